What follows belongs to an exercise in optimizing a design on an open flow for small area; a production flow would make more cautious choices.
Function was checked by simulation only, so behaviour that the tests miss may differ from the original.
The runs stand in the order in which they began. Some may have run side by side, so a run need not build on the results above it, and the first need not be the original design.
Not every run is shown, and edits may drop behaviour that the tests do not exercise.

==> flow/design.v <==
module Font_rom(
  input wire [5:0] code,
  input wire [3:0] row,
  output reg [7:0] data
  );
always @*
  case ({code, row})
    10'h002: data = 8'b01111100;  
    10'h003: data = 8'b11000110;  
    10'h004: data = 8'b11000110;  
    10'h005: data = 8'b11001110;  
    10'h006: data = 8'b11011110;  
    10'h007: data = 8'b11110110;  
    10'h008: data = 8'b11100110;  
    10'h009: data = 8'b11000110;  
    10'h00a: data = 8'b11000110;  
    10'h00b: data = 8'b01111100;  
    10'h012: data = 8'b00011000;  
    10'h013: data = 8'b00111000;  
    10'h014: data = 8'b01111000;  
    10'h015: data = 8'b00011000;  
    10'h016: data = 8'b00011000;  
    10'h017: data = 8'b00011000;  
    10'h018: data = 8'b00011000;  
    10'h019: data = 8'b00011000;  
    10'h01a: data = 8'b00011000;  
    10'h01b: data = 8'b01111110;  
    10'h022: data = 8'b01111100;  
    10'h023: data = 8'b11000110;  
    10'h024: data = 8'b00000110;  
    10'h025: data = 8'b00001100;  
    10'h026: data = 8'b00011000;  
    10'h027: data = 8'b00110000;  
    10'h028: data = 8'b01100000;  
    10'h029: data = 8'b11000000;  
    10'h02a: data = 8'b11000110;  
    10'h02b: data = 8'b11111110;  
    10'h032: data = 8'b01111100;  
    10'h033: data = 8'b11000110;  
    10'h034: data = 8'b00000110;  
    10'h035: data = 8'b00000110;  
    10'h036: data = 8'b00111100;  
    10'h037: data = 8'b00000110;  
    10'h038: data = 8'b00000110;  
    10'h039: data = 8'b00000110;  
    10'h03a: data = 8'b11000110;  
    10'h03b: data = 8'b01111100;  
    10'h042: data = 8'b00001100;  
    10'h043: data = 8'b00011100;  
    10'h044: data = 8'b00111100;  
    10'h045: data = 8'b01101100;  
    10'h046: data = 8'b11001100;  
    10'h047: data = 8'b11111110;  
    10'h048: data = 8'b00001100;  
    10'h049: data = 8'b00001100;  
    10'h04a: data = 8'b00001100;  
    10'h04b: data = 8'b00011110;  
    10'h052: data = 8'b11111110;  
    10'h053: data = 8'b11000000;  
    10'h054: data = 8'b11000000;  
    10'h055: data = 8'b11000000;  
    10'h056: data = 8'b11111100;  
    10'h057: data = 8'b00000110;  
    10'h058: data = 8'b00000110;  
    10'h059: data = 8'b00000110;  
    10'h05a: data = 8'b11000110;  
    10'h05b: data = 8'b01111100;  
    10'h062: data = 8'b00111000;  
    10'h063: data = 8'b01100000;  
    10'h064: data = 8'b11000000;  
    10'h065: data = 8'b11000000;  
    10'h066: data = 8'b11111100;  
    10'h067: data = 8'b11000110;  
    10'h068: data = 8'b11000110;  
    10'h069: data = 8'b11000110;  
    10'h06a: data = 8'b11000110;  
    10'h06b: data = 8'b01111100;  
    10'h072: data = 8'b11111110;  
    10'h073: data = 8'b11000110;  
    10'h074: data = 8'b00000110;  
    10'h075: data = 8'b00000110;  
    10'h076: data = 8'b00001100;  
    10'h077: data = 8'b00011000;  
    10'h078: data = 8'b00110000;  
    10'h079: data = 8'b00110000;  
    10'h07a: data = 8'b00110000;  
    10'h07b: data = 8'b00110000;  
    10'h082: data = 8'b01111100;  
    10'h083: data = 8'b11000110;  
    10'h084: data = 8'b11000110;  
    10'h085: data = 8'b11000110;  
    10'h086: data = 8'b01111100;  
    10'h087: data = 8'b11000110;  
    10'h088: data = 8'b11000110;  
    10'h089: data = 8'b11000110;  
    10'h08a: data = 8'b11000110;  
    10'h08b: data = 8'b01111100;  
    10'h092: data = 8'b01111100;  
    10'h093: data = 8'b11000110;  
    10'h094: data = 8'b11000110;  
    10'h095: data = 8'b11000110;  
    10'h096: data = 8'b01111110;  
    10'h097: data = 8'b00000110;  
    10'h098: data = 8'b00000110;  
    10'h099: data = 8'b00000110;  
    10'h09a: data = 8'b00001100;  
    10'h09b: data = 8'b01111000;  
    10'h0a4: data = 8'b00011000;  
    10'h0a5: data = 8'b00011000;  
    10'h0a9: data = 8'b00011000;  
    10'h0aa: data = 8'b00011000;  
    10'h0b4: data = 8'b00011000;  
    10'h0b5: data = 8'b00011000;  
    10'h0b9: data = 8'b00011000;  
    10'h0ba: data = 8'b00011000;  
    10'h0bb: data = 8'b00110000;  
    10'h0c3: data = 8'b00000110;  
    10'h0c4: data = 8'b00001100;  
    10'h0c5: data = 8'b00011000;  
    10'h0c6: data = 8'b00110000;  
    10'h0c7: data = 8'b01100000;  
    10'h0c8: data = 8'b00110000;  
    10'h0c9: data = 8'b00011000;  
    10'h0ca: data = 8'b00001100;  
    10'h0cb: data = 8'b00000110;  
    10'h0d5: data = 8'b01111110;  
    10'h0d8: data = 8'b01111110;  
    10'h0e3: data = 8'b01100000;  
    10'h0e4: data = 8'b00110000;  
    10'h0e5: data = 8'b00011000;  
    10'h0e6: data = 8'b00001100;  
    10'h0e7: data = 8'b00000110;  
    10'h0e8: data = 8'b00001100;  
    10'h0e9: data = 8'b00011000;  
    10'h0ea: data = 8'b00110000;  
    10'h0eb: data = 8'b01100000;  
    10'h0f2: data = 8'b01111100;  
    10'h0f3: data = 8'b11000110;  
    10'h0f4: data = 8'b11000110;  
    10'h0f5: data = 8'b00001100;  
    10'h0f6: data = 8'b00011000;  
    10'h0f7: data = 8'b00011000;  
    10'h0f8: data = 8'b00011000;  
    10'h0fa: data = 8'b00011000;  
    10'h0fb: data = 8'b00011000;  
    10'h110: data = 8'b11111111;  
    10'h111: data = 8'b11111111;  
    10'h112: data = 8'b11111111;  
    10'h113: data = 8'b11111111;  
    10'h114: data = 8'b11111111;  
    10'h115: data = 8'b11111111;  
    10'h116: data = 8'b11111111;  
    10'h117: data = 8'b11111111;  
    10'h118: data = 8'b11111111;  
    10'h119: data = 8'b11111111;  
    10'h11a: data = 8'b11111111;  
    10'h11b: data = 8'b11111111;  
    10'h11c: data = 8'b11111111;  
    10'h11d: data = 8'b11111111;  
    10'h11e: data = 8'b11111111;  
    10'h11f: data = 8'b11111111;  
    10'h125: data = 8'b00111100;  
    10'h126: data = 8'b01100110;  
    10'h127: data = 8'b01000010;  
    10'h128: data = 8'b01000010;  
    10'h129: data = 8'b01100110;  
    10'h12a: data = 8'b00111100;  
    10'h134: data = 8'b00010000;  
    10'h135: data = 8'b00111000;  
    10'h136: data = 8'b00111000;  
    10'h137: data = 8'b01111100;  
    10'h138: data = 8'b01111100;  
    10'h139: data = 8'b11111110;  
    10'h13a: data = 8'b11111110;  
    10'h144: data = 8'b11111110;  
    10'h145: data = 8'b11111110;  
    10'h146: data = 8'b01111100;  
    10'h147: data = 8'b01111100;  
    10'h148: data = 8'b00111000;  
    10'h149: data = 8'b00111000;  
    10'h14a: data = 8'b00010000;  
    10'h152: data = 8'b00010000;  
    10'h153: data = 8'b00111000;  
    10'h154: data = 8'b01101100;  
    10'h155: data = 8'b11000110;  
    10'h156: data = 8'b11000110;  
    10'h157: data = 8'b11111110;  
    10'h158: data = 8'b11000110;  
    10'h159: data = 8'b11000110;  
    10'h15a: data = 8'b11000110;  
    10'h15b: data = 8'b11000110;  
    10'h162: data = 8'b11111100;  
    10'h163: data = 8'b01100110;  
    10'h164: data = 8'b01100110;  
    10'h165: data = 8'b01100110;  
    10'h166: data = 8'b01111100;  
    10'h167: data = 8'b01100110;  
    10'h168: data = 8'b01100110;  
    10'h169: data = 8'b01100110;  
    10'h16a: data = 8'b01100110;  
    10'h16b: data = 8'b11111100;  
    10'h172: data = 8'b00111100;  
    10'h173: data = 8'b01100110;  
    10'h174: data = 8'b11000010;  
    10'h175: data = 8'b11000000;  
    10'h176: data = 8'b11000000;  
    10'h177: data = 8'b11000000;  
    10'h178: data = 8'b11000000;  
    10'h179: data = 8'b11000010;  
    10'h17a: data = 8'b01100110;  
    10'h17b: data = 8'b00111100;  
    10'h182: data = 8'b11111000;  
    10'h183: data = 8'b01101100;  
    10'h184: data = 8'b01100110;  
    10'h185: data = 8'b01100110;  
    10'h186: data = 8'b01100110;  
    10'h187: data = 8'b01100110;  
    10'h188: data = 8'b01100110;  
    10'h189: data = 8'b01100110;  
    10'h18a: data = 8'b01101100;  
    10'h18b: data = 8'b11111000;  
    10'h192: data = 8'b11111110;  
    10'h193: data = 8'b01100110;  
    10'h194: data = 8'b01100010;  
    10'h195: data = 8'b01101000;  
    10'h196: data = 8'b01111000;  
    10'h197: data = 8'b01101000;  
    10'h198: data = 8'b01100000;  
    10'h199: data = 8'b01100010;  
    10'h19a: data = 8'b01100110;  
    10'h19b: data = 8'b11111110;  
    10'h1a2: data = 8'b11000110;  
    10'h1a3: data = 8'b11000110;  
    10'h1a4: data = 8'b11000110;  
    10'h1a5: data = 8'b11000110;  
    10'h1a6: data = 8'b11111110;  
    10'h1a7: data = 8'b11000110;  
    10'h1a8: data = 8'b11000110;  
    10'h1a9: data = 8'b11000110;  
    10'h1aa: data = 8'b11000110;  
    10'h1ab: data = 8'b11000110;  
    10'h1b2: data = 8'b00111100;  
    10'h1b3: data = 8'b00011000;  
    10'h1b4: data = 8'b00011000;  
    10'h1b5: data = 8'b00011000;  
    10'h1b6: data = 8'b00011000;  
    10'h1b7: data = 8'b00011000;  
    10'h1b8: data = 8'b00011000;  
    10'h1b9: data = 8'b00011000;  
    10'h1ba: data = 8'b00011000;  
    10'h1bb: data = 8'b00111100;  
    10'h1c2: data = 8'b11000011;  
    10'h1c3: data = 8'b11100111;  
    10'h1c4: data = 8'b11111111;  
    10'h1c5: data = 8'b11111111;  
    10'h1c6: data = 8'b11011011;  
    10'h1c7: data = 8'b11000011;  
    10'h1c8: data = 8'b11000011;  
    10'h1c9: data = 8'b11000011;  
    10'h1ca: data = 8'b11000011;  
    10'h1cb: data = 8'b11000011;  
    10'h1d2: data = 8'b11000110;  
    10'h1d3: data = 8'b11100110;  
    10'h1d4: data = 8'b11110110;  
    10'h1d5: data = 8'b11111110;  
    10'h1d6: data = 8'b11011110;  
    10'h1d7: data = 8'b11001110;  
    10'h1d8: data = 8'b11000110;  
    10'h1d9: data = 8'b11000110;  
    10'h1da: data = 8'b11000110;  
    10'h1db: data = 8'b11000110;  
    10'h1e2: data = 8'b01111100;  
    10'h1e3: data = 8'b11000110;  
    10'h1e4: data = 8'b11000110;  
    10'h1e5: data = 8'b11000110;  
    10'h1e6: data = 8'b11000110;  
    10'h1e7: data = 8'b11000110;  
    10'h1e8: data = 8'b11000110;  
    10'h1e9: data = 8'b11000110;  
    10'h1ea: data = 8'b11000110;  
    10'h1eb: data = 8'b01111100;  
    10'h1f2: data = 8'b11111100;  
    10'h1f3: data = 8'b01100110;  
    10'h1f4: data = 8'b01100110;  
    10'h1f5: data = 8'b01100110;  
    10'h1f6: data = 8'b01111100;  
    10'h1f7: data = 8'b01100000;  
    10'h1f8: data = 8'b01100000;  
    10'h1f9: data = 8'b01100000;  
    10'h1fa: data = 8'b01100000;  
    10'h1fb: data = 8'b11110000;  
    10'h202: data = 8'b01111100;  
    10'h203: data = 8'b11000110;  
    10'h204: data = 8'b11000110;  
    10'h205: data = 8'b11000110;  
    10'h206: data = 8'b11000110;  
    10'h207: data = 8'b11000110;  
    10'h208: data = 8'b11000110;  
    10'h209: data = 8'b11010110;  
    10'h20a: data = 8'b11011110;  
    10'h20b: data = 8'b01111100;  
    10'h20c: data = 8'b00001100;  
    10'h20d: data = 8'b00001110;  
    10'h212: data = 8'b11111100;  
    10'h213: data = 8'b01100110;  
    10'h214: data = 8'b01100110;  
    10'h215: data = 8'b01100110;  
    10'h216: data = 8'b01111100;  
    10'h217: data = 8'b01101100;  
    10'h218: data = 8'b01100110;  
    10'h219: data = 8'b01100110;  
    10'h21a: data = 8'b01100110;  
    10'h21b: data = 8'b11100110;  
    10'h222: data = 8'b01111100;  
    10'h223: data = 8'b11000110;  
    10'h224: data = 8'b11000110;  
    10'h225: data = 8'b01100000;  
    10'h226: data = 8'b00111000;  
    10'h227: data = 8'b00001100;  
    10'h228: data = 8'b00000110;  
    10'h229: data = 8'b11000110;  
    10'h22a: data = 8'b11000110;  
    10'h22b: data = 8'b01111100;  
    10'h232: data = 8'b11111111;  
    10'h233: data = 8'b11011011;  
    10'h234: data = 8'b10011001;  
    10'h235: data = 8'b00011000;  
    10'h236: data = 8'b00011000;  
    10'h237: data = 8'b00011000;  
    10'h238: data = 8'b00011000;  
    10'h239: data = 8'b00011000;  
    10'h23a: data = 8'b00011000;  
    10'h23b: data = 8'b00111100;  
    10'h242: data = 8'b11000110;  
    10'h243: data = 8'b11000110;  
    10'h244: data = 8'b11000110;  
    10'h245: data = 8'b11000110;  
    10'h246: data = 8'b11000110;  
    10'h247: data = 8'b11000110;  
    10'h248: data = 8'b11000110;  
    10'h249: data = 8'b11000110;  
    10'h24a: data = 8'b11000110;  
    10'h24b: data = 8'b01111100;  
    10'h252: data = 8'b11000011;  
    10'h253: data = 8'b11000011;  
    10'h254: data = 8'b11000011;  
    10'h255: data = 8'b11000011;  
    10'h256: data = 8'b11000011;  
    10'h257: data = 8'b11011011;  
    10'h258: data = 8'b11011011;  
    10'h259: data = 8'b11111111;  
    10'h25a: data = 8'b01100110;  
    10'h25b: data = 8'b01100110;  
    10'h262: data = 8'b11111111;  
    10'h263: data = 8'b11000011;  
    10'h264: data = 8'b10000110;  
    10'h265: data = 8'b00001100;  
    10'h266: data = 8'b00011000;  
    10'h267: data = 8'b00110000;  
    10'h268: data = 8'b01100000;  
    10'h269: data = 8'b11000001;  
    10'h26a: data = 8'b11000011;  
    10'h26b: data = 8'b11111111;  
    default: data = 8'b00000000;
  endcase
endmodule
`timescale 10ns / 1ps 
module SincronizadorVGA(
  input wire clk,reset,
  output wire hsync,vsync,video_on,
  output wire [9:0] pixelx,pixely
  );
localparam HD=10'd640;  
localparam HF=10'd48; 
localparam HB=10'd16; 
localparam HR=10'd96; 
localparam VD=10'd480; 
localparam VF=10'd10; 
localparam VB=10'd33; 
localparam VR=10'd2; 
reg [1:0] mod4_reg;  
reg [9:0] hcount_reg,hcount_next; 
reg [9:0] vcount_reg,vcount_next; 
reg vsync_reg,hsync_reg;
wire vsync_next,hsync_next;
wire h_end,v_end; 
reg pixel_tick;
always @(posedge clk,posedge reset)
if (reset) 
begin
vcount_reg<=0;
hcount_reg<=0;
vsync_reg<=1'b0;
hsync_reg<=1'b0;
end
else 
begin
vcount_reg<=vcount_next;
hcount_reg<=hcount_next;
vsync_reg<=vsync_next;
hsync_reg<=hsync_next;
end
always @(posedge clk,posedge reset)
if (reset)
begin
pixel_tick<=0;
mod4_reg<=2'b00;
end
else if (mod4_reg== 2'b11) 
begin
pixel_tick<=0;
mod4_reg<=2'b00;
end
else 
begin
if (mod4_reg== 2'b10)
begin
pixel_tick<=~pixel_tick;  
mod4_reg<=mod4_reg+1;
end
else
begin
pixel_tick<=0;
mod4_reg<=mod4_reg+1;
end
end
assign h_end=(hcount_reg==(HD+HF+HB+HR-1)); 
assign v_end=(vcount_reg==(VD+VF+VB+VR-1)); 
always @*
if (pixel_tick) 
if (h_end)  
hcount_next=0;
else
hcount_next=hcount_reg+1; 
else
hcount_next=hcount_reg; 
always @*
if (pixel_tick & h_end) 
if (v_end)  
vcount_next=0;
else
vcount_next=vcount_reg+1; 
else
vcount_next=vcount_reg;  
assign hsync_next=~(hcount_reg>=(HD+HB) && hcount_reg<=(HD+HB+HR-1));
assign vsync_next=~(vcount_reg>=(VD+VB-23) && vcount_reg<=(VD+VB+VR-1-23));
assign video_on=(hcount_reg<HD) && (vcount_reg<VD); 
assign hsync=hsync_reg;
assign vsync=vsync_reg;
assign pixelx=hcount_reg;
assign pixely=vcount_reg;
endmodule
module ImpresionDatos(
  input wire [9:0] x, y,
  input wire I,
  output wire fg_big, fg_txt,
  output wire [21:0] dsel,
  output wire [5:0] ccode,
  output wire [2:0] bgcolor
  );
wire [6:0] xc = x[9:3];
wire [9:0] x1 = x + 10'd1;
wire [6:0] xc1 = x1[9:3];
assign fg_big = ((y >= 10'd197 && y <= 10'd295) && (x >= 10'd58 && x <= 10'd122)) || ((y == 10'd296) && (x >= 10'd58 && x <= 10'd122)) || ((y >= 10'd197 && y <= 10'd295) && (x >= 10'd123 && x <= 10'd182)) || ((y == 10'd296) && (x >= 10'd123 && x <= 10'd182)) || ((y >= 10'd197 && y <= 10'd295) && (x >= 10'd260 && x <= 10'd323)) || ((y >= 10'd197 && y <= 10'd295) && (x >= 10'd324 && x <= 10'd388)) || ((y >= 10'd197 && y <= 10'd295) && (x >= 10'd459 && x <= 10'd523)) || ((y == 10'd296) && (x >= 10'd459 && x <= 10'd523)) || ((y >= 10'd197 && y <= 10'd295) && (x >= 10'd524 && x <= 10'd587)) || ((y == 10'd296) && (x >= 10'd524 && x <= 10'd587));
assign fg_txt = ((y >= 10'd16 && y <= 10'd29) && (xc == 7'd36)) || ((y >= 10'd80 && y <= 10'd95) && (xc == 7'd30) && I) || ((y >= 10'd80 && y <= 10'd95) && (xc == 7'd36) && I) || ((y >= 10'd80 && y <= 10'd95) && (xc == 7'd51) && I) || ((y == 10'd96) && (xc == 7'd3)) || ((y == 10'd96) && (xc == 7'd18)) || ((y == 10'd96) && (xc == 7'd30) && I) || ((y == 10'd96) && (xc == 7'd36) && I) || ((y == 10'd96) && (xc == 7'd51) && I) || ((y >= 10'd97 && y <= 10'd111) && (xc == 7'd3)) || ((y >= 10'd97 && y <= 10'd111) && (xc == 7'd18)) || ((y >= 10'd97 && y <= 10'd111) && (xc == 7'd30) && I) || ((y >= 10'd97 && y <= 10'd111) && (xc == 7'd35) && I) || ((y >= 10'd97 && y <= 10'd111) && (xc == 7'd53) && I) || ((y == 10'd112) && (xc == 7'd3)) || ((y == 10'd112) && (xc == 7'd18)) || ((y == 10'd112) && (xc == 7'd30) && I) || ((y == 10'd112) && (xc == 7'd35) && I) || ((y == 10'd112) && (xc == 7'd53) && I) || ((y >= 10'd113 && y <= 10'd128) && (xc == 7'd30) && I) || ((y >= 10'd16 && y <= 10'd29) && (xc == 7'd37)) || ((y >= 10'd80 && y <= 10'd95) && (xc == 7'd35) && I) || ((y >= 10'd80 && y <= 10'd95) && (xc == 7'd37) && I) || ((y >= 10'd80 && y <= 10'd95) && (xc == 7'd69) && I) || ((y >= 10'd80 && y <= 10'd95) && (xc == 7'd71) && I) || ((y == 10'd96) && (xc == 7'd17)) || ((y == 10'd96) && (xc == 7'd35) && I) || ((y == 10'd96) && (xc == 7'd37) && I) || ((y == 10'd96) && (xc == 7'd69) && I) || ((y == 10'd96) && (xc == 7'd71) && I) || ((y >= 10'd97 && y <= 10'd111) && (xc == 7'd17)) || ((y >= 10'd97 && y <= 10'd111) && (xc == 7'd34) && I) || ((y >= 10'd97 && y <= 10'd111) && (xc == 7'd52) && I) || ((y == 10'd112) && (xc == 7'd17)) || ((y == 10'd112) && (xc == 7'd34) && I) || ((y == 10'd112) && (xc == 7'd52) && I) || ((y >= 10'd113 && y <= 10'd128) && (xc == 7'd56) && I) || ((y >= 10'd418 && y <= 10'd428) && (xc == 7'd9)) || ((y >= 10'd16 && y <= 10'd29) && (xc == 7'd38)) || ((y >= 10'd80 && y <= 10'd95) && (xc == 7'd53) && I) || ((y == 10'd96) && (xc == 7'd53) && I) || ((y >= 10'd418 && y <= 10'd428) && (xc == 7'd8)) || ((y >= 10'd16 && y <= 10'd29) && (xc == 7'd39)) || ((y >= 10'd16 && y <= 10'd29) && (xc == 7'd41)) || ((y >= 10'd80 && y <= 10'd95) && (xc == 7'd54) && I) || ((y >= 10'd80 && y <= 10'd95) && (xc == 7'd74) && I) || ((y == 10'd96) && (xc == 7'd54) && I) || ((y == 10'd96) && (xc == 7'd74) && I) || ((y >= 10'd97 && y <= 10'd111) && (xc == 7'd55) && I) || ((y >= 10'd97 && y <= 10'd111) && (xc == 7'd68) && I) || ((y == 10'd112) && (xc == 7'd55) && I) || ((y == 10'd112) && (xc == 7'd59) && I) || ((y == 10'd112) && (xc == 7'd68) && I) || ((y >= 10'd113 && y <= 10'd128) && (xc == 7'd59) && I) || ((y >= 10'd434 && y <= 10'd446) && (xc1 == 7'd72)) || ((y >= 10'd16 && y <= 10'd29) && (xc == 7'd40)) || ((y == 10'd96) && (xc == 7'd8)) || ((y == 10'd96) && (xc == 7'd16)) || ((y == 10'd96) && (xc == 7'd75) && I) || ((y >= 10'd97 && y <= 10'd111) && (xc == 7'd8)) || ((y >= 10'd97 && y <= 10'd111) && (xc == 7'd16)) || ((y >= 10'd97 && y <= 10'd111) && (xc == 7'd75) && I) || ((y == 10'd112) && (xc == 7'd8)) || ((y == 10'd112) && (xc == 7'd16)) || ((y == 10'd112) && (xc == 7'd75) && I) || ((y >= 10'd113 && y <= 10'd128) && (xc == 7'd40) && I) || ((y >= 10'd418 && y <= 10'd428) && (xc == 7'd6)) || ((y >= 10'd16 && y <= 10'd29) && (xc1 == 7'd43)) || ((y >= 10'd16 && y <= 10'd29) && (xc1 == 7'd44)) || ((y >= 10'd80 && y <= 10'd95) && (xc == 7'd31) && I) || ((y == 10'd96) && (xc == 7'd4)) || ((y == 10'd96) && (xc == 7'd31) && I) || ((y >= 10'd97 && y <= 10'd111) && (xc == 7'd4)) || ((y >= 10'd97 && y <= 10'd111) && (xc == 7'd31) && I) || ((y == 10'd112) && (xc == 7'd4)) || ((y == 10'd112) && (xc == 7'd31) && I) || ((y >= 10'd113 && y <= 10'd128) && (xc == 7'd31) && I) || ((y >= 10'd80 && y <= 10'd95) && (xc == 7'd32) && I) || ((y == 10'd96) && (xc == 7'd32) && I) || ((y >= 10'd418 && y <= 10'd428) && (xc1 == 7'd74)) || ((y >= 10'd80 && y <= 10'd95) && (xc == 7'd33) && I) || ((y >= 10'd80 && y <= 10'd95) && (xc == 7'd50) && I) || ((y >= 10'd80 && y <= 10'd95) && (xc == 7'd55) && I) || ((y >= 10'd80 && y <= 10'd95) && (xc == 7'd67) && I) || ((y == 10'd96) && (xc == 7'd6)) || ((y == 10'd96) && (xc == 7'd33) && I) || ((y == 10'd96) && (xc == 7'd50) && I) || ((y == 10'd96) && (xc == 7'd55) && I) || ((y == 10'd96) && (xc == 7'd67) && I) || ((y >= 10'd97 && y <= 10'd111) && (xc == 7'd6)) || ((y >= 10'd97 && y <= 10'd111) && (xc == 7'd33) && I) || ((y >= 10'd97 && y <= 10'd111) && (xc == 7'd50) && I) || ((y >= 10'd97 && y <= 10'd111) && (xc == 7'd56) && I) || ((y >= 10'd97 && y <= 10'd111) && (xc == 7'd67) && I) || ((y >= 10'd97 && y <= 10'd111) && (xc == 7'd71) && I) || ((y == 10'd112) && (xc == 7'd6)) || ((y == 10'd112) && (xc == 7'd33) && I) || ((y == 10'd112) && (xc == 7'd50) && I) || ((y == 10'd112) && (xc == 7'd56) && I) || ((y == 10'd112) && (xc == 7'd67) && I) || ((y == 10'd112) && (xc == 7'd71) && I) || ((y >= 10'd113 && y <= 10'd128) && (xc == 7'd33) && I) || ((y >= 10'd113 && y <= 10'd128) && (xc == 7'd36) && I) || ((y >= 10'd113 && y <= 10'd128) && (xc == 7'd50) && I) || ((y >= 10'd80 && y <= 10'd95) && (xc == 7'd34) && I) || ((y >= 10'd80 && y <= 10'd95) && (xc == 7'd70) && I) || ((y == 10'd96) && (xc == 7'd10)) || ((y == 10'd96) && (xc == 7'd34) && I) || ((y == 10'd96) && (xc == 7'd41) && I) || ((y == 10'd96) && (xc == 7'd70) && I) || ((y >= 10'd97 && y <= 10'd111) && (xc == 7'd10)) || ((y >= 10'd97 && y <= 10'd111) && (xc == 7'd37) && I) || ((y >= 10'd97 && y <= 10'd111) && (xc == 7'd41) && I) || ((y >= 10'd97 && y <= 10'd111) && (xc == 7'd51) && I) || ((y >= 10'd97 && y <= 10'd111) && (xc == 7'd73) && I) || ((y == 10'd112) && (xc == 7'd10)) || ((y == 10'd112) && (xc == 7'd37) && I) || ((y == 10'd112) && (xc == 7'd41) && I) || ((y == 10'd112) && (xc == 7'd51) && I) || ((y == 10'd112) && (xc == 7'd73) && I) || ((y >= 10'd113 && y <= 10'd128) && (xc == 7'd35) && I) || ((y >= 10'd113 && y <= 10'd128) && (xc == 7'd38) && I) || ((y >= 10'd113 && y <= 10'd128) && (xc == 7'd57) && I) || ((y >= 10'd418 && y <= 10'd428) && (xc == 7'd4)) || ((y >= 10'd418 && y <= 10'd428) && (xc == 7'd11)) || ((y >= 10'd80 && y <= 10'd95) && (xc == 7'd38) && I) || ((y >= 10'd80 && y <= 10'd95) && (xc == 7'd48) && I) || ((y >= 10'd80 && y <= 10'd95) && (xc == 7'd65) && I) || ((y == 10'd96) && (xc == 7'd9)) || ((y == 10'd96) && (xc == 7'd38) && I) || ((y == 10'd96) && (xc == 7'd48) && I) || ((y == 10'd96) && (xc == 7'd65) && I) || ((y >= 10'd97 && y <= 10'd111) && (xc == 7'd9)) || ((y >= 10'd97 && y <= 10'd111) && (xc == 7'd48) && I) || ((y >= 10'd97 && y <= 10'd111) && (xc == 7'd54) && I) || ((y >= 10'd97 && y <= 10'd111) && (xc == 7'd65) && I) || ((y >= 10'd97 && y <= 10'd111) && (xc == 7'd70) && I) || ((y == 10'd112) && (xc == 7'd9)) || ((y == 10'd112) && (xc == 7'd48) && I) || ((y == 10'd112) && (xc == 7'd54) && I) || ((y == 10'd112) && (xc == 7'd65) && I) || ((y == 10'd112) && (xc == 7'd70) && I) || ((y >= 10'd113 && y <= 10'd128) && (xc == 7'd48) && I) || ((y >= 10'd418 && y <= 10'd428) && (xc == 7'd10)) || ((y >= 10'd80 && y <= 10'd95) && (xc == 7'd47) && I) || ((y >= 10'd80 && y <= 10'd95) && (xc == 7'd64) && I) || ((y == 10'd96) && (xc == 7'd39) && I) || ((y == 10'd96) && (xc == 7'd47) && I) || ((y == 10'd96) && (xc == 7'd64) && I) || ((y >= 10'd97 && y <= 10'd111) && (xc == 7'd39) && I) || ((y >= 10'd97 && y <= 10'd111) && (xc == 7'd47) && I) || ((y >= 10'd97 && y <= 10'd111) && (xc == 7'd64) && I) || ((y == 10'd112) && (xc == 7'd39) && I) || ((y == 10'd112) && (xc == 7'd47) && I) || ((y == 10'd112) && (xc == 7'd64) && I) || ((y >= 10'd113 && y <= 10'd128) && (xc == 7'd47) && I) || ((y >= 10'd80 && y <= 10'd95) && (xc == 7'd49) && I) || ((y == 10'd96) && (xc == 7'd49) && I) || ((y >= 10'd80 && y <= 10'd95) && (xc == 7'd52) && I) || ((y == 10'd96) && (xc == 7'd11)) || ((y == 10'd96) && (xc == 7'd52) && I) || ((y >= 10'd97 && y <= 10'd111) && (xc == 7'd11)) || ((y == 10'd112) && (xc == 7'd11)) || ((y >= 10'd113 && y <= 10'd128) && (xc == 7'd54) && I) || ((y >= 10'd80 && y <= 10'd95) && (xc == 7'd56) && I) || ((y == 10'd96) && (xc >= 7'd56 && xc <= 7'd57) && I) || ((y >= 10'd97 && y <= 10'd111) && (xc == 7'd32) && I) || ((y >= 10'd97 && y <= 10'd111) && (xc == 7'd57) && I) || ((y == 10'd112) && (xc == 7'd32) && I) || ((y == 10'd112) && (xc == 7'd57) && I) || ((y >= 10'd80 && y <= 10'd95) && (xc == 7'd66) && I) || ((y == 10'd96) && (xc == 7'd66) && I) || ((y >= 10'd80 && y <= 10'd95) && (xc == 7'd68) && I) || ((y == 10'd96) && (xc == 7'd68) && I) || ((y == 10'd112) && (xc == 7'd58) && I) || ((y >= 10'd113 && y <= 10'd128) && (xc == 7'd58) && I) || ((y >= 10'd434 && y <= 10'd446) && (xc1 == 7'd70)) || ((y >= 10'd80 && y <= 10'd95) && (xc == 7'd72) && I) || ((y == 10'd96) && (xc >= 7'd12 && xc <= 7'd13)) || ((y == 10'd96) && (xc == 7'd72) && I) || ((y >= 10'd97 && y <= 10'd111) && (xc >= 7'd12 && xc <= 7'd13)) || ((y >= 10'd97 && y <= 10'd111) && (xc == 7'd36) && I) || ((y >= 10'd97 && y <= 10'd111) && (xc == 7'd69) && I) || ((y >= 10'd97 && y <= 10'd111) && (xc == 7'd72) && I) || ((y == 10'd112) && (xc >= 7'd12 && xc <= 7'd13)) || ((y == 10'd112) && (xc == 7'd36) && I) || ((y == 10'd112) && (xc == 7'd69) && I) || ((y == 10'd112) && (xc == 7'd72) && I) || ((y >= 10'd113 && y <= 10'd128) && (xc == 7'd37) && I) || ((y >= 10'd418 && y <= 10'd428) && (xc == 7'd3)) || ((y >= 10'd80 && y <= 10'd95) && (xc == 7'd73) && I) || ((y == 10'd96) && (xc == 7'd73) && I) || ((y == 10'd96) && (xc == 7'd5)) || ((y >= 10'd97 && y <= 10'd111) && (xc == 7'd5)) || ((y == 10'd112) && (xc == 7'd5)) || ((y == 10'd96) && (xc == 7'd7)) || ((y == 10'd96) && (xc == 7'd14)) || ((y == 10'd96) && (xc == 7'd40) && I) || ((y >= 10'd97 && y <= 10'd111) && (xc == 7'd7)) || ((y >= 10'd97 && y <= 10'd111) && (xc == 7'd14)) || ((y >= 10'd97 && y <= 10'd111) && (xc == 7'd38) && I) || ((y >= 10'd97 && y <= 10'd111) && (xc == 7'd40) && I) || ((y == 10'd112) && (xc == 7'd7)) || ((y == 10'd112) && (xc == 7'd14)) || ((y == 10'd112) && (xc == 7'd38) && I) || ((y == 10'd112) && (xc == 7'd40) && I) || ((y >= 10'd113 && y <= 10'd128) && (xc == 7'd51) && I) || ((y >= 10'd113 && y <= 10'd128) && (xc == 7'd55) && I) || ((y >= 10'd434 && y <= 10'd446) && (xc1 == 7'd71)) || ((y == 10'd96) && (xc == 7'd15)) || ((y == 10'd96) && (xc == 7'd76) && I) || ((y >= 10'd97 && y <= 10'd111) && (xc == 7'd15)) || ((y >= 10'd97 && y <= 10'd111) && (xc == 7'd74) && I) || ((y >= 10'd97 && y <= 10'd111) && (xc == 7'd76) && I) || ((y == 10'd112) && (xc == 7'd15)) || ((y == 10'd112) && (xc == 7'd74) && I) || ((y == 10'd112) && (xc == 7'd76) && I) || ((y >= 10'd113 && y <= 10'd128) && (xc == 7'd39) && I) || ((y >= 10'd113 && y <= 10'd128) && (xc == 7'd41) && I) || ((y >= 10'd418 && y <= 10'd428) && (xc == 7'd5)) || ((y >= 10'd418 && y <= 10'd428) && (xc == 7'd7)) || ((y >= 10'd418 && y <= 10'd428) && (xc == 7'd12)) || ((y >= 10'd97 && y <= 10'd111) && (xc == 7'd49) && I) || ((y == 10'd112) && (xc == 7'd49) && I) || ((y >= 10'd97 && y <= 10'd111) && (xc == 7'd66) && I) || ((y == 10'd112) && (xc == 7'd66) && I) || ((y >= 10'd113 && y <= 10'd128) && (xc == 7'd32) && I) || ((y >= 10'd418 && y <= 10'd428) && (xc1 == 7'd73)) || ((y >= 10'd113 && y <= 10'd128) && (xc == 7'd34) && I) || ((y >= 10'd113 && y <= 10'd128) && (xc == 7'd49) && I) || ((y >= 10'd113 && y <= 10'd128) && (xc == 7'd52) && I) || ((y >= 10'd113 && y <= 10'd128) && (xc == 7'd53) && I) || ((y >= 10'd418 && y <= 10'd428) && (xc1 == 7'd75)) || ((y >= 10'd418 && y <= 10'd428) && (xc1 == 7'd76)) || ((y >= 10'd434 && y <= 10'd446) && (xc1 == 7'd74)) || ((y >= 10'd434 && y <= 10'd446) && (xc1 == 7'd75)) || ((y >= 10'd450 && y <= 10'd461) && (xc == 7'd13)) || ((y >= 10'd450 && y <= 10'd461) && (xc == 7'd14)) || ((y >= 10'd450 && y <= 10'd461) && (xc == 7'd16)) || ((y >= 10'd450 && y <= 10'd461) && (xc == 7'd17)) || ((y >= 10'd450 && y <= 10'd461) && (xc == 7'd19)) || ((y >= 10'd450 && y <= 10'd461) && (xc == 7'd20)) || ((y >= 10'd450 && y <= 10'd461) && (xc == 7'd72)) || ((y >= 10'd450 && y <= 10'd461) && (x >= 10'd585 && x <= 10'd591)) || ((y >= 10'd450 && y <= 10'd461) && (xc1 == 7'd76)) || ((y >= 10'd450 && y <= 10'd461) && (xc1 == 7'd77));
assign dsel[0] = ((y >= 10'd197 && y <= 10'd295) && (x >= 10'd524 && x <= 10'd587)) || ((y == 10'd296) && (x >= 10'd524 && x <= 10'd587));  
assign dsel[1] = ((y >= 10'd197 && y <= 10'd295) && (x >= 10'd459 && x <= 10'd523)) || ((y == 10'd296) && (x >= 10'd459 && x <= 10'd523));  
assign dsel[2] = ((y >= 10'd197 && y <= 10'd295) && (x >= 10'd324 && x <= 10'd388));  
assign dsel[3] = ((y >= 10'd197 && y <= 10'd295) && (x >= 10'd260 && x <= 10'd323));  
assign dsel[4] = ((y >= 10'd197 && y <= 10'd295) && (x >= 10'd123 && x <= 10'd182)) || ((y == 10'd296) && (x >= 10'd123 && x <= 10'd182));  
assign dsel[5] = ((y >= 10'd197 && y <= 10'd295) && (x >= 10'd58 && x <= 10'd122)) || ((y == 10'd296) && (x >= 10'd58 && x <= 10'd122));  
assign dsel[6] = ((y >= 10'd450 && y <= 10'd461) && (x >= 10'd585 && x <= 10'd591));  
assign dsel[7] = ((y >= 10'd450 && y <= 10'd461) && (xc == 7'd72));  
assign dsel[8] = ((y >= 10'd450 && y <= 10'd461) && (xc1 == 7'd77));  
assign dsel[9] = ((y >= 10'd450 && y <= 10'd461) && (xc1 == 7'd76));  
assign dsel[10] = ((y >= 10'd418 && y <= 10'd428) && (xc1 == 7'd76));  
assign dsel[11] = ((y >= 10'd418 && y <= 10'd428) && (xc1 == 7'd75));  
assign dsel[12] = ((y >= 10'd434 && y <= 10'd446) && (xc1 == 7'd75));  
assign dsel[13] = ((y >= 10'd434 && y <= 10'd446) && (xc1 == 7'd74));  
assign dsel[14] = ((y >= 10'd16 && y <= 10'd29) && (xc1 == 7'd44));  
assign dsel[15] = ((y >= 10'd16 && y <= 10'd29) && (xc1 == 7'd43));  
assign dsel[16] = ((y >= 10'd450 && y <= 10'd461) && (xc == 7'd20));  
assign dsel[17] = ((y >= 10'd450 && y <= 10'd461) && (xc == 7'd19));  
assign dsel[18] = ((y >= 10'd450 && y <= 10'd461) && (xc == 7'd17));  
assign dsel[19] = ((y >= 10'd450 && y <= 10'd461) && (xc == 7'd16));  
assign dsel[20] = ((y >= 10'd450 && y <= 10'd461) && (xc == 7'd14));  
assign dsel[21] = ((y >= 10'd450 && y <= 10'd461) && (xc == 7'd13));  
assign ccode[0] = ((y >= 10'd16 && y <= 10'd29) && (xc == 7'd37)) || ((y >= 10'd80 && y <= 10'd95) && (xc == 7'd35) && I) || ((y >= 10'd80 && y <= 10'd95) && (xc == 7'd37) && I) || ((y >= 10'd80 && y <= 10'd95) && (xc == 7'd69) && I) || ((y >= 10'd80 && y <= 10'd95) && (xc == 7'd71) && I) || ((y == 10'd96) && (xc == 7'd17)) || ((y == 10'd96) && (xc == 7'd35) && I) || ((y == 10'd96) && (xc == 7'd37) && I) || ((y == 10'd96) && (xc == 7'd69) && I) || ((y == 10'd96) && (xc == 7'd71) && I) || ((y >= 10'd97 && y <= 10'd111) && (xc == 7'd17)) || ((y >= 10'd97 && y <= 10'd111) && (xc == 7'd34) && I) || ((y >= 10'd97 && y <= 10'd111) && (xc == 7'd52) && I) || ((y == 10'd112) && (xc == 7'd17)) || ((y == 10'd112) && (xc == 7'd34) && I) || ((y == 10'd112) && (xc == 7'd52) && I) || ((y >= 10'd113 && y <= 10'd128) && (xc == 7'd56) && I) || ((y >= 10'd418 && y <= 10'd428) && (xc == 7'd9)) || ((y >= 10'd16 && y <= 10'd29) && (xc == 7'd39)) || ((y >= 10'd16 && y <= 10'd29) && (xc == 7'd41)) || ((y >= 10'd80 && y <= 10'd95) && (xc == 7'd54) && I) || ((y >= 10'd80 && y <= 10'd95) && (xc == 7'd74) && I) || ((y == 10'd96) && (xc == 7'd54) && I) || ((y == 10'd96) && (xc == 7'd74) && I) || ((y >= 10'd97 && y <= 10'd111) && (xc == 7'd55) && I) || ((y >= 10'd97 && y <= 10'd111) && (xc == 7'd68) && I) || ((y == 10'd112) && (xc == 7'd55) && I) || ((y == 10'd112) && (xc == 7'd59) && I) || ((y == 10'd112) && (xc == 7'd68) && I) || ((y >= 10'd113 && y <= 10'd128) && (xc == 7'd59) && I) || ((y >= 10'd434 && y <= 10'd446) && (xc1 == 7'd72)) || ((y >= 10'd16 && y <= 10'd29) && (xc == 7'd40)) || ((y == 10'd96) && (xc == 7'd8)) || ((y == 10'd96) && (xc == 7'd16)) || ((y == 10'd96) && (xc == 7'd75) && I) || ((y >= 10'd97 && y <= 10'd111) && (xc == 7'd8)) || ((y >= 10'd97 && y <= 10'd111) && (xc == 7'd16)) || ((y >= 10'd97 && y <= 10'd111) && (xc == 7'd75) && I) || ((y == 10'd112) && (xc == 7'd8)) || ((y == 10'd112) && (xc == 7'd16)) || ((y == 10'd112) && (xc == 7'd75) && I) || ((y >= 10'd113 && y <= 10'd128) && (xc == 7'd40) && I) || ((y >= 10'd418 && y <= 10'd428) && (xc == 7'd6)) || ((y >= 10'd80 && y <= 10'd95) && (xc == 7'd31) && I) || ((y == 10'd96) && (xc == 7'd4)) || ((y == 10'd96) && (xc == 7'd31) && I) || ((y >= 10'd97 && y <= 10'd111) && (xc == 7'd4)) || ((y >= 10'd97 && y <= 10'd111) && (xc == 7'd31) && I) || ((y == 10'd112) && (xc == 7'd4)) || ((y == 10'd112) && (xc == 7'd31) && I) || ((y >= 10'd113 && y <= 10'd128) && (xc == 7'd31) && I) || ((y >= 10'd80 && y <= 10'd95) && (xc == 7'd34) && I) || ((y >= 10'd80 && y <= 10'd95) && (xc == 7'd70) && I) || ((y == 10'd96) && (xc == 7'd10)) || ((y == 10'd96) && (xc == 7'd34) && I) || ((y == 10'd96) && (xc == 7'd41) && I) || ((y == 10'd96) && (xc == 7'd70) && I) || ((y >= 10'd97 && y <= 10'd111) && (xc == 7'd10)) || ((y >= 10'd97 && y <= 10'd111) && (xc == 7'd37) && I) || ((y >= 10'd97 && y <= 10'd111) && (xc == 7'd41) && I) || ((y >= 10'd97 && y <= 10'd111) && (xc == 7'd51) && I) || ((y >= 10'd97 && y <= 10'd111) && (xc == 7'd73) && I) || ((y == 10'd112) && (xc == 7'd10)) || ((y == 10'd112) && (xc == 7'd37) && I) || ((y == 10'd112) && (xc == 7'd41) && I) || ((y == 10'd112) && (xc == 7'd51) && I) || ((y == 10'd112) && (xc == 7'd73) && I) || ((y >= 10'd113 && y <= 10'd128) && (xc == 7'd35) && I) || ((y >= 10'd113 && y <= 10'd128) && (xc == 7'd38) && I) || ((y >= 10'd113 && y <= 10'd128) && (xc == 7'd57) && I) || ((y >= 10'd418 && y <= 10'd428) && (xc == 7'd4)) || ((y >= 10'd418 && y <= 10'd428) && (xc == 7'd11)) || ((y >= 10'd80 && y <= 10'd95) && (xc == 7'd38) && I) || ((y >= 10'd80 && y <= 10'd95) && (xc == 7'd48) && I) || ((y >= 10'd80 && y <= 10'd95) && (xc == 7'd65) && I) || ((y == 10'd96) && (xc == 7'd9)) || ((y == 10'd96) && (xc == 7'd38) && I) || ((y == 10'd96) && (xc == 7'd48) && I) || ((y == 10'd96) && (xc == 7'd65) && I) || ((y >= 10'd97 && y <= 10'd111) && (xc == 7'd9)) || ((y >= 10'd97 && y <= 10'd111) && (xc == 7'd48) && I) || ((y >= 10'd97 && y <= 10'd111) && (xc == 7'd54) && I) || ((y >= 10'd97 && y <= 10'd111) && (xc == 7'd65) && I) || ((y >= 10'd97 && y <= 10'd111) && (xc == 7'd70) && I) || ((y == 10'd112) && (xc == 7'd9)) || ((y == 10'd112) && (xc == 7'd48) && I) || ((y == 10'd112) && (xc == 7'd54) && I) || ((y == 10'd112) && (xc == 7'd65) && I) || ((y == 10'd112) && (xc == 7'd70) && I) || ((y >= 10'd113 && y <= 10'd128) && (xc == 7'd48) && I) || ((y >= 10'd418 && y <= 10'd428) && (xc == 7'd10)) || ((y >= 10'd80 && y <= 10'd95) && (xc == 7'd49) && I) || ((y == 10'd96) && (xc == 7'd49) && I) || ((y >= 10'd80 && y <= 10'd95) && (xc == 7'd56) && I) || ((y == 10'd96) && (xc >= 7'd56 && xc <= 7'd57) && I) || ((y >= 10'd97 && y <= 10'd111) && (xc == 7'd32) && I) || ((y >= 10'd97 && y <= 10'd111) && (xc == 7'd57) && I) || ((y == 10'd112) && (xc == 7'd32) && I) || ((y == 10'd112) && (xc == 7'd57) && I) || ((y >= 10'd80 && y <= 10'd95) && (xc == 7'd72) && I) || ((y == 10'd96) && (xc >= 7'd12 && xc <= 7'd13)) || ((y == 10'd96) && (xc == 7'd72) && I) || ((y >= 10'd97 && y <= 10'd111) && (xc >= 7'd12 && xc <= 7'd13)) || ((y >= 10'd97 && y <= 10'd111) && (xc == 7'd36) && I) || ((y >= 10'd97 && y <= 10'd111) && (xc == 7'd69) && I) || ((y >= 10'd97 && y <= 10'd111) && (xc == 7'd72) && I) || ((y == 10'd112) && (xc >= 7'd12 && xc <= 7'd13)) || ((y == 10'd112) && (xc == 7'd36) && I) || ((y == 10'd112) && (xc == 7'd69) && I) || ((y == 10'd112) && (xc == 7'd72) && I) || ((y >= 10'd113 && y <= 10'd128) && (xc == 7'd37) && I) || ((y >= 10'd418 && y <= 10'd428) && (xc == 7'd3)) || ((y == 10'd96) && (xc == 7'd5)) || ((y >= 10'd97 && y <= 10'd111) && (xc == 7'd5)) || ((y == 10'd112) && (xc == 7'd5)) || ((y == 10'd96) && (xc == 7'd7)) || ((y == 10'd96) && (xc == 7'd14)) || ((y == 10'd96) && (xc == 7'd40) && I) || ((y >= 10'd97 && y <= 10'd111) && (xc == 7'd7)) || ((y >= 10'd97 && y <= 10'd111) && (xc == 7'd14)) || ((y >= 10'd97 && y <= 10'd111) && (xc == 7'd38) && I) || ((y >= 10'd97 && y <= 10'd111) && (xc == 7'd40) && I) || ((y == 10'd112) && (xc == 7'd7)) || ((y == 10'd112) && (xc == 7'd14)) || ((y == 10'd112) && (xc == 7'd38) && I) || ((y == 10'd112) && (xc == 7'd40) && I) || ((y >= 10'd113 && y <= 10'd128) && (xc == 7'd51) && I) || ((y >= 10'd113 && y <= 10'd128) && (xc == 7'd55) && I) || ((y >= 10'd434 && y <= 10'd446) && (xc1 == 7'd71)) || ((y >= 10'd113 && y <= 10'd128) && (xc == 7'd34) && I);
assign ccode[1] = ((y >= 10'd16 && y <= 10'd29) && (xc == 7'd36)) || ((y >= 10'd80 && y <= 10'd95) && (xc == 7'd30) && I) || ((y >= 10'd80 && y <= 10'd95) && (xc == 7'd36) && I) || ((y >= 10'd80 && y <= 10'd95) && (xc == 7'd51) && I) || ((y == 10'd96) && (xc == 7'd3)) || ((y == 10'd96) && (xc == 7'd18)) || ((y == 10'd96) && (xc == 7'd30) && I) || ((y == 10'd96) && (xc == 7'd36) && I) || ((y == 10'd96) && (xc == 7'd51) && I) || ((y >= 10'd97 && y <= 10'd111) && (xc == 7'd3)) || ((y >= 10'd97 && y <= 10'd111) && (xc == 7'd18)) || ((y >= 10'd97 && y <= 10'd111) && (xc == 7'd30) && I) || ((y >= 10'd97 && y <= 10'd111) && (xc == 7'd35) && I) || ((y >= 10'd97 && y <= 10'd111) && (xc == 7'd53) && I) || ((y == 10'd112) && (xc == 7'd3)) || ((y == 10'd112) && (xc == 7'd18)) || ((y == 10'd112) && (xc == 7'd30) && I) || ((y == 10'd112) && (xc == 7'd35) && I) || ((y == 10'd112) && (xc == 7'd53) && I) || ((y >= 10'd113 && y <= 10'd128) && (xc == 7'd30) && I) || ((y >= 10'd80 && y <= 10'd95) && (xc == 7'd38) && I) || ((y >= 10'd80 && y <= 10'd95) && (xc == 7'd48) && I) || ((y >= 10'd80 && y <= 10'd95) && (xc == 7'd65) && I) || ((y == 10'd96) && (xc == 7'd9)) || ((y == 10'd96) && (xc == 7'd38) && I) || ((y == 10'd96) && (xc == 7'd48) && I) || ((y == 10'd96) && (xc == 7'd65) && I) || ((y >= 10'd97 && y <= 10'd111) && (xc == 7'd9)) || ((y >= 10'd97 && y <= 10'd111) && (xc == 7'd48) && I) || ((y >= 10'd97 && y <= 10'd111) && (xc == 7'd54) && I) || ((y >= 10'd97 && y <= 10'd111) && (xc == 7'd65) && I) || ((y >= 10'd97 && y <= 10'd111) && (xc == 7'd70) && I) || ((y == 10'd112) && (xc == 7'd9)) || ((y == 10'd112) && (xc == 7'd48) && I) || ((y == 10'd112) && (xc == 7'd54) && I) || ((y == 10'd112) && (xc == 7'd65) && I) || ((y == 10'd112) && (xc == 7'd70) && I) || ((y >= 10'd113 && y <= 10'd128) && (xc == 7'd48) && I) || ((y >= 10'd418 && y <= 10'd428) && (xc == 7'd10)) || ((y >= 10'd80 && y <= 10'd95) && (xc == 7'd47) && I) || ((y >= 10'd80 && y <= 10'd95) && (xc == 7'd64) && I) || ((y == 10'd96) && (xc == 7'd39) && I) || ((y == 10'd96) && (xc == 7'd47) && I) || ((y == 10'd96) && (xc == 7'd64) && I) || ((y >= 10'd97 && y <= 10'd111) && (xc == 7'd39) && I) || ((y >= 10'd97 && y <= 10'd111) && (xc == 7'd47) && I) || ((y >= 10'd97 && y <= 10'd111) && (xc == 7'd64) && I) || ((y == 10'd112) && (xc == 7'd39) && I) || ((y == 10'd112) && (xc == 7'd47) && I) || ((y == 10'd112) && (xc == 7'd64) && I) || ((y >= 10'd113 && y <= 10'd128) && (xc == 7'd47) && I) || ((y >= 10'd80 && y <= 10'd95) && (xc == 7'd49) && I) || ((y == 10'd96) && (xc == 7'd49) && I) || ((y >= 10'd80 && y <= 10'd95) && (xc == 7'd66) && I) || ((y == 10'd96) && (xc == 7'd66) && I) || ((y >= 10'd80 && y <= 10'd95) && (xc == 7'd72) && I) || ((y == 10'd96) && (xc >= 7'd12 && xc <= 7'd13)) || ((y == 10'd96) && (xc == 7'd72) && I) || ((y >= 10'd97 && y <= 10'd111) && (xc >= 7'd12 && xc <= 7'd13)) || ((y >= 10'd97 && y <= 10'd111) && (xc == 7'd36) && I) || ((y >= 10'd97 && y <= 10'd111) && (xc == 7'd69) && I) || ((y >= 10'd97 && y <= 10'd111) && (xc == 7'd72) && I) || ((y == 10'd112) && (xc >= 7'd12 && xc <= 7'd13)) || ((y == 10'd112) && (xc == 7'd36) && I) || ((y == 10'd112) && (xc == 7'd69) && I) || ((y == 10'd112) && (xc == 7'd72) && I) || ((y >= 10'd113 && y <= 10'd128) && (xc == 7'd37) && I) || ((y >= 10'd418 && y <= 10'd428) && (xc == 7'd3)) || ((y >= 10'd80 && y <= 10'd95) && (xc == 7'd73) && I) || ((y == 10'd96) && (xc == 7'd73) && I) || ((y == 10'd96) && (xc == 7'd5)) || ((y >= 10'd97 && y <= 10'd111) && (xc == 7'd5)) || ((y == 10'd112) && (xc == 7'd5)) || ((y == 10'd96) && (xc == 7'd7)) || ((y == 10'd96) && (xc == 7'd14)) || ((y == 10'd96) && (xc == 7'd40) && I) || ((y >= 10'd97 && y <= 10'd111) && (xc == 7'd7)) || ((y >= 10'd97 && y <= 10'd111) && (xc == 7'd14)) || ((y >= 10'd97 && y <= 10'd111) && (xc == 7'd38) && I) || ((y >= 10'd97 && y <= 10'd111) && (xc == 7'd40) && I) || ((y == 10'd112) && (xc == 7'd7)) || ((y == 10'd112) && (xc == 7'd14)) || ((y == 10'd112) && (xc == 7'd38) && I) || ((y == 10'd112) && (xc == 7'd40) && I) || ((y >= 10'd113 && y <= 10'd128) && (xc == 7'd51) && I) || ((y >= 10'd113 && y <= 10'd128) && (xc == 7'd55) && I) || ((y >= 10'd434 && y <= 10'd446) && (xc1 == 7'd71)) || ((y == 10'd96) && (xc == 7'd15)) || ((y == 10'd96) && (xc == 7'd76) && I) || ((y >= 10'd97 && y <= 10'd111) && (xc == 7'd15)) || ((y >= 10'd97 && y <= 10'd111) && (xc == 7'd74) && I) || ((y >= 10'd97 && y <= 10'd111) && (xc == 7'd76) && I) || ((y == 10'd112) && (xc == 7'd15)) || ((y == 10'd112) && (xc == 7'd74) && I) || ((y == 10'd112) && (xc == 7'd76) && I) || ((y >= 10'd113 && y <= 10'd128) && (xc == 7'd39) && I) || ((y >= 10'd113 && y <= 10'd128) && (xc == 7'd41) && I) || ((y >= 10'd418 && y <= 10'd428) && (xc == 7'd5)) || ((y >= 10'd418 && y <= 10'd428) && (xc == 7'd7)) || ((y >= 10'd418 && y <= 10'd428) && (xc == 7'd12)) || ((y >= 10'd97 && y <= 10'd111) && (xc == 7'd66) && I) || ((y == 10'd112) && (xc == 7'd66) && I) || ((y >= 10'd113 && y <= 10'd128) && (xc == 7'd32) && I) || ((y >= 10'd418 && y <= 10'd428) && (xc1 == 7'd73)) || ((y >= 10'd113 && y <= 10'd128) && (xc == 7'd34) && I) || ((y >= 10'd113 && y <= 10'd128) && (xc == 7'd52) && I);
assign ccode[2] = ((y >= 10'd16 && y <= 10'd29) && (xc == 7'd38)) || ((y >= 10'd80 && y <= 10'd95) && (xc == 7'd53) && I) || ((y == 10'd96) && (xc == 7'd53) && I) || ((y >= 10'd418 && y <= 10'd428) && (xc == 7'd8)) || ((y >= 10'd16 && y <= 10'd29) && (xc == 7'd39)) || ((y >= 10'd16 && y <= 10'd29) && (xc == 7'd41)) || ((y >= 10'd80 && y <= 10'd95) && (xc == 7'd54) && I) || ((y >= 10'd80 && y <= 10'd95) && (xc == 7'd74) && I) || ((y == 10'd96) && (xc == 7'd54) && I) || ((y == 10'd96) && (xc == 7'd74) && I) || ((y >= 10'd97 && y <= 10'd111) && (xc == 7'd55) && I) || ((y >= 10'd97 && y <= 10'd111) && (xc == 7'd68) && I) || ((y == 10'd112) && (xc == 7'd55) && I) || ((y == 10'd112) && (xc == 7'd59) && I) || ((y == 10'd112) && (xc == 7'd68) && I) || ((y >= 10'd113 && y <= 10'd128) && (xc == 7'd59) && I) || ((y >= 10'd434 && y <= 10'd446) && (xc1 == 7'd72)) || ((y >= 10'd16 && y <= 10'd29) && (xc == 7'd40)) || ((y == 10'd96) && (xc == 7'd8)) || ((y == 10'd96) && (xc == 7'd16)) || ((y == 10'd96) && (xc == 7'd75) && I) || ((y >= 10'd97 && y <= 10'd111) && (xc == 7'd8)) || ((y >= 10'd97 && y <= 10'd111) && (xc == 7'd16)) || ((y >= 10'd97 && y <= 10'd111) && (xc == 7'd75) && I) || ((y == 10'd112) && (xc == 7'd8)) || ((y == 10'd112) && (xc == 7'd16)) || ((y == 10'd112) && (xc == 7'd75) && I) || ((y >= 10'd113 && y <= 10'd128) && (xc == 7'd40) && I) || ((y >= 10'd418 && y <= 10'd428) && (xc == 7'd6)) || ((y >= 10'd80 && y <= 10'd95) && (xc == 7'd31) && I) || ((y == 10'd96) && (xc == 7'd4)) || ((y == 10'd96) && (xc == 7'd31) && I) || ((y >= 10'd97 && y <= 10'd111) && (xc == 7'd4)) || ((y >= 10'd97 && y <= 10'd111) && (xc == 7'd31) && I) || ((y == 10'd112) && (xc == 7'd4)) || ((y == 10'd112) && (xc == 7'd31) && I) || ((y >= 10'd113 && y <= 10'd128) && (xc == 7'd31) && I) || ((y >= 10'd80 && y <= 10'd95) && (xc == 7'd47) && I) || ((y >= 10'd80 && y <= 10'd95) && (xc == 7'd64) && I) || ((y == 10'd96) && (xc == 7'd39) && I) || ((y == 10'd96) && (xc == 7'd47) && I) || ((y == 10'd96) && (xc == 7'd64) && I) || ((y >= 10'd97 && y <= 10'd111) && (xc == 7'd39) && I) || ((y >= 10'd97 && y <= 10'd111) && (xc == 7'd47) && I) || ((y >= 10'd97 && y <= 10'd111) && (xc == 7'd64) && I) || ((y == 10'd112) && (xc == 7'd39) && I) || ((y == 10'd112) && (xc == 7'd47) && I) || ((y == 10'd112) && (xc == 7'd64) && I) || ((y >= 10'd113 && y <= 10'd128) && (xc == 7'd47) && I) || ((y >= 10'd80 && y <= 10'd95) && (xc == 7'd52) && I) || ((y == 10'd96) && (xc == 7'd11)) || ((y == 10'd96) && (xc == 7'd52) && I) || ((y >= 10'd97 && y <= 10'd111) && (xc == 7'd11)) || ((y == 10'd112) && (xc == 7'd11)) || ((y >= 10'd113 && y <= 10'd128) && (xc == 7'd54) && I) || ((y >= 10'd80 && y <= 10'd95) && (xc == 7'd66) && I) || ((y == 10'd96) && (xc == 7'd66) && I) || ((y >= 10'd80 && y <= 10'd95) && (xc == 7'd72) && I) || ((y == 10'd96) && (xc >= 7'd12 && xc <= 7'd13)) || ((y == 10'd96) && (xc == 7'd72) && I) || ((y >= 10'd97 && y <= 10'd111) && (xc >= 7'd12 && xc <= 7'd13)) || ((y >= 10'd97 && y <= 10'd111) && (xc == 7'd36) && I) || ((y >= 10'd97 && y <= 10'd111) && (xc == 7'd69) && I) || ((y >= 10'd97 && y <= 10'd111) && (xc == 7'd72) && I) || ((y == 10'd112) && (xc >= 7'd12 && xc <= 7'd13)) || ((y == 10'd112) && (xc == 7'd36) && I) || ((y == 10'd112) && (xc == 7'd69) && I) || ((y == 10'd112) && (xc == 7'd72) && I) || ((y >= 10'd113 && y <= 10'd128) && (xc == 7'd37) && I) || ((y >= 10'd418 && y <= 10'd428) && (xc == 7'd3)) || ((y == 10'd96) && (xc == 7'd15)) || ((y == 10'd96) && (xc == 7'd76) && I) || ((y >= 10'd97 && y <= 10'd111) && (xc == 7'd15)) || ((y >= 10'd97 && y <= 10'd111) && (xc == 7'd74) && I) || ((y >= 10'd97 && y <= 10'd111) && (xc == 7'd76) && I) || ((y == 10'd112) && (xc == 7'd15)) || ((y == 10'd112) && (xc == 7'd74) && I) || ((y == 10'd112) && (xc == 7'd76) && I) || ((y >= 10'd113 && y <= 10'd128) && (xc == 7'd39) && I) || ((y >= 10'd113 && y <= 10'd128) && (xc == 7'd41) && I) || ((y >= 10'd418 && y <= 10'd428) && (xc == 7'd5)) || ((y >= 10'd418 && y <= 10'd428) && (xc == 7'd7)) || ((y >= 10'd418 && y <= 10'd428) && (xc == 7'd12)) || ((y >= 10'd97 && y <= 10'd111) && (xc == 7'd49) && I) || ((y == 10'd112) && (xc == 7'd49) && I) || ((y >= 10'd113 && y <= 10'd128) && (xc == 7'd34) && I) || ((y >= 10'd113 && y <= 10'd128) && (xc == 7'd49) && I) || ((y >= 10'd113 && y <= 10'd128) && (xc == 7'd52) && I);
assign ccode[3] = ((y >= 10'd16 && y <= 10'd29) && (xc == 7'd37)) || ((y >= 10'd80 && y <= 10'd95) && (xc == 7'd35) && I) || ((y >= 10'd80 && y <= 10'd95) && (xc == 7'd37) && I) || ((y >= 10'd80 && y <= 10'd95) && (xc == 7'd69) && I) || ((y >= 10'd80 && y <= 10'd95) && (xc == 7'd71) && I) || ((y == 10'd96) && (xc == 7'd17)) || ((y == 10'd96) && (xc == 7'd35) && I) || ((y == 10'd96) && (xc == 7'd37) && I) || ((y == 10'd96) && (xc == 7'd69) && I) || ((y == 10'd96) && (xc == 7'd71) && I) || ((y >= 10'd97 && y <= 10'd111) && (xc == 7'd17)) || ((y >= 10'd97 && y <= 10'd111) && (xc == 7'd34) && I) || ((y >= 10'd97 && y <= 10'd111) && (xc == 7'd52) && I) || ((y == 10'd112) && (xc == 7'd17)) || ((y == 10'd112) && (xc == 7'd34) && I) || ((y == 10'd112) && (xc == 7'd52) && I) || ((y >= 10'd113 && y <= 10'd128) && (xc == 7'd56) && I) || ((y >= 10'd418 && y <= 10'd428) && (xc == 7'd9)) || ((y >= 10'd16 && y <= 10'd29) && (xc == 7'd38)) || ((y >= 10'd80 && y <= 10'd95) && (xc == 7'd53) && I) || ((y == 10'd96) && (xc == 7'd53) && I) || ((y >= 10'd418 && y <= 10'd428) && (xc == 7'd8)) || ((y >= 10'd16 && y <= 10'd29) && (xc == 7'd40)) || ((y == 10'd96) && (xc == 7'd8)) || ((y == 10'd96) && (xc == 7'd16)) || ((y == 10'd96) && (xc == 7'd75) && I) || ((y >= 10'd97 && y <= 10'd111) && (xc == 7'd8)) || ((y >= 10'd97 && y <= 10'd111) && (xc == 7'd16)) || ((y >= 10'd97 && y <= 10'd111) && (xc == 7'd75) && I) || ((y == 10'd112) && (xc == 7'd8)) || ((y == 10'd112) && (xc == 7'd16)) || ((y == 10'd112) && (xc == 7'd75) && I) || ((y >= 10'd113 && y <= 10'd128) && (xc == 7'd40) && I) || ((y >= 10'd418 && y <= 10'd428) && (xc == 7'd6)) || ((y >= 10'd80 && y <= 10'd95) && (xc == 7'd66) && I) || ((y == 10'd96) && (xc == 7'd66) && I) || ((y >= 10'd80 && y <= 10'd95) && (xc == 7'd68) && I) || ((y == 10'd96) && (xc == 7'd68) && I) || ((y == 10'd112) && (xc == 7'd58) && I) || ((y >= 10'd113 && y <= 10'd128) && (xc == 7'd58) && I) || ((y >= 10'd434 && y <= 10'd446) && (xc1 == 7'd70)) || ((y >= 10'd80 && y <= 10'd95) && (xc == 7'd73) && I) || ((y == 10'd96) && (xc == 7'd73) && I) || ((y == 10'd96) && (xc == 7'd7)) || ((y == 10'd96) && (xc == 7'd14)) || ((y == 10'd96) && (xc == 7'd40) && I) || ((y >= 10'd97 && y <= 10'd111) && (xc == 7'd7)) || ((y >= 10'd97 && y <= 10'd111) && (xc == 7'd14)) || ((y >= 10'd97 && y <= 10'd111) && (xc == 7'd38) && I) || ((y >= 10'd97 && y <= 10'd111) && (xc == 7'd40) && I) || ((y == 10'd112) && (xc == 7'd7)) || ((y == 10'd112) && (xc == 7'd14)) || ((y == 10'd112) && (xc == 7'd38) && I) || ((y == 10'd112) && (xc == 7'd40) && I) || ((y >= 10'd113 && y <= 10'd128) && (xc == 7'd51) && I) || ((y >= 10'd113 && y <= 10'd128) && (xc == 7'd55) && I) || ((y >= 10'd434 && y <= 10'd446) && (xc1 == 7'd71)) || ((y == 10'd96) && (xc == 7'd15)) || ((y == 10'd96) && (xc == 7'd76) && I) || ((y >= 10'd97 && y <= 10'd111) && (xc == 7'd15)) || ((y >= 10'd97 && y <= 10'd111) && (xc == 7'd74) && I) || ((y >= 10'd97 && y <= 10'd111) && (xc == 7'd76) && I) || ((y == 10'd112) && (xc == 7'd15)) || ((y == 10'd112) && (xc == 7'd74) && I) || ((y == 10'd112) && (xc == 7'd76) && I) || ((y >= 10'd113 && y <= 10'd128) && (xc == 7'd39) && I) || ((y >= 10'd113 && y <= 10'd128) && (xc == 7'd41) && I) || ((y >= 10'd418 && y <= 10'd428) && (xc == 7'd5)) || ((y >= 10'd418 && y <= 10'd428) && (xc == 7'd7)) || ((y >= 10'd418 && y <= 10'd428) && (xc == 7'd12)) || ((y >= 10'd113 && y <= 10'd128) && (xc == 7'd34) && I) || ((y >= 10'd113 && y <= 10'd128) && (xc == 7'd49) && I);
assign ccode[4] = ((y >= 10'd16 && y <= 10'd29) && (xc == 7'd37)) || ((y >= 10'd80 && y <= 10'd95) && (xc == 7'd35) && I) || ((y >= 10'd80 && y <= 10'd95) && (xc == 7'd37) && I) || ((y >= 10'd80 && y <= 10'd95) && (xc == 7'd69) && I) || ((y >= 10'd80 && y <= 10'd95) && (xc == 7'd71) && I) || ((y == 10'd96) && (xc == 7'd17)) || ((y == 10'd96) && (xc == 7'd35) && I) || ((y == 10'd96) && (xc == 7'd37) && I) || ((y == 10'd96) && (xc == 7'd69) && I) || ((y == 10'd96) && (xc == 7'd71) && I) || ((y >= 10'd97 && y <= 10'd111) && (xc == 7'd17)) || ((y >= 10'd97 && y <= 10'd111) && (xc == 7'd34) && I) || ((y >= 10'd97 && y <= 10'd111) && (xc == 7'd52) && I) || ((y == 10'd112) && (xc == 7'd17)) || ((y == 10'd112) && (xc == 7'd34) && I) || ((y == 10'd112) && (xc == 7'd52) && I) || ((y >= 10'd113 && y <= 10'd128) && (xc == 7'd56) && I) || ((y >= 10'd418 && y <= 10'd428) && (xc == 7'd9)) || ((y >= 10'd16 && y <= 10'd29) && (xc == 7'd38)) || ((y >= 10'd80 && y <= 10'd95) && (xc == 7'd53) && I) || ((y == 10'd96) && (xc == 7'd53) && I) || ((y >= 10'd418 && y <= 10'd428) && (xc == 7'd8)) || ((y >= 10'd16 && y <= 10'd29) && (xc == 7'd39)) || ((y >= 10'd16 && y <= 10'd29) && (xc == 7'd41)) || ((y >= 10'd80 && y <= 10'd95) && (xc == 7'd54) && I) || ((y >= 10'd80 && y <= 10'd95) && (xc == 7'd74) && I) || ((y == 10'd96) && (xc == 7'd54) && I) || ((y == 10'd96) && (xc == 7'd74) && I) || ((y >= 10'd97 && y <= 10'd111) && (xc == 7'd55) && I) || ((y >= 10'd97 && y <= 10'd111) && (xc == 7'd68) && I) || ((y == 10'd112) && (xc == 7'd55) && I) || ((y == 10'd112) && (xc == 7'd59) && I) || ((y == 10'd112) && (xc == 7'd68) && I) || ((y >= 10'd113 && y <= 10'd128) && (xc == 7'd59) && I) || ((y >= 10'd434 && y <= 10'd446) && (xc1 == 7'd72)) || ((y >= 10'd16 && y <= 10'd29) && (xc == 7'd40)) || ((y == 10'd96) && (xc == 7'd8)) || ((y == 10'd96) && (xc == 7'd16)) || ((y == 10'd96) && (xc == 7'd75) && I) || ((y >= 10'd97 && y <= 10'd111) && (xc == 7'd8)) || ((y >= 10'd97 && y <= 10'd111) && (xc == 7'd16)) || ((y >= 10'd97 && y <= 10'd111) && (xc == 7'd75) && I) || ((y == 10'd112) && (xc == 7'd8)) || ((y == 10'd112) && (xc == 7'd16)) || ((y == 10'd112) && (xc == 7'd75) && I) || ((y >= 10'd113 && y <= 10'd128) && (xc == 7'd40) && I) || ((y >= 10'd418 && y <= 10'd428) && (xc == 7'd6)) || ((y >= 10'd80 && y <= 10'd95) && (xc == 7'd33) && I) || ((y >= 10'd80 && y <= 10'd95) && (xc == 7'd50) && I) || ((y >= 10'd80 && y <= 10'd95) && (xc == 7'd55) && I) || ((y >= 10'd80 && y <= 10'd95) && (xc == 7'd67) && I) || ((y == 10'd96) && (xc == 7'd6)) || ((y == 10'd96) && (xc == 7'd33) && I) || ((y == 10'd96) && (xc == 7'd50) && I) || ((y == 10'd96) && (xc == 7'd55) && I) || ((y == 10'd96) && (xc == 7'd67) && I) || ((y >= 10'd97 && y <= 10'd111) && (xc == 7'd6)) || ((y >= 10'd97 && y <= 10'd111) && (xc == 7'd33) && I) || ((y >= 10'd97 && y <= 10'd111) && (xc == 7'd50) && I) || ((y >= 10'd97 && y <= 10'd111) && (xc == 7'd56) && I) || ((y >= 10'd97 && y <= 10'd111) && (xc == 7'd67) && I) || ((y >= 10'd97 && y <= 10'd111) && (xc == 7'd71) && I) || ((y == 10'd112) && (xc == 7'd6)) || ((y == 10'd112) && (xc == 7'd33) && I) || ((y == 10'd112) && (xc == 7'd50) && I) || ((y == 10'd112) && (xc == 7'd56) && I) || ((y == 10'd112) && (xc == 7'd67) && I) || ((y == 10'd112) && (xc == 7'd71) && I) || ((y >= 10'd113 && y <= 10'd128) && (xc == 7'd33) && I) || ((y >= 10'd113 && y <= 10'd128) && (xc == 7'd36) && I) || ((y >= 10'd113 && y <= 10'd128) && (xc == 7'd50) && I) || ((y >= 10'd80 && y <= 10'd95) && (xc == 7'd47) && I) || ((y >= 10'd80 && y <= 10'd95) && (xc == 7'd64) && I) || ((y == 10'd96) && (xc == 7'd39) && I) || ((y == 10'd96) && (xc == 7'd47) && I) || ((y == 10'd96) && (xc == 7'd64) && I) || ((y >= 10'd97 && y <= 10'd111) && (xc == 7'd39) && I) || ((y >= 10'd97 && y <= 10'd111) && (xc == 7'd47) && I) || ((y >= 10'd97 && y <= 10'd111) && (xc == 7'd64) && I) || ((y == 10'd112) && (xc == 7'd39) && I) || ((y == 10'd112) && (xc == 7'd47) && I) || ((y == 10'd112) && (xc == 7'd64) && I) || ((y >= 10'd113 && y <= 10'd128) && (xc == 7'd47) && I) || ((y >= 10'd80 && y <= 10'd95) && (xc == 7'd49) && I) || ((y == 10'd96) && (xc == 7'd49) && I) || ((y >= 10'd80 && y <= 10'd95) && (xc == 7'd68) && I) || ((y == 10'd96) && (xc == 7'd68) && I) || ((y == 10'd112) && (xc == 7'd58) && I) || ((y >= 10'd113 && y <= 10'd128) && (xc == 7'd58) && I) || ((y >= 10'd434 && y <= 10'd446) && (xc1 == 7'd70)) || ((y >= 10'd80 && y <= 10'd95) && (xc == 7'd72) && I) || ((y == 10'd96) && (xc >= 7'd12 && xc <= 7'd13)) || ((y == 10'd96) && (xc == 7'd72) && I) || ((y >= 10'd97 && y <= 10'd111) && (xc >= 7'd12 && xc <= 7'd13)) || ((y >= 10'd97 && y <= 10'd111) && (xc == 7'd36) && I) || ((y >= 10'd97 && y <= 10'd111) && (xc == 7'd69) && I) || ((y >= 10'd97 && y <= 10'd111) && (xc == 7'd72) && I) || ((y == 10'd112) && (xc >= 7'd12 && xc <= 7'd13)) || ((y == 10'd112) && (xc == 7'd36) && I) || ((y == 10'd112) && (xc == 7'd69) && I) || ((y == 10'd112) && (xc == 7'd72) && I) || ((y >= 10'd113 && y <= 10'd128) && (xc == 7'd37) && I) || ((y >= 10'd418 && y <= 10'd428) && (xc == 7'd3)) || ((y >= 10'd80 && y <= 10'd95) && (xc == 7'd73) && I) || ((y == 10'd96) && (xc == 7'd73) && I) || ((y == 10'd96) && (xc == 7'd7)) || ((y == 10'd96) && (xc == 7'd14)) || ((y == 10'd96) && (xc == 7'd40) && I) || ((y >= 10'd97 && y <= 10'd111) && (xc == 7'd7)) || ((y >= 10'd97 && y <= 10'd111) && (xc == 7'd14)) || ((y >= 10'd97 && y <= 10'd111) && (xc == 7'd38) && I) || ((y >= 10'd97 && y <= 10'd111) && (xc == 7'd40) && I) || ((y == 10'd112) && (xc == 7'd7)) || ((y == 10'd112) && (xc == 7'd14)) || ((y == 10'd112) && (xc == 7'd38) && I) || ((y == 10'd112) && (xc == 7'd40) && I) || ((y >= 10'd113 && y <= 10'd128) && (xc == 7'd51) && I) || ((y >= 10'd113 && y <= 10'd128) && (xc == 7'd55) && I) || ((y >= 10'd434 && y <= 10'd446) && (xc1 == 7'd71)) || ((y == 10'd96) && (xc == 7'd15)) || ((y == 10'd96) && (xc == 7'd76) && I) || ((y >= 10'd97 && y <= 10'd111) && (xc == 7'd15)) || ((y >= 10'd97 && y <= 10'd111) && (xc == 7'd74) && I) || ((y >= 10'd97 && y <= 10'd111) && (xc == 7'd76) && I) || ((y == 10'd112) && (xc == 7'd15)) || ((y == 10'd112) && (xc == 7'd74) && I) || ((y == 10'd112) && (xc == 7'd76) && I) || ((y >= 10'd113 && y <= 10'd128) && (xc == 7'd39) && I) || ((y >= 10'd113 && y <= 10'd128) && (xc == 7'd41) && I) || ((y >= 10'd418 && y <= 10'd428) && (xc == 7'd5)) || ((y >= 10'd418 && y <= 10'd428) && (xc == 7'd7)) || ((y >= 10'd418 && y <= 10'd428) && (xc == 7'd12)) || ((y >= 10'd97 && y <= 10'd111) && (xc == 7'd49) && I) || ((y == 10'd112) && (xc == 7'd49) && I) || ((y >= 10'd97 && y <= 10'd111) && (xc == 7'd66) && I) || ((y == 10'd112) && (xc == 7'd66) && I) || ((y >= 10'd113 && y <= 10'd128) && (xc == 7'd34) && I);
assign ccode[5] = ((y >= 10'd16 && y <= 10'd29) && (xc == 7'd36)) || ((y >= 10'd80 && y <= 10'd95) && (xc == 7'd30) && I) || ((y >= 10'd80 && y <= 10'd95) && (xc == 7'd36) && I) || ((y >= 10'd80 && y <= 10'd95) && (xc == 7'd51) && I) || ((y == 10'd96) && (xc == 7'd3)) || ((y == 10'd96) && (xc == 7'd18)) || ((y == 10'd96) && (xc == 7'd30) && I) || ((y == 10'd96) && (xc == 7'd36) && I) || ((y == 10'd96) && (xc == 7'd51) && I) || ((y >= 10'd97 && y <= 10'd111) && (xc == 7'd3)) || ((y >= 10'd97 && y <= 10'd111) && (xc == 7'd18)) || ((y >= 10'd97 && y <= 10'd111) && (xc == 7'd30) && I) || ((y >= 10'd97 && y <= 10'd111) && (xc == 7'd35) && I) || ((y >= 10'd97 && y <= 10'd111) && (xc == 7'd53) && I) || ((y == 10'd112) && (xc == 7'd3)) || ((y == 10'd112) && (xc == 7'd18)) || ((y == 10'd112) && (xc == 7'd30) && I) || ((y == 10'd112) && (xc == 7'd35) && I) || ((y == 10'd112) && (xc == 7'd53) && I) || ((y >= 10'd113 && y <= 10'd128) && (xc == 7'd30) && I) || ((y >= 10'd80 && y <= 10'd95) && (xc == 7'd31) && I) || ((y == 10'd96) && (xc == 7'd4)) || ((y == 10'd96) && (xc == 7'd31) && I) || ((y >= 10'd97 && y <= 10'd111) && (xc == 7'd4)) || ((y >= 10'd97 && y <= 10'd111) && (xc == 7'd31) && I) || ((y == 10'd112) && (xc == 7'd4)) || ((y == 10'd112) && (xc == 7'd31) && I) || ((y >= 10'd113 && y <= 10'd128) && (xc == 7'd31) && I) || ((y >= 10'd80 && y <= 10'd95) && (xc == 7'd34) && I) || ((y >= 10'd80 && y <= 10'd95) && (xc == 7'd70) && I) || ((y == 10'd96) && (xc == 7'd10)) || ((y == 10'd96) && (xc == 7'd34) && I) || ((y == 10'd96) && (xc == 7'd41) && I) || ((y == 10'd96) && (xc == 7'd70) && I) || ((y >= 10'd97 && y <= 10'd111) && (xc == 7'd10)) || ((y >= 10'd97 && y <= 10'd111) && (xc == 7'd37) && I) || ((y >= 10'd97 && y <= 10'd111) && (xc == 7'd41) && I) || ((y >= 10'd97 && y <= 10'd111) && (xc == 7'd51) && I) || ((y >= 10'd97 && y <= 10'd111) && (xc == 7'd73) && I) || ((y == 10'd112) && (xc == 7'd10)) || ((y == 10'd112) && (xc == 7'd37) && I) || ((y == 10'd112) && (xc == 7'd41) && I) || ((y == 10'd112) && (xc == 7'd51) && I) || ((y == 10'd112) && (xc == 7'd73) && I) || ((y >= 10'd113 && y <= 10'd128) && (xc == 7'd35) && I) || ((y >= 10'd113 && y <= 10'd128) && (xc == 7'd38) && I) || ((y >= 10'd113 && y <= 10'd128) && (xc == 7'd57) && I) || ((y >= 10'd418 && y <= 10'd428) && (xc == 7'd4)) || ((y >= 10'd418 && y <= 10'd428) && (xc == 7'd11)) || ((y >= 10'd80 && y <= 10'd95) && (xc == 7'd38) && I) || ((y >= 10'd80 && y <= 10'd95) && (xc == 7'd48) && I) || ((y >= 10'd80 && y <= 10'd95) && (xc == 7'd65) && I) || ((y == 10'd96) && (xc == 7'd9)) || ((y == 10'd96) && (xc == 7'd38) && I) || ((y == 10'd96) && (xc == 7'd48) && I) || ((y == 10'd96) && (xc == 7'd65) && I) || ((y >= 10'd97 && y <= 10'd111) && (xc == 7'd9)) || ((y >= 10'd97 && y <= 10'd111) && (xc == 7'd48) && I) || ((y >= 10'd97 && y <= 10'd111) && (xc == 7'd54) && I) || ((y >= 10'd97 && y <= 10'd111) && (xc == 7'd65) && I) || ((y >= 10'd97 && y <= 10'd111) && (xc == 7'd70) && I) || ((y == 10'd112) && (xc == 7'd9)) || ((y == 10'd112) && (xc == 7'd48) && I) || ((y == 10'd112) && (xc == 7'd54) && I) || ((y == 10'd112) && (xc == 7'd65) && I) || ((y == 10'd112) && (xc == 7'd70) && I) || ((y >= 10'd113 && y <= 10'd128) && (xc == 7'd48) && I) || ((y >= 10'd418 && y <= 10'd428) && (xc == 7'd10)) || ((y >= 10'd80 && y <= 10'd95) && (xc == 7'd52) && I) || ((y == 10'd96) && (xc == 7'd11)) || ((y == 10'd96) && (xc == 7'd52) && I) || ((y >= 10'd97 && y <= 10'd111) && (xc == 7'd11)) || ((y == 10'd112) && (xc == 7'd11)) || ((y >= 10'd113 && y <= 10'd128) && (xc == 7'd54) && I) || ((y >= 10'd113 && y <= 10'd128) && (xc == 7'd52) && I) || ((y >= 10'd113 && y <= 10'd128) && (xc == 7'd53) && I);
assign bgcolor[0] = ((y >= 10'd141 && y <= 10'd151) && 1'b1) || ((y == 10'd152) && (x <= 10'd32)) || ((y == 10'd152) && (x == 10'd33)) || ((y == 10'd152) && (x == 10'd34)) || ((y == 10'd152) && (x >= 10'd37 && x <= 10'd205)) || ((y == 10'd152) && (x == 10'd208)) || ((y == 10'd152) && (x == 10'd209)) || ((y == 10'd152) && (x >= 10'd210 && x <= 10'd232)) || ((y == 10'd152) && (x == 10'd233)) || ((y == 10'd152) && (x == 10'd234)) || ((y == 10'd152) && (x >= 10'd237 && x <= 10'd405)) || ((y == 10'd152) && (x == 10'd408)) || ((y == 10'd152) && (x == 10'd409)) || ((y == 10'd152) && (x >= 10'd410 && x <= 10'd432)) || ((y == 10'd152) && (x == 10'd433)) || ((y == 10'd152) && (x == 10'd434)) || ((y == 10'd152) && (x >= 10'd437 && x <= 10'd605)) || ((y == 10'd152) && (x == 10'd608)) || ((y == 10'd152) && (x == 10'd609)) || ((y == 10'd152) && (x >= 10'd610)) || ((y == 10'd153) && (x <= 10'd30)) || ((y == 10'd153) && (x == 10'd31)) || ((y == 10'd153) && (x >= 10'd34 && x <= 10'd208)) || ((y == 10'd153) && (x == 10'd211)) || ((y == 10'd153) && (x >= 10'd212 && x <= 10'd230)) || ((y == 10'd153) && (x == 10'd231)) || ((y == 10'd153) && (x >= 10'd234 && x <= 10'd408)) || ((y == 10'd153) && (x == 10'd411)) || ((y == 10'd153) && (x >= 10'd412 && x <= 10'd430)) || ((y == 10'd153) && (x == 10'd431)) || ((y == 10'd153) && (x >= 10'd434 && x <= 10'd608)) || ((y == 10'd153) && (x == 10'd611)) || ((y == 10'd153) && (x >= 10'd612)) || ((y == 10'd154) && (x <= 10'd30)) || ((y == 10'd154) && (x >= 10'd33 && x <= 10'd209)) || ((y == 10'd154) && (x >= 10'd212 && x <= 10'd230)) || ((y == 10'd154) && (x >= 10'd233 && x <= 10'd409)) || ((y == 10'd154) && (x >= 10'd412 && x <= 10'd430)) || ((y == 10'd154) && (x >= 10'd433 && x <= 10'd609)) || ((y == 10'd154) && (x >= 10'd612)) || ((y == 10'd155) && (x <= 10'd29)) || ((y == 10'd155) && (x == 10'd30)) || ((y == 10'd155) && (x >= 10'd32 && x <= 10'd210)) || ((y == 10'd155) && (x == 10'd212)) || ((y == 10'd155) && (x >= 10'd213 && x <= 10'd229)) || ((y == 10'd155) && (x == 10'd230)) || ((y == 10'd155) && (x >= 10'd232 && x <= 10'd410)) || ((y == 10'd155) && (x == 10'd412)) || ((y == 10'd155) && (x >= 10'd413 && x <= 10'd429)) || ((y == 10'd155) && (x == 10'd430)) || ((y == 10'd155) && (x >= 10'd432 && x <= 10'd610)) || ((y == 10'd155) && (x == 10'd612)) || ((y == 10'd155) && (x >= 10'd613)) || ((y == 10'd156) && (x <= 10'd28)) || ((y == 10'd156) && (x == 10'd29)) || ((y == 10'd156) && (x == 10'd30)) || ((y == 10'd156) && (x >= 10'd31 && x <= 10'd211)) || ((y == 10'd156) && (x == 10'd212)) || ((y == 10'd156) && (x == 10'd213)) || ((y == 10'd156) && (x >= 10'd214 && x <= 10'd228)) || ((y == 10'd156) && (x == 10'd229)) || ((y == 10'd156) && (x == 10'd230)) || ((y == 10'd156) && (x >= 10'd231 && x <= 10'd411)) || ((y == 10'd156) && (x == 10'd412)) || ((y == 10'd156) && (x == 10'd413)) || ((y == 10'd156) && (x >= 10'd414 && x <= 10'd428)) || ((y == 10'd156) && (x == 10'd429)) || ((y == 10'd156) && (x == 10'd430)) || ((y == 10'd156) && (x >= 10'd431 && x <= 10'd611)) || ((y == 10'd156) && (x == 10'd612)) || ((y == 10'd156) && (x == 10'd613)) || ((y == 10'd156) && (x >= 10'd614)) || ((y == 10'd157) && (x <= 10'd28)) || ((y == 10'd157) && (x == 10'd29)) || ((y == 10'd157) && (x >= 10'd31 && x <= 10'd211)) || ((y == 10'd157) && (x == 10'd213)) || ((y == 10'd157) && (x >= 10'd214 && x <= 10'd228)) || ((y == 10'd157) && (x == 10'd229)) || ((y == 10'd157) && (x >= 10'd231 && x <= 10'd411)) || ((y == 10'd157) && (x == 10'd413)) || ((y == 10'd157) && (x >= 10'd414 && x <= 10'd428)) || ((y == 10'd157) && (x == 10'd429)) || ((y == 10'd157) && (x >= 10'd431 && x <= 10'd611)) || ((y == 10'd157) && (x == 10'd613)) || ((y == 10'd157) && (x >= 10'd614)) || ((y == 10'd158) && (x <= 10'd28)) || ((y == 10'd158) && (x >= 10'd31 && x <= 10'd211)) || ((y == 10'd158) && (x >= 10'd214 && x <= 10'd228)) || ((y == 10'd158) && (x >= 10'd231 && x <= 10'd411)) || ((y == 10'd158) && (x >= 10'd414 && x <= 10'd428)) || ((y == 10'd158) && (x >= 10'd431 && x <= 10'd611)) || ((y == 10'd158) && (x >= 10'd614)) || ((y >= 10'd159 && y <= 10'd244) && (x <= 10'd28)) || ((y >= 10'd159 && y <= 10'd244) && (x == 10'd29)) || ((y >= 10'd159 && y <= 10'd244) && (x >= 10'd30 && x <= 10'd212)) || ((y >= 10'd159 && y <= 10'd244) && (x == 10'd213)) || ((y >= 10'd159 && y <= 10'd244) && (x >= 10'd214 && x <= 10'd228)) || ((y >= 10'd159 && y <= 10'd244) && (x == 10'd229)) || ((y >= 10'd159 && y <= 10'd244) && (x >= 10'd230 && x <= 10'd412)) || ((y >= 10'd159 && y <= 10'd244) && (x == 10'd413)) || ((y >= 10'd159 && y <= 10'd244) && (x >= 10'd414 && x <= 10'd428)) || ((y >= 10'd159 && y <= 10'd244) && (x == 10'd429)) || ((y >= 10'd159 && y <= 10'd244) && (x >= 10'd430 && x <= 10'd612)) || ((y >= 10'd159 && y <= 10'd244) && (x == 10'd613)) || ((y >= 10'd159 && y <= 10'd244) && (x >= 10'd614)) || ((y >= 10'd245 && y <= 10'd247) && 1'b1) || ((y >= 10'd248 && y <= 10'd333) && (x <= 10'd28)) || ((y >= 10'd248 && y <= 10'd333) && (x == 10'd29)) || ((y >= 10'd248 && y <= 10'd333) && (x >= 10'd30 && x <= 10'd212)) || ((y >= 10'd248 && y <= 10'd333) && (x == 10'd213)) || ((y >= 10'd248 && y <= 10'd333) && (x >= 10'd214 && x <= 10'd228)) || ((y >= 10'd248 && y <= 10'd333) && (x == 10'd229)) || ((y >= 10'd248 && y <= 10'd333) && (x >= 10'd230 && x <= 10'd412)) || ((y >= 10'd248 && y <= 10'd333) && (x == 10'd413)) || ((y >= 10'd248 && y <= 10'd333) && (x >= 10'd414 && x <= 10'd428)) || ((y >= 10'd248 && y <= 10'd333) && (x == 10'd429)) || ((y >= 10'd248 && y <= 10'd333) && (x >= 10'd430 && x <= 10'd611)) || ((y >= 10'd248 && y <= 10'd333) && (x >= 10'd612 && x <= 10'd613)) || ((y >= 10'd248 && y <= 10'd333) && (x >= 10'd614)) || ((y == 10'd334) && (x <= 10'd30)) || ((y == 10'd334) && (x >= 10'd33 && x <= 10'd209)) || ((y == 10'd334) && (x >= 10'd212 && x <= 10'd230)) || ((y == 10'd334) && (x >= 10'd233 && x <= 10'd409)) || ((y == 10'd334) && (x >= 10'd412 && x <= 10'd430)) || ((y == 10'd334) && (x >= 10'd433 && x <= 10'd609)) || ((y == 10'd334) && (x >= 10'd612)) || ((y == 10'd335) && (x <= 10'd30)) || ((y == 10'd335) && (x == 10'd31)) || ((y == 10'd335) && (x >= 10'd34 && x <= 10'd208)) || ((y == 10'd335) && (x == 10'd211)) || ((y == 10'd335) && (x >= 10'd212 && x <= 10'd230)) || ((y == 10'd335) && (x == 10'd231)) || ((y == 10'd335) && (x >= 10'd234 && x <= 10'd408)) || ((y == 10'd335) && (x == 10'd411)) || ((y == 10'd335) && (x >= 10'd412 && x <= 10'd430)) || ((y == 10'd335) && (x == 10'd431)) || ((y == 10'd335) && (x >= 10'd434 && x <= 10'd608)) || ((y == 10'd335) && (x == 10'd611)) || ((y == 10'd335) && (x >= 10'd612)) || ((y == 10'd336) && (x <= 10'd32)) || ((y == 10'd336) && (x == 10'd33)) || ((y == 10'd336) && (x == 10'd34)) || ((y == 10'd336) && (x >= 10'd37 && x <= 10'd205)) || ((y == 10'd336) && (x == 10'd208)) || ((y == 10'd336) && (x == 10'd209)) || ((y == 10'd336) && (x >= 10'd210 && x <= 10'd232)) || ((y == 10'd336) && (x == 10'd233)) || ((y == 10'd336) && (x == 10'd234)) || ((y == 10'd336) && (x >= 10'd237 && x <= 10'd405)) || ((y == 10'd336) && (x == 10'd408)) || ((y == 10'd336) && (x == 10'd409)) || ((y == 10'd336) && (x >= 10'd410 && x <= 10'd432)) || ((y == 10'd336) && (x == 10'd433)) || ((y == 10'd336) && (x == 10'd434)) || ((y == 10'd336) && (x >= 10'd437 && x <= 10'd605)) || ((y == 10'd336) && (x == 10'd608)) || ((y == 10'd336) && (x == 10'd609)) || ((y == 10'd336) && (x >= 10'd610)) || ((y == 10'd337) && (x <= 10'd33)) || ((y == 10'd337) && (x >= 10'd34 && x <= 10'd35)) || ((y == 10'd337) && (x >= 10'd37 && x <= 10'd205)) || ((y == 10'd337) && (x >= 10'd207 && x <= 10'd208)) || ((y == 10'd337) && (x >= 10'd209 && x <= 10'd233)) || ((y == 10'd337) && (x >= 10'd234 && x <= 10'd235)) || ((y == 10'd337) && (x >= 10'd237 && x <= 10'd405)) || ((y == 10'd337) && (x >= 10'd407 && x <= 10'd408)) || ((y == 10'd337) && (x >= 10'd409 && x <= 10'd433)) || ((y == 10'd337) && (x >= 10'd434 && x <= 10'd435)) || ((y == 10'd337) && (x >= 10'd437 && x <= 10'd605)) || ((y == 10'd337) && (x >= 10'd607 && x <= 10'd608)) || ((y == 10'd337) && (x >= 10'd609)) || ((y >= 10'd338 && y <= 10'd348) && 1'b1) || ((y >= 10'd352 && y <= 10'd353) && 1'b1);
assign bgcolor[1] = ((y == 10'd152) && (x == 10'd33)) || ((y == 10'd152) && (x >= 10'd37 && x <= 10'd205)) || ((y == 10'd152) && (x == 10'd209)) || ((y == 10'd152) && (x == 10'd233)) || ((y == 10'd152) && (x >= 10'd237 && x <= 10'd405)) || ((y == 10'd152) && (x == 10'd409)) || ((y == 10'd152) && (x == 10'd433)) || ((y == 10'd152) && (x >= 10'd437 && x <= 10'd605)) || ((y == 10'd152) && (x == 10'd609)) || ((y == 10'd153) && (x == 10'd31)) || ((y == 10'd153) && (x >= 10'd34 && x <= 10'd208)) || ((y == 10'd153) && (x == 10'd211)) || ((y == 10'd153) && (x == 10'd231)) || ((y == 10'd153) && (x >= 10'd234 && x <= 10'd408)) || ((y == 10'd153) && (x == 10'd411)) || ((y == 10'd153) && (x == 10'd431)) || ((y == 10'd153) && (x >= 10'd434 && x <= 10'd608)) || ((y == 10'd153) && (x == 10'd611)) || ((y == 10'd154) && (x >= 10'd33 && x <= 10'd209)) || ((y == 10'd154) && (x >= 10'd233 && x <= 10'd409)) || ((y == 10'd154) && (x >= 10'd433 && x <= 10'd609)) || ((y == 10'd155) && (x == 10'd30)) || ((y == 10'd155) && (x >= 10'd32 && x <= 10'd210)) || ((y == 10'd155) && (x == 10'd212)) || ((y == 10'd155) && (x == 10'd230)) || ((y == 10'd155) && (x >= 10'd232 && x <= 10'd410)) || ((y == 10'd155) && (x == 10'd412)) || ((y == 10'd155) && (x == 10'd430)) || ((y == 10'd155) && (x >= 10'd432 && x <= 10'd610)) || ((y == 10'd155) && (x == 10'd612)) || ((y == 10'd156) && (x == 10'd29)) || ((y == 10'd156) && (x >= 10'd31 && x <= 10'd211)) || ((y == 10'd156) && (x == 10'd213)) || ((y == 10'd156) && (x == 10'd229)) || ((y == 10'd156) && (x >= 10'd231 && x <= 10'd411)) || ((y == 10'd156) && (x == 10'd413)) || ((y == 10'd156) && (x == 10'd429)) || ((y == 10'd156) && (x >= 10'd431 && x <= 10'd611)) || ((y == 10'd156) && (x == 10'd613)) || ((y == 10'd157) && (x == 10'd29)) || ((y == 10'd157) && (x >= 10'd31 && x <= 10'd211)) || ((y == 10'd157) && (x == 10'd213)) || ((y == 10'd157) && (x == 10'd229)) || ((y == 10'd157) && (x >= 10'd231 && x <= 10'd411)) || ((y == 10'd157) && (x == 10'd413)) || ((y == 10'd157) && (x == 10'd429)) || ((y == 10'd157) && (x >= 10'd431 && x <= 10'd611)) || ((y == 10'd157) && (x == 10'd613)) || ((y == 10'd158) && (x >= 10'd31 && x <= 10'd211)) || ((y == 10'd158) && (x >= 10'd231 && x <= 10'd411)) || ((y == 10'd158) && (x >= 10'd431 && x <= 10'd611)) || ((y >= 10'd159 && y <= 10'd244) && (x >= 10'd30 && x <= 10'd212)) || ((y >= 10'd159 && y <= 10'd244) && (x >= 10'd230 && x <= 10'd412)) || ((y >= 10'd159 && y <= 10'd244) && (x >= 10'd430 && x <= 10'd612)) || ((y >= 10'd248 && y <= 10'd333) && (x >= 10'd30 && x <= 10'd212)) || ((y >= 10'd248 && y <= 10'd333) && (x >= 10'd230 && x <= 10'd412)) || ((y >= 10'd248 && y <= 10'd333) && (x >= 10'd430 && x <= 10'd611)) || ((y == 10'd334) && (x >= 10'd33 && x <= 10'd209)) || ((y == 10'd334) && (x >= 10'd233 && x <= 10'd409)) || ((y == 10'd334) && (x >= 10'd433 && x <= 10'd609)) || ((y == 10'd335) && (x == 10'd31)) || ((y == 10'd335) && (x >= 10'd34 && x <= 10'd208)) || ((y == 10'd335) && (x == 10'd211)) || ((y == 10'd335) && (x == 10'd231)) || ((y == 10'd335) && (x >= 10'd234 && x <= 10'd408)) || ((y == 10'd335) && (x == 10'd411)) || ((y == 10'd335) && (x == 10'd431)) || ((y == 10'd335) && (x >= 10'd434 && x <= 10'd608)) || ((y == 10'd335) && (x == 10'd611)) || ((y == 10'd336) && (x == 10'd33)) || ((y == 10'd336) && (x >= 10'd37 && x <= 10'd205)) || ((y == 10'd336) && (x == 10'd209)) || ((y == 10'd336) && (x == 10'd233)) || ((y == 10'd336) && (x >= 10'd237 && x <= 10'd405)) || ((y == 10'd336) && (x == 10'd409)) || ((y == 10'd336) && (x == 10'd433)) || ((y == 10'd336) && (x >= 10'd437 && x <= 10'd605)) || ((y == 10'd336) && (x == 10'd609)) || ((y == 10'd337) && (x >= 10'd34 && x <= 10'd35)) || ((y == 10'd337) && (x >= 10'd207 && x <= 10'd208)) || ((y == 10'd337) && (x >= 10'd234 && x <= 10'd235)) || ((y == 10'd337) && (x >= 10'd407 && x <= 10'd408)) || ((y == 10'd337) && (x >= 10'd434 && x <= 10'd435)) || ((y == 10'd337) && (x >= 10'd607 && x <= 10'd608)) || ((y >= 10'd473 && y <= 10'd480) && 1'b1);
assign bgcolor[2] = ((y == 10'd152) && (x == 10'd34)) || ((y == 10'd152) && (x >= 10'd35 && x <= 10'd36)) || ((y == 10'd152) && (x >= 10'd206 && x <= 10'd207)) || ((y == 10'd152) && (x == 10'd208)) || ((y == 10'd152) && (x == 10'd234)) || ((y == 10'd152) && (x >= 10'd235 && x <= 10'd236)) || ((y == 10'd152) && (x >= 10'd406 && x <= 10'd407)) || ((y == 10'd152) && (x == 10'd408)) || ((y == 10'd152) && (x == 10'd434)) || ((y == 10'd152) && (x >= 10'd435 && x <= 10'd436)) || ((y == 10'd152) && (x >= 10'd606 && x <= 10'd607)) || ((y == 10'd152) && (x == 10'd608)) || ((y == 10'd153) && (x >= 10'd32 && x <= 10'd33)) || ((y == 10'd153) && (x >= 10'd209 && x <= 10'd210)) || ((y == 10'd153) && (x >= 10'd232 && x <= 10'd233)) || ((y == 10'd153) && (x >= 10'd409 && x <= 10'd410)) || ((y == 10'd153) && (x >= 10'd432 && x <= 10'd433)) || ((y == 10'd153) && (x >= 10'd609 && x <= 10'd610)) || ((y == 10'd154) && (x >= 10'd31 && x <= 10'd32)) || ((y == 10'd154) && (x >= 10'd210 && x <= 10'd211)) || ((y == 10'd154) && (x >= 10'd231 && x <= 10'd232)) || ((y == 10'd154) && (x >= 10'd410 && x <= 10'd411)) || ((y == 10'd154) && (x >= 10'd431 && x <= 10'd432)) || ((y == 10'd154) && (x >= 10'd610 && x <= 10'd611)) || ((y == 10'd155) && (x == 10'd31)) || ((y == 10'd155) && (x == 10'd211)) || ((y == 10'd155) && (x == 10'd231)) || ((y == 10'd155) && (x == 10'd411)) || ((y == 10'd155) && (x == 10'd431)) || ((y == 10'd155) && (x == 10'd611)) || ((y == 10'd156) && (x == 10'd30)) || ((y == 10'd156) && (x == 10'd212)) || ((y == 10'd156) && (x == 10'd230)) || ((y == 10'd156) && (x == 10'd412)) || ((y == 10'd156) && (x == 10'd430)) || ((y == 10'd156) && (x == 10'd612)) || ((y == 10'd157) && (x == 10'd30)) || ((y == 10'd157) && (x == 10'd212)) || ((y == 10'd157) && (x == 10'd230)) || ((y == 10'd157) && (x == 10'd412)) || ((y == 10'd157) && (x == 10'd430)) || ((y == 10'd157) && (x == 10'd612)) || ((y == 10'd158) && (x >= 10'd29 && x <= 10'd30)) || ((y == 10'd158) && (x >= 10'd212 && x <= 10'd213)) || ((y == 10'd158) && (x >= 10'd229 && x <= 10'd230)) || ((y == 10'd158) && (x >= 10'd412 && x <= 10'd413)) || ((y == 10'd158) && (x >= 10'd429 && x <= 10'd430)) || ((y == 10'd158) && (x >= 10'd612 && x <= 10'd613)) || ((y >= 10'd159 && y <= 10'd244) && (x == 10'd29)) || ((y >= 10'd159 && y <= 10'd244) && (x == 10'd213)) || ((y >= 10'd159 && y <= 10'd244) && (x == 10'd229)) || ((y >= 10'd159 && y <= 10'd244) && (x == 10'd413)) || ((y >= 10'd159 && y <= 10'd244) && (x == 10'd429)) || ((y >= 10'd159 && y <= 10'd244) && (x == 10'd613)) || ((y >= 10'd248 && y <= 10'd333) && (x == 10'd29)) || ((y >= 10'd248 && y <= 10'd333) && (x == 10'd213)) || ((y >= 10'd248 && y <= 10'd333) && (x == 10'd229)) || ((y >= 10'd248 && y <= 10'd333) && (x == 10'd413)) || ((y >= 10'd248 && y <= 10'd333) && (x == 10'd429)) || ((y >= 10'd248 && y <= 10'd333) && (x >= 10'd612 && x <= 10'd613)) || ((y == 10'd334) && (x >= 10'd31 && x <= 10'd32)) || ((y == 10'd334) && (x >= 10'd210 && x <= 10'd211)) || ((y == 10'd334) && (x >= 10'd231 && x <= 10'd232)) || ((y == 10'd334) && (x >= 10'd410 && x <= 10'd411)) || ((y == 10'd334) && (x >= 10'd431 && x <= 10'd432)) || ((y == 10'd334) && (x >= 10'd610 && x <= 10'd611)) || ((y == 10'd335) && (x >= 10'd32 && x <= 10'd33)) || ((y == 10'd335) && (x >= 10'd209 && x <= 10'd210)) || ((y == 10'd335) && (x >= 10'd232 && x <= 10'd233)) || ((y == 10'd335) && (x >= 10'd409 && x <= 10'd410)) || ((y == 10'd335) && (x >= 10'd432 && x <= 10'd433)) || ((y == 10'd335) && (x >= 10'd609 && x <= 10'd610)) || ((y == 10'd336) && (x == 10'd34)) || ((y == 10'd336) && (x >= 10'd35 && x <= 10'd36)) || ((y == 10'd336) && (x >= 10'd206 && x <= 10'd207)) || ((y == 10'd336) && (x == 10'd208)) || ((y == 10'd336) && (x == 10'd234)) || ((y == 10'd336) && (x >= 10'd235 && x <= 10'd236)) || ((y == 10'd336) && (x >= 10'd406 && x <= 10'd407)) || ((y == 10'd336) && (x == 10'd408)) || ((y == 10'd336) && (x == 10'd434)) || ((y == 10'd336) && (x >= 10'd435 && x <= 10'd436)) || ((y == 10'd336) && (x >= 10'd606 && x <= 10'd607)) || ((y == 10'd336) && (x == 10'd608)) || ((y == 10'd337) && (x == 10'd36)) || ((y == 10'd337) && (x >= 10'd37 && x <= 10'd205)) || ((y == 10'd337) && (x == 10'd206)) || ((y == 10'd337) && (x == 10'd236)) || ((y == 10'd337) && (x >= 10'd237 && x <= 10'd405)) || ((y == 10'd337) && (x == 10'd406)) || ((y == 10'd337) && (x == 10'd436)) || ((y == 10'd337) && (x >= 10'd437 && x <= 10'd605)) || ((y == 10'd337) && (x == 10'd606));
endmodule
`timescale 1ns / 1ps
module Interfaz(
    input wire clk,reset,
    input wire instrucciones,ProgramarCrono,ring,
    input wire inicioSecuencia,
    input wire [7:0] datoRTC,
    input wire [7:0] cursor,
    input wire Escribir,
    output wire  [11:0] rgbO,
    output wire hsync,vsync,
    output wire video_on,
    input wire [7:0] datos0,datos1,datos2,datos3,datos4,datos5,datos6,datos7,datos8,
    datos9,datos10,
    output wire [9:0] pixelx, pixely,
    output wire [17:0] rom_addrGraficos,
    input wire [11:0] datoGraficos
    );
localparam [5:0] BLANK = 6'd16;  
localparam [5:0] BLOCK = 6'd17;  
SincronizadorVGA SincronizadorVGA_unit(
    .clk(clk),.reset(reset),
    .hsync(hsync),.vsync(vsync),.video_on(video_on),
    .pixelx(pixelx),.pixely(pixely));
wire [9:0] x = pixelx;
wire [9:0] y = pixely;
reg tick;
always @(posedge clk)
  tick <= (y >= 10'd480);
reg cargado;
always @(posedge clk, posedge reset)
  if (reset) cargado <= 1'b0;
  else if (tick) cargado <= 1'b1;
reg [7:0] d0,d1,d2,d3,d4,d5,d6,d7,d8,d9,d10;
always @(posedge clk)
  if (tick) begin
    d0 <= datos0; d1 <= datos1; d2 <= datos2; d3 <= datos3; d4 <= datos4; d5 <= datos5;
    d6 <= datos6; d7 <= datos7; d8 <= datos8; d9 <= datos9; d10 <= datos10;
  end
wire fg_big, fg_txt;
wire [21:0] dsel;
wire [5:0] ccode;
wire [2:0] bgcolor;
ImpresionDatos ImpresionDatos_unit(
    .x(x), .y(y), .I(instrucciones),
    .fg_big(fg_big), .fg_txt(fg_txt), .dsel(dsel), .ccode(ccode), .bgcolor(bgcolor));
wire ce = Escribir;
wire cc = Escribir | ProgramarCrono;
wire fg_cur =
    (cursor == 8'h21 && ce && x >= 10'd459 && x <= 10'd587 && y >= 10'd300 && y <= 10'd302) ||
    (cursor == 8'h22 && ce && x >= 10'd260 && x <= 10'd388 && y >= 10'd299 && y <= 10'd301) ||
    (cursor == 8'h23 && ce && x >= 10'd58  && x <= 10'd182 && y >= 10'd300 && y <= 10'd302) ||
    (cursor == 8'h43 && cc && x >= 10'd104 && x <= 10'd120 && y >= 10'd463 && y <= 10'd464) ||
    (cursor == 8'h42 && cc && x >= 10'd128 && x <= 10'd144 && y >= 10'd463 && y <= 10'd464) ||
    (cursor == 8'h41 && cc && x >= 10'd152 && x <= 10'd168 && y >= 10'd463 && y <= 10'd464) ||
    (cursor == 8'h28 && ce && x >= 10'd343 && x <= 10'd358 && y >= 10'd31  && y <= 10'd32 ) ||
    (cursor == 8'h27 && ce && x >= 10'd591 && x <= 10'd606 && y >= 10'd448 && y <= 10'd449) ||
    (cursor == 8'h24 && ce && x >= 10'd576 && x <= 10'd591 && y >= 10'd463 && y <= 10'd464) ||
    (cursor == 8'h26 && ce && x >= 10'd599 && x <= 10'd614 && y >= 10'd430 && y <= 10'd431) ||
    (cursor == 8'h25 && ce && x >= 10'd607 && x <= 10'd622 && y >= 10'd463 && y <= 10'd464);
wire [3:0] nib =
    ({4{dsel[0]}}  & d0[3:0]) | ({4{dsel[1]}}  & d0[7:4]) |
    ({4{dsel[2]}}  & d1[3:0]) | ({4{dsel[3]}}  & d1[7:4]) |
    ({4{dsel[4]}}  & d2[3:0]) | ({4{dsel[5]}}  & d2[7:4]) |
    ({4{dsel[6]}}  & d3[3:0]) | ({4{dsel[7]}}  & d3[7:4]) |
    ({4{dsel[8]}}  & d4[3:0]) | ({4{dsel[9]}}  & d4[7:4]) |
    ({4{dsel[10]}} & d5[3:0]) | ({4{dsel[11]}} & d5[7:4]) |
    ({4{dsel[12]}} & d6[3:0]) | ({4{dsel[13]}} & d6[7:4]) |
    ({4{dsel[14]}} & d7[3:0]) | ({4{dsel[15]}} & d7[7:4]) |
    ({4{dsel[16]}} & d8[3:0]) | ({4{dsel[17]}} & d8[7:4]) |
    ({4{dsel[18]}} & d9[3:0]) | ({4{dsel[19]}} & d9[7:4]) |
    ({4{dsel[20]}} & d10[3:0]) | ({4{dsel[21]}} & d10[7:4]);
wire esdigito = |dsel;
wire fg = fg_big | fg_txt | fg_cur;
wire [5:0] fgcode = esdigito ? (cargado ? {2'b00, nib} : BLANK) : (fg_cur ? BLOCK : ccode);
reg [5:0] code;
reg [2:0] color_addr;
reg memInt, graficos;
reg [3:0] row_addr;
reg [2:0] f8;
reg [5:0] contadorx;
wire zona_cuadros = (y >= 10'd152) && (y <= 10'd338);
always @(posedge clk) begin
  color_addr <= fg ? 3'd2 : bgcolor;
  memInt <= fg ? ~fg_txt : (y >= 10'd152);
  graficos <= fg_big;
  if (fg) code <= fgcode;
  else if (!zona_cuadros) code <= BLOCK;
  row_addr <= y[3:0];
  if (!memInt) f8 <= x[2:0];
  if (x < 10'd212) contadorx <= x[5:0] + 6'd5;
  else if (x < 10'd412) contadorx <= x[5:0] - 6'd4;
  else if (x < 10'd640) contadorx <= x[5:0] - 6'd12;
  else contadorx <= x[5:0] + 6'd5;
end
wire [7:0] font_word;
Font_rom Font_memory_unit(.code(code), .row(row_addr), .data(font_word));
reg font_bit;
always @(posedge clk, posedge reset)
  if (reset) font_bit <= 1'b0;
  else font_bit <= memInt | font_word[~f8];
reg [9:0] kdig;
always @*
  case (code)
    6'd1: kdig = 10'd928;
    6'd2: kdig = 10'd6;
    6'd3: kdig = 10'd107;
    6'd4: kdig = 10'd208;
    6'd5: kdig = 10'd308;
    6'd6: kdig = 10'd409;
    6'd7: kdig = 10'd510;
    6'd8: kdig = 10'd611;
    6'd9: kdig = 10'd713;
    default: kdig = 10'd827;
  endcase
assign rom_addrGraficos = {contadorx, 2'b00, y + kdig};
reg [11:0] color;
always @*
  case (color_addr)
    3'd0: color = 12'h032;
    3'd1: color = 12'h000;
    3'd2: color = 12'hFFE;
    3'd3: color = 12'h111;
    3'd4: color = 12'h222;
    3'd5: color = 12'h333;
    3'd6: color = 12'h032;
    default: color = 12'h120;
  endcase
wire [11:0] colorMux = graficos ? datoGraficos :
                       (ring && y >= 10'd473 && y <= 10'd480) ? 12'hf11 : color;
assign rgbO = (font_bit && video_on) ? colorMux : 12'h032;
endmodule
==> flow/run.sh <==
#!/bin/bash
# synth_recipe.tcl (not shown) runs the flow's synth.tcl, then flattens the netlist and writes it again
# the make line also repeats each setting of config.mk as NAME=value (left out here)
make -C /OpenROAD-flow-scripts/flow DESIGN_CONFIG=/design/flow/config.mk WORK_HOME=/design/flow/orfs CLKGATE_MAP_FILE= SYNTH_SCRIPT=/design/flow/synth_recipe.tcl finish
==> flow/config.mk <==
export PLATFORM = sky130hd
export DESIGN_NAME = Interfaz
export DESIGN_NICKNAME = Interfaz
export VERILOG_FILES = /design/flow/design.v
export SDC_FILE = /design/flow/constraint.sdc
export NUM_CORES = 4
export LEC_CHECK = 0
export CAP_MARGIN = 20
export CORE_MARGIN = 2
export CORE_UTILIZATION = 40
export SLEW_MARGIN = 20
export SYNTH_MEMORY_MAX_BITS = 32768
==> flow/constraint.sdc <==
create_clock -name core_clock -period 10.0 [get_ports {clk}]
set_input_delay 2.0000 -clock core_clock [delete_from_list [all_inputs] [get_ports {clk}]]
set_output_delay 2.0000 -clock core_clock [all_outputs]
set_load 0.01 [all_outputs]
==> results.cfg, run 1 <==
[clock_network]
clkTransAtPathRegs_ns = 0.08
hold_buffers = 0
post_cts_resized = 0
cts-root-buf = clkbuf_16
htree_levels = 4
cts_setup_buffers = 0
cts_buffers = 17
tritoncts = built
worstSkewPairLatency_ns = 0.47
numClockSinks = 150
cts_buffer_depth = 2

[logic_synthesis]
synth_edf_count = 97
synth_area_sq_um = 16600
ys_seq_area_frac = 0.248
ys_types = 105
syn_inst = 2212
synthArstFlopShare = 0.180
ys_ff_latch = 150
postSynthAreaPerCell_sq_um = 7.49
ys.flop_type = edfxtp_1
yosys_warnings = 3

[global_route]
antenna_found_initial = 1
grt_pass1_wl_um = 122000
grt_usage = 0.371
grt_max_degree = 89
grt_pass1_vias = 18284
grt_overflow_total = 0

[sta]
fin_ws_ns = 3.26
slew_violations = 0
setup_tns_ns = 0
relSlewSlack = 0.182
fin_crit_ns = 6.74
max_freq_mhz = 148
fin_crit_sh = 0.674
worstMarginPinSlew_ns = 1.23
rsz0062_at_grt = false
setup_viol = 0
hold_violations = 0
fin_worst_skew_ns = 0.0164

[placed_design]
place.gp.congestion = 1.09
pre_cts_ws_ns = 2.99
portBuffers = 164
dp_hpwl_um = 60500
place_area_sq_um = 18600

[setup_path]
start_kind = register
critPathCaptureType = register
crit_start = SincronizadorVGA_unit.hcount_reg[1]$_DFFE_PP0P_
timing.rr.start = SincronizadorVGA_unit.hcount_reg[1]$_DFFE_PP0P_
r2r_cells = 17
cp.arrival_ns = 7.05
crit_required_ns = 10.30
critical_path_peak_fanout = 37
path_class = register to register
regToRegSetupSlack_ns = 3.26

[final_layout]
final_cell_mix = 227 x nand2_1, 179 x nor2_1, 165 x a21oi_1
utilization = 0.469
synthToLayoutAreaGrowth_pct = 15.6
final_nets = 2429
n_antenna_cell = 0
final_cell_area_sq_um = 19200
final_common_cell = nand2_1
layout-drive-gt1-share = 0.0709

[worst_hold_path]
hold_path.startpoint = SincronizadorVGA_unit.mod4_reg[0]$_DFF_PP0_
hold_class = register to register

[drt]
drc = 0
wl_per_cell_um = 29.6
vias = 19816
ant_nets = 0
first_pass_iters = 6
dr.first_iter.drc_count = 3318
routed_via_density = 7.07
routed_wl_um = 82900

[run_status]
status = timing/DRC/antenna clean

[floorplanning]
dieWidth_um = 208
dieArea_sq_um = 43100
io_pins = 176
die_y_um = 208
start_util = 0.406
fp-row-count = 74
core-area_sq_um = 40800

[job]
cap_violations = 0
==> cells in the mapped netlist, types with 22 or more instances <==
cell | count | area (sq um)
edfxtp_1 | 97 | 2910
o211ai_1 | 34 | 255
a21oi_1 | 165 | 826
ha_1 | 46 | 576
mux2i_1 | 23 | 230
inv_1 | 49 | 184
nor3_1 | 64 | 320
nor4_1 | 24 | 150
o22ai_1 | 35 | 219
o21ai_0 | 162 | 811
dfxtp_1 | 26 | 521
nand4_1 | 36 | 225
and3_1 | 25 | 156
dfrtp_1 | 27 | 676
o31ai_1 | 26 | 195
xnor2_1 | 22 | 193
nand2_1 | 227 | 852
buf_2 | 39 | 195
a31oi_1 | 39 | 244
a211oi_1 | 33 | 248
or3_1 | 28 | 175
nor2_1 | 179 | 672
and2_1 | 26 | 163
nor2b_1 | 40 | 250
a22oi_1 | 35 | 263
nand2b_1 | 38 | 238
nand3_1 | 84 | 420
clkbuf_1 | 134 | 503
==> cell families (layout without fill, tap and decap cells) <==
kind of cell | count (synthesis) | count (layout) | synth area share
simple gates | 921 | 921 | 0.297
compound gates | 784 | 784 | 0.322
buf+inv | 251 | 309 | 0.0621
flops | 150 | 150 | 0.248
fa+ha+maj | 48 | 48 | 0.0371
mux | 29 | 29 | 0.0191
xor+xnor | 28 | 28 | 0.0148
other cells | 1 | 2 | 0.000226
==> layer usage <==
layer | up-vias | share of wire | track usage
li1 | 8592 | - | -
met1 | 9431 | 0.40 | 0.500
met4 | 2 | 0.056 | 0.194
met3 | 263 | 0.13 | 0.107
met5 | - | 0.00039 | 0
met2 | 1528 | 0.42 | 0.534
==> stage by stage <==
step | hold WS, ns | instances
floorplan | 0.430 | 2213
global placement | 0.442 | 2771
detailed placement | 0.461 | 2771
CTS | 0.479 | 2803
global route | 0.489 | 2803
finish | 0.473 | 2803
==> worst max-delay path, cell delays in order (launching register included) <==
cell	delay (ns)
dfrtp_1	0.34
buf_4	0.43
clkinv_1	0.56
ha_1	0.37
buf_4	0.23
nand2b_1	0.50
a211oi_1	0.38
nor4_1	0.10
buf_4	0.22
o41ai_1	0.35
o311ai_1	0.17
a311oi_2	0.76
nand4_1	0.31
nor4_1	0.63
o22ai_1	0.46
ha_1	0.46
mux2i_1	0.10
a2bb2oi_1	0.16
==> how the worst min path moves through the flow <==
stage                                                             end  depth (start not counted)
after floorplan           SincronizadorVGA_unit.mod4_reg[0]$_DFF_PP0_                          1
after global placement    SincronizadorVGA_unit.mod4_reg[0]$_DFF_PP0_                          1
final                     SincronizadorVGA_unit.mod4_reg[0]$_DFF_PP0_                          1
after CTS                 SincronizadorVGA_unit.mod4_reg[0]$_DFF_PP0_                          1
after detailed placement  SincronizadorVGA_unit.mod4_reg[0]$_DFF_PP0_                          1
after global routing      SincronizadorVGA_unit.mod4_reg[0]$_DFF_PP0_                          1
==> final cells by class <==
type / instances / area, sq um
well taps: 532 / 666
clock inverters: 14 / 180
flip-flops and latches: 150 / 4120
fillers: 4096 / 21700
clock buffers: 18 / 429
repair buffers: 223 / 2080
multi-input cells: 1812 / 11500
inverters: 54 / 203
Power of run 1 is not shown: the default activity estimate is doubtful for this run.
==> inputs of run 2 (changes only) <==
==> flow/design.v (replaced) <==
module Font_rom(
  input wire [5:0] code,
  input wire [3:0] row,
  output reg [7:0] data
  );
always @*
  case ({code, row})
    10'h002: data = 8'b01111100;  
    10'h003: data = 8'b11000110;  
    10'h004: data = 8'b11000110;  
    10'h005: data = 8'b11001110;  
    10'h006: data = 8'b11011110;  
    10'h007: data = 8'b11110110;  
    10'h008: data = 8'b11100110;  
    10'h009: data = 8'b11000110;  
    10'h00a: data = 8'b11000110;  
    10'h00b: data = 8'b01111100;  
    10'h012: data = 8'b00011000;  
    10'h013: data = 8'b00111000;  
    10'h014: data = 8'b01111000;  
    10'h015: data = 8'b00011000;  
    10'h016: data = 8'b00011000;  
    10'h017: data = 8'b00011000;  
    10'h018: data = 8'b00011000;  
    10'h019: data = 8'b00011000;  
    10'h01a: data = 8'b00011000;  
    10'h01b: data = 8'b01111110;  
    10'h022: data = 8'b01111100;  
    10'h023: data = 8'b11000110;  
    10'h024: data = 8'b00000110;  
    10'h025: data = 8'b00001100;  
    10'h026: data = 8'b00011000;  
    10'h027: data = 8'b00110000;  
    10'h028: data = 8'b01100000;  
    10'h029: data = 8'b11000000;  
    10'h02a: data = 8'b11000110;  
    10'h02b: data = 8'b11111110;  
    10'h032: data = 8'b01111100;  
    10'h033: data = 8'b11000110;  
    10'h034: data = 8'b00000110;  
    10'h035: data = 8'b00000110;  
    10'h036: data = 8'b00111100;  
    10'h037: data = 8'b00000110;  
    10'h038: data = 8'b00000110;  
    10'h039: data = 8'b00000110;  
    10'h03a: data = 8'b11000110;  
    10'h03b: data = 8'b01111100;  
    10'h042: data = 8'b00001100;  
    10'h043: data = 8'b00011100;  
    10'h044: data = 8'b00111100;  
    10'h045: data = 8'b01101100;  
    10'h046: data = 8'b11001100;  
    10'h047: data = 8'b11111110;  
    10'h048: data = 8'b00001100;  
    10'h049: data = 8'b00001100;  
    10'h04a: data = 8'b00001100;  
    10'h04b: data = 8'b00011110;  
    10'h052: data = 8'b11111110;  
    10'h053: data = 8'b11000000;  
    10'h054: data = 8'b11000000;  
    10'h055: data = 8'b11000000;  
    10'h056: data = 8'b11111100;  
    10'h057: data = 8'b00000110;  
    10'h058: data = 8'b00000110;  
    10'h059: data = 8'b00000110;  
    10'h05a: data = 8'b11000110;  
    10'h05b: data = 8'b01111100;  
    10'h062: data = 8'b00111000;  
    10'h063: data = 8'b01100000;  
    10'h064: data = 8'b11000000;  
    10'h065: data = 8'b11000000;  
    10'h066: data = 8'b11111100;  
    10'h067: data = 8'b11000110;  
    10'h068: data = 8'b11000110;  
    10'h069: data = 8'b11000110;  
    10'h06a: data = 8'b11000110;  
    10'h06b: data = 8'b01111100;  
    10'h072: data = 8'b11111110;  
    10'h073: data = 8'b11000110;  
    10'h074: data = 8'b00000110;  
    10'h075: data = 8'b00000110;  
    10'h076: data = 8'b00001100;  
    10'h077: data = 8'b00011000;  
    10'h078: data = 8'b00110000;  
    10'h079: data = 8'b00110000;  
    10'h07a: data = 8'b00110000;  
    10'h07b: data = 8'b00110000;  
    10'h082: data = 8'b01111100;  
    10'h083: data = 8'b11000110;  
    10'h084: data = 8'b11000110;  
    10'h085: data = 8'b11000110;  
    10'h086: data = 8'b01111100;  
    10'h087: data = 8'b11000110;  
    10'h088: data = 8'b11000110;  
    10'h089: data = 8'b11000110;  
    10'h08a: data = 8'b11000110;  
    10'h08b: data = 8'b01111100;  
    10'h092: data = 8'b01111100;  
    10'h093: data = 8'b11000110;  
    10'h094: data = 8'b11000110;  
    10'h095: data = 8'b11000110;  
    10'h096: data = 8'b01111110;  
    10'h097: data = 8'b00000110;  
    10'h098: data = 8'b00000110;  
    10'h099: data = 8'b00000110;  
    10'h09a: data = 8'b00001100;  
    10'h09b: data = 8'b01111000;  
    10'h0a4: data = 8'b00011000;  
    10'h0a5: data = 8'b00011000;  
    10'h0a9: data = 8'b00011000;  
    10'h0aa: data = 8'b00011000;  
    10'h0b4: data = 8'b00011000;  
    10'h0b5: data = 8'b00011000;  
    10'h0b9: data = 8'b00011000;  
    10'h0ba: data = 8'b00011000;  
    10'h0bb: data = 8'b00110000;  
    10'h0c3: data = 8'b00000110;  
    10'h0c4: data = 8'b00001100;  
    10'h0c5: data = 8'b00011000;  
    10'h0c6: data = 8'b00110000;  
    10'h0c7: data = 8'b01100000;  
    10'h0c8: data = 8'b00110000;  
    10'h0c9: data = 8'b00011000;  
    10'h0ca: data = 8'b00001100;  
    10'h0cb: data = 8'b00000110;  
    10'h0d5: data = 8'b01111110;  
    10'h0d8: data = 8'b01111110;  
    10'h0e3: data = 8'b01100000;  
    10'h0e4: data = 8'b00110000;  
    10'h0e5: data = 8'b00011000;  
    10'h0e6: data = 8'b00001100;  
    10'h0e7: data = 8'b00000110;  
    10'h0e8: data = 8'b00001100;  
    10'h0e9: data = 8'b00011000;  
    10'h0ea: data = 8'b00110000;  
    10'h0eb: data = 8'b01100000;  
    10'h0f2: data = 8'b01111100;  
    10'h0f3: data = 8'b11000110;  
    10'h0f4: data = 8'b11000110;  
    10'h0f5: data = 8'b00001100;  
    10'h0f6: data = 8'b00011000;  
    10'h0f7: data = 8'b00011000;  
    10'h0f8: data = 8'b00011000;  
    10'h0fa: data = 8'b00011000;  
    10'h0fb: data = 8'b00011000;  
    10'h110: data = 8'b11111111;  
    10'h111: data = 8'b11111111;  
    10'h112: data = 8'b11111111;  
    10'h113: data = 8'b11111111;  
    10'h114: data = 8'b11111111;  
    10'h115: data = 8'b11111111;  
    10'h116: data = 8'b11111111;  
    10'h117: data = 8'b11111111;  
    10'h118: data = 8'b11111111;  
    10'h119: data = 8'b11111111;  
    10'h11a: data = 8'b11111111;  
    10'h11b: data = 8'b11111111;  
    10'h11c: data = 8'b11111111;  
    10'h11d: data = 8'b11111111;  
    10'h11e: data = 8'b11111111;  
    10'h11f: data = 8'b11111111;  
    10'h125: data = 8'b00111100;  
    10'h126: data = 8'b01100110;  
    10'h127: data = 8'b01000010;  
    10'h128: data = 8'b01000010;  
    10'h129: data = 8'b01100110;  
    10'h12a: data = 8'b00111100;  
    10'h134: data = 8'b00010000;  
    10'h135: data = 8'b00111000;  
    10'h136: data = 8'b00111000;  
    10'h137: data = 8'b01111100;  
    10'h138: data = 8'b01111100;  
    10'h139: data = 8'b11111110;  
    10'h13a: data = 8'b11111110;  
    10'h144: data = 8'b11111110;  
    10'h145: data = 8'b11111110;  
    10'h146: data = 8'b01111100;  
    10'h147: data = 8'b01111100;  
    10'h148: data = 8'b00111000;  
    10'h149: data = 8'b00111000;  
    10'h14a: data = 8'b00010000;  
    10'h152: data = 8'b00010000;  
    10'h153: data = 8'b00111000;  
    10'h154: data = 8'b01101100;  
    10'h155: data = 8'b11000110;  
    10'h156: data = 8'b11000110;  
    10'h157: data = 8'b11111110;  
    10'h158: data = 8'b11000110;  
    10'h159: data = 8'b11000110;  
    10'h15a: data = 8'b11000110;  
    10'h15b: data = 8'b11000110;  
    10'h162: data = 8'b11111100;  
    10'h163: data = 8'b01100110;  
    10'h164: data = 8'b01100110;  
    10'h165: data = 8'b01100110;  
    10'h166: data = 8'b01111100;  
    10'h167: data = 8'b01100110;  
    10'h168: data = 8'b01100110;  
    10'h169: data = 8'b01100110;  
    10'h16a: data = 8'b01100110;  
    10'h16b: data = 8'b11111100;  
    10'h172: data = 8'b00111100;  
    10'h173: data = 8'b01100110;  
    10'h174: data = 8'b11000010;  
    10'h175: data = 8'b11000000;  
    10'h176: data = 8'b11000000;  
    10'h177: data = 8'b11000000;  
    10'h178: data = 8'b11000000;  
    10'h179: data = 8'b11000010;  
    10'h17a: data = 8'b01100110;  
    10'h17b: data = 8'b00111100;  
    10'h182: data = 8'b11111000;  
    10'h183: data = 8'b01101100;  
    10'h184: data = 8'b01100110;  
    10'h185: data = 8'b01100110;  
    10'h186: data = 8'b01100110;  
    10'h187: data = 8'b01100110;  
    10'h188: data = 8'b01100110;  
    10'h189: data = 8'b01100110;  
    10'h18a: data = 8'b01101100;  
    10'h18b: data = 8'b11111000;  
    10'h192: data = 8'b11111110;  
    10'h193: data = 8'b01100110;  
    10'h194: data = 8'b01100010;  
    10'h195: data = 8'b01101000;  
    10'h196: data = 8'b01111000;  
    10'h197: data = 8'b01101000;  
    10'h198: data = 8'b01100000;  
    10'h199: data = 8'b01100010;  
    10'h19a: data = 8'b01100110;  
    10'h19b: data = 8'b11111110;  
    10'h1a2: data = 8'b11000110;  
    10'h1a3: data = 8'b11000110;  
    10'h1a4: data = 8'b11000110;  
    10'h1a5: data = 8'b11000110;  
    10'h1a6: data = 8'b11111110;  
    10'h1a7: data = 8'b11000110;  
    10'h1a8: data = 8'b11000110;  
    10'h1a9: data = 8'b11000110;  
    10'h1aa: data = 8'b11000110;  
    10'h1ab: data = 8'b11000110;  
    10'h1b2: data = 8'b00111100;  
    10'h1b3: data = 8'b00011000;  
    10'h1b4: data = 8'b00011000;  
    10'h1b5: data = 8'b00011000;  
    10'h1b6: data = 8'b00011000;  
    10'h1b7: data = 8'b00011000;  
    10'h1b8: data = 8'b00011000;  
    10'h1b9: data = 8'b00011000;  
    10'h1ba: data = 8'b00011000;  
    10'h1bb: data = 8'b00111100;  
    10'h1c2: data = 8'b11000011;  
    10'h1c3: data = 8'b11100111;  
    10'h1c4: data = 8'b11111111;  
    10'h1c5: data = 8'b11111111;  
    10'h1c6: data = 8'b11011011;  
    10'h1c7: data = 8'b11000011;  
    10'h1c8: data = 8'b11000011;  
    10'h1c9: data = 8'b11000011;  
    10'h1ca: data = 8'b11000011;  
    10'h1cb: data = 8'b11000011;  
    10'h1d2: data = 8'b11000110;  
    10'h1d3: data = 8'b11100110;  
    10'h1d4: data = 8'b11110110;  
    10'h1d5: data = 8'b11111110;  
    10'h1d6: data = 8'b11011110;  
    10'h1d7: data = 8'b11001110;  
    10'h1d8: data = 8'b11000110;  
    10'h1d9: data = 8'b11000110;  
    10'h1da: data = 8'b11000110;  
    10'h1db: data = 8'b11000110;  
    10'h1e2: data = 8'b01111100;  
    10'h1e3: data = 8'b11000110;  
    10'h1e4: data = 8'b11000110;  
    10'h1e5: data = 8'b11000110;  
    10'h1e6: data = 8'b11000110;  
    10'h1e7: data = 8'b11000110;  
    10'h1e8: data = 8'b11000110;  
    10'h1e9: data = 8'b11000110;  
    10'h1ea: data = 8'b11000110;  
    10'h1eb: data = 8'b01111100;  
    10'h1f2: data = 8'b11111100;  
    10'h1f3: data = 8'b01100110;  
    10'h1f4: data = 8'b01100110;  
    10'h1f5: data = 8'b01100110;  
    10'h1f6: data = 8'b01111100;  
    10'h1f7: data = 8'b01100000;  
    10'h1f8: data = 8'b01100000;  
    10'h1f9: data = 8'b01100000;  
    10'h1fa: data = 8'b01100000;  
    10'h1fb: data = 8'b11110000;  
    10'h202: data = 8'b01111100;  
    10'h203: data = 8'b11000110;  
    10'h204: data = 8'b11000110;  
    10'h205: data = 8'b11000110;  
    10'h206: data = 8'b11000110;  
    10'h207: data = 8'b11000110;  
    10'h208: data = 8'b11000110;  
    10'h209: data = 8'b11010110;  
    10'h20a: data = 8'b11011110;  
    10'h20b: data = 8'b01111100;  
    10'h20c: data = 8'b00001100;  
    10'h20d: data = 8'b00001110;  
    10'h212: data = 8'b11111100;  
    10'h213: data = 8'b01100110;  
    10'h214: data = 8'b01100110;  
    10'h215: data = 8'b01100110;  
    10'h216: data = 8'b01111100;  
    10'h217: data = 8'b01101100;  
    10'h218: data = 8'b01100110;  
    10'h219: data = 8'b01100110;  
    10'h21a: data = 8'b01100110;  
    10'h21b: data = 8'b11100110;  
    10'h222: data = 8'b01111100;  
    10'h223: data = 8'b11000110;  
    10'h224: data = 8'b11000110;  
    10'h225: data = 8'b01100000;  
    10'h226: data = 8'b00111000;  
    10'h227: data = 8'b00001100;  
    10'h228: data = 8'b00000110;  
    10'h229: data = 8'b11000110;  
    10'h22a: data = 8'b11000110;  
    10'h22b: data = 8'b01111100;  
    10'h232: data = 8'b11111111;  
    10'h233: data = 8'b11011011;  
    10'h234: data = 8'b10011001;  
    10'h235: data = 8'b00011000;  
    10'h236: data = 8'b00011000;  
    10'h237: data = 8'b00011000;  
    10'h238: data = 8'b00011000;  
    10'h239: data = 8'b00011000;  
    10'h23a: data = 8'b00011000;  
    10'h23b: data = 8'b00111100;  
    10'h242: data = 8'b11000110;  
    10'h243: data = 8'b11000110;  
    10'h244: data = 8'b11000110;  
    10'h245: data = 8'b11000110;  
    10'h246: data = 8'b11000110;  
    10'h247: data = 8'b11000110;  
    10'h248: data = 8'b11000110;  
    10'h249: data = 8'b11000110;  
    10'h24a: data = 8'b11000110;  
    10'h24b: data = 8'b01111100;  
    10'h252: data = 8'b11000011;  
    10'h253: data = 8'b11000011;  
    10'h254: data = 8'b11000011;  
    10'h255: data = 8'b11000011;  
    10'h256: data = 8'b11000011;  
    10'h257: data = 8'b11011011;  
    10'h258: data = 8'b11011011;  
    10'h259: data = 8'b11111111;  
    10'h25a: data = 8'b01100110;  
    10'h25b: data = 8'b01100110;  
    10'h262: data = 8'b11111111;  
    10'h263: data = 8'b11000011;  
    10'h264: data = 8'b10000110;  
    10'h265: data = 8'b00001100;  
    10'h266: data = 8'b00011000;  
    10'h267: data = 8'b00110000;  
    10'h268: data = 8'b01100000;  
    10'h269: data = 8'b11000001;  
    10'h26a: data = 8'b11000011;  
    10'h26b: data = 8'b11111111;  
    default: data = 8'b00000000;
  endcase
endmodule
`timescale 1ns / 1ps
module SincronizadorVGA(
  input wire clk,reset,
  output wire hsync,vsync,video_on,
  output wire [9:0] pixelx,pixely
  );
function automatic ge(input [9:0] a, input [9:0] c);
  integer i;
  reg r;
  begin
    r = 1'b1;
    for (i = 0; i < 10; i = i + 1)
      r = c[i] ? (a[i] & r) : (a[i] | r);
    ge = r;
  end
endfunction
reg [1:0] mod4_reg;
reg [9:0] hcount_reg, vcount_reg;
reg vsync_reg, hsync_reg;
wire pixel_tick = &mod4_reg;
wire h_end = (hcount_reg == 10'd799);
wire v_end = (vcount_reg == 10'd524);
always @(posedge clk, posedge reset)
  if (reset) begin
    mod4_reg <= 2'b00;
    hcount_reg <= 10'd0;
    vcount_reg <= 10'd0;
    hsync_reg <= 1'b0;
    vsync_reg <= 1'b0;
  end else begin
    mod4_reg <= mod4_reg + 2'd1;
    if (pixel_tick) begin
      hcount_reg <= h_end ? 10'd0 : hcount_reg + 10'd1;
      if (h_end)
        vcount_reg <= v_end ? 10'd0 : vcount_reg + 10'd1;
    end
    hsync_reg <= ~(ge(hcount_reg, 10'd656) & ~ge(hcount_reg, 10'd752));
    vsync_reg <= ~(vcount_reg[9:1] == 9'd245);
  end
assign video_on = ~ge(hcount_reg, 10'd640) & ~ge(vcount_reg, 10'd480);
assign hsync = hsync_reg;
assign vsync = vsync_reg;
assign pixelx = hcount_reg;
assign pixely = vcount_reg;
endmodule
module ImpresionDatos(
  input wire [9:0] x, y,
  input wire I,
  output wire fg_big,    
  output wire fg_txt,    
  output wire isdig,     
  output wire [5:0] tval,  
  output reg [2:0] bgcolor
  );
function automatic ge(input [9:0] a, input [9:0] c);
  integer i;
  reg r;
  begin
    r = 1'b1;
    for (i = 0; i < 10; i = i + 1)
      r = c[i] ? (a[i] & r) : (a[i] | r);
    ge = r;
  end
endfunction
reg [3:0] band;
always @*
  if ((ge(y, 10'd16) & ~ge(y, 10'd30))) band = 4'd1; else if ((ge(y, 10'd80) & ~ge(y, 10'd96))) band = 4'd2; else if ((y == 10'd96)) band = 4'd3; else if ((ge(y, 10'd97) & ~ge(y, 10'd112))) band = 4'd4; else if ((y == 10'd112)) band = 4'd5; else if ((ge(y, 10'd113) & ~ge(y, 10'd129))) band = 4'd6; else if ((ge(y, 10'd418) & ~ge(y, 10'd429))) band = 4'd7; else if ((ge(y, 10'd434) & ~ge(y, 10'd447))) band = 4'd8; else if ((ge(y, 10'd450) & ~ge(y, 10'd462))) band = 4'd9; else band = 4'd0;
wire x7 = &x[2:0];
reg [8:0] t;  
always @*
  case ({band, x[9:3], x7})
    12'h148: t = 9'h122;
    12'h149: t = 9'h122;
    12'h14a: t = 9'h119;
    12'h14b: t = 9'h119;
    12'h14c: t = 9'h11c;
    12'h14d: t = 9'h11c;
    12'h14e: t = 9'h115;
    12'h14f: t = 9'h115;
    12'h150: t = 9'h11d;
    12'h151: t = 9'h11d;
    12'h152: t = 9'h115;
    12'h153: t = 9'h115;
    12'h155: t = 9'h14f;
    12'h156: t = 9'h14f;
    12'h157: t = 9'h14e;
    12'h158: t = 9'h14e;
    12'h23c: t = 9'h1a2;
    12'h23d: t = 9'h1a2;
    12'h23e: t = 9'h1a5;
    12'h23f: t = 9'h1a5;
    12'h240: t = 9'h180;
    12'h241: t = 9'h180;
    12'h242: t = 9'h190;
    12'h243: t = 9'h190;
    12'h244: t = 9'h1a1;
    12'h245: t = 9'h1a1;
    12'h246: t = 9'h199;
    12'h247: t = 9'h199;
    12'h248: t = 9'h1a2;
    12'h249: t = 9'h1a2;
    12'h24a: t = 9'h199;
    12'h24b: t = 9'h199;
    12'h24c: t = 9'h1a3;
    12'h24d: t = 9'h1a3;
    12'h25e: t = 9'h196;
    12'h25f: t = 9'h196;
    12'h260: t = 9'h1a3;
    12'h261: t = 9'h1a3;
    12'h262: t = 9'h193;
    12'h263: t = 9'h193;
    12'h264: t = 9'h190;
    12'h265: t = 9'h190;
    12'h266: t = 9'h1a2;
    12'h267: t = 9'h1a2;
    12'h268: t = 9'h1a4;
    12'h269: t = 9'h1a4;
    12'h26a: t = 9'h19c;
    12'h26b: t = 9'h19c;
    12'h26c: t = 9'h195;
    12'h26d: t = 9'h195;
    12'h26e: t = 9'h190;
    12'h26f: t = 9'h190;
    12'h270: t = 9'h181;
    12'h271: t = 9'h181;
    12'h280: t = 9'h196;
    12'h281: t = 9'h196;
    12'h282: t = 9'h1a3;
    12'h283: t = 9'h1a3;
    12'h284: t = 9'h18e;
    12'h285: t = 9'h18e;
    12'h286: t = 9'h190;
    12'h287: t = 9'h190;
    12'h288: t = 9'h198;
    12'h289: t = 9'h198;
    12'h28a: t = 9'h199;
    12'h28b: t = 9'h199;
    12'h28c: t = 9'h1a1;
    12'h28d: t = 9'h1a1;
    12'h28e: t = 9'h199;
    12'h28f: t = 9'h199;
    12'h290: t = 9'h197;
    12'h291: t = 9'h197;
    12'h292: t = 9'h19a;
    12'h293: t = 9'h19a;
    12'h294: t = 9'h195;
    12'h295: t = 9'h195;
    12'h306: t = 9'h122;
    12'h307: t = 9'h122;
    12'h308: t = 9'h125;
    12'h309: t = 9'h125;
    12'h30a: t = 9'h103;
    12'h30b: t = 9'h103;
    12'h30c: t = 9'h110;
    12'h30d: t = 9'h110;
    12'h30e: t = 9'h11b;
    12'h30f: t = 9'h11b;
    12'h310: t = 9'h11d;
    12'h311: t = 9'h11d;
    12'h312: t = 9'h123;
    12'h313: t = 9'h123;
    12'h314: t = 9'h121;
    12'h315: t = 9'h121;
    12'h316: t = 9'h124;
    12'h317: t = 9'h124;
    12'h318: t = 9'h117;
    12'h319: t = 9'h117;
    12'h31a: t = 9'h117;
    12'h31b: t = 9'h117;
    12'h31c: t = 9'h11b;
    12'h31d: t = 9'h11b;
    12'h31e: t = 9'h11e;
    12'h31f: t = 9'h11e;
    12'h320: t = 9'h11d;
    12'h321: t = 9'h11d;
    12'h322: t = 9'h119;
    12'h323: t = 9'h119;
    12'h324: t = 9'h122;
    12'h325: t = 9'h122;
    12'h33c: t = 9'h1a2;
    12'h33d: t = 9'h1a2;
    12'h33e: t = 9'h1a5;
    12'h33f: t = 9'h1a5;
    12'h340: t = 9'h180;
    12'h341: t = 9'h180;
    12'h342: t = 9'h190;
    12'h343: t = 9'h190;
    12'h344: t = 9'h1a1;
    12'h345: t = 9'h1a1;
    12'h346: t = 9'h199;
    12'h347: t = 9'h199;
    12'h348: t = 9'h1a2;
    12'h349: t = 9'h1a2;
    12'h34a: t = 9'h199;
    12'h34b: t = 9'h199;
    12'h34c: t = 9'h1a3;
    12'h34d: t = 9'h1a3;
    12'h34e: t = 9'h196;
    12'h34f: t = 9'h196;
    12'h350: t = 9'h19b;
    12'h351: t = 9'h19b;
    12'h352: t = 9'h1a1;
    12'h353: t = 9'h1a1;
    12'h35e: t = 9'h196;
    12'h35f: t = 9'h196;
    12'h360: t = 9'h1a3;
    12'h361: t = 9'h1a3;
    12'h362: t = 9'h193;
    12'h363: t = 9'h193;
    12'h364: t = 9'h190;
    12'h365: t = 9'h190;
    12'h366: t = 9'h1a2;
    12'h367: t = 9'h1a2;
    12'h368: t = 9'h1a4;
    12'h369: t = 9'h1a4;
    12'h36a: t = 9'h19c;
    12'h36b: t = 9'h19c;
    12'h36c: t = 9'h195;
    12'h36d: t = 9'h195;
    12'h36e: t = 9'h190;
    12'h36f: t = 9'h190;
    12'h370: t = 9'h181;
    12'h371: t = 9'h181;
    12'h372: t = 9'h181;
    12'h373: t = 9'h181;
    12'h380: t = 9'h196;
    12'h381: t = 9'h196;
    12'h382: t = 9'h1a3;
    12'h383: t = 9'h1a3;
    12'h384: t = 9'h18e;
    12'h385: t = 9'h18e;
    12'h386: t = 9'h190;
    12'h387: t = 9'h190;
    12'h388: t = 9'h198;
    12'h389: t = 9'h198;
    12'h38a: t = 9'h199;
    12'h38b: t = 9'h199;
    12'h38c: t = 9'h1a1;
    12'h38d: t = 9'h1a1;
    12'h38e: t = 9'h199;
    12'h38f: t = 9'h199;
    12'h390: t = 9'h197;
    12'h391: t = 9'h197;
    12'h392: t = 9'h19a;
    12'h393: t = 9'h19a;
    12'h394: t = 9'h195;
    12'h395: t = 9'h195;
    12'h396: t = 9'h19d;
    12'h397: t = 9'h19d;
    12'h398: t = 9'h19e;
    12'h399: t = 9'h19e;
    12'h406: t = 9'h122;
    12'h407: t = 9'h122;
    12'h408: t = 9'h125;
    12'h409: t = 9'h125;
    12'h40a: t = 9'h103;
    12'h40b: t = 9'h103;
    12'h40c: t = 9'h110;
    12'h40d: t = 9'h110;
    12'h40e: t = 9'h11b;
    12'h40f: t = 9'h11b;
    12'h410: t = 9'h11d;
    12'h411: t = 9'h11d;
    12'h412: t = 9'h123;
    12'h413: t = 9'h123;
    12'h414: t = 9'h121;
    12'h415: t = 9'h121;
    12'h416: t = 9'h124;
    12'h417: t = 9'h124;
    12'h418: t = 9'h117;
    12'h419: t = 9'h117;
    12'h41a: t = 9'h117;
    12'h41b: t = 9'h117;
    12'h41c: t = 9'h11b;
    12'h41d: t = 9'h11b;
    12'h41e: t = 9'h11e;
    12'h41f: t = 9'h11e;
    12'h420: t = 9'h11d;
    12'h421: t = 9'h11d;
    12'h422: t = 9'h119;
    12'h423: t = 9'h119;
    12'h424: t = 9'h122;
    12'h425: t = 9'h122;
    12'h43c: t = 9'h1a2;
    12'h43d: t = 9'h1a2;
    12'h43e: t = 9'h1a5;
    12'h43f: t = 9'h1a5;
    12'h440: t = 9'h181;
    12'h441: t = 9'h181;
    12'h442: t = 9'h190;
    12'h443: t = 9'h190;
    12'h444: t = 9'h199;
    12'h445: t = 9'h199;
    12'h446: t = 9'h1a2;
    12'h447: t = 9'h1a2;
    12'h448: t = 9'h197;
    12'h449: t = 9'h197;
    12'h44a: t = 9'h1a1;
    12'h44b: t = 9'h1a1;
    12'h44c: t = 9'h19b;
    12'h44d: t = 9'h19b;
    12'h44e: t = 9'h196;
    12'h44f: t = 9'h196;
    12'h450: t = 9'h19b;
    12'h451: t = 9'h19b;
    12'h452: t = 9'h1a1;
    12'h453: t = 9'h1a1;
    12'h45e: t = 9'h196;
    12'h45f: t = 9'h196;
    12'h460: t = 9'h1a3;
    12'h461: t = 9'h1a3;
    12'h462: t = 9'h194;
    12'h463: t = 9'h194;
    12'h464: t = 9'h190;
    12'h465: t = 9'h190;
    12'h466: t = 9'h1a1;
    12'h467: t = 9'h1a1;
    12'h468: t = 9'h199;
    12'h469: t = 9'h199;
    12'h46a: t = 9'h1a2;
    12'h46b: t = 9'h1a2;
    12'h46c: t = 9'h1a3;
    12'h46d: t = 9'h1a3;
    12'h46e: t = 9'h195;
    12'h46f: t = 9'h195;
    12'h470: t = 9'h190;
    12'h471: t = 9'h190;
    12'h472: t = 9'h181;
    12'h473: t = 9'h181;
    12'h480: t = 9'h196;
    12'h481: t = 9'h196;
    12'h482: t = 9'h1a3;
    12'h483: t = 9'h1a3;
    12'h484: t = 9'h192;
    12'h485: t = 9'h192;
    12'h486: t = 9'h190;
    12'h487: t = 9'h190;
    12'h488: t = 9'h195;
    12'h489: t = 9'h195;
    12'h48a: t = 9'h197;
    12'h48b: t = 9'h197;
    12'h48c: t = 9'h1a3;
    12'h48d: t = 9'h1a3;
    12'h48e: t = 9'h190;
    12'h48f: t = 9'h190;
    12'h490: t = 9'h197;
    12'h491: t = 9'h197;
    12'h492: t = 9'h1a1;
    12'h493: t = 9'h1a1;
    12'h494: t = 9'h19e;
    12'h495: t = 9'h19e;
    12'h496: t = 9'h19d;
    12'h497: t = 9'h19d;
    12'h498: t = 9'h19e;
    12'h499: t = 9'h19e;
    12'h506: t = 9'h122;
    12'h507: t = 9'h122;
    12'h508: t = 9'h125;
    12'h509: t = 9'h125;
    12'h50a: t = 9'h103;
    12'h50b: t = 9'h103;
    12'h50c: t = 9'h110;
    12'h50d: t = 9'h110;
    12'h50e: t = 9'h11b;
    12'h50f: t = 9'h11b;
    12'h510: t = 9'h11d;
    12'h511: t = 9'h11d;
    12'h512: t = 9'h123;
    12'h513: t = 9'h123;
    12'h514: t = 9'h121;
    12'h515: t = 9'h121;
    12'h516: t = 9'h124;
    12'h517: t = 9'h124;
    12'h518: t = 9'h117;
    12'h519: t = 9'h117;
    12'h51a: t = 9'h117;
    12'h51b: t = 9'h117;
    12'h51c: t = 9'h11b;
    12'h51d: t = 9'h11b;
    12'h51e: t = 9'h11e;
    12'h51f: t = 9'h11e;
    12'h520: t = 9'h11d;
    12'h521: t = 9'h11d;
    12'h522: t = 9'h119;
    12'h523: t = 9'h119;
    12'h524: t = 9'h122;
    12'h525: t = 9'h122;
    12'h53c: t = 9'h1a2;
    12'h53d: t = 9'h1a2;
    12'h53e: t = 9'h1a5;
    12'h53f: t = 9'h1a5;
    12'h540: t = 9'h181;
    12'h541: t = 9'h181;
    12'h542: t = 9'h190;
    12'h543: t = 9'h190;
    12'h544: t = 9'h199;
    12'h545: t = 9'h199;
    12'h546: t = 9'h1a2;
    12'h547: t = 9'h1a2;
    12'h548: t = 9'h197;
    12'h549: t = 9'h197;
    12'h54a: t = 9'h1a1;
    12'h54b: t = 9'h1a1;
    12'h54c: t = 9'h19b;
    12'h54d: t = 9'h19b;
    12'h54e: t = 9'h196;
    12'h54f: t = 9'h196;
    12'h550: t = 9'h19b;
    12'h551: t = 9'h19b;
    12'h552: t = 9'h1a1;
    12'h553: t = 9'h1a1;
    12'h55e: t = 9'h196;
    12'h55f: t = 9'h196;
    12'h560: t = 9'h1a3;
    12'h561: t = 9'h1a3;
    12'h562: t = 9'h194;
    12'h563: t = 9'h194;
    12'h564: t = 9'h190;
    12'h565: t = 9'h190;
    12'h566: t = 9'h1a1;
    12'h567: t = 9'h1a1;
    12'h568: t = 9'h199;
    12'h569: t = 9'h199;
    12'h56a: t = 9'h1a2;
    12'h56b: t = 9'h1a2;
    12'h56c: t = 9'h1a3;
    12'h56d: t = 9'h1a3;
    12'h56e: t = 9'h195;
    12'h56f: t = 9'h195;
    12'h570: t = 9'h190;
    12'h571: t = 9'h190;
    12'h572: t = 9'h181;
    12'h573: t = 9'h181;
    12'h574: t = 9'h198;
    12'h575: t = 9'h198;
    12'h576: t = 9'h195;
    12'h577: t = 9'h195;
    12'h580: t = 9'h196;
    12'h581: t = 9'h196;
    12'h582: t = 9'h1a3;
    12'h583: t = 9'h1a3;
    12'h584: t = 9'h192;
    12'h585: t = 9'h192;
    12'h586: t = 9'h190;
    12'h587: t = 9'h190;
    12'h588: t = 9'h195;
    12'h589: t = 9'h195;
    12'h58a: t = 9'h197;
    12'h58b: t = 9'h197;
    12'h58c: t = 9'h1a3;
    12'h58d: t = 9'h1a3;
    12'h58e: t = 9'h190;
    12'h58f: t = 9'h190;
    12'h590: t = 9'h197;
    12'h591: t = 9'h197;
    12'h592: t = 9'h1a1;
    12'h593: t = 9'h1a1;
    12'h594: t = 9'h19e;
    12'h595: t = 9'h19e;
    12'h596: t = 9'h19d;
    12'h597: t = 9'h19d;
    12'h598: t = 9'h19e;
    12'h599: t = 9'h19e;
    12'h63c: t = 9'h1a2;
    12'h63d: t = 9'h1a2;
    12'h63e: t = 9'h1a5;
    12'h63f: t = 9'h1a5;
    12'h640: t = 9'h182;
    12'h641: t = 9'h182;
    12'h642: t = 9'h190;
    12'h643: t = 9'h190;
    12'h644: t = 9'h19f;
    12'h645: t = 9'h19f;
    12'h646: t = 9'h1a1;
    12'h647: t = 9'h1a1;
    12'h648: t = 9'h190;
    12'h649: t = 9'h190;
    12'h64a: t = 9'h197;
    12'h64b: t = 9'h197;
    12'h64c: t = 9'h1a1;
    12'h64d: t = 9'h1a1;
    12'h64e: t = 9'h19e;
    12'h64f: t = 9'h19e;
    12'h650: t = 9'h19d;
    12'h651: t = 9'h19d;
    12'h652: t = 9'h19e;
    12'h653: t = 9'h19e;
    12'h65e: t = 9'h196;
    12'h65f: t = 9'h196;
    12'h660: t = 9'h1a3;
    12'h661: t = 9'h1a3;
    12'h662: t = 9'h18c;
    12'h663: t = 9'h18c;
    12'h664: t = 9'h190;
    12'h665: t = 9'h190;
    12'h666: t = 9'h19b;
    12'h667: t = 9'h19b;
    12'h668: t = 9'h1a6;
    12'h669: t = 9'h1a6;
    12'h66a: t = 9'h1a0;
    12'h66b: t = 9'h1a0;
    12'h66c: t = 9'h1a4;
    12'h66d: t = 9'h1a4;
    12'h66e: t = 9'h19b;
    12'h66f: t = 9'h19b;
    12'h670: t = 9'h199;
    12'h671: t = 9'h199;
    12'h672: t = 9'h1a1;
    12'h673: t = 9'h1a1;
    12'h674: t = 9'h198;
    12'h675: t = 9'h198;
    12'h676: t = 9'h195;
    12'h677: t = 9'h195;
    12'h706: t = 9'h117;
    12'h707: t = 9'h117;
    12'h708: t = 9'h121;
    12'h709: t = 9'h121;
    12'h70a: t = 9'h11e;
    12'h70b: t = 9'h11e;
    12'h70c: t = 9'h11d;
    12'h70d: t = 9'h11d;
    12'h70e: t = 9'h11e;
    12'h70f: t = 9'h11e;
    12'h710: t = 9'h11c;
    12'h711: t = 9'h11c;
    12'h712: t = 9'h119;
    12'h713: t = 9'h119;
    12'h714: t = 9'h123;
    12'h715: t = 9'h123;
    12'h716: t = 9'h121;
    12'h717: t = 9'h121;
    12'h718: t = 9'h11e;
    12'h719: t = 9'h11e;
    12'h791: t = 9'h102;
    12'h792: t = 9'h102;
    12'h793: t = 9'h100;
    12'h794: t = 9'h100;
    12'h795: t = 9'h14b;
    12'h796: t = 9'h14b;
    12'h797: t = 9'h14a;
    12'h798: t = 9'h14a;
    12'h88b: t = 9'h118;
    12'h88c: t = 9'h118;
    12'h88d: t = 9'h11b;
    12'h88e: t = 9'h11b;
    12'h88f: t = 9'h115;
    12'h890: t = 9'h115;
    12'h893: t = 9'h14d;
    12'h894: t = 9'h14d;
    12'h895: t = 9'h14c;
    12'h896: t = 9'h14c;
    12'h91a: t = 9'h155;
    12'h91b: t = 9'h155;
    12'h91c: t = 9'h154;
    12'h91d: t = 9'h154;
    12'h920: t = 9'h153;
    12'h921: t = 9'h153;
    12'h922: t = 9'h152;
    12'h923: t = 9'h152;
    12'h926: t = 9'h151;
    12'h927: t = 9'h151;
    12'h928: t = 9'h150;
    12'h929: t = 9'h150;
    12'h990: t = 9'h147;
    12'h991: t = 9'h147;
    12'h992: t = 9'h146;
    12'h993: t = 9'h146;
    12'h997: t = 9'h149;
    12'h998: t = 9'h149;
    12'h999: t = 9'h148;
    12'h99a: t = 9'h148;
    default: t = 9'h000;
  endcase
assign fg_txt = t[8] & (~t[7] | I) & ~((band == 4'd9 && x == 10'd584));
assign isdig = t[6];
assign tval = t[5:0];
assign fg_big = ((ge(x, 10'd58) & ~ge(x, 10'd123)) & (ge(y, 10'd197) & ~ge(y, 10'd297))) ||
                ((ge(x, 10'd123) & ~ge(x, 10'd183)) & (ge(y, 10'd197) & ~ge(y, 10'd297))) ||
                ((ge(x, 10'd260) & ~ge(x, 10'd324)) & (ge(y, 10'd197) & ~ge(y, 10'd296))) ||
                ((ge(x, 10'd324) & ~ge(x, 10'd389)) & (ge(y, 10'd197) & ~ge(y, 10'd296))) ||
                ((ge(x, 10'd459) & ~ge(x, 10'd524)) & (ge(y, 10'd197) & ~ge(y, 10'd297))) ||
                ((ge(x, 10'd524) & ~ge(x, 10'd588)) & (ge(y, 10'd197) & ~ge(y, 10'd297)));
reg [3:0] e;
always @*
  case (x)
    10'd29: e = 4'd0;
    10'd30: e = 4'd1;
    10'd31: e = 4'd2;
    10'd32: e = 4'd3;
    10'd33: e = 4'd4;
    10'd34: e = 4'd5;
    10'd35: e = 4'd6;
    10'd36: e = 4'd7;
    10'd206: e = 4'd7;
    10'd207: e = 4'd6;
    10'd208: e = 4'd5;
    10'd209: e = 4'd4;
    10'd210: e = 4'd3;
    10'd211: e = 4'd2;
    10'd212: e = 4'd1;
    10'd213: e = 4'd0;
    10'd229: e = 4'd0;
    10'd230: e = 4'd1;
    10'd231: e = 4'd2;
    10'd232: e = 4'd3;
    10'd233: e = 4'd4;
    10'd234: e = 4'd5;
    10'd235: e = 4'd6;
    10'd236: e = 4'd7;
    10'd406: e = 4'd7;
    10'd407: e = 4'd6;
    10'd408: e = 4'd5;
    10'd409: e = 4'd4;
    10'd410: e = 4'd3;
    10'd411: e = 4'd2;
    10'd412: e = 4'd1;
    10'd413: e = 4'd0;
    10'd429: e = 4'd0;
    10'd430: e = 4'd1;
    10'd431: e = 4'd2;
    10'd432: e = 4'd3;
    10'd433: e = 4'd4;
    10'd434: e = 4'd5;
    10'd435: e = 4'd6;
    10'd436: e = 4'd7;
    10'd606: e = 4'd7;
    10'd607: e = 4'd6;
    10'd608: e = 4'd5;
    10'd609: e = 4'd4;
    10'd610: e = 4'd3;
    10'd611: e = 4'd2;
    10'd612: e = 4'd10;
    10'd613: e = 4'd0;
    default: e = ((ge(x, 10'd29) & ~ge(x, 10'd214)) | (ge(x, 10'd229) & ~ge(x, 10'd414)) | (ge(x, 10'd429) & ~ge(x, 10'd614))) ? 4'd8 : 4'd9;
  endcase
reg [4:0] rt;
always @*
  if (~ge(y, 10'd141)) rt = 5'd0; else if ((ge(y, 10'd141) & ~ge(y, 10'd152))) rt = 5'd1; else if ((y == 10'd152)) rt = 5'd2; else if ((y == 10'd153)) rt = 5'd3; else if ((y == 10'd154)) rt = 5'd4; else if ((y == 10'd155)) rt = 5'd5; else if ((y == 10'd156)) rt = 5'd6; else if ((y == 10'd157)) rt = 5'd7; else if ((y == 10'd158)) rt = 5'd8; else if ((ge(y, 10'd159) & ~ge(y, 10'd245))) rt = 5'd9; else if ((ge(y, 10'd245) & ~ge(y, 10'd248))) rt = 5'd10; else if ((ge(y, 10'd248) & ~ge(y, 10'd334))) rt = 5'd11; else if ((y == 10'd334)) rt = 5'd12; else if ((y == 10'd335)) rt = 5'd13; else if ((y == 10'd336)) rt = 5'd14; else if ((y == 10'd337)) rt = 5'd15; else if ((ge(y, 10'd338) & ~ge(y, 10'd349))) rt = 5'd16; else if ((ge(y, 10'd349) & ~ge(y, 10'd352))) rt = 5'd17; else if ((ge(y, 10'd352) & ~ge(y, 10'd354))) rt = 5'd18; else if ((ge(y, 10'd354) & ~ge(y, 10'd473))) rt = 5'd19; else if ((ge(y, 10'd473) & ~ge(y, 10'd481))) rt = 5'd20; else if ((ge(y, 10'd481) & ~ge(y, 10'd525))) rt = 5'd21; else rt = 5'd31;
always @*
  case ({rt, e})
    9'h010: bgcolor = 3'd1;
    9'h011: bgcolor = 3'd1;
    9'h012: bgcolor = 3'd1;
    9'h013: bgcolor = 3'd1;
    9'h014: bgcolor = 3'd1;
    9'h015: bgcolor = 3'd1;
    9'h016: bgcolor = 3'd1;
    9'h017: bgcolor = 3'd1;
    9'h018: bgcolor = 3'd1;
    9'h019: bgcolor = 3'd1;
    9'h01a: bgcolor = 3'd1;
    9'h020: bgcolor = 3'd1;
    9'h021: bgcolor = 3'd1;
    9'h022: bgcolor = 3'd1;
    9'h023: bgcolor = 3'd1;
    9'h024: bgcolor = 3'd3;
    9'h025: bgcolor = 3'd5;
    9'h026: bgcolor = 3'd4;
    9'h027: bgcolor = 3'd4;
    9'h028: bgcolor = 3'd3;
    9'h029: bgcolor = 3'd1;
    9'h02a: bgcolor = 3'd1;
    9'h030: bgcolor = 3'd1;
    9'h031: bgcolor = 3'd1;
    9'h032: bgcolor = 3'd3;
    9'h033: bgcolor = 3'd4;
    9'h034: bgcolor = 3'd4;
    9'h035: bgcolor = 3'd3;
    9'h036: bgcolor = 3'd3;
    9'h037: bgcolor = 3'd3;
    9'h038: bgcolor = 3'd3;
    9'h039: bgcolor = 3'd1;
    9'h03a: bgcolor = 3'd1;
    9'h040: bgcolor = 3'd1;
    9'h041: bgcolor = 3'd1;
    9'h042: bgcolor = 3'd4;
    9'h043: bgcolor = 3'd4;
    9'h044: bgcolor = 3'd3;
    9'h045: bgcolor = 3'd3;
    9'h046: bgcolor = 3'd3;
    9'h047: bgcolor = 3'd3;
    9'h048: bgcolor = 3'd3;
    9'h049: bgcolor = 3'd1;
    9'h04a: bgcolor = 3'd1;
    9'h050: bgcolor = 3'd1;
    9'h051: bgcolor = 3'd3;
    9'h052: bgcolor = 3'd4;
    9'h053: bgcolor = 3'd3;
    9'h054: bgcolor = 3'd3;
    9'h055: bgcolor = 3'd3;
    9'h056: bgcolor = 3'd3;
    9'h057: bgcolor = 3'd3;
    9'h058: bgcolor = 3'd3;
    9'h059: bgcolor = 3'd1;
    9'h05a: bgcolor = 3'd3;
    9'h060: bgcolor = 3'd3;
    9'h061: bgcolor = 3'd5;
    9'h062: bgcolor = 3'd3;
    9'h063: bgcolor = 3'd3;
    9'h064: bgcolor = 3'd3;
    9'h065: bgcolor = 3'd3;
    9'h066: bgcolor = 3'd3;
    9'h067: bgcolor = 3'd3;
    9'h068: bgcolor = 3'd3;
    9'h069: bgcolor = 3'd1;
    9'h06a: bgcolor = 3'd5;
    9'h070: bgcolor = 3'd3;
    9'h071: bgcolor = 3'd4;
    9'h072: bgcolor = 3'd3;
    9'h073: bgcolor = 3'd3;
    9'h074: bgcolor = 3'd3;
    9'h075: bgcolor = 3'd3;
    9'h076: bgcolor = 3'd3;
    9'h077: bgcolor = 3'd3;
    9'h078: bgcolor = 3'd3;
    9'h079: bgcolor = 3'd1;
    9'h07a: bgcolor = 3'd4;
    9'h080: bgcolor = 3'd4;
    9'h081: bgcolor = 3'd4;
    9'h082: bgcolor = 3'd3;
    9'h083: bgcolor = 3'd3;
    9'h084: bgcolor = 3'd3;
    9'h085: bgcolor = 3'd3;
    9'h086: bgcolor = 3'd3;
    9'h087: bgcolor = 3'd3;
    9'h088: bgcolor = 3'd3;
    9'h089: bgcolor = 3'd1;
    9'h08a: bgcolor = 3'd4;
    9'h090: bgcolor = 3'd5;
    9'h091: bgcolor = 3'd3;
    9'h092: bgcolor = 3'd3;
    9'h093: bgcolor = 3'd3;
    9'h094: bgcolor = 3'd3;
    9'h095: bgcolor = 3'd3;
    9'h096: bgcolor = 3'd3;
    9'h097: bgcolor = 3'd3;
    9'h098: bgcolor = 3'd3;
    9'h099: bgcolor = 3'd1;
    9'h09a: bgcolor = 3'd3;
    9'h0a0: bgcolor = 3'd1;
    9'h0a1: bgcolor = 3'd1;
    9'h0a2: bgcolor = 3'd1;
    9'h0a3: bgcolor = 3'd1;
    9'h0a4: bgcolor = 3'd1;
    9'h0a5: bgcolor = 3'd1;
    9'h0a6: bgcolor = 3'd1;
    9'h0a7: bgcolor = 3'd1;
    9'h0a8: bgcolor = 3'd1;
    9'h0a9: bgcolor = 3'd1;
    9'h0aa: bgcolor = 3'd1;
    9'h0b0: bgcolor = 3'd5;
    9'h0b1: bgcolor = 3'd3;
    9'h0b2: bgcolor = 3'd3;
    9'h0b3: bgcolor = 3'd3;
    9'h0b4: bgcolor = 3'd3;
    9'h0b5: bgcolor = 3'd3;
    9'h0b6: bgcolor = 3'd3;
    9'h0b7: bgcolor = 3'd3;
    9'h0b8: bgcolor = 3'd3;
    9'h0b9: bgcolor = 3'd1;
    9'h0ba: bgcolor = 3'd5;
    9'h0c0: bgcolor = 3'd1;
    9'h0c1: bgcolor = 3'd1;
    9'h0c2: bgcolor = 3'd4;
    9'h0c3: bgcolor = 3'd4;
    9'h0c4: bgcolor = 3'd3;
    9'h0c5: bgcolor = 3'd3;
    9'h0c6: bgcolor = 3'd3;
    9'h0c7: bgcolor = 3'd3;
    9'h0c8: bgcolor = 3'd3;
    9'h0c9: bgcolor = 3'd1;
    9'h0ca: bgcolor = 3'd1;
    9'h0d0: bgcolor = 3'd1;
    9'h0d1: bgcolor = 3'd1;
    9'h0d2: bgcolor = 3'd3;
    9'h0d3: bgcolor = 3'd4;
    9'h0d4: bgcolor = 3'd4;
    9'h0d5: bgcolor = 3'd3;
    9'h0d6: bgcolor = 3'd3;
    9'h0d7: bgcolor = 3'd3;
    9'h0d8: bgcolor = 3'd3;
    9'h0d9: bgcolor = 3'd1;
    9'h0da: bgcolor = 3'd1;
    9'h0e0: bgcolor = 3'd1;
    9'h0e1: bgcolor = 3'd1;
    9'h0e2: bgcolor = 3'd1;
    9'h0e3: bgcolor = 3'd1;
    9'h0e4: bgcolor = 3'd3;
    9'h0e5: bgcolor = 3'd5;
    9'h0e6: bgcolor = 3'd4;
    9'h0e7: bgcolor = 3'd4;
    9'h0e8: bgcolor = 3'd3;
    9'h0e9: bgcolor = 3'd1;
    9'h0ea: bgcolor = 3'd1;
    9'h0f0: bgcolor = 3'd1;
    9'h0f1: bgcolor = 3'd1;
    9'h0f2: bgcolor = 3'd1;
    9'h0f3: bgcolor = 3'd1;
    9'h0f4: bgcolor = 3'd1;
    9'h0f5: bgcolor = 3'd3;
    9'h0f6: bgcolor = 3'd3;
    9'h0f7: bgcolor = 3'd4;
    9'h0f8: bgcolor = 3'd5;
    9'h0f9: bgcolor = 3'd1;
    9'h0fa: bgcolor = 3'd1;
    9'h100: bgcolor = 3'd1;
    9'h101: bgcolor = 3'd1;
    9'h102: bgcolor = 3'd1;
    9'h103: bgcolor = 3'd1;
    9'h104: bgcolor = 3'd1;
    9'h105: bgcolor = 3'd1;
    9'h106: bgcolor = 3'd1;
    9'h107: bgcolor = 3'd1;
    9'h108: bgcolor = 3'd1;
    9'h109: bgcolor = 3'd1;
    9'h10a: bgcolor = 3'd1;
    9'h120: bgcolor = 3'd1;
    9'h121: bgcolor = 3'd1;
    9'h122: bgcolor = 3'd1;
    9'h123: bgcolor = 3'd1;
    9'h124: bgcolor = 3'd1;
    9'h125: bgcolor = 3'd1;
    9'h126: bgcolor = 3'd1;
    9'h127: bgcolor = 3'd1;
    9'h128: bgcolor = 3'd1;
    9'h129: bgcolor = 3'd1;
    9'h12a: bgcolor = 3'd1;
    9'h140: bgcolor = 3'd2;
    9'h141: bgcolor = 3'd2;
    9'h142: bgcolor = 3'd2;
    9'h143: bgcolor = 3'd2;
    9'h144: bgcolor = 3'd2;
    9'h145: bgcolor = 3'd2;
    9'h146: bgcolor = 3'd2;
    9'h147: bgcolor = 3'd2;
    9'h148: bgcolor = 3'd2;
    9'h149: bgcolor = 3'd2;
    9'h14a: bgcolor = 3'd2;
    default: bgcolor = 3'd0;
  endcase
endmodule
`timescale 1ns / 1ps
module Interfaz(
    input wire clk,reset,
    input wire instrucciones,ProgramarCrono,ring,
    input wire inicioSecuencia,
    input wire [7:0] datoRTC,
    input wire [7:0] cursor,
    input wire Escribir,
    output wire  [11:0] rgbO,
    output wire hsync,vsync,
    output wire video_on,
    input wire [7:0] datos0,datos1,datos2,datos3,datos4,datos5,datos6,datos7,datos8,
    datos9,datos10,
    output wire [9:0] pixelx, pixely,
    output wire [17:0] rom_addrGraficos,
    input wire [11:0] datoGraficos
    );
function automatic ge(input [9:0] a, input [9:0] c);
  integer i;
  reg r;
  begin
    r = 1'b1;
    for (i = 0; i < 10; i = i + 1)
      r = c[i] ? (a[i] & r) : (a[i] | r);
    ge = r;
  end
endfunction
function automatic rng(input [9:0] v, input [9:0] a, input [9:0] b);
  rng = ge(v, a) & ~ge(v, b + 10'd1);
endfunction
function automatic [9:0] add10(input [9:0] a, input [9:0] b);
  integer i;
  reg c;
  begin
    c = 1'b0;
    for (i = 0; i < 10; i = i + 1) begin
      add10[i] = a[i] ^ b[i] ^ c;
      c = (a[i] & b[i]) | (c & (a[i] ^ b[i]));
    end
  end
endfunction
localparam [5:0] BLANK = 6'd16;  
localparam [5:0] BLOCK = 6'd17;  
SincronizadorVGA SincronizadorVGA_unit(
    .clk(clk),.reset(reset),
    .hsync(hsync),.vsync(vsync),.video_on(video_on),
    .pixelx(pixelx),.pixely(pixely));
wire [9:0] x = pixelx;
wire [9:0] y = pixely;
reg tick;
always @(posedge clk)
  tick <= ge(y, 10'd480);
reg cargado;
always @(posedge clk, posedge reset)
  if (reset) cargado <= 1'b0;
  else if (tick) cargado <= 1'b1;
reg [7:0] d0,d1,d2,d3,d4,d5,d6,d7,d8,d9,d10;
always @(posedge clk)
  if (tick) begin
    d0 <= datos0; d1 <= datos1; d2 <= datos2; d3 <= datos3; d4 <= datos4; d5 <= datos5;
    d6 <= datos6; d7 <= datos7; d8 <= datos8; d9 <= datos9; d10 <= datos10;
  end
wire fg_big, fg_txt, isdig;
wire [5:0] tval;
wire [2:0] bgcolor;
ImpresionDatos ImpresionDatos_unit(
    .x(x), .y(y), .I(instrucciones),
    .fg_big(fg_big), .fg_txt(fg_txt), .isdig(isdig), .tval(tval), .bgcolor(bgcolor));
wire ce = Escribir;
wire cc = Escribir | ProgramarCrono;
wire fg_cur =
    (cursor == 8'h21 && ce && rng(x, 10'd459, 10'd587) && rng(y, 10'd300, 10'd302)) ||
    (cursor == 8'h22 && ce && rng(x, 10'd260, 10'd388) && rng(y, 10'd299, 10'd301)) ||
    (cursor == 8'h23 && ce && rng(x, 10'd58, 10'd182) && rng(y, 10'd300, 10'd302)) ||
    (cursor == 8'h43 && cc && rng(x, 10'd104, 10'd120) && rng(y, 10'd463, 10'd464)) ||
    (cursor == 8'h42 && cc && rng(x, 10'd128, 10'd144) && rng(y, 10'd463, 10'd464)) ||
    (cursor == 8'h41 && cc && rng(x, 10'd152, 10'd168) && rng(y, 10'd463, 10'd464)) ||
    (cursor == 8'h28 && ce && rng(x, 10'd343, 10'd358) && rng(y, 10'd31, 10'd32)) ||
    (cursor == 8'h27 && ce && rng(x, 10'd591, 10'd606) && rng(y, 10'd448, 10'd449)) ||
    (cursor == 8'h24 && ce && rng(x, 10'd576, 10'd591) && rng(y, 10'd463, 10'd464)) ||
    (cursor == 8'h26 && ce && rng(x, 10'd599, 10'd614) && rng(y, 10'd430, 10'd431)) ||
    (cursor == 8'h25 && ce && rng(x, 10'd607, 10'd622) && rng(y, 10'd463, 10'd464));
wire [4:0] dbig = ge(x, 10'd524) ? 5'd0 : ge(x, 10'd459) ? 5'd1 : ge(x, 10'd324) ? 5'd2 :
                  ge(x, 10'd260) ? 5'd3 : ge(x, 10'd123) ? 5'd4 : 5'd5;
wire [4:0] dn = fg_big ? dbig : tval[4:0];
reg [3:0] nib;
always @*
  case (dn)
    5'd0:  nib = d0[3:0];  5'd1:  nib = d0[7:4];
    5'd2:  nib = d1[3:0];  5'd3:  nib = d1[7:4];
    5'd4:  nib = d2[3:0];  5'd5:  nib = d2[7:4];
    5'd6:  nib = d3[3:0];  5'd7:  nib = d3[7:4];
    5'd8:  nib = d4[3:0];  5'd9:  nib = d4[7:4];
    5'd10: nib = d5[3:0];  5'd11: nib = d5[7:4];
    5'd12: nib = d6[3:0];  5'd13: nib = d6[7:4];
    5'd14: nib = d7[3:0];  5'd15: nib = d7[7:4];
    5'd16: nib = d8[3:0];  5'd17: nib = d8[7:4];
    5'd18: nib = d9[3:0];  5'd19: nib = d9[7:4];
    5'd20: nib = d10[3:0]; default: nib = d10[7:4];
  endcase
wire esdigito = fg_big | isdig;
wire fg = fg_big | fg_txt | fg_cur;
wire [5:0] fgcode = esdigito ? (cargado ? {2'b00, nib} : BLANK) : (fg_txt ? tval : BLOCK);
reg [5:0] code;
reg [2:0] color_addr;
reg memInt, graficos;
reg [3:0] row_addr;
reg [2:0] f8;
reg [5:0] contadorx;
wire [5:0] kx = ~ge(x, 10'd212) ? 6'd5 : ~ge(x, 10'd412) ? 6'd60 : ~ge(x, 10'd640) ? 6'd52 : 6'd5;
wire [9:0] cx = add10({4'd0, x[5:0]}, {4'd0, kx});
wire zona_cuadros = rng(y, 10'd152, 10'd338);
always @(posedge clk) begin
  color_addr <= fg ? 3'd2 : bgcolor;
  memInt <= fg ? ~fg_txt : ge(y, 10'd152);
  graficos <= fg_big;
  if (fg) code <= fgcode;
  else if (!zona_cuadros) code <= BLOCK;
  row_addr <= y[3:0];
  if (!memInt) f8 <= x[2:0];
  contadorx <= cx[5:0];
end
wire [7:0] font_word;
Font_rom Font_memory_unit(.code(code), .row(row_addr), .data(font_word));
reg font_bit;
always @(posedge clk, posedge reset)
  if (reset) font_bit <= 1'b0;
  else font_bit <= memInt | font_word[~f8];
reg [9:0] kdig;
always @*
  case (code)
    6'd1: kdig = 10'd928;
    6'd2: kdig = 10'd6;
    6'd3: kdig = 10'd107;
    6'd4: kdig = 10'd208;
    6'd5: kdig = 10'd308;
    6'd6: kdig = 10'd409;
    6'd7: kdig = 10'd510;
    6'd8: kdig = 10'd611;
    6'd9: kdig = 10'd713;
    default: kdig = 10'd827;
  endcase
assign rom_addrGraficos = {contadorx, 2'b00, add10(y, kdig)};
reg [11:0] color;
always @*
  case (color_addr)
    3'd0: color = 12'h032;
    3'd1: color = 12'h000;
    3'd2: color = 12'hFFE;
    3'd3: color = 12'h111;
    3'd4: color = 12'h222;
    3'd5: color = 12'h333;
    3'd6: color = 12'h032;
    default: color = 12'h120;
  endcase
wire [11:0] colorMux = graficos ? datoGraficos :
                       (ring && rng(y, 10'd473, 10'd480)) ? 12'hf11 : color;
assign rgbO = (font_bit && video_on) ? colorMux : 12'h032;
endmodule
--- a/flow/config.mk
+++ b/flow/config.mk
@@ -7,5 +7,6 @@
 export LEC_CHECK = 0
+export ABC_AREA = 1
 export CAP_MARGIN = 20
 export CORE_MARGIN = 2
-export CORE_UTILIZATION = 40
+export CORE_UTILIZATION = 60
 export SLEW_MARGIN = 20
==> results.cfg, run 2 <==
[final_layout]
utilization = 0.713
final_cell_count_no_fill = 2664
layout-drive-gt1-share = 0.0614
nFillCells = 1921
n_antenna_cell = 0
final_nets = 2510
final_common_cell = nand2_1
final_cell_mix = 573 x nand2_1, 343 x nor2_1, 274 x inv_1
synthToLayoutAreaGrowth_pct = 17.5

[floorplanning]
die_y_um = 157
core-area_sq_um = 23300
io_pins = 176
dieArea_sq_um = 24800
start_util = 0.607
dieWidth_um = 157
fp-row-count = 56

[drt]
drc = 0
wl_met2_um = 22900
routed_wl_um = 54500
ant_nets = 0
first_pass_iters = 17
m1WireLength_um = 19800
vias = 17278
routed_via_density = 6.49
top_layer_used = met4
wl_met3_um = 8270
dr.first_iter.drc_count = 3155
wl_per_cell_um = 20.4

[clock_network]
tritoncts = built
numClockSinks = 149
hold_buffers = 0
cts_buffers = 17
cts_setup_buffers = 0
cts-root-buf = clkbuf_16
htree_levels = 4
clkTransAtPathRegs_ns = 0.07
cts_buffer_depth = 2
worstSkewPairLatency_ns = 0.45
post_cts_resized = 0

[global_route]
antenna_found_initial = 0
grt_max_degree = 90
grt_pass1_wl_um = 83900
grt_usage = 0.433
grt_overflow_total = 0
grt_pass1_vias = 15956

[setup_path]
start_kind = register
critical_path_buf_inv_count = 5
critical_path_peak_fanout = 11
critPathCaptureType = output pin
cp_slowest_stage_delay_ns = 0.55
cp.arrival_ns = 5.11
crit_family = adder cells
path_class = register to output pin
crit_start = code[5]$_SDFFCE_PP0N_
timing.rr.start = SincronizadorVGA_unit.vcount_reg[1]$_DFFE_PP0P_
timing.critical_path.cells = nor2_1 > inv_1 > or2_2 > ha_1 > fa_1 > fa_1 > inv_1 > fa_1 > fa_1 > fa_1 > inv_1 > fa_1 > fa_1 > inv_1 > fa_1 > xnor2_1 > xnor2_1 > clkdlybuf4s50_1
crit_required_ns = 8.00
worst_path_most_repeated_cell = fa_1
critPathSlowestCell = edfxtp_1

[logic_synthesis]
ys_ff_latch = 149
synth_top_area_cell = edfxtp_1
yosysMostFrequentCell = nand2_1
synthArstFlopShare = 0.174
synth_top_area_share = 0.206
syn_inst = 2195
postSynthAreaPerCell_sq_um = 6.43
ys_types = 71
synth_area_sq_um = 14100
synthTopCellsByCount = 573 x nand2_1, 343 x nor2_1, 274 x inv_1, 143 x nand3_1, 124 x o21ai_0
yosys_warnings = 4
ys_seq_area_frac = 0.289
synth_area_leaders = edfxtp_1 21%, nand2_1 15%, nor2_1 9.1%, inv_1 7.3%, nand3_1 5.1%
synth_edf_count = 97
ys.flop_type = edfxtp_1

[sta]
fin_crit_ns = 7.11
max_freq_mhz = 141
worstMarginPinSlew_ns = 0.962
slew_violations = 0
relSlewSlack = 0.352
setup_tns_ns = 0
setup_viol = 0
fin_worst_skew_ns = 0.0204
fin_ws_ns = 2.89
hold_violations = 0
fin_crit_sh = 0.711
rsz0062_at_grt = false

[placed_design]
dp_cells = 2631
portBuffers = 164
place.gp.congestion = 1.13
pre_cts_ws_ns = 3.36
dp_hpwl_um = 40800

[run_status]
status = timing/DRC/antenna clean

[worst_hold_path]
hold_path.startpoint = SincronizadorVGA_unit.mod4_reg[0]$_DFF_PP0_
hold_class = register to register

[job]
cap_violations = 0
## run 2: cell types whose count changed in the layout (fill, tap and decap cells not counted), sizes merged, moves of 30 or more
cell / change
nor2: +196
nand3: +65
buf: -52
nand2: +370
nand2b: -38
nor2b: -40
o21ai: -37
inv: +249
a21oi: -69
a31oi: -30
## run 2: routing by layer
| layer | up-vias | GRT usage |
|---|---|---|
| met2 | 1624 | 0.658 |
| met1 | 7679 | 0.562 |
| met5 | - | 0 |
| li1 | 7589 | - |
| met4 | 0 | 0.226 |
| met3 | 386 | 0.120 |
## run 2: cell families (layout without fill, tap and decap cells)
family | count (synthesis) | in the layout | share of synthesized area
flip-flops | 149 | 149 | 0.289
AND/OR/NAND/NOR | 1247 | 1247 | 0.386
XOR/XNOR | 11 | 11 | 0.00682
AO/OA/AOI/OAI | 378 | 378 | 0.164
buffers and inverters | 354 | 503 | 0.0992
other | 1 | 2 | 0.000266
adder cells (fa/ha/maj) | 55 | 55 | 0.0546
## run 2: final timing paths
check                                                                        to  slack, ns  depth (start not counted)
worst min register to register      SincronizadorVGA_unit.mod4_reg[0]$_DFF_PP0_       0.49                          1
max in group asynchronous       SincronizadorVGA_unit.vcount_reg[7]$_DFFE_PP0P_       7.73                          3
min in group asynchronous       SincronizadorVGA_unit.hcount_reg[2]$_DFFE_PP0P_       1.95                          3
worst max-delay path                                        rom_addrGraficos[9]       2.89                         18
worst max register to register                                         register       4.30                         29
worst min-delay path                SincronizadorVGA_unit.mod4_reg[0]$_DFF_PP0_       0.49                          1
## run 2: worst reg2reg max path, delay by kind of cell (launching register included)
kind | cells | cell delay [ns]
simple gates | 20 | 3.04
buf+inv | 5 | 0.76
fa+ha+maj | 2 | 0.75
compound gates | 2 | 0.52
flops | 1 | 0.50
## run 2: final cells by class
class / count / area, sq um / share of cell area
Clock buffer: 17 / 425 / 0.0257
Sequential cell: 149 / 4090 / 0.246
Tap cell: 319 / 399 / 0.0241
Inverter: 300 / 1130 / 0.0680
Timing Repair Buffer: 171 / 1710 / 0.103
Clock inverter: 15 / 191 / 0.0115
Multi-Input combinational cell: 1693 / 8640 / 0.521
## run 2: metrics by stage
stage / cell area (sq um) / hold slack, ns
detailed placement: 15900 / 0.479
CTS: 16600 / 0.490
floorplan: 14100 / 0.429
global route: 16600 / 0.514
finish: 16600 / 0.491
global placement: 15900 / 0.454
Power of run 2 is not shown: the default activity estimate is doubtful for this run.
==> inputs of run 3 (changes only) <==
==> flow/flow/run.sh (new file) <==
#!/bin/bash
# Own layout flow: the standard ORFS flow with three changes that only affect cell area:
#  - synthesis maps the logic with an area-oriented ABC script (flow/abc_area.script) and
#    without the adder extraction pass (ADDER_MAP_FILE empty); registers are untouched;
#  - ports are buffered with sky130_fd_sc_hd__buf_1 instead of the resizer's default choice.
# Each make run writes its full output to its own log file here.
set -euo pipefail
W=$PWD
mkdir -p "$W/scripts_area"
cp -r "$FLOW_HOME/scripts/." "$W/scripts_area/"
cp "$W/flow/abc_area.script" "$W/scripts_area/abc_area.script"
bash standard.sh SCRIPTS_DIR="$W/scripts_area" ABC_AREA=1 ADDER_MAP_FILE= \
  BUFFER_PORTS_ARGS="-buffer_cell sky130_fd_sc_hd__buf_1" synth > "$W/flow_synth.log" 2>&1
bash standard.sh SCRIPTS_DIR="$W/scripts_area" ABC_AREA=1 ADDER_MAP_FILE= \
  BUFFER_PORTS_ARGS="-buffer_cell sky130_fd_sc_hd__buf_1" finish > "$W/flow_finish.log" 2>&1
==> flow/flow/abc_area.script (new file) <==
strash
ifraig
scorr
dc2
strash
&get -n
&dch -f
&nf -R 1000
&put
==> flow/standard.sh (new file) <==
#!/bin/bash
# synth_recipe.tcl (not shown) runs the flow's synth.tcl, then flattens the netlist and writes it again
# the make line also repeats each setting of config.mk as NAME=value (left out here)
make -C /OpenROAD-flow-scripts/flow DESIGN_CONFIG=/design/flow/config.mk WORK_HOME=/design/flow/orfs CLKGATE_MAP_FILE= SYNTH_SCRIPT=/design/flow/synth_recipe.tcl "${@:-finish}"
removed: flow/run.sh
==> results.cfg, run 3 <==
[run_status]
status = timing/DRC/antenna clean

[sta]
fin_crit_sh = 0.803
worstMarginPinSlew_ns = 1.09
rsz0062_at_grt = false
hold_violations = 0
fin_worst_skew_ns = 0.0146
max_freq_mhz = 124
setup_viol = 0
relSlewSlack = 0.268
setup_tns_ns = 0
fin_crit_ns = 8.03
slew_violations = 0

[clock_network]
cts_buffer_depth = 2
clkTransAtPathRegs_ns = 0.07
cts_buffers = 17
cts-root-buf = clkbuf_16
htree_levels = 4
tritoncts = built
numClockSinks = 149
post_cts_resized = 0
cts_setup_buffers = 0
worstSkewPairLatency_ns = 0.44
hold_buffers = 0

[setup_path]
critPathCaptureType = register
worst_path_most_repeated_cell = nand2_1
critical_path_peak_fanout = 24
r2r_cells = 28
path_class = register to register
critPathSlowestCell = dfrtp_1
start_kind = register
cp.arrival_ns = 8.37
cp_slowest_stage_delay_ns = 0.92
regToRegSetupSlack_ns = 1.97
crit_required_ns = 10.34
timing.rr.start = SincronizadorVGA_unit.vcount_reg[7]$_DFFE_PP0P_

[drt]
routed_via_density = 7.49
vias = 14746
wl_per_cell_um = 23.9
routed_wl_um = 47100
dr.first_iter.drc_count = 3710
ant_nets = 0
first_pass_iters = 13
drc = 0

[logic_synthesis]
ys_ff_latch = 149
synth_top_area_cell = edfxtp_1
ys_seq_area_frac = 0.356
synthArstFlopShare = 0.174
synth_top_family_by_area = simple AND/OR/NAND/NOR gates
syn_inst = 1519
synth_edf_count = 97
yosys.area_share.xor_xnor = 0.0221
synthTopCellsByCount = 233 x nand2_1, 210 x nor2_1, 131 x o21ai_0, 124 x a21oi_1, 97 x edfxtp_1
synth_compound_area_frac = 0.269
yosys.area_share.simple = 0.337
synth_top_area_share = 0.254
yosysMostFrequentCell = nand2_1
synth_mux_area_frac = 0
yosys_warnings = 4
synthAdderAreaFrac = 0.00262
ys.flop_type = edfxtp_1
ys_types = 65
postSynthAreaPerCell_sq_um = 7.55
synth_area_leaders = edfxtp_1 25%, nand2_1 7.6%, nor2_1 6.9%, o21ai_0 5.7%, dfrtp_1 5.7%
synth_area_sq_um = 11500

[placed_design]
place.gp.congestion = 1.09
portBuffers = 164
dp_cells = 1937
dp_hpwl_um = 32900

[floorplanning]
dieArea_sq_um = 20200
dieWidth_um = 142
start_util = 0.613
core-area_sq_um = 18700
io_pins = 176
fp-row-count = 50
die_y_um = 142

[global_route]
grt_max_degree = 90
grt_pass1_wl_um = 71100
grt_usage = 0.452
grt_overflow_total = 0
grt_pass1_vias = 12937
antenna_found_initial = 0

[final_layout]
n_antenna_cell = 0
final_common_cell = nand2_1
final_cell_mix = 233 x nand2_1, 210 x nor2_1, 164 x buf_1
final_cell_count_no_fill = 1970
layout-drive-gt1-share = 0.0323
synthToLayoutAreaGrowth_pct = 14.9
final_nets = 1846

[worst_hold_path]
hold_class = register to register
hold_path.startpoint = SincronizadorVGA_unit.mod4_reg[0]$_DFF_PP0_
hold_end = SincronizadorVGA_unit.mod4_reg[0]$_DFF_PP0_
worstHoldPathCells = 1

[job]
cap_violations = 0
==> run 3: metrics by stage <==
stage	setup slack (ns)	area (sq um)	hold WS (ns)	utilization
2_1_floorplan	4.47	11500	0.454	-
3_3_place_gp	2.78	12500	0.467	0.670
3_5_place_dp	2.37	12500	0.484	0.670
4_1_cts	2.33	13200	0.500	0.703
5_1_grt	1.72	13200	0.547	0.705
6_report	1.97	13200	0.496	0.705
==> run 3: kinds of logic after synthesis <==
family | count (synthesis)
compound gates | 485
xor+xnor | 29
fa+ha+maj | 3
buf+inv | 36
flops | 149
other cells | 1
simple gates | 816
==> run 3: per-layer routing <==
layer,wire length (um),share of wire,track usage
met1,16200,0.35,0.584
met4,3180,0.068,0.218
met2,20200,0.43,0.696
met5,75,0.0016,0.0201
met3,7340,0.16,0.130
==> run 3: worst max-delay path: cells and delay by family (launching register included) <==
| kind | cells | cell delay (ns) |
|---|---|---|
| flip-flops | 1 | 0.92 |
| AND/OR/NAND/NOR | 18 | 4.90 |
| buffers and inverters | 4 | 0.65 |
| AO/OA/AOI/OAI | 6 | 1.45 |
==> run 3: how the worst max path moves through the flow <==
stage | from | cells past startpoint | slack, ns | to
floorplan | SincronizadorVGA_unit.vcount_reg[9]$_DFFE_PP0P_ | 27 | 4.47 | register
global placement | SincronizadorVGA_unit.vcount_reg[7]$_DFFE_PP0P_ | 28 | 2.78 | register
detailed placement | SincronizadorVGA_unit.vcount_reg[7]$_DFFE_PP0P_ | 28 | 2.37 | register
CTS | SincronizadorVGA_unit.vcount_reg[7]$_DFFE_PP0P_ | 28 | 2.33 | register
global route | SincronizadorVGA_unit.vcount_reg[9]$_DFFE_PP0P_ | 29 | 1.72 | register
finish | SincronizadorVGA_unit.vcount_reg[7]$_DFFE_PP0P_ | 28 | 1.97 | register
==> run 3: layout make-up <==
| class | instances | area [sq um] |
|---|---|---|
| Multi-Input combinational cell | 1335 | 7250 |
| Fill cell | 1503 | 5520 |
| Sequential cell | 149 | 4090 |
| Timing Repair Buffer | 186 | 801 |
| Clock buffer | 17 | 425 |
| Tap cell | 234 | 293 |
| Clock inverter | 15 | 199 |
| Inverter | 34 | 128 |
Power of run 3 is not shown: the default activity estimate is doubtful for this run.
==> inputs of run 4 (changes only) <==
==> flow/design.v (replaced) <==
module Font_rom(
  input wire [5:0] code,
  input wire [3:0] row,
  output reg [7:0] data
  );
always @*
  case ({code, row})
    10'h012: data = 8'b11000110;  
    10'h013: data = 8'b11000110;  
    10'h014: data = 8'b11000110;  
    10'h015: data = 8'b11000110;  
    10'h016: data = 8'b11000110;  
    10'h017: data = 8'b11000110;  
    10'h018: data = 8'b11000110;  
    10'h019: data = 8'b11000110;  
    10'h01a: data = 8'b11000110;  
    10'h01b: data = 8'b01111100;  
    10'h022: data = 8'b00010000;  
    10'h023: data = 8'b00111000;  
    10'h024: data = 8'b01101100;  
    10'h025: data = 8'b11000110;  
    10'h026: data = 8'b11000110;  
    10'h027: data = 8'b11111110;  
    10'h028: data = 8'b11000110;  
    10'h029: data = 8'b11000110;  
    10'h02a: data = 8'b11000110;  
    10'h02b: data = 8'b11000110;  
    10'h032: data = 8'b01111100;  
    10'h033: data = 8'b11000110;  
    10'h034: data = 8'b11000110;  
    10'h035: data = 8'b11000110;  
    10'h036: data = 8'b11000110;  
    10'h037: data = 8'b11000110;  
    10'h038: data = 8'b11000110;  
    10'h039: data = 8'b11010110;  
    10'h03a: data = 8'b11011110;  
    10'h03b: data = 8'b01111100;  
    10'h03c: data = 8'b00001100;  
    10'h03d: data = 8'b00001110;  
    10'h042: data = 8'b11111110;  
    10'h043: data = 8'b01100110;  
    10'h044: data = 8'b01100010;  
    10'h045: data = 8'b01101000;  
    10'h046: data = 8'b01111000;  
    10'h047: data = 8'b01101000;  
    10'h048: data = 8'b01100000;  
    10'h049: data = 8'b01100010;  
    10'h04a: data = 8'b01100110;  
    10'h04b: data = 8'b11111110;  
    10'h052: data = 8'b11111111;  
    10'h053: data = 8'b11011011;  
    10'h054: data = 8'b10011001;  
    10'h055: data = 8'b00011000;  
    10'h056: data = 8'b00011000;  
    10'h057: data = 8'b00011000;  
    10'h058: data = 8'b00011000;  
    10'h059: data = 8'b00011000;  
    10'h05a: data = 8'b00011000;  
    10'h05b: data = 8'b00111100;  
    10'h062: data = 8'b11111111;  
    10'h063: data = 8'b11000011;  
    10'h064: data = 8'b10000110;  
    10'h065: data = 8'b00001100;  
    10'h066: data = 8'b00011000;  
    10'h067: data = 8'b00110000;  
    10'h068: data = 8'b01100000;  
    10'h069: data = 8'b11000001;  
    10'h06a: data = 8'b11000011;  
    10'h06b: data = 8'b11111111;  
    10'h072: data = 8'b00111100;  
    10'h073: data = 8'b00011000;  
    10'h074: data = 8'b00011000;  
    10'h075: data = 8'b00011000;  
    10'h076: data = 8'b00011000;  
    10'h077: data = 8'b00011000;  
    10'h078: data = 8'b00011000;  
    10'h079: data = 8'b00011000;  
    10'h07a: data = 8'b00011000;  
    10'h07b: data = 8'b00111100;  
    10'h082: data = 8'b11000110;  
    10'h083: data = 8'b11100110;  
    10'h084: data = 8'b11110110;  
    10'h085: data = 8'b11111110;  
    10'h086: data = 8'b11011110;  
    10'h087: data = 8'b11001110;  
    10'h088: data = 8'b11000110;  
    10'h089: data = 8'b11000110;  
    10'h08a: data = 8'b11000110;  
    10'h08b: data = 8'b11000110;  
    10'h0a2: data = 8'b00111100;  
    10'h0a3: data = 8'b01100110;  
    10'h0a4: data = 8'b11000010;  
    10'h0a5: data = 8'b11000000;  
    10'h0a6: data = 8'b11000000;  
    10'h0a7: data = 8'b11000000;  
    10'h0a8: data = 8'b11000000;  
    10'h0a9: data = 8'b11000010;  
    10'h0aa: data = 8'b01100110;  
    10'h0ab: data = 8'b00111100;  
    10'h0b0: data = 8'b11111111;  
    10'h0b1: data = 8'b11111111;  
    10'h0b2: data = 8'b11111111;  
    10'h0b3: data = 8'b11111111;  
    10'h0b4: data = 8'b11111111;  
    10'h0b5: data = 8'b11111111;  
    10'h0b6: data = 8'b11111111;  
    10'h0b7: data = 8'b11111111;  
    10'h0b8: data = 8'b11111111;  
    10'h0b9: data = 8'b11111111;  
    10'h0ba: data = 8'b11111111;  
    10'h0bb: data = 8'b11111111;  
    10'h0bc: data = 8'b11111111;  
    10'h0bd: data = 8'b11111111;  
    10'h0be: data = 8'b11111111;  
    10'h0bf: data = 8'b11111111;  
    10'h0c2: data = 8'b11000011;  
    10'h0c3: data = 8'b11000011;  
    10'h0c4: data = 8'b11000011;  
    10'h0c5: data = 8'b11000011;  
    10'h0c6: data = 8'b11000011;  
    10'h0c7: data = 8'b11011011;  
    10'h0c8: data = 8'b11011011;  
    10'h0c9: data = 8'b11111111;  
    10'h0ca: data = 8'b01100110;  
    10'h0cb: data = 8'b01100110;  
    10'h0d2: data = 8'b11000011;  
    10'h0d3: data = 8'b11100111;  
    10'h0d4: data = 8'b11111111;  
    10'h0d5: data = 8'b11111111;  
    10'h0d6: data = 8'b11011011;  
    10'h0d7: data = 8'b11000011;  
    10'h0d8: data = 8'b11000011;  
    10'h0d9: data = 8'b11000011;  
    10'h0da: data = 8'b11000011;  
    10'h0db: data = 8'b11000011;  
    10'h0e2: data = 8'b11111100;  
    10'h0e3: data = 8'b01100110;  
    10'h0e4: data = 8'b01100110;  
    10'h0e5: data = 8'b01100110;  
    10'h0e6: data = 8'b01111100;  
    10'h0e7: data = 8'b01100110;  
    10'h0e8: data = 8'b01100110;  
    10'h0e9: data = 8'b01100110;  
    10'h0ea: data = 8'b01100110;  
    10'h0eb: data = 8'b11111100;  
    10'h0f2: data = 8'b11000110;  
    10'h0f3: data = 8'b11000110;  
    10'h0f4: data = 8'b11000110;  
    10'h0f5: data = 8'b11000110;  
    10'h0f6: data = 8'b11111110;  
    10'h0f7: data = 8'b11000110;  
    10'h0f8: data = 8'b11000110;  
    10'h0f9: data = 8'b11000110;  
    10'h0fa: data = 8'b11000110;  
    10'h0fb: data = 8'b11000110;  
    10'h102: data = 8'b11111100;  
    10'h103: data = 8'b01100110;  
    10'h104: data = 8'b01100110;  
    10'h105: data = 8'b01100110;  
    10'h106: data = 8'b01111100;  
    10'h107: data = 8'b01101100;  
    10'h108: data = 8'b01100110;  
    10'h109: data = 8'b01100110;  
    10'h10a: data = 8'b01100110;  
    10'h10b: data = 8'b11100110;  
    10'h112: data = 8'b01111100;  
    10'h113: data = 8'b11000110;  
    10'h114: data = 8'b11000110;  
    10'h115: data = 8'b11000110;  
    10'h116: data = 8'b11000110;  
    10'h117: data = 8'b11000110;  
    10'h118: data = 8'b11000110;  
    10'h119: data = 8'b11000110;  
    10'h11a: data = 8'b11000110;  
    10'h11b: data = 8'b01111100;  
    10'h122: data = 8'b11111100;  
    10'h123: data = 8'b01100110;  
    10'h124: data = 8'b01100110;  
    10'h125: data = 8'b01100110;  
    10'h126: data = 8'b01111100;  
    10'h127: data = 8'b01100000;  
    10'h128: data = 8'b01100000;  
    10'h129: data = 8'b01100000;  
    10'h12a: data = 8'b01100000;  
    10'h12b: data = 8'b11110000;  
    10'h134: data = 8'b00010000;  
    10'h135: data = 8'b00111000;  
    10'h136: data = 8'b00111000;  
    10'h137: data = 8'b01111100;  
    10'h138: data = 8'b01111100;  
    10'h139: data = 8'b11111110;  
    10'h13a: data = 8'b11111110;  
    10'h142: data = 8'b11111000;  
    10'h143: data = 8'b01101100;  
    10'h144: data = 8'b01100110;  
    10'h145: data = 8'b01100110;  
    10'h146: data = 8'b01100110;  
    10'h147: data = 8'b01100110;  
    10'h148: data = 8'b01100110;  
    10'h149: data = 8'b01100110;  
    10'h14a: data = 8'b01101100;  
    10'h14b: data = 8'b11111000;  
    10'h155: data = 8'b00111100;  
    10'h156: data = 8'b01100110;  
    10'h157: data = 8'b01000010;  
    10'h158: data = 8'b01000010;  
    10'h159: data = 8'b01100110;  
    10'h15a: data = 8'b00111100;  
    10'h162: data = 8'b01111100;  
    10'h163: data = 8'b11000110;  
    10'h164: data = 8'b11000110;  
    10'h165: data = 8'b01100000;  
    10'h166: data = 8'b00111000;  
    10'h167: data = 8'b00001100;  
    10'h168: data = 8'b00000110;  
    10'h169: data = 8'b11000110;  
    10'h16a: data = 8'b11000110;  
    10'h16b: data = 8'b01111100;  
    10'h174: data = 8'b11111110;  
    10'h175: data = 8'b11111110;  
    10'h176: data = 8'b01111100;  
    10'h177: data = 8'b01111100;  
    10'h178: data = 8'b00111000;  
    10'h179: data = 8'b00111000;  
    10'h17a: data = 8'b00010000;  
    10'h302: data = 8'b01111100;  
    10'h303: data = 8'b11000110;  
    10'h304: data = 8'b11000110;  
    10'h305: data = 8'b11001110;  
    10'h306: data = 8'b11011110;  
    10'h307: data = 8'b11110110;  
    10'h308: data = 8'b11100110;  
    10'h309: data = 8'b11000110;  
    10'h30a: data = 8'b11000110;  
    10'h30b: data = 8'b01111100;  
    10'h312: data = 8'b00011000;  
    10'h313: data = 8'b00111000;  
    10'h314: data = 8'b01111000;  
    10'h315: data = 8'b00011000;  
    10'h316: data = 8'b00011000;  
    10'h317: data = 8'b00011000;  
    10'h318: data = 8'b00011000;  
    10'h319: data = 8'b00011000;  
    10'h31a: data = 8'b00011000;  
    10'h31b: data = 8'b01111110;  
    10'h322: data = 8'b01111100;  
    10'h323: data = 8'b11000110;  
    10'h324: data = 8'b00000110;  
    10'h325: data = 8'b00001100;  
    10'h326: data = 8'b00011000;  
    10'h327: data = 8'b00110000;  
    10'h328: data = 8'b01100000;  
    10'h329: data = 8'b11000000;  
    10'h32a: data = 8'b11000110;  
    10'h32b: data = 8'b11111110;  
    10'h332: data = 8'b01111100;  
    10'h333: data = 8'b11000110;  
    10'h334: data = 8'b00000110;  
    10'h335: data = 8'b00000110;  
    10'h336: data = 8'b00111100;  
    10'h337: data = 8'b00000110;  
    10'h338: data = 8'b00000110;  
    10'h339: data = 8'b00000110;  
    10'h33a: data = 8'b11000110;  
    10'h33b: data = 8'b01111100;  
    10'h342: data = 8'b00001100;  
    10'h343: data = 8'b00011100;  
    10'h344: data = 8'b00111100;  
    10'h345: data = 8'b01101100;  
    10'h346: data = 8'b11001100;  
    10'h347: data = 8'b11111110;  
    10'h348: data = 8'b00001100;  
    10'h349: data = 8'b00001100;  
    10'h34a: data = 8'b00001100;  
    10'h34b: data = 8'b00011110;  
    10'h352: data = 8'b11111110;  
    10'h353: data = 8'b11000000;  
    10'h354: data = 8'b11000000;  
    10'h355: data = 8'b11000000;  
    10'h356: data = 8'b11111100;  
    10'h357: data = 8'b00000110;  
    10'h358: data = 8'b00000110;  
    10'h359: data = 8'b00000110;  
    10'h35a: data = 8'b11000110;  
    10'h35b: data = 8'b01111100;  
    10'h362: data = 8'b00111000;  
    10'h363: data = 8'b01100000;  
    10'h364: data = 8'b11000000;  
    10'h365: data = 8'b11000000;  
    10'h366: data = 8'b11111100;  
    10'h367: data = 8'b11000110;  
    10'h368: data = 8'b11000110;  
    10'h369: data = 8'b11000110;  
    10'h36a: data = 8'b11000110;  
    10'h36b: data = 8'b01111100;  
    10'h372: data = 8'b11111110;  
    10'h373: data = 8'b11000110;  
    10'h374: data = 8'b00000110;  
    10'h375: data = 8'b00000110;  
    10'h376: data = 8'b00001100;  
    10'h377: data = 8'b00011000;  
    10'h378: data = 8'b00110000;  
    10'h379: data = 8'b00110000;  
    10'h37a: data = 8'b00110000;  
    10'h37b: data = 8'b00110000;  
    10'h382: data = 8'b01111100;  
    10'h383: data = 8'b11000110;  
    10'h384: data = 8'b11000110;  
    10'h385: data = 8'b11000110;  
    10'h386: data = 8'b01111100;  
    10'h387: data = 8'b11000110;  
    10'h388: data = 8'b11000110;  
    10'h389: data = 8'b11000110;  
    10'h38a: data = 8'b11000110;  
    10'h38b: data = 8'b01111100;  
    10'h392: data = 8'b01111100;  
    10'h393: data = 8'b11000110;  
    10'h394: data = 8'b11000110;  
    10'h395: data = 8'b11000110;  
    10'h396: data = 8'b01111110;  
    10'h397: data = 8'b00000110;  
    10'h398: data = 8'b00000110;  
    10'h399: data = 8'b00000110;  
    10'h39a: data = 8'b00001100;  
    10'h39b: data = 8'b01111000;  
    10'h3a4: data = 8'b00011000;  
    10'h3a5: data = 8'b00011000;  
    10'h3a9: data = 8'b00011000;  
    10'h3aa: data = 8'b00011000;  
    10'h3b4: data = 8'b00011000;  
    10'h3b5: data = 8'b00011000;  
    10'h3b9: data = 8'b00011000;  
    10'h3ba: data = 8'b00011000;  
    10'h3bb: data = 8'b00110000;  
    10'h3c3: data = 8'b00000110;  
    10'h3c4: data = 8'b00001100;  
    10'h3c5: data = 8'b00011000;  
    10'h3c6: data = 8'b00110000;  
    10'h3c7: data = 8'b01100000;  
    10'h3c8: data = 8'b00110000;  
    10'h3c9: data = 8'b00011000;  
    10'h3ca: data = 8'b00001100;  
    10'h3cb: data = 8'b00000110;  
    10'h3d5: data = 8'b01111110;  
    10'h3d8: data = 8'b01111110;  
    10'h3e3: data = 8'b01100000;  
    10'h3e4: data = 8'b00110000;  
    10'h3e5: data = 8'b00011000;  
    10'h3e6: data = 8'b00001100;  
    10'h3e7: data = 8'b00000110;  
    10'h3e8: data = 8'b00001100;  
    10'h3e9: data = 8'b00011000;  
    10'h3ea: data = 8'b00110000;  
    10'h3eb: data = 8'b01100000;  
    10'h3f2: data = 8'b01111100;  
    10'h3f3: data = 8'b11000110;  
    10'h3f4: data = 8'b11000110;  
    10'h3f5: data = 8'b00001100;  
    10'h3f6: data = 8'b00011000;  
    10'h3f7: data = 8'b00011000;  
    10'h3f8: data = 8'b00011000;  
    10'h3fa: data = 8'b00011000;  
    10'h3fb: data = 8'b00011000;  
    default: data = 8'b00000000;
  endcase
endmodule
`timescale 1ns / 1ps
module SincronizadorVGA(
  input wire clk,reset,
  output wire hsync,vsync,video_on,
  output wire [9:0] pixelx,pixely
  );
function automatic ge(input [9:0] a, input [9:0] c);
  integer i;
  reg r;
  begin
    r = 1'b1;
    for (i = 0; i < 10; i = i + 1)
      r = c[i] ? (a[i] & r) : (a[i] | r);
    ge = r;
  end
endfunction
reg [1:0] mod4_reg;
reg [9:0] hcount_reg, vcount_reg;
reg vsync_reg, hsync_reg;
wire pixel_tick = &mod4_reg;
wire h_end = (hcount_reg == 10'd799);
wire v_end = (vcount_reg == 10'd524);
always @(posedge clk, posedge reset)
  if (reset) begin
    mod4_reg <= 2'b00;
    hcount_reg <= 10'd0;
    vcount_reg <= 10'd0;
    hsync_reg <= 1'b0;
    vsync_reg <= 1'b0;
  end else begin
    mod4_reg <= mod4_reg + 2'd1;
    if (pixel_tick) begin
      hcount_reg <= h_end ? 10'd0 : hcount_reg + 10'd1;
      if (h_end)
        vcount_reg <= v_end ? 10'd0 : vcount_reg + 10'd1;
    end
    hsync_reg <= ~(ge(hcount_reg, 10'd656) & ~ge(hcount_reg, 10'd752));
    vsync_reg <= ~(vcount_reg[9:1] == 9'd245);
  end
assign video_on = ~ge(hcount_reg, 10'd640) & ~ge(vcount_reg, 10'd480);
assign hsync = hsync_reg;
assign vsync = vsync_reg;
assign pixelx = hcount_reg;
assign pixely = vcount_reg;
endmodule
module ImpresionDatos(
  input wire [9:0] x, y,
  input wire I,
  output wire fg_big,    
  output wire fg_txt,    
  output wire tcur,      
  output wire isdig,     
  output wire [5:0] tval,  
  output reg [2:0] bgcolor,
  output wire [5:0] cblank, cblock  
  );
function automatic ge(input [9:0] a, input [9:0] c);
  integer i;
  reg r;
  begin
    r = 1'b1;
    for (i = 0; i < 10; i = i + 1)
      r = c[i] ? (a[i] & r) : (a[i] | r);
    ge = r;
  end
endfunction
reg [3:0] band;
always @*
  if ((ge(y, 10'd16) & ~ge(y, 10'd30))) band = 4'd1; else if ((ge(y, 10'd31) & ~ge(y, 10'd33))) band = 4'd2; else if ((ge(y, 10'd80) & ~ge(y, 10'd96))) band = 4'd3; else if ((y == 10'd96)) band = 4'd4; else if ((ge(y, 10'd97) & ~ge(y, 10'd112))) band = 4'd5; else if ((y == 10'd112)) band = 4'd6; else if ((ge(y, 10'd113) & ~ge(y, 10'd129))) band = 4'd7; else if ((ge(y, 10'd418) & ~ge(y, 10'd429))) band = 4'd8; else if ((ge(y, 10'd430) & ~ge(y, 10'd432))) band = 4'd9; else if ((ge(y, 10'd434) & ~ge(y, 10'd447))) band = 4'd10; else if ((ge(y, 10'd448) & ~ge(y, 10'd450))) band = 4'd11; else if ((ge(y, 10'd450) & ~ge(y, 10'd462))) band = 4'd12; else if ((ge(y, 10'd463) & ~ge(y, 10'd465))) band = 4'd13; else band = 4'd0;
assign cblank = 6'd9;
assign cblock = 6'd11;
wire [1:0] xk = (x[2:0] == 3'd0) ? 2'd0 : (x[2:0] == 3'd7) ? 2'd2 : 2'd1;
reg [5:0] t;  
always @*
  case ({band, x[9:3], xk})
    13'h0290: t = 6'd22;
    13'h0291: t = 6'd22;
    13'h0292: t = 6'd22;
    13'h0294: t = 6'd4;
    13'h0295: t = 6'd4;
    13'h0296: t = 6'd4;
    13'h0298: t = 6'd13;
    13'h0299: t = 6'd13;
    13'h029a: t = 6'd13;
    13'h029c: t = 6'd2;
    13'h029d: t = 6'd2;
    13'h029e: t = 6'd2;
    13'h02a0: t = 6'd8;
    13'h02a1: t = 6'd8;
    13'h02a2: t = 6'd8;
    13'h02a4: t = 6'd2;
    13'h02a5: t = 6'd2;
    13'h02a6: t = 6'd2;
    13'h02aa: t = 6'd39;
    13'h02ac: t = 6'd39;
    13'h02ad: t = 6'd39;
    13'h02ae: t = 6'd38;
    13'h02b0: t = 6'd38;
    13'h02b1: t = 6'd38;
    13'h04aa: t = 6'd8;
    13'h04ac: t = 6'd8;
    13'h04ad: t = 6'd8;
    13'h04ae: t = 6'd8;
    13'h04b0: t = 6'd8;
    13'h04b1: t = 6'd8;
    13'h0678: t = 6'd22;
    13'h0679: t = 6'd22;
    13'h067a: t = 6'd22;
    13'h067c: t = 6'd12;
    13'h067d: t = 6'd12;
    13'h067e: t = 6'd12;
    13'h0680: t = 6'd48;
    13'h0681: t = 6'd48;
    13'h0682: t = 6'd48;
    13'h0684: t = 6'd9;
    13'h0685: t = 6'd9;
    13'h0686: t = 6'd9;
    13'h0688: t = 6'd16;
    13'h0689: t = 6'd16;
    13'h068a: t = 6'd16;
    13'h068c: t = 6'd4;
    13'h068d: t = 6'd4;
    13'h068e: t = 6'd4;
    13'h0690: t = 6'd22;
    13'h0691: t = 6'd22;
    13'h0692: t = 6'd22;
    13'h0694: t = 6'd4;
    13'h0695: t = 6'd4;
    13'h0696: t = 6'd4;
    13'h0698: t = 6'd5;
    13'h0699: t = 6'd5;
    13'h069a: t = 6'd5;
    13'h06bc: t = 6'd14;
    13'h06bd: t = 6'd14;
    13'h06be: t = 6'd14;
    13'h06c0: t = 6'd5;
    13'h06c1: t = 6'd5;
    13'h06c2: t = 6'd5;
    13'h06c4: t = 6'd19;
    13'h06c5: t = 6'd19;
    13'h06c6: t = 6'd19;
    13'h06c8: t = 6'd9;
    13'h06c9: t = 6'd9;
    13'h06ca: t = 6'd9;
    13'h06cc: t = 6'd22;
    13'h06cd: t = 6'd22;
    13'h06ce: t = 6'd22;
    13'h06d0: t = 6'd1;
    13'h06d1: t = 6'd1;
    13'h06d2: t = 6'd1;
    13'h06d4: t = 6'd13;
    13'h06d5: t = 6'd13;
    13'h06d6: t = 6'd13;
    13'h06d8: t = 6'd2;
    13'h06d9: t = 6'd2;
    13'h06da: t = 6'd2;
    13'h06dc: t = 6'd9;
    13'h06dd: t = 6'd9;
    13'h06de: t = 6'd9;
    13'h06e0: t = 6'd49;
    13'h06e1: t = 6'd49;
    13'h06e2: t = 6'd49;
    13'h0700: t = 6'd14;
    13'h0701: t = 6'd14;
    13'h0702: t = 6'd14;
    13'h0704: t = 6'd5;
    13'h0705: t = 6'd5;
    13'h0706: t = 6'd5;
    13'h0708: t = 6'd62;
    13'h0709: t = 6'd62;
    13'h070a: t = 6'd62;
    13'h070c: t = 6'd9;
    13'h070d: t = 6'd9;
    13'h070e: t = 6'd9;
    13'h0710: t = 6'd20;
    13'h0711: t = 6'd20;
    13'h0712: t = 6'd20;
    13'h0714: t = 6'd4;
    13'h0715: t = 6'd4;
    13'h0716: t = 6'd4;
    13'h0718: t = 6'd16;
    13'h0719: t = 6'd16;
    13'h071a: t = 6'd16;
    13'h071c: t = 6'd4;
    13'h071d: t = 6'd4;
    13'h071e: t = 6'd4;
    13'h0720: t = 6'd10;
    13'h0721: t = 6'd10;
    13'h0722: t = 6'd10;
    13'h0724: t = 6'd15;
    13'h0725: t = 6'd15;
    13'h0726: t = 6'd15;
    13'h0728: t = 6'd2;
    13'h0729: t = 6'd2;
    13'h072a: t = 6'd2;
    13'h080c: t = 6'd22;
    13'h080d: t = 6'd22;
    13'h080e: t = 6'd22;
    13'h0810: t = 6'd12;
    13'h0811: t = 6'd12;
    13'h0812: t = 6'd12;
    13'h0814: t = 6'd51;
    13'h0815: t = 6'd51;
    13'h0816: t = 6'd51;
    13'h0818: t = 6'd9;
    13'h0819: t = 6'd9;
    13'h081a: t = 6'd9;
    13'h081c: t = 6'd7;
    13'h081d: t = 6'd7;
    13'h081e: t = 6'd7;
    13'h0820: t = 6'd8;
    13'h0821: t = 6'd8;
    13'h0822: t = 6'd8;
    13'h0824: t = 6'd5;
    13'h0825: t = 6'd5;
    13'h0826: t = 6'd5;
    13'h0828: t = 6'd16;
    13'h0829: t = 6'd16;
    13'h082a: t = 6'd16;
    13'h082c: t = 6'd1;
    13'h082d: t = 6'd1;
    13'h082e: t = 6'd1;
    13'h0830: t = 6'd10;
    13'h0831: t = 6'd10;
    13'h0832: t = 6'd10;
    13'h0834: t = 6'd10;
    13'h0835: t = 6'd10;
    13'h0836: t = 6'd10;
    13'h0838: t = 6'd7;
    13'h0839: t = 6'd7;
    13'h083a: t = 6'd7;
    13'h083c: t = 6'd17;
    13'h083d: t = 6'd17;
    13'h083e: t = 6'd17;
    13'h0840: t = 6'd8;
    13'h0841: t = 6'd8;
    13'h0842: t = 6'd8;
    13'h0844: t = 6'd4;
    13'h0845: t = 6'd4;
    13'h0846: t = 6'd4;
    13'h0848: t = 6'd22;
    13'h0849: t = 6'd22;
    13'h084a: t = 6'd22;
    13'h0878: t = 6'd22;
    13'h0879: t = 6'd22;
    13'h087a: t = 6'd22;
    13'h087c: t = 6'd12;
    13'h087d: t = 6'd12;
    13'h087e: t = 6'd12;
    13'h0880: t = 6'd48;
    13'h0881: t = 6'd48;
    13'h0882: t = 6'd48;
    13'h0884: t = 6'd9;
    13'h0885: t = 6'd9;
    13'h0886: t = 6'd9;
    13'h0888: t = 6'd16;
    13'h0889: t = 6'd16;
    13'h088a: t = 6'd16;
    13'h088c: t = 6'd4;
    13'h088d: t = 6'd4;
    13'h088e: t = 6'd4;
    13'h0890: t = 6'd22;
    13'h0891: t = 6'd22;
    13'h0892: t = 6'd22;
    13'h0894: t = 6'd4;
    13'h0895: t = 6'd4;
    13'h0896: t = 6'd4;
    13'h0898: t = 6'd5;
    13'h0899: t = 6'd5;
    13'h089a: t = 6'd5;
    13'h089c: t = 6'd14;
    13'h089d: t = 6'd14;
    13'h089e: t = 6'd14;
    13'h08a0: t = 6'd7;
    13'h08a1: t = 6'd7;
    13'h08a2: t = 6'd7;
    13'h08a4: t = 6'd16;
    13'h08a5: t = 6'd16;
    13'h08a6: t = 6'd16;
    13'h08bc: t = 6'd14;
    13'h08bd: t = 6'd14;
    13'h08be: t = 6'd14;
    13'h08c0: t = 6'd5;
    13'h08c1: t = 6'd5;
    13'h08c2: t = 6'd5;
    13'h08c4: t = 6'd19;
    13'h08c5: t = 6'd19;
    13'h08c6: t = 6'd19;
    13'h08c8: t = 6'd9;
    13'h08c9: t = 6'd9;
    13'h08ca: t = 6'd9;
    13'h08cc: t = 6'd22;
    13'h08cd: t = 6'd22;
    13'h08ce: t = 6'd22;
    13'h08d0: t = 6'd1;
    13'h08d1: t = 6'd1;
    13'h08d2: t = 6'd1;
    13'h08d4: t = 6'd13;
    13'h08d5: t = 6'd13;
    13'h08d6: t = 6'd13;
    13'h08d8: t = 6'd2;
    13'h08d9: t = 6'd2;
    13'h08da: t = 6'd2;
    13'h08dc: t = 6'd9;
    13'h08dd: t = 6'd9;
    13'h08de: t = 6'd9;
    13'h08e0: t = 6'd49;
    13'h08e1: t = 6'd49;
    13'h08e2: t = 6'd49;
    13'h08e4: t = 6'd49;
    13'h08e5: t = 6'd49;
    13'h08e6: t = 6'd49;
    13'h0900: t = 6'd14;
    13'h0901: t = 6'd14;
    13'h0902: t = 6'd14;
    13'h0904: t = 6'd5;
    13'h0905: t = 6'd5;
    13'h0906: t = 6'd5;
    13'h0908: t = 6'd62;
    13'h0909: t = 6'd62;
    13'h090a: t = 6'd62;
    13'h090c: t = 6'd9;
    13'h090d: t = 6'd9;
    13'h090e: t = 6'd9;
    13'h0910: t = 6'd20;
    13'h0911: t = 6'd20;
    13'h0912: t = 6'd20;
    13'h0914: t = 6'd4;
    13'h0915: t = 6'd4;
    13'h0916: t = 6'd4;
    13'h0918: t = 6'd16;
    13'h0919: t = 6'd16;
    13'h091a: t = 6'd16;
    13'h091c: t = 6'd4;
    13'h091d: t = 6'd4;
    13'h091e: t = 6'd4;
    13'h0920: t = 6'd10;
    13'h0921: t = 6'd10;
    13'h0922: t = 6'd10;
    13'h0924: t = 6'd15;
    13'h0925: t = 6'd15;
    13'h0926: t = 6'd15;
    13'h0928: t = 6'd2;
    13'h0929: t = 6'd2;
    13'h092a: t = 6'd2;
    13'h092c: t = 6'd8;
    13'h092d: t = 6'd8;
    13'h092e: t = 6'd8;
    13'h0930: t = 6'd17;
    13'h0931: t = 6'd17;
    13'h0932: t = 6'd17;
    13'h0a0c: t = 6'd22;
    13'h0a0d: t = 6'd22;
    13'h0a0e: t = 6'd22;
    13'h0a10: t = 6'd12;
    13'h0a11: t = 6'd12;
    13'h0a12: t = 6'd12;
    13'h0a14: t = 6'd51;
    13'h0a15: t = 6'd51;
    13'h0a16: t = 6'd51;
    13'h0a18: t = 6'd9;
    13'h0a19: t = 6'd9;
    13'h0a1a: t = 6'd9;
    13'h0a1c: t = 6'd7;
    13'h0a1d: t = 6'd7;
    13'h0a1e: t = 6'd7;
    13'h0a20: t = 6'd8;
    13'h0a21: t = 6'd8;
    13'h0a22: t = 6'd8;
    13'h0a24: t = 6'd5;
    13'h0a25: t = 6'd5;
    13'h0a26: t = 6'd5;
    13'h0a28: t = 6'd16;
    13'h0a29: t = 6'd16;
    13'h0a2a: t = 6'd16;
    13'h0a2c: t = 6'd1;
    13'h0a2d: t = 6'd1;
    13'h0a2e: t = 6'd1;
    13'h0a30: t = 6'd10;
    13'h0a31: t = 6'd10;
    13'h0a32: t = 6'd10;
    13'h0a34: t = 6'd10;
    13'h0a35: t = 6'd10;
    13'h0a36: t = 6'd10;
    13'h0a38: t = 6'd7;
    13'h0a39: t = 6'd7;
    13'h0a3a: t = 6'd7;
    13'h0a3c: t = 6'd17;
    13'h0a3d: t = 6'd17;
    13'h0a3e: t = 6'd17;
    13'h0a40: t = 6'd8;
    13'h0a41: t = 6'd8;
    13'h0a42: t = 6'd8;
    13'h0a44: t = 6'd4;
    13'h0a45: t = 6'd4;
    13'h0a46: t = 6'd4;
    13'h0a48: t = 6'd22;
    13'h0a49: t = 6'd22;
    13'h0a4a: t = 6'd22;
    13'h0a78: t = 6'd22;
    13'h0a79: t = 6'd22;
    13'h0a7a: t = 6'd22;
    13'h0a7c: t = 6'd12;
    13'h0a7d: t = 6'd12;
    13'h0a7e: t = 6'd12;
    13'h0a80: t = 6'd49;
    13'h0a81: t = 6'd49;
    13'h0a82: t = 6'd49;
    13'h0a84: t = 6'd9;
    13'h0a85: t = 6'd9;
    13'h0a86: t = 6'd9;
    13'h0a88: t = 6'd4;
    13'h0a89: t = 6'd4;
    13'h0a8a: t = 6'd4;
    13'h0a8c: t = 6'd22;
    13'h0a8d: t = 6'd22;
    13'h0a8e: t = 6'd22;
    13'h0a90: t = 6'd10;
    13'h0a91: t = 6'd10;
    13'h0a92: t = 6'd10;
    13'h0a94: t = 6'd16;
    13'h0a95: t = 6'd16;
    13'h0a96: t = 6'd16;
    13'h0a98: t = 6'd7;
    13'h0a99: t = 6'd7;
    13'h0a9a: t = 6'd7;
    13'h0a9c: t = 6'd14;
    13'h0a9d: t = 6'd14;
    13'h0a9e: t = 6'd14;
    13'h0aa0: t = 6'd7;
    13'h0aa1: t = 6'd7;
    13'h0aa2: t = 6'd7;
    13'h0aa4: t = 6'd16;
    13'h0aa5: t = 6'd16;
    13'h0aa6: t = 6'd16;
    13'h0abc: t = 6'd14;
    13'h0abd: t = 6'd14;
    13'h0abe: t = 6'd14;
    13'h0ac0: t = 6'd5;
    13'h0ac1: t = 6'd5;
    13'h0ac2: t = 6'd5;
    13'h0ac4: t = 6'd23;
    13'h0ac5: t = 6'd23;
    13'h0ac6: t = 6'd23;
    13'h0ac8: t = 6'd9;
    13'h0ac9: t = 6'd9;
    13'h0aca: t = 6'd9;
    13'h0acc: t = 6'd16;
    13'h0acd: t = 6'd16;
    13'h0ace: t = 6'd16;
    13'h0ad0: t = 6'd4;
    13'h0ad1: t = 6'd4;
    13'h0ad2: t = 6'd4;
    13'h0ad4: t = 6'd22;
    13'h0ad5: t = 6'd22;
    13'h0ad6: t = 6'd22;
    13'h0ad8: t = 6'd5;
    13'h0ad9: t = 6'd5;
    13'h0ada: t = 6'd5;
    13'h0adc: t = 6'd2;
    13'h0add: t = 6'd2;
    13'h0ade: t = 6'd2;
    13'h0ae0: t = 6'd9;
    13'h0ae1: t = 6'd9;
    13'h0ae2: t = 6'd9;
    13'h0ae4: t = 6'd49;
    13'h0ae5: t = 6'd49;
    13'h0ae6: t = 6'd49;
    13'h0b00: t = 6'd14;
    13'h0b01: t = 6'd14;
    13'h0b02: t = 6'd14;
    13'h0b04: t = 6'd5;
    13'h0b05: t = 6'd5;
    13'h0b06: t = 6'd5;
    13'h0b08: t = 6'd21;
    13'h0b09: t = 6'd21;
    13'h0b0a: t = 6'd21;
    13'h0b0c: t = 6'd9;
    13'h0b0d: t = 6'd9;
    13'h0b0e: t = 6'd9;
    13'h0b10: t = 6'd2;
    13'h0b11: t = 6'd2;
    13'h0b12: t = 6'd2;
    13'h0b14: t = 6'd10;
    13'h0b15: t = 6'd10;
    13'h0b16: t = 6'd10;
    13'h0b18: t = 6'd5;
    13'h0b19: t = 6'd5;
    13'h0b1a: t = 6'd5;
    13'h0b1c: t = 6'd9;
    13'h0b1d: t = 6'd9;
    13'h0b1e: t = 6'd9;
    13'h0b20: t = 6'd10;
    13'h0b21: t = 6'd10;
    13'h0b22: t = 6'd10;
    13'h0b24: t = 6'd16;
    13'h0b25: t = 6'd16;
    13'h0b26: t = 6'd16;
    13'h0b28: t = 6'd17;
    13'h0b29: t = 6'd17;
    13'h0b2a: t = 6'd17;
    13'h0b2c: t = 6'd8;
    13'h0b2d: t = 6'd8;
    13'h0b2e: t = 6'd8;
    13'h0b30: t = 6'd17;
    13'h0b31: t = 6'd17;
    13'h0b32: t = 6'd17;
    13'h0c0c: t = 6'd22;
    13'h0c0d: t = 6'd22;
    13'h0c0e: t = 6'd22;
    13'h0c10: t = 6'd12;
    13'h0c11: t = 6'd12;
    13'h0c12: t = 6'd12;
    13'h0c14: t = 6'd51;
    13'h0c15: t = 6'd51;
    13'h0c16: t = 6'd51;
    13'h0c18: t = 6'd9;
    13'h0c19: t = 6'd9;
    13'h0c1a: t = 6'd9;
    13'h0c1c: t = 6'd7;
    13'h0c1d: t = 6'd7;
    13'h0c1e: t = 6'd7;
    13'h0c20: t = 6'd8;
    13'h0c21: t = 6'd8;
    13'h0c22: t = 6'd8;
    13'h0c24: t = 6'd5;
    13'h0c25: t = 6'd5;
    13'h0c26: t = 6'd5;
    13'h0c28: t = 6'd16;
    13'h0c29: t = 6'd16;
    13'h0c2a: t = 6'd16;
    13'h0c2c: t = 6'd1;
    13'h0c2d: t = 6'd1;
    13'h0c2e: t = 6'd1;
    13'h0c30: t = 6'd10;
    13'h0c31: t = 6'd10;
    13'h0c32: t = 6'd10;
    13'h0c34: t = 6'd10;
    13'h0c35: t = 6'd10;
    13'h0c36: t = 6'd10;
    13'h0c38: t = 6'd7;
    13'h0c39: t = 6'd7;
    13'h0c3a: t = 6'd7;
    13'h0c3c: t = 6'd17;
    13'h0c3d: t = 6'd17;
    13'h0c3e: t = 6'd17;
    13'h0c40: t = 6'd8;
    13'h0c41: t = 6'd8;
    13'h0c42: t = 6'd8;
    13'h0c44: t = 6'd4;
    13'h0c45: t = 6'd4;
    13'h0c46: t = 6'd4;
    13'h0c48: t = 6'd22;
    13'h0c49: t = 6'd22;
    13'h0c4a: t = 6'd22;
    13'h0c78: t = 6'd22;
    13'h0c79: t = 6'd22;
    13'h0c7a: t = 6'd22;
    13'h0c7c: t = 6'd12;
    13'h0c7d: t = 6'd12;
    13'h0c7e: t = 6'd12;
    13'h0c80: t = 6'd49;
    13'h0c81: t = 6'd49;
    13'h0c82: t = 6'd49;
    13'h0c84: t = 6'd9;
    13'h0c85: t = 6'd9;
    13'h0c86: t = 6'd9;
    13'h0c88: t = 6'd4;
    13'h0c89: t = 6'd4;
    13'h0c8a: t = 6'd4;
    13'h0c8c: t = 6'd22;
    13'h0c8d: t = 6'd22;
    13'h0c8e: t = 6'd22;
    13'h0c90: t = 6'd10;
    13'h0c91: t = 6'd10;
    13'h0c92: t = 6'd10;
    13'h0c94: t = 6'd16;
    13'h0c95: t = 6'd16;
    13'h0c96: t = 6'd16;
    13'h0c98: t = 6'd7;
    13'h0c99: t = 6'd7;
    13'h0c9a: t = 6'd7;
    13'h0c9c: t = 6'd14;
    13'h0c9d: t = 6'd14;
    13'h0c9e: t = 6'd14;
    13'h0ca0: t = 6'd7;
    13'h0ca1: t = 6'd7;
    13'h0ca2: t = 6'd7;
    13'h0ca4: t = 6'd16;
    13'h0ca5: t = 6'd16;
    13'h0ca6: t = 6'd16;
    13'h0cbc: t = 6'd14;
    13'h0cbd: t = 6'd14;
    13'h0cbe: t = 6'd14;
    13'h0cc0: t = 6'd5;
    13'h0cc1: t = 6'd5;
    13'h0cc2: t = 6'd5;
    13'h0cc4: t = 6'd23;
    13'h0cc5: t = 6'd23;
    13'h0cc6: t = 6'd23;
    13'h0cc8: t = 6'd9;
    13'h0cc9: t = 6'd9;
    13'h0cca: t = 6'd9;
    13'h0ccc: t = 6'd16;
    13'h0ccd: t = 6'd16;
    13'h0cce: t = 6'd16;
    13'h0cd0: t = 6'd4;
    13'h0cd1: t = 6'd4;
    13'h0cd2: t = 6'd4;
    13'h0cd4: t = 6'd22;
    13'h0cd5: t = 6'd22;
    13'h0cd6: t = 6'd22;
    13'h0cd8: t = 6'd5;
    13'h0cd9: t = 6'd5;
    13'h0cda: t = 6'd5;
    13'h0cdc: t = 6'd2;
    13'h0cdd: t = 6'd2;
    13'h0cde: t = 6'd2;
    13'h0ce0: t = 6'd9;
    13'h0ce1: t = 6'd9;
    13'h0ce2: t = 6'd9;
    13'h0ce4: t = 6'd49;
    13'h0ce5: t = 6'd49;
    13'h0ce6: t = 6'd49;
    13'h0ce8: t = 6'd20;
    13'h0ce9: t = 6'd20;
    13'h0cea: t = 6'd20;
    13'h0cec: t = 6'd2;
    13'h0ced: t = 6'd2;
    13'h0cee: t = 6'd2;
    13'h0d00: t = 6'd14;
    13'h0d01: t = 6'd14;
    13'h0d02: t = 6'd14;
    13'h0d04: t = 6'd5;
    13'h0d05: t = 6'd5;
    13'h0d06: t = 6'd5;
    13'h0d08: t = 6'd21;
    13'h0d09: t = 6'd21;
    13'h0d0a: t = 6'd21;
    13'h0d0c: t = 6'd9;
    13'h0d0d: t = 6'd9;
    13'h0d0e: t = 6'd9;
    13'h0d10: t = 6'd2;
    13'h0d11: t = 6'd2;
    13'h0d12: t = 6'd2;
    13'h0d14: t = 6'd10;
    13'h0d15: t = 6'd10;
    13'h0d16: t = 6'd10;
    13'h0d18: t = 6'd5;
    13'h0d19: t = 6'd5;
    13'h0d1a: t = 6'd5;
    13'h0d1c: t = 6'd9;
    13'h0d1d: t = 6'd9;
    13'h0d1e: t = 6'd9;
    13'h0d20: t = 6'd10;
    13'h0d21: t = 6'd10;
    13'h0d22: t = 6'd10;
    13'h0d24: t = 6'd16;
    13'h0d25: t = 6'd16;
    13'h0d26: t = 6'd16;
    13'h0d28: t = 6'd17;
    13'h0d29: t = 6'd17;
    13'h0d2a: t = 6'd17;
    13'h0d2c: t = 6'd8;
    13'h0d2d: t = 6'd8;
    13'h0d2e: t = 6'd8;
    13'h0d30: t = 6'd17;
    13'h0d31: t = 6'd17;
    13'h0d32: t = 6'd17;
    13'h0e78: t = 6'd22;
    13'h0e79: t = 6'd22;
    13'h0e7a: t = 6'd22;
    13'h0e7c: t = 6'd12;
    13'h0e7d: t = 6'd12;
    13'h0e7e: t = 6'd12;
    13'h0e80: t = 6'd50;
    13'h0e81: t = 6'd50;
    13'h0e82: t = 6'd50;
    13'h0e84: t = 6'd9;
    13'h0e85: t = 6'd9;
    13'h0e86: t = 6'd9;
    13'h0e88: t = 6'd18;
    13'h0e89: t = 6'd18;
    13'h0e8a: t = 6'd18;
    13'h0e8c: t = 6'd16;
    13'h0e8d: t = 6'd16;
    13'h0e8e: t = 6'd16;
    13'h0e90: t = 6'd9;
    13'h0e91: t = 6'd9;
    13'h0e92: t = 6'd9;
    13'h0e94: t = 6'd10;
    13'h0e95: t = 6'd10;
    13'h0e96: t = 6'd10;
    13'h0e98: t = 6'd16;
    13'h0e99: t = 6'd16;
    13'h0e9a: t = 6'd16;
    13'h0e9c: t = 6'd17;
    13'h0e9d: t = 6'd17;
    13'h0e9e: t = 6'd17;
    13'h0ea0: t = 6'd8;
    13'h0ea1: t = 6'd8;
    13'h0ea2: t = 6'd8;
    13'h0ea4: t = 6'd17;
    13'h0ea5: t = 6'd17;
    13'h0ea6: t = 6'd17;
    13'h0ebc: t = 6'd14;
    13'h0ebd: t = 6'd14;
    13'h0ebe: t = 6'd14;
    13'h0ec0: t = 6'd5;
    13'h0ec1: t = 6'd5;
    13'h0ec2: t = 6'd5;
    13'h0ec4: t = 6'd60;
    13'h0ec5: t = 6'd60;
    13'h0ec6: t = 6'd60;
    13'h0ec8: t = 6'd9;
    13'h0ec9: t = 6'd9;
    13'h0eca: t = 6'd9;
    13'h0ecc: t = 6'd7;
    13'h0ecd: t = 6'd7;
    13'h0ece: t = 6'd7;
    13'h0ed0: t = 6'd6;
    13'h0ed1: t = 6'd6;
    13'h0ed2: t = 6'd6;
    13'h0ed4: t = 6'd3;
    13'h0ed5: t = 6'd3;
    13'h0ed6: t = 6'd3;
    13'h0ed8: t = 6'd1;
    13'h0ed9: t = 6'd1;
    13'h0eda: t = 6'd1;
    13'h0edc: t = 6'd7;
    13'h0edd: t = 6'd7;
    13'h0ede: t = 6'd7;
    13'h0ee0: t = 6'd4;
    13'h0ee1: t = 6'd4;
    13'h0ee2: t = 6'd4;
    13'h0ee4: t = 6'd16;
    13'h0ee5: t = 6'd16;
    13'h0ee6: t = 6'd16;
    13'h0ee8: t = 6'd20;
    13'h0ee9: t = 6'd20;
    13'h0eea: t = 6'd20;
    13'h0eec: t = 6'd2;
    13'h0eed: t = 6'd2;
    13'h0eee: t = 6'd2;
    13'h100c: t = 6'd10;
    13'h100d: t = 6'd10;
    13'h100e: t = 6'd10;
    13'h1010: t = 6'd16;
    13'h1011: t = 6'd16;
    13'h1012: t = 6'd16;
    13'h1014: t = 6'd17;
    13'h1015: t = 6'd17;
    13'h1016: t = 6'd17;
    13'h1018: t = 6'd8;
    13'h1019: t = 6'd8;
    13'h101a: t = 6'd8;
    13'h101c: t = 6'd17;
    13'h101d: t = 6'd17;
    13'h101e: t = 6'd17;
    13'h1020: t = 6'd13;
    13'h1021: t = 6'd13;
    13'h1022: t = 6'd13;
    13'h1024: t = 6'd4;
    13'h1025: t = 6'd4;
    13'h1026: t = 6'd4;
    13'h1028: t = 6'd5;
    13'h1029: t = 6'd5;
    13'h102a: t = 6'd5;
    13'h102c: t = 6'd16;
    13'h102d: t = 6'd16;
    13'h102e: t = 6'd16;
    13'h1030: t = 6'd17;
    13'h1031: t = 6'd17;
    13'h1032: t = 6'd17;
    13'h1122: t = 6'd50;
    13'h1124: t = 6'd50;
    13'h1125: t = 6'd50;
    13'h1126: t = 6'd48;
    13'h1128: t = 6'd48;
    13'h1129: t = 6'd48;
    13'h112a: t = 6'd35;
    13'h112c: t = 6'd35;
    13'h112d: t = 6'd35;
    13'h112e: t = 6'd34;
    13'h1130: t = 6'd34;
    13'h1131: t = 6'd34;
    13'h132a: t = 6'd6;
    13'h132c: t = 6'd6;
    13'h132d: t = 6'd6;
    13'h132e: t = 6'd6;
    13'h1330: t = 6'd6;
    13'h1331: t = 6'd6;
    13'h1516: t = 6'd20;
    13'h1518: t = 6'd20;
    13'h1519: t = 6'd20;
    13'h151a: t = 6'd7;
    13'h151c: t = 6'd7;
    13'h151d: t = 6'd7;
    13'h151e: t = 6'd2;
    13'h1520: t = 6'd2;
    13'h1521: t = 6'd2;
    13'h1526: t = 6'd37;
    13'h1528: t = 6'd37;
    13'h1529: t = 6'd37;
    13'h152a: t = 6'd36;
    13'h152c: t = 6'd36;
    13'h152d: t = 6'd36;
    13'h1726: t = 6'd7;
    13'h1728: t = 6'd7;
    13'h1729: t = 6'd7;
    13'h172a: t = 6'd7;
    13'h172c: t = 6'd7;
    13'h172d: t = 6'd7;
    13'h1834: t = 6'd45;
    13'h1835: t = 6'd45;
    13'h1836: t = 6'd45;
    13'h1838: t = 6'd44;
    13'h1839: t = 6'd44;
    13'h183a: t = 6'd44;
    13'h1840: t = 6'd43;
    13'h1841: t = 6'd43;
    13'h1842: t = 6'd43;
    13'h1844: t = 6'd42;
    13'h1845: t = 6'd42;
    13'h1846: t = 6'd42;
    13'h184c: t = 6'd41;
    13'h184d: t = 6'd41;
    13'h184e: t = 6'd41;
    13'h1850: t = 6'd40;
    13'h1851: t = 6'd40;
    13'h1852: t = 6'd40;
    13'h1920: t = 6'd31;
    13'h1921: t = 6'd31;
    13'h1922: t = 6'd31;
    13'h1925: t = 6'd30;
    13'h1926: t = 6'd30;
    13'h192e: t = 6'd33;
    13'h1930: t = 6'd33;
    13'h1931: t = 6'd33;
    13'h1932: t = 6'd32;
    13'h1934: t = 6'd32;
    13'h1935: t = 6'd32;
    13'h1a34: t = 6'd19;
    13'h1a35: t = 6'd19;
    13'h1a36: t = 6'd19;
    13'h1a38: t = 6'd19;
    13'h1a39: t = 6'd19;
    13'h1a3a: t = 6'd19;
    13'h1a3c: t = 6'd19;
    13'h1a40: t = 6'd18;
    13'h1a41: t = 6'd18;
    13'h1a42: t = 6'd18;
    13'h1a44: t = 6'd18;
    13'h1a45: t = 6'd18;
    13'h1a46: t = 6'd18;
    13'h1a48: t = 6'd18;
    13'h1a4c: t = 6'd17;
    13'h1a4d: t = 6'd17;
    13'h1a4e: t = 6'd17;
    13'h1a50: t = 6'd17;
    13'h1a51: t = 6'd17;
    13'h1a52: t = 6'd17;
    13'h1a54: t = 6'd17;
    13'h1b20: t = 6'd4;
    13'h1b21: t = 6'd4;
    13'h1b22: t = 6'd4;
    13'h1b24: t = 6'd4;
    13'h1b25: t = 6'd4;
    13'h1b26: t = 6'd4;
    13'h1b2e: t = 6'd5;
    13'h1b30: t = 6'd5;
    13'h1b31: t = 6'd5;
    13'h1b32: t = 6'd5;
    13'h1b34: t = 6'd5;
    13'h1b35: t = 6'd5;
    default: t = 6'd0;
  endcase
wire curband = (band == 4'd2) | (band == 4'd9) | (band == 4'd11) | (band == 4'd13);
wire instr = ((band == 4'd3) | (band == 4'd4) | (band == 4'd5) | (band == 4'd6) | (band == 4'd7)) & ge(x, 10'd240);  
wire valid = |t;
assign fg_txt = valid & ~curband & (~instr | I);
assign tcur = valid & curband;
assign isdig = (t[5:3] == 3'd3) | (t[5:3] == 3'd4) | ((t[5:3] == 3'd5) & ~(t[2] & t[1]));  
assign tval = t[5:0];
assign fg_big = ((ge(x, 10'd58) & ~ge(x, 10'd123)) & (ge(y, 10'd197) & ~ge(y, 10'd297))) ||
                ((ge(x, 10'd123) & ~ge(x, 10'd183)) & (ge(y, 10'd197) & ~ge(y, 10'd297))) ||
                ((ge(x, 10'd260) & ~ge(x, 10'd324)) & (ge(y, 10'd197) & ~ge(y, 10'd296))) ||
                ((ge(x, 10'd324) & ~ge(x, 10'd389)) & (ge(y, 10'd197) & ~ge(y, 10'd296))) ||
                ((ge(x, 10'd459) & ~ge(x, 10'd524)) & (ge(y, 10'd197) & ~ge(y, 10'd297))) ||
                ((ge(x, 10'd524) & ~ge(x, 10'd588)) & (ge(y, 10'd197) & ~ge(y, 10'd297)));
reg [3:0] e;
wire [2:0] dl = x[2:0] + 3'd3;       
wire [2:0] dr = ~(x[2:0] + 3'd2);    
wire zl = (ge(x, 10'd29) & ~ge(x, 10'd37)) | (ge(x, 10'd229) & ~ge(x, 10'd237)) | (ge(x, 10'd429) & ~ge(x, 10'd437));
wire zr = (ge(x, 10'd206) & ~ge(x, 10'd214)) | (ge(x, 10'd406) & ~ge(x, 10'd414)) | (ge(x, 10'd606) & ~ge(x, 10'd614));
wire zi = (ge(x, 10'd29) & ~ge(x, 10'd214)) | (ge(x, 10'd229) & ~ge(x, 10'd414)) | (ge(x, 10'd429) & ~ge(x, 10'd614));
always @*
  if (x == 10'd612) e = 4'd10;
  else if (zl) e = {1'b0, dl};
  else if (zr) e = {1'b0, dr};
  else if (zi) e = 4'd8;
  else e = 4'd9;
wire upper = ge(y, 10'd152) & ~ge(y, 10'd159);
wire lower = ge(y, 10'd334) & ~ge(y, 10'd338);
wire [2:0] r = upper ? y[2:0] : (3'd0 - y[2:0]);
wire [3:0] ec = (e == 4'd10) ? 4'd1 : e;
reg [2:0] corner;
always @*
  case (r)
    3'd0: corner = (ec == 4'd9 || ec <= 4'd3) ? 3'd1 : (ec == 4'd4) ? 3'd3 : (ec == 4'd5) ? 3'd5 : (ec <= 4'd7) ? 3'd4 : 3'd3;
    3'd1: corner = (ec == 4'd9 || ec <= 4'd1) ? 3'd1 : (ec == 4'd2) ? 3'd3 : (ec <= 4'd4) ? 3'd4 : 3'd3;
    3'd2: corner = (ec == 4'd9 || ec <= 4'd1) ? 3'd1 : (ec <= 4'd3) ? 3'd4 : 3'd3;
    3'd3: corner = (ec == 4'd9 || ec == 4'd0) ? 3'd1 : (ec == 4'd1) ? 3'd3 : (ec == 4'd2) ? 3'd4 : 3'd3;
    3'd4: corner = (ec == 4'd9) ? 3'd1 : (ec == 4'd1) ? 3'd5 : 3'd3;
    3'd5: corner = (ec == 4'd9) ? 3'd1 : (ec == 4'd1) ? 3'd4 : 3'd3;
    3'd6: corner = (ec == 4'd9) ? 3'd1 : (ec <= 4'd1) ? 3'd4 : 3'd3;
    default: corner = (ec == 4'd9 || ec <= 4'd4) ? 3'd1 : (ec <= 4'd6) ? 3'd3 : (ec == 4'd7) ? 3'd4 : 3'd5;
  endcase
wire side = (ge(y, 10'd159) & ~ge(y, 10'd245)) | (ge(y, 10'd248) & ~ge(y, 10'd334));
wire side_edge = (e == 4'd0) | ((e == 4'd10) & ge(y, 10'd248));
wire [2:0] sidec = (e == 4'd9) ? 3'd1 : side_edge ? 3'd5 : 3'd3;
wire [2:0] flat = (~ge(y, 10'd141)) ? 3'd0 : (~ge(y, 10'd152)) ? 3'd1 : (~ge(y, 10'd338)) ? 3'd1 :
                  (~ge(y, 10'd349)) ? 3'd1 : (~ge(y, 10'd352)) ? 3'd0 : (~ge(y, 10'd354)) ? 3'd1 :
                  (~ge(y, 10'd473)) ? 3'd0 : (~ge(y, 10'd481)) ? 3'd2 : 3'd0;
always @*
  bgcolor = (upper | lower) ? corner : side ? sidec : flat;
endmodule
`timescale 1ns / 1ps
module Interfaz(
    input wire clk,reset,
    input wire instrucciones,ProgramarCrono,ring,
    input wire inicioSecuencia,
    input wire [7:0] datoRTC,
    input wire [7:0] cursor,
    input wire Escribir,
    output wire  [11:0] rgbO,
    output wire hsync,vsync,
    output wire video_on,
    input wire [7:0] datos0,datos1,datos2,datos3,datos4,datos5,datos6,datos7,datos8,
    datos9,datos10,
    output wire [9:0] pixelx, pixely,
    output wire [17:0] rom_addrGraficos,
    input wire [11:0] datoGraficos
    );
function automatic ge(input [9:0] a, input [9:0] c);
  integer i;
  reg r;
  begin
    r = 1'b1;
    for (i = 0; i < 10; i = i + 1)
      r = c[i] ? (a[i] & r) : (a[i] | r);
    ge = r;
  end
endfunction
function automatic rng(input [9:0] v, input [9:0] a, input [9:0] b);
  rng = ge(v, a) & ~ge(v, b + 10'd1);
endfunction
function automatic [9:0] add10(input [9:0] a, input [9:0] b);
  integer i;
  reg c;
  begin
    c = 1'b0;
    for (i = 0; i < 10; i = i + 1) begin
      add10[i] = a[i] ^ b[i] ^ c;
      c = (a[i] & b[i]) | (c & (a[i] ^ b[i]));
    end
  end
endfunction
SincronizadorVGA SincronizadorVGA_unit(
    .clk(clk),.reset(reset),
    .hsync(hsync),.vsync(vsync),.video_on(video_on),
    .pixelx(pixelx),.pixely(pixely));
wire [9:0] x = pixelx;
wire [9:0] y = pixely;
reg tick;
always @(posedge clk)
  tick <= ge(y, 10'd480);
reg cargado;
always @(posedge clk, posedge reset)
  if (reset) cargado <= 1'b0;
  else if (tick) cargado <= 1'b1;
reg [7:0] d0,d1,d2,d3,d4,d5,d6,d7,d8,d9,d10;
always @(posedge clk)
  if (tick) begin
    d0 <= datos0; d1 <= datos1; d2 <= datos2; d3 <= datos3; d4 <= datos4; d5 <= datos5;
    d6 <= datos6; d7 <= datos7; d8 <= datos8; d9 <= datos9; d10 <= datos10;
  end
wire fg_big, fg_txt, isdig, tcur;
wire [5:0] tval;
wire [2:0] bgcolor;
wire [5:0] BLANK, BLOCK;  
ImpresionDatos ImpresionDatos_unit(
    .x(x), .y(y), .I(instrucciones),
    .fg_big(fg_big), .fg_txt(fg_txt), .tcur(tcur), .isdig(isdig), .tval(tval), .bgcolor(bgcolor),
    .cblank(BLANK), .cblock(BLOCK));
wire c2 = (cursor[7:4] == 4'h2) & Escribir;
wire c4 = (cursor[7:4] == 4'h4) & (Escribir | ProgramarCrono);
wire fg_cur =
    (tcur && cursor[3:0] == tval[3:0] && (tval[4] ? c4 : c2)) ||
    (c2 && cursor[3:0] == 4'h1 && rng(x, 10'd459, 10'd587) && rng(y, 10'd300, 10'd302)) ||
    (c2 && cursor[3:0] == 4'h2 && rng(x, 10'd260, 10'd388) && rng(y, 10'd299, 10'd301)) ||
    (c2 && cursor[3:0] == 4'h3 && rng(x, 10'd58, 10'd182) && rng(y, 10'd300, 10'd302));
wire [5:0] dbig = ge(x, 10'd524) ? 6'd24 : ge(x, 10'd459) ? 6'd25 : ge(x, 10'd324) ? 6'd26 :
                  ge(x, 10'd260) ? 6'd27 : ge(x, 10'd123) ? 6'd28 : 6'd29;
wire [5:0] dn = fg_big ? dbig : tval;  
reg [3:0] nib;
always @*
  case (dn)
    6'd24: nib = d0[3:0];
    6'd25: nib = d0[7:4];
    6'd26: nib = d1[3:0];
    6'd27: nib = d1[7:4];
    6'd28: nib = d2[3:0];
    6'd29: nib = d2[7:4];
    6'd30: nib = d3[3:0];
    6'd31: nib = d3[7:4];
    6'd32: nib = d4[3:0];
    6'd33: nib = d4[7:4];
    6'd34: nib = d5[3:0];
    6'd35: nib = d5[7:4];
    6'd36: nib = d6[3:0];
    6'd37: nib = d6[7:4];
    6'd38: nib = d7[3:0];
    6'd39: nib = d7[7:4];
    6'd40: nib = d8[3:0];
    6'd41: nib = d8[7:4];
    6'd42: nib = d9[3:0];
    6'd43: nib = d9[7:4];
    6'd44: nib = d10[3:0];
    default: nib = d10[7:4];
  endcase
wire esdigito = fg_big | isdig;
wire fg = fg_big | fg_txt | fg_cur;
wire [5:0] fgcode = esdigito ? (cargado ? {2'b11, nib} : BLANK) : (fg_txt ? tval : BLOCK);
reg [5:0] code;
reg [2:0] color_addr;
reg memInt, graficos;
reg [2:0] f8;
reg [5:0] contadorx;
wire [5:0] kx = ~ge(x, 10'd212) ? 6'd5 : ~ge(x, 10'd412) ? 6'd60 : ~ge(x, 10'd640) ? 6'd52 : 6'd5;
wire [9:0] cx = add10({4'd0, x[5:0]}, {4'd0, kx});
wire zona_cuadros = rng(y, 10'd152, 10'd338);
always @(posedge clk) begin
  color_addr <= fg ? 3'd2 : bgcolor;
  memInt <= fg ? ~fg_txt : ge(y, 10'd152);
  graficos <= fg_big;
  if (fg) code <= fgcode;
  else if (!zona_cuadros) code <= BLOCK;
  if (!memInt) f8 <= x[2:0];
  contadorx <= cx[5:0];
end
wire [3:0] row_addr = y[3:0];
wire [7:0] font_word;
Font_rom Font_memory_unit(.code(code), .row(row_addr), .data(font_word));
reg font_bit;
always @(posedge clk, posedge reset)
  if (reset) font_bit <= 1'b0;
  else font_bit <= memInt | font_word[~f8];
reg [9:0] kdig;
always @*
  case (code)
    6'd49: kdig = 10'd928;
    6'd50: kdig = 10'd6;
    6'd51: kdig = 10'd107;
    6'd52: kdig = 10'd208;
    6'd53: kdig = 10'd308;
    6'd54: kdig = 10'd409;
    6'd55: kdig = 10'd510;
    6'd56: kdig = 10'd611;
    6'd57: kdig = 10'd713;
    default: kdig = 10'd827;
  endcase
assign rom_addrGraficos = {contadorx, 2'b00, add10(y, kdig)};
reg [11:0] color;
always @*
  case (color_addr)
    3'd0: color = 12'h032;
    3'd1: color = 12'h000;
    3'd2: color = 12'hFFE;
    3'd3: color = 12'h111;
    3'd4: color = 12'h222;
    3'd5: color = 12'h333;
    3'd6: color = 12'h032;
    default: color = 12'h120;
  endcase
wire [11:0] colorMux = graficos ? datoGraficos :
                       (ring && rng(y, 10'd473, 10'd480)) ? 12'hf11 : color;
assign rgbO = (font_bit && video_on) ? colorMux : 12'h032;
endmodule
==> flow/flow/abc_area.script (replaced) <==
strash
ifraig
scorr
dc2
strash
&get -n
&dch -f
&nf -R 1000
&put
strash
&get -n
&dch -f
&nf -R 1000
&put
strash
&get -n
&dch -f
&nf -R 1000
&put
==> results.cfg, run 4 <==
[placed_design]
place.gp.congestion = 1.11
place_area_sq_um = 11500
dp_hpwl_um = 32500
dp_cells = 1785
portBuffers = 164

[setup_path]
cp.arrival_ns = 8.69
critical_path_peak_fanout = 23
start_kind = register
timing.rr.start = SincronizadorVGA_unit.vcount_reg[2]$_DFFE_PP0P_
crit_required_ns = 10.13
endpoint = code[0]$_SDFFCE_PN1P_
r2r_cells = 21
regToRegSetupSlack_ns = 1.44
path_class = register to register
r2r-end = code[0]$_SDFFCE_PN1P_
crit_start = SincronizadorVGA_unit.vcount_reg[2]$_DFFE_PP0P_
critPathCaptureType = register

[floorplanning]
dieArea_sq_um = 18500
start_util = 0.608
core-area_sq_um = 17200
io_pins = 176
dieWidth_um = 136
fp-row-count = 48
die_y_um = 136

[logic_synthesis]
yosys.area_share.simple = 0.311
synth_mux_area_frac = 0
synth_compound_area_frac = 0.277
synth_area_leaders = edfxtp_1 28%, nand2_1 7.7%, nor2_1 7.2%, a21oi_1 6.5%, dfrtp_1 6.2%
yosys_warnings = 4
ys_seq_area_frac = 0.364
yosysMostFrequentCell = nand2_1
ys.flop_type = edfxtp_1
syn_inst = 1372
ys_ff_latch = 135
synth_top_area_cell = edfxtp_1
synth_top_area_share = 0.279
postSynthAreaPerCell_sq_um = 7.61
synthArstFlopShare = 0.193
synth_edf_count = 97
synthAdderAreaFrac = 0.00383
yosys.area_share.xor_xnor = 0.0327
synthTopCellsByCount = 214 x nand2_1, 201 x nor2_1, 135 x a21oi_1, 123 x o21ai_0, 97 x edfxtp_1
synth_area_sq_um = 10400
synth_top_family_by_area = simple AND/OR/NAND/NOR gates
ys_types = 61

[final_layout]
ff_latch_area_sq_um = 3810
final_nets = 1703
n_antenna_cell = 0
multi_input_area_sq_um = 6530
synthToLayoutAreaGrowth_pct = 16.6
final_cell_area_sq_um = 12200
final_cell_mix = 214 x nand2_1, 201 x nor2_1, 164 x buf_1
final_cell_count_no_fill = 1818
utilization = 0.709
layout-drive-gt1-share = 0.0377
nFillCells = 1376
final_common_cell = nand2_1

[job]
cap_violations = 0

[drt]
routed_wl_um = 46600
drc = 0
first_pass_iters = 11
wl_per_cell_um = 25.6
dr.first_iter.drc_count = 3290
vias = 13795
routed_via_density = 7.59
ant_nets = 0

[clock_network]
clkTransAtPathRegs_ns = 0.07
cts-root-buf = clkbuf_16
numClockSinks = 135
worstSkewPairLatency_ns = 0.44
tritoncts = built
cts_buffers = 17
htree_levels = 4
cts_buffer_depth = 2
hold_buffers = 0
cts_setup_buffers = 0
post_cts_resized = 0

[sta]
worstMarginPinSlew_ns = 1.24
fin_crit_sh = 0.856
fin_crit_ns = 8.56
relSlewSlack = 0.169
fin_worst_skew_ns = 0.0163
rsz0062_at_grt = false
slew_violations = 0
hold_violations = 0
max_freq_mhz = 117
setup_tns_ns = 0
setup_viol = 0

[global_route]
grt_usage = 0.501
grt_max_degree = 90
grt_pass1_vias = 12676
grt_overflow_total = 0
grt_pass1_wl_um = 70300
antenna_found_initial = 0

[run_status]
status = timing/DRC/antenna clean

[worst_hold_path]
hold_class = register to register
==> run 4: final cells by class <==
class | count | share of cell area
Multi-Input combinational cell | 1209 | 0.536
Sequential cell | 135 | 0.313
Timing Repair Buffer | 190 | 0.0682
Clock buffer | 17 | 0.0349
Tap cell | 225 | 0.0231
Clock inverter | 15 | 0.0166
Inverter | 27 | 0.00832
==> run 4: metal layers <==
layer	track usage	routed length, um	vias to the layer above
met1	0.599	14900	6000
met5	0	0	-
met2	0.760	19700	1654
met4	0.322	4220	0
li1	-	-	5691
met3	0.186	7760	450
==> run 4: cell families (layout without fill, tap and decap cells) <==
family          count (synthesis)  in the layout
fa+ha+maj                       4              4
xor+xnor                       39             39
other cells                     1              2
compound gates                461            461
buf+inv                        29            249
flops                         135            135
simple gates                  703            703
==> run 4: critical path, stage by stage, from the launching register on <==
cell and delay, ns:
dfrtp_1 0.90, nand2_1 0.40, nor2_1 0.45, nor2_1 0.11, a2111oi_0 0.88, nor2_1 0.31
clkinv_1 0.12, or3_1 0.25, or2_0 0.30, o22ai_1 0.38, nor2_1 0.72, a21oi_1 0.15
a2111oi_0 0.68, nand4b_1 0.28, nand4bb_1 0.27, or4_1 0.53, or3_1 0.37, nand3_1 0.09
a2111oi_0 0.07, a21oi_1 0.23, nor2b_1 0.43, nand2_1 0.32
==> run 4: how the worst min path moves through the flow <==
stage | from | endpoint | cells after the start
floorplan | memInt$_DFF_P_ | font_bit$_DFF_PP0_ | 2
global placement | cargado$_DFFE_PP0P_ | cargado$_DFFE_PP0P_ | 1
detailed placement | SincronizadorVGA_unit.mod4_reg[0]$_DFF_PP0_ | SincronizadorVGA_unit.mod4_reg[0]$_DFF_PP0_ | 1
CTS | SincronizadorVGA_unit.mod4_reg[0]$_DFF_PP0_ | SincronizadorVGA_unit.mod4_reg[0]$_DFF_PP0_ | 1
global route | SincronizadorVGA_unit.mod4_reg[0]$_DFF_PP0_ | SincronizadorVGA_unit.mod4_reg[0]$_DFF_PP0_ | 1
finish | SincronizadorVGA_unit.mod4_reg[0]$_DFF_PP0_ | SincronizadorVGA_unit.mod4_reg[0]$_DFF_PP0_ | 1
==> run 4: metrics by stage <==
stage                     hold slack (ns)  worst slack (ns)
final                               0.510              1.44
after global routing                0.526              1.50
after floorplan                     0.435              3.48
after global placement              0.462              2.60
after CTS                           0.508              2.33
after detailed placement            0.491              2.45
Power of run 4 is not shown: the default activity estimate is doubtful for this run.
==> inputs of run 5 (changes only) <==
==> flow/flow/run.sh (replaced) <==
#!/bin/bash
# Own layout flow: the standard ORFS flow with changes that only affect cell area:
#  - synthesis maps the logic with an area-oriented ABC script (flow/abc_area.script) and
#    without the adder extraction pass (ADDER_MAP_FILE empty); registers are untouched;
#  - ports are buffered with sky130_fd_sc_hd__buf_1 instead of the resizer's default choice;
#  - the clock tree is built from sky130_fd_sc_hd__clkbuf_8 without dummy loads.
# Each make run writes its full output to its own log file here.
set -euo pipefail
W=$PWD
mkdir -p "$W/scripts_area"
cp -r "$FLOW_HOME/scripts/." "$W/scripts_area/"
cp "$W/flow/abc_area.script" "$W/scripts_area/abc_area.script"
ARGS=(SCRIPTS_DIR="$W/scripts_area" ABC_AREA=1 ADDER_MAP_FILE=
  BUFFER_PORTS_ARGS="-buffer_cell sky130_fd_sc_hd__buf_1"
  CTS_ARGS="-sink_clustering_enable -repair_clock_nets -buf_list sky130_fd_sc_hd__clkbuf_8 -root_buf sky130_fd_sc_hd__clkbuf_8 -sink_clustering_size 12 -dont_use_dummy_load")
bash standard.sh "${ARGS[@]}" synth > "$W/flow_synth.log" 2>&1
bash standard.sh "${ARGS[@]}" finish > "$W/flow_finish.log" 2>&1
--- a/flow/config.mk
+++ b/flow/config.mk
@@ -10,3 +10,4 @@
 export CORE_MARGIN = 2
-export CORE_UTILIZATION = 60
+export CORE_UTILIZATION = 50
+export GPL_TIMING_DRIVEN = 0
 export SLEW_MARGIN = 20
==> results.cfg, run 5 <==
[final_layout]
final_common_cell = nand2_1
n_antenna_cell = 0
nFillCells = 1898
synthToLayoutAreaGrowth_pct = 12.9
layout-drive-gt1-share = 0.0231
multi_input_area_sq_um = 6560
final_cell_mix = 214 x nand2_1, 198 x nor2_1, 164 x buf_1
final_nets = 1686
ff_latch_area_sq_um = 3810

[drt]
wl_per_cell_um = 25.3
dr.first_iter.drc_count = 2352
drc = 0
first_pass_iters = 7
routed_via_density = 7.13
routed_wl_um = 46400
vias = 13059
ant_nets = 0

[clock_network]
hold_buffers = 0
worstSkewPairLatency_ns = 0.45
cts_buffer_depth = 2
cts_buffers = 17
clkTransAtPathRegs_ns = 0.07
tritoncts = built
htree_levels = 4
cts_setup_buffers = 0
numClockSinks = 135
post_cts_resized = 0
cts-root-buf = clkbuf_8

[logic_synthesis]
ys_types = 61
synth_edf_count = 97
yosysMostFrequentCell = nand2_1
synth_top_area_share = 0.279
synth_top_area_cell = edfxtp_1
synth_area_sq_um = 10400
synthTopCellsByCount = 214 x nand2_1, 201 x nor2_1, 135 x a21oi_1, 123 x o21ai_0, 97 x edfxtp_1
synthArstFlopShare = 0.193
syn_inst = 1372
synth_area_leaders = edfxtp_1 28%, nand2_1 7.7%, nor2_1 7.2%, a21oi_1 6.5%, dfrtp_1 6.2%
yosys_warnings = 4
postSynthAreaPerCell_sq_um = 7.61
ys_ff_latch = 135
ys_seq_area_frac = 0.364
ys.flop_type = edfxtp_1

[floorplanning]
start_util = 0.513
dieWidth_um = 149
io_pins = 176
die_y_um = 149
dieArea_sq_um = 22100
core-area_sq_um = 20400
fp-row-count = 52

[sta]
slew_violations = 0
relSlewSlack = 0.264
fin_worst_skew_ns = 0.0281
fin_crit_sh = 0.841
fin_crit_ns = 8.41
max_freq_mhz = 119
setup_tns_ns = 0
worstMarginPinSlew_ns = 1.10
hold_violations = 0
setup_viol = 0
rsz0062_at_grt = false

[global_route]
grt_pass1_wl_um = 68900
grt_usage = 0.409
grt_pass1_vias = 11973
antenna_found_initial = 0
grt_overflow_total = 0
grt_max_degree = 63

[worst_hold_path]
hold_class = register to register
worstHoldPathCells = 1
hold_path.startpoint = cargado$_DFFE_PP0P_

[run_status]
status = timing/DRC/antenna clean

[setup_path]
crit_start = SincronizadorVGA_unit.vcount_reg[1]$_DFFE_PP0P_
cp_slowest_stage_delay_ns = 0.90
timing.critical_path.cells = nand2_1 > nor2_1 > nor2_1 > a2111oi_0 > nor2_1 > clkinv_1 > or3_1 > or2_0 > o22ai_1 > nor2_1 > a21oi_1 > a2111oi_0 > nand4b_1 > nand4bb_1 > or4_1 > or3_1 > nand3_1 > a2111oi_0 > a21oi_1 > nor2b_1 > nand2_1
endpoint = code[4]$_SDFFCE_PN0P_
crit_family = simple AND/OR/NAND/NOR gates
regToRegSetupSlack_ns = 1.59
cp.arrival_ns = 8.53
critical_path_peak_fanout = 18
r2r_cells = 21
start_kind = register
timing.rr.start = SincronizadorVGA_unit.vcount_reg[1]$_DFFE_PP0P_
r2r-end = code[4]$_SDFFCE_PN0P_
cp_num_cells = 21
critPathSlowestCell = dfrtp_1
critPathCaptureType = register
critical_path_buf_inv_count = 1
worst_path_most_repeated_cell = nor2_1
path_class = register to register
crit_required_ns = 10.12

[job]
cap_violations = 0

[placed_design]
place.gp.congestion = 1.07
portBuffers = 164
dp_hpwl_um = 34300
==> run 5: how the worst min path moves through the flow <==
stage / to / slack, ns
floorplan: font_bit$_DFF_PP0_ / 0.44
global route: cargado$_DFFE_PP0P_ / 0.53
global placement: cargado$_DFFE_PP0P_ / 0.46
detailed placement: cargado$_DFFE_PP0P_ / 0.46
finish: cargado$_DFFE_PP0P_ / 0.48
CTS: cargado$_DFFE_PP0P_ / 0.48
==> run 5: cell type report <==
type,count,share of cell area
repair buffers,171,0.0623
plain buffers,2,0.00127
well taps,270,0.0287
inverters,27,0.00860
clock buffers,17,0.0199
multi-input cells,1209,0.556
flip-flops and latches,135,0.323
==> run 5: cell families (layout without fill, tap and decap cells) <==
group                    Yosys count  count (layout)  share of synthesized area
flip-flops                       135             135                      0.364
AND/OR/NAND/NOR                  703             703                      0.311
XOR/XNOR                          39              39                     0.0327
AO/OA/AOI/OAI                    461             461                      0.277
buffers and inverters             29             217                     0.0111
other                              1               2                   0.000359
adder cells (fa/ha/maj)            4               4                    0.00383
==> run 5: metal layers <==
layer,track usage,share of wire
met1,0.503,0.35
met2,0.661,0.45
met3,0.0905,0.13
met4,0.240,0.074
met5,0,0
==> run 5: metrics by stage <==
| step | area (sq um) | utilization | hold WS [ns] | setup slack, ns | std cells |
|---|---|---|---|---|---|
| floorplan | 10400 | - | 0.435 | 3.48 | 1373 |
| global placement | 11400 | 0.560 | 0.455 | 1.33 | 1807 |
| detailed placement | 11500 | 0.567 | 0.460 | 2.02 | 1814 |
| CTS | 11800 | 0.578 | 0.479 | 2.02 | 1831 |
| global route | 11800 | 0.579 | 0.527 | 1.52 | 1831 |
| finish | 11800 | 0.579 | 0.482 | 1.59 | 1831 |
Power of run 5 is not shown: the default activity estimate is doubtful for this run.
==> inputs of run 6 (changes only) <==
--- a/flow/flow/run.sh
+++ b/flow/flow/run.sh
@@ -14,3 +14,3 @@
   BUFFER_PORTS_ARGS="-buffer_cell sky130_fd_sc_hd__buf_1"
-  CTS_ARGS="-sink_clustering_enable -repair_clock_nets -buf_list sky130_fd_sc_hd__clkbuf_8 -root_buf sky130_fd_sc_hd__clkbuf_8 -sink_clustering_size 12 -dont_use_dummy_load")
+  CTS_ARGS="-sink_clustering_enable -repair_clock_nets -buf_list sky130_fd_sc_hd__clkbuf_8 -root_buf sky130_fd_sc_hd__clkbuf_8 -sink_clustering_size 14 -dont_use_dummy_load")
 bash standard.sh "${ARGS[@]}" synth > "$W/flow_synth.log" 2>&1
--- a/flow/flow/abc_area.script
+++ b/flow/flow/abc_area.script
@@ -19 +19,11 @@
 &put
+strash
+&get -n
+&dch -f
+&nf -R 1000
+&put
+strash
+&get -n
+&dch -f
+&nf -R 1000
+&put
--- a/flow/config.mk
+++ b/flow/config.mk
@@ -8,3 +8,3 @@
 export ABC_AREA = 1
-export CAP_MARGIN = 20
+export CAP_MARGIN = 10
 export CORE_MARGIN = 2
@@ -12,3 +12,3 @@
 export GPL_TIMING_DRIVEN = 0
-export SLEW_MARGIN = 20
+export SLEW_MARGIN = 10
 export SYNTH_MEMORY_MAX_BITS = 32768
==> results.cfg, run 6 <==
[run_status]
status = timing/DRC/antenna clean

[sta]
setup_tns_ns = 0
fin_crit_sh = 0.789
relSlewSlack = 0.119
setup_viol = 0
fin_crit_ns = 7.89
max_freq_mhz = 127
timing.hold.ws_ns = 0.476
rsz0062_at_grt = false
slew_violations = 0
hold_violations = 0
fin_worst_skew_ns = 0.0373
worstMarginPinSlew_ns = 1.32

[drt]
dr.first_iter.drc_count = 2240
drc = 0
first_pass_iters = 9
vias = 12991
routed_via_density = 7.20
ant_nets = 0
wl_per_cell_um = 25.6
routed_wl_um = 46300

[floorplanning]
dieArea_sq_um = 22000
start_util = 0.512
die_y_um = 148
fp-row-count = 52
core-area_sq_um = 20400
dieWidth_um = 148
io_pins = 176

[setup_path]
crit_required_ns = 10.29
critPathCaptureType = register
r2r-end = code[2]$_SDFFCE_PN0P_
path_class = register to register
cp_slowest_stage_delay_ns = 0.93
critical_path_buf_inv_count = 0
start_kind = register
r2r_cells = 19
timing.critical_path.cells = nor2_1 > a21oi_1 > nor2b_1 > o22ai_1 > o31ai_1 > nor3_1 > nor2_1 > and2_0 > a21oi_1 > nor2_1 > a311o_1 > nor4_1 > nand4_1 > a31oi_1 > nor4b_2 > a222oi_1 > nand3_1 > a21oi_1 > o22ai_1
crit_family = simple AND/OR/NAND/NOR gates
critical_path_peak_fanout = 38
critPathSlowestCell = nor2_1
regToRegSetupSlack_ns = 2.11
cp.arrival_ns = 8.18
timing.rr.start = SincronizadorVGA_unit.vcount_reg[3]$_DFFE_PP0P_

[logic_synthesis]
ys_ff_latch = 135
postSynthAreaPerCell_sq_um = 7.75
synth_area_sq_um = 10400
yosysMostFrequentCell = nand2_1
synthTopCellsByCount = 211 x nand2_1, 175 x nor2_1, 139 x a21oi_1, 106 x o21ai_0, 97 x edfxtp_1
synth_top_area_cell = edfxtp_1
ys_seq_area_frac = 0.365
yosys_warnings = 4
synth_area_leaders = edfxtp_1 28%, nand2_1 7.6%, a21oi_1 6.7%, nor2_1 6.3%, dfrtp_1 6.2%
synth_top_area_share = 0.279
synthArstFlopShare = 0.193
synth_edf_count = 97
ys.flop_type = edfxtp_1
ys_types = 64
syn_inst = 1345

[clock_network]
htree_levels = 4
post_cts_resized = 0
hold_buffers = 0
cts_buffers = 17
tritoncts = built
cts_setup_buffers = 0
worstSkewPairLatency_ns = 0.45
numClockSinks = 135
cts-root-buf = clkbuf_8
cts_buffer_depth = 2
clkTransAtPathRegs_ns = 0.07

[final_layout]
layout-drive-gt1-share = 0.0176
final_common_cell = nand2_1
ff_latch_area_sq_um = 3810
nFillCells = 1937
multi_input_area_sq_um = 6520
synthToLayoutAreaGrowth_pct = 12.8
final_cell_mix = 211 x nand2_1, 174 x nor2_1, 165 x buf_1
final_cell_area_sq_um = 11800
final_nets = 1658

[placed_design]
place.gp.congestion = 1.09
place_area_sq_um = 11500
dp_hpwl_um = 34500
portBuffers = 164

[worst_hold_path]
worstHoldPathCells = 1
hold_path.startpoint = SincronizadorVGA_unit.mod4_reg[1]$_DFF_PP0_
hold_class = register to register
hold_end = SincronizadorVGA_unit.mod4_reg[1]$_DFF_PP0_

[job]
cap_violations = 0

[global_route]
grt_max_degree = 51
antenna_found_initial = 2
grt_pass1_vias = 11936
grt_pass1_wl_um = 69300
grt_usage = 0.410
grt_overflow_total = 0
## run 6: cell count changes after synthesis, sizes merged, moves of 6 or more
cell,delta
a211oi,+11
a22o,-6
a22oi,+7
nand2b,+6
nand3,-12
nand4,+6
nor2,-26
nor2b,+12
nor3,-12
o21ai,-17
## run 6: worst max path at each step
stage / from / endpoint / slack [ns] / cells after the start
after floorplan: code[1]$_SDFFCE_PN1P_ / rom_addrGraficos[9] / 3.67 / 20
after global placement: SincronizadorVGA_unit.vcount_reg[3]$_DFFE_PP0P_ / code[2]$_SDFFCE_PN0P_ / 1.77 / 18
after detailed placement: SincronizadorVGA_unit.vcount_reg[3]$_DFFE_PP0P_ / code[1]$_SDFFCE_PN1P_ / 2.30 / 19
after CTS: SincronizadorVGA_unit.vcount_reg[3]$_DFFE_PP0P_ / code[2]$_SDFFCE_PN0P_ / 2.28 / 19
after global routing: code[2]$_SDFFCE_PN0P_ / rom_addrGraficos[9] / 1.94 / 21
final: SincronizadorVGA_unit.vcount_reg[3]$_DFFE_PP0P_ / code[2]$_SDFFCE_PN0P_ / 2.11 / 19
## run 6: worst register-to-register path: stages (launching register included)
cell and delay [ns]:
dfrtp_1 0.87, nor2_1 0.94, a21oi_1 0.31, nor2b_1 0.21, o22ai_1 0.21, o31ai_1 0.16
nor3_1 0.42, nor2_1 0.14, and2_0 0.28, a21oi_1 0.92, nor2_1 0.18, a311o_1 0.35
nor4_1 0.53, nand4_1 0.43, a31oi_1 0.54, nor4b_2 0.69, a222oi_1 0.21, nand3_1 0.14
a21oi_1 0.06, o22ai_1 0.15
## run 6: layer usage
metal,wire (um),vias up,share of wire,global-route usage
li1,-,5584,-,-
met1,17700,5957,0.38,0.563
met2,19300,1247,0.42,0.599
met3,7260,201,0.16,0.140
met4,1940,2,0.042,0.159
met5,13,-,0.00028,0
## run 6: area by class of cell
type | count | area share
buffer | 2 | 0.00128
timing repair buffer | 170 | 0.0627
tap | 270 | 0.0287
multi-input combinational | 1182 | 0.555
clock buffer | 17 | 0.0199
antenna | 2 | 0.000426
sequential | 135 | 0.324
inverter | 27 | 0.00862
## run 6: per-stage QoR
step           std cells  setup WS, ns   util
2_1_floorplan       1346          3.67      -
3_3_place_gp        1780          1.77  0.559
3_5_place_dp        1786          2.30  0.565
4_1_cts             1803          2.28  0.577
5_1_grt             1804          1.94  0.577
6_report            1805          2.11  0.577
## run 6: logic make-up (layout without fill, tap and decap cells)
group,Yosys count,in the layout,share of synthesized area
compound gates,467,467,0.286
xor+xnor,35,35,0.0294
fa+ha+maj,3,3,0.00288
buf+inv,29,216,0.0112
flops,135,135,0.365
mux,3,3,0.00312
other cells,1,4,0.000360
simple gates,672,672,0.302
Power of run 6 is not shown: the default activity estimate is doubtful for this run.
==> inputs of run 7 (changes only) <==
--- a/flow/design.v
+++ b/flow/design.v
@@ -1275,10 +1275,10 @@
   case (r)
-    3'd0: corner = (ec == 4'd9 || ec <= 4'd3) ? 3'd1 : (ec == 4'd4) ? 3'd3 : (ec == 4'd5) ? 3'd5 : (ec <= 4'd7) ? 3'd4 : 3'd3;
-    3'd1: corner = (ec == 4'd9 || ec <= 4'd1) ? 3'd1 : (ec == 4'd2) ? 3'd3 : (ec <= 4'd4) ? 3'd4 : 3'd3;
-    3'd2: corner = (ec == 4'd9 || ec <= 4'd1) ? 3'd1 : (ec <= 4'd3) ? 3'd4 : 3'd3;
-    3'd3: corner = (ec == 4'd9 || ec == 4'd0) ? 3'd1 : (ec == 4'd1) ? 3'd3 : (ec == 4'd2) ? 3'd4 : 3'd3;
-    3'd4: corner = (ec == 4'd9) ? 3'd1 : (ec == 4'd1) ? 3'd5 : 3'd3;
-    3'd5: corner = (ec == 4'd9) ? 3'd1 : (ec == 4'd1) ? 3'd4 : 3'd3;
-    3'd6: corner = (ec == 4'd9) ? 3'd1 : (ec <= 4'd1) ? 3'd4 : 3'd3;
-    default: corner = (ec == 4'd9 || ec <= 4'd4) ? 3'd1 : (ec <= 4'd6) ? 3'd3 : (ec == 4'd7) ? 3'd4 : 3'd5;
+    3'd0: corner = (ec == 4'd9 || ec <= 4'd3) ? 3'd0 : (ec == 4'd4) ? 3'd1 : (ec == 4'd5) ? 3'd3 : (ec <= 4'd7) ? 3'd2 : 3'd1;
+    3'd1: corner = (ec == 4'd9 || ec <= 4'd1) ? 3'd0 : (ec == 4'd2) ? 3'd1 : (ec <= 4'd4) ? 3'd2 : 3'd1;
+    3'd2: corner = (ec == 4'd9 || ec <= 4'd1) ? 3'd0 : (ec <= 4'd3) ? 3'd2 : 3'd1;
+    3'd3: corner = (ec == 4'd9 || ec == 4'd0) ? 3'd0 : (ec == 4'd1) ? 3'd1 : (ec == 4'd2) ? 3'd2 : 3'd1;
+    3'd4: corner = (ec == 4'd9) ? 3'd0 : (ec == 4'd1) ? 3'd3 : 3'd1;
+    3'd5: corner = (ec == 4'd9) ? 3'd0 : (ec == 4'd1) ? 3'd2 : 3'd1;
+    3'd6: corner = (ec == 4'd9) ? 3'd0 : (ec <= 4'd1) ? 3'd2 : 3'd1;
+    default: corner = (ec == 4'd9 || ec <= 4'd4) ? 3'd0 : (ec <= 4'd6) ? 3'd1 : (ec == 4'd7) ? 3'd2 : 3'd3;
   endcase
@@ -1286,6 +1286,6 @@
 wire side_edge = (e == 4'd0) | ((e == 4'd10) & ge(y, 10'd248));
-wire [2:0] sidec = (e == 4'd9) ? 3'd1 : side_edge ? 3'd5 : 3'd3;
-wire [2:0] flat = (~ge(y, 10'd141)) ? 3'd0 : (~ge(y, 10'd152)) ? 3'd1 : (~ge(y, 10'd338)) ? 3'd1 :
-                  (~ge(y, 10'd349)) ? 3'd1 : (~ge(y, 10'd352)) ? 3'd0 : (~ge(y, 10'd354)) ? 3'd1 :
-                  (~ge(y, 10'd473)) ? 3'd0 : (~ge(y, 10'd481)) ? 3'd2 : 3'd0;
+wire [2:0] sidec = (e == 4'd9) ? 3'd0 : side_edge ? 3'd3 : 3'd1;
+wire [2:0] flat = (~ge(y, 10'd141)) ? 3'd4 : (~ge(y, 10'd152)) ? 3'd0 : (~ge(y, 10'd338)) ? 3'd0 :
+                  (~ge(y, 10'd349)) ? 3'd0 : (~ge(y, 10'd352)) ? 3'd4 : (~ge(y, 10'd354)) ? 3'd0 :
+                  (~ge(y, 10'd473)) ? 3'd4 : (~ge(y, 10'd481)) ? 3'd5 : 3'd4;
 always @*
@@ -1409,3 +1409,3 @@
 always @(posedge clk) begin
-  color_addr <= fg ? 3'd2 : bgcolor;
+  color_addr <= fg ? 3'd5 : bgcolor;
   memInt <= fg ? ~fg_txt : ge(y, 10'd152);
@@ -1439,14 +1439,4 @@
 assign rom_addrGraficos = {contadorx, 2'b00, add10(y, kdig)};
-reg [11:0] color;
-always @*
-  case (color_addr)
-    3'd0: color = 12'h032;
-    3'd1: color = 12'h000;
-    3'd2: color = 12'hFFE;
-    3'd3: color = 12'h111;
-    3'd4: color = 12'h222;
-    3'd5: color = 12'h333;
-    3'd6: color = 12'h032;
-    default: color = 12'h120;
-  endcase
+wire [3:0] gris = {2'b00, color_addr[1:0]};
+wire [11:0] color = ~color_addr[2] ? {gris, gris, gris} : color_addr[0] ? 12'hFFE : 12'h032;
 wire [11:0] colorMux = graficos ? datoGraficos :
--- a/flow/flow/run.sh
+++ b/flow/flow/run.sh
@@ -14,3 +14,3 @@
   BUFFER_PORTS_ARGS="-buffer_cell sky130_fd_sc_hd__buf_1"
-  CTS_ARGS="-sink_clustering_enable -repair_clock_nets -buf_list sky130_fd_sc_hd__clkbuf_8 -root_buf sky130_fd_sc_hd__clkbuf_8 -sink_clustering_size 14 -dont_use_dummy_load")
+  CTS_ARGS="-sink_clustering_enable -repair_clock_nets -buf_list sky130_fd_sc_hd__clkbuf_8 -root_buf sky130_fd_sc_hd__clkbuf_8 -sink_clustering_size 12 -dont_use_dummy_load")
 bash standard.sh "${ARGS[@]}" synth > "$W/flow_synth.log" 2>&1
==> flow/flow/abc_area.script (replaced) <==
strash
ifraig
scorr
dc2
strash
&get -n
&dch -f
&nf -R 1000
&put
strash
&get -n
&dch -f
&nf -R 1000
&put
strash
&get -n
&dch -f
&nf -R 1000
&put
--- a/flow/config.mk
+++ b/flow/config.mk
@@ -8,3 +8,3 @@
 export ABC_AREA = 1
-export CAP_MARGIN = 10
+export CAP_MARGIN = 20
 export CORE_MARGIN = 2
@@ -12,3 +12,3 @@
 export GPL_TIMING_DRIVEN = 0
-export SLEW_MARGIN = 10
+export SLEW_MARGIN = 20
 export SYNTH_MEMORY_MAX_BITS = 32768
==> results.cfg, run 7 <==
[logic_synthesis]
synthArstFlopShare = 0.193
ys.flop_type = edfxtp_1
postSynthAreaPerCell_sq_um = 7.57
synth_area_leaders = edfxtp_1 28%, nor2_1 7.6%, nand2_1 7.4%, o21ai_0 6.6%, dfrtp_1 6.1%
synth_area_sq_um = 10600
synth_top_area_cell = edfxtp_1
ys_types = 61
ys_seq_area_frac = 0.359
ys_ff_latch = 135
synthTopCellsByCount = 215 x nor2_1, 208 x nand2_1, 139 x o21ai_0, 113 x a21oi_1, 97 x edfxtp_1
syn_inst = 1399
synth_top_area_share = 0.275
synth_edf_count = 97
yosys_warnings = 4
yosysMostFrequentCell = nor2_1

[floorplanning]
io_pins = 176
fp-row-count = 53
core-area_sq_um = 20900
dieWidth_um = 150
die_y_um = 150
dieArea_sq_um = 22400
start_util = 0.507

[setup_path]
crit_required_ns = 8.00
critPathCaptureType = output pin
critical_path_peak_fanout = 26
start_kind = register
cp_slowest_stage_delay_ns = 0.89
path_class = register to output pin
cp.arrival_ns = 6.13
worst_path_most_repeated_cell = nand2_1
timing.critical_path.cells = buf_8 > buf_8 > nor2b_1 > nand2_1 > nand3_1 > nand2_1 > a21oi_1 > nand2_1 > nand2_1 > nor2_1 > o21ai_0 > and2_0 > nor2_1 > maj3_1 > maj3_1 > o21a_1 > a21oi_1 > a21oi_1 > nand2_1 > o21ai_0 > maj3_1 > xnor2_1 > buf_1
critPathSlowestCell = nor2b_1

[drt]
drc = 0
ant_nets = 0
wl_per_cell_um = 25.5
routed_via_density = 7.19
vias = 13396
first_pass_iters = 8
routed_wl_um = 47600
dr.first_iter.drc_count = 2397

[clock_network]
htree_levels = 4
numClockSinks = 135
worstSkewPairLatency_ns = 0.46
cts_setup_buffers = 0
tritoncts = built
post_cts_resized = 0
cts_buffer_depth = 2
cts_buffers = 17
clkTransAtPathRegs_ns = 0.07
hold_buffers = 0
cts-root-buf = clkbuf_8

[worst_hold_path]
hold_class = register to register

[global_route]
grt_pass1_vias = 12229
grt_pass1_wl_um = 71300
grt_max_degree = 53
grt_usage = 0.419
grt_overflow_total = 0
antenna_found_initial = 0

[sta]
relSlewSlack = 0.160
setup_viol = 0
slew_violations = 0
fin_crit_sh = 0.813
hold_violations = 0
setup_tns_ns = 0
max_freq_mhz = 123
rsz0062_at_grt = false
fin_worst_skew_ns = 0.0507
worstMarginPinSlew_ns = 1.25
fin_crit_ns = 8.13
fin_ws_ns = 1.87

[final_layout]
final_nets = 1713
layout-drive-gt1-share = 0.0227
n_antenna_cell = 0
nFillCells = 2011
synthToLayoutAreaGrowth_pct = 12.6
final_cell_count_no_fill = 1863
final_common_cell = nor2_1
final_cell_mix = 214 x nor2_1, 208 x nand2_1, 164 x buf_1
utilization = 0.571

[run_status]
status = timing/DRC/antenna clean

[placed_design]
place.gp.congestion = 1.05
pre_cts_ws_ns = 2.56
dp_hpwl_um = 35500
dp_cells = 1846
portBuffers = 164

[job]
cap_violations = 0
run 7: cell types whose count changed in the layout (fill, tap and decap cells not counted), sizes merged, moves of 7 or more:
cell and delta:
a211oi -10, a21oi -26, a31oi -12, nand3 +7, nand4 +7, nor2 +40
nor3 +22, nor4 +8, o211ai +8, o21ai +33, or2 -8
run 7: final cells by class:
type	instances	area, sq um	share of cell area
clock buffers	17	234	0.0196
inverters	27	101	0.00849
well taps	275	344	0.0288
flip-flops and latches	135	3810	0.319
multi-input cells	1236	6700	0.562
plain buffers	2	15.0	0.00126
repair buffers	171	723	0.0606
run 7: path summary, 6_finish.rpt:
| check | slack [ns] | cells past startpoint | to | startpoint |
|---|---|---|---|---|
| worst max-delay path | 1.87 | 23 | rom_addrGraficos[9] | code[0]$_SDFFCE_PN1P_ |
| worst min-delay path | 0.47 | 2 | font_bit$_DFF_PP0_ | memInt$_DFF_P_ |
| worst max register to register | 2.19 | 22 | code[1]$_SDFFCE_PN1P_ | SincronizadorVGA_unit.vcount_reg[2]$_DFFE_PP0P_ |
| worst min register to register | 0.47 | 2 | font_bit$_DFF_PP0_ | memInt$_DFF_P_ |
| max in group asynchronous | 7.94 | 2 | SincronizadorVGA_unit.vcount_reg[3]$_DFFE_PP0P_ | reset |
| min in group asynchronous | 1.61 | 2 | SincronizadorVGA_unit.hcount_reg[3]$_DFFE_PP0P_ | reset |
run 7: metal layers:
layer	vias up	wire, um	global-route usage
li1	5734	-	-
met1	6180	18200	0.571
met2	1239	19900	0.623
met3	243	7000	0.126
met4	0	2470	0.171
met5	-	0	0
run 7: through the flow:
stage / cell area [sq um] / hold slack (ns)
4_1_cts: 11900 / 0.477
2_1_floorplan: 10600 / 0.435
5_1_grt: 11900 / 0.504
6_report: 11900 / 0.474
3_5_place_dp: 11700 / 0.465
3_3_place_gp: 11600 / 0.454
run 7: cells by family (layout without fill, tap and decap cells):
kind of cell	Yosys count	in the layout	share of synthesized area
simple gates	742	742	0.326
buf+inv	29	217	0.0110
fa+ha+maj	4	4	0.00378
compound gates	451	451	0.269
flops	135	135	0.359
xor+xnor	37	37	0.0306
other cells	1	2	0.000354
run 7: critical path, delay by kind of cell, from the launching register on:
kind                     cells  cell delay [ns]
AO/OA/AOI/OAI                6             0.96
XOR/XNOR                     1             0.15
adder cells (fa/ha/maj)      3             1.16
buffers and inverters        3             0.63
flip-flops                   1             0.67
AND/OR/NAND/NOR             10             2.13
Power of run 7 is not shown: the default activity estimate is doubtful for this run.

[afterwards: timing with drivers on the ports]
The flow's constraints put no driver on any port. The routed layouts listed below were extracted and timed again, unchanged, in two steps. Step 1: set_driving_cell puts a clkbuf_16 on clk and a buf_2 on each other input, an assumption about the parent block. Step 2 also shifts input and output timing later by t, the mid clock arrival at the registers, as if the neighbouring blocks saw the same clock. a / b / c = ideal / step 1 / step 2; a / b = the first two.
run | t (ns) | slack for setup (ns) | worst setup path at the end
run 1 | 0.518 | 3.255 / 3.255 / 2.776 | input to register
run 2 | 0.491 | 2.889 / 2.838 / 3.329 | register to output
run 3 | 0.482 | 1.968 / 1.968 / 1.968 | register to register
run 4 | 0.482 | 1.441 / 1.441 / 1.441 | register to register
run 5 | 0.490 | 1.594 / 1.594 / 1.594 | register to register
run 6 | 0.477 | 2.107 / 2.107 / 2.107 | register to register
run 7 | 0.482 | 1.865 / 1.822 / 2.185 | register to register
After both steps every run listed still meets setup and hold. For run 1, which loses most, drivers alone change the setup slack by 0.000 ns; drivers and shift together by -0.479 ns.
